From an optimization exercise on the open Yosys and OpenROAD flow, aimed at small area and a short achievable clock period; shortcuts taken in it are not production practice. At most, simulation tests tie the RTL to the original design; equivalence was not proved. Order is by start time. A run may have started before the one above it ended, and the first run may already hold edits. The series may have gaps, and a smaller design here may also do less where the tests do not look. Function not checked in run 3: the RTL went through the layout flow alone. Power and IR drop assume default switching activity.

==> flow/design.v <==
`timescale 1ns / 1ps
module line_buffer_3x3 #(
    parameter IMG_W = 256
)(
    input  wire        clk,
    input  wire        rst,
    input  wire [7:0]  pixel_in,
    output wire [7:0]  w0,w1,w2,w3,w4,w5,w6,w7,w8
);
    reg [7:0] line1 [0:IMG_W-1];
    reg [7:0] line2 [0:IMG_W-1];
    reg [7:0] p0,p1,p2;
    integer i;
    always @(posedge clk or posedge rst) begin
        if (rst) begin
            p0<=0; p1<=0; p2<=0;
            for (i=0;i<IMG_W;i=i+1) begin
                line1[i]<=0; line2[i]<=0;
            end
        end else begin
            p2<=p1; p1<=p0; p0<=pixel_in;
            for (i=IMG_W-1;i>0;i=i-1) begin
                line2[i]<=line2[i-1];
                line1[i]<=line1[i-1];
            end
            line2[0]<=line1[IMG_W-1];
            line1[0]<=pixel_in;
        end
    end
    assign w0=line2[2]; assign w1=line2[1]; assign w2=line2[0];
    assign w3=line1[2]; assign w4=line1[1]; assign w5=line1[0];
    assign w6=p2;       assign w7=p1;       assign w8=p0;
endmodule
module line_buffer_5x5 #(
    parameter IMG_W = 256
)(
    input  wire        clk,
    input  wire        rst,
    input  wire [7:0]  pixel_in,
    output wire [7:0] w0,  w1,  w2,  w3,  w4,
    output wire [7:0] w5,  w6,  w7,  w8,  w9,
    output wire [7:0] w10, w11, w12, w13, w14,
    output wire [7:0] w15, w16, w17, w18, w19,
    output wire [7:0] w20, w21, w22, w23, w24
);
    reg [7:0] line [0:3][0:IMG_W-1];
    reg [7:0] p0,p1,p2,p3,p4;
    integer i,j;
    always @(posedge clk or posedge rst) begin
        if (rst) begin
            p0<=0; p1<=0; p2<=0; p3<=0; p4<=0;
            for (j=0;j<4;j=j+1)
                for (i=0;i<IMG_W;i=i+1)
                    line[j][i] <= 0;
        end else begin
            p4<=p3; p3<=p2; p2<=p1; p1<=p0; p0<=pixel_in;
            for (j=3;j>0;j=j-1)
                for (i=IMG_W-1;i>0;i=i-1)
                    line[j][i] <= line[j][i-1];
            for (i=IMG_W-1;i>0;i=i-1)
                line[0][i] <= line[0][i-1];
            line[3][0] <= line[2][IMG_W-1];
            line[2][0] <= line[1][IMG_W-1];
            line[1][0] <= line[0][IMG_W-1];
            line[0][0] <= pixel_in;
        end
    end
    assign w0=line[3][4];  assign w1=line[3][3];  assign w2=line[3][2];  assign w3=line[3][1];  assign w4=line[3][0];
    assign w5=line[2][4];  assign w6=line[2][3];  assign w7=line[2][2];  assign w8=line[2][1];  assign w9=line[2][0];
    assign w10=line[1][4]; assign w11=line[1][3]; assign w12=line[1][2]; assign w13=line[1][1]; assign w14=line[1][0];
    assign w15=line[0][4]; assign w16=line[0][3]; assign w17=line[0][2]; assign w18=line[0][1]; assign w19=line[0][0];
    assign w20=p4;         assign w21=p3;         assign w22=p2;         assign w23=p1;         assign w24=p0;
endmodule
module morph_dilate_3x3(
    input  wire [7:0] w0,w1,w2,w3,w4,w5,w6,w7,w8,
    output reg  [7:0] out
);
    always @(*) begin
        out=w0;
        if(w1>out)out=w1; if(w2>out)out=w2; if(w3>out)out=w3;
        if(w4>out)out=w4; if(w5>out)out=w5; if(w6>out)out=w6;
        if(w7>out)out=w7; if(w8>out)out=w8;
    end
endmodule
module morph_erode_3x3(
    input  wire [7:0] w0,w1,w2,w3,w4,w5,w6,w7,w8,
    output reg  [7:0] out
);
    always @(*) begin
        out=w0;
        if(w1<out)out=w1; if(w2<out)out=w2; if(w3<out)out=w3;
        if(w4<out)out=w4; if(w5<out)out=w5; if(w6<out)out=w6;
        if(w7<out)out=w7; if(w8<out)out=w8;
    end
endmodule
module morph_dilate_5x5(
    input wire [7:0] w0, w1, w2, w3, w4,
    input wire [7:0] w5, w6, w7, w8, w9,
    input wire [7:0] w10,w11,w12,w13,w14,
    input wire [7:0] w15,w16,w17,w18,w19,
    input wire [7:0] w20,w21,w22,w23,w24,
    output reg [7:0] out
);
    always @(*) begin
        out = w0;
        if(w1>out)out=w1; if(w2>out)out=w2; if(w3>out)out=w3; if(w4>out)out=w4;
        if(w5>out)out=w5; if(w6>out)out=w6; if(w7>out)out=w7; if(w8>out)out=w8; if(w9>out)out=w9;
        if(w10>out)out=w10; if(w11>out)out=w11; if(w12>out)out=w12; if(w13>out)out=w13; if(w14>out)out=w14;
        if(w15>out)out=w15; if(w16>out)out=w16; if(w17>out)out=w17; if(w18>out)out=w18; if(w19>out)out=w19;
        if(w20>out)out=w20; if(w21>out)out=w21; if(w22>out)out=w22; if(w23>out)out=w23; if(w24>out)out=w24;
    end
endmodule
module morph_erode_5x5(
    input wire [7:0] w0, w1, w2, w3, w4,
    input wire [7:0] w5, w6, w7, w8, w9,
    input wire [7:0] w10,w11,w12,w13,w14,
    input wire [7:0] w15,w16,w17,w18,w19,
    input wire [7:0] w20,w21,w22,w23,w24,
    output reg [7:0] out
);
    always @(*) begin
        out = w0;
        if(w1<out)out=w1; if(w2<out)out=w2; if(w3<out)out=w3; if(w4<out)out=w4;
        if(w5<out)out=w5; if(w6<out)out=w6; if(w7<out)out=w7; if(w8<out)out=w8; if(w9<out)out=w9;
        if(w10<out)out=w10; if(w11<out)out=w11; if(w12<out)out=w12; if(w13<out)out=w13; if(w14<out)out=w14;
        if(w15<out)out=w15; if(w16<out)out=w16; if(w17<out)out=w17; if(w18<out)out=w18; if(w19<out)out=w19;
        if(w20<out)out=w20; if(w21<out)out=w21; if(w22<out)out=w22; if(w23<out)out=w23; if(w24<out)out=w24;
    end
endmodule
module morph_edge_enhance(
    input  wire [7:0] pixel,
    input  wire [7:0] dilate,
    input  wire [7:0] erode,
    output wire [7:0] edge_out
);
    wire [7:0] yd, ye, emax, emin, diff;
    wire [8:0] sum;
    assign yd = (dilate > pixel) ? (dilate - pixel) : 8'd0;
    assign ye = (pixel > erode)  ? (pixel - erode)  : 8'd0;
    assign emax = (yd > ye) ? yd : ye;
    assign emin = (yd < ye) ? yd : ye;
    assign diff = emax - emin;
    assign sum = yd + ye + (diff >> 1);
    assign edge_out = (sum > 255) ? 8'hFF : sum[7:0];
endmodule
module morph_top_multiscale #(
    parameter IMG_W = 256
)(
    input  wire        clk,
    input  wire        rst,
    input  wire [7:0]  pixel_in,
    output reg  [7:0]  pixel_out
);
    wire [7:0] w0,w1,w2,w3,w4,w5,w6,w7,w8;
    wire [7:0] dilate_3, erode_3, edge_3;
    line_buffer_3x3 u_lb3 (
        .clk(clk), .rst(rst), .pixel_in(pixel_in),
        .w0(w0), .w1(w1), .w2(w2),
        .w3(w3), .w4(w4), .w5(w5),
        .w6(w6), .w7(w7), .w8(w8)
    );
    morph_dilate_3x3 u_d3 (
        w0,w1,w2,w3,w4,w5,w6,w7,w8,
        dilate_3
    );
    morph_erode_3x3 u_e3 (
        w0,w1,w2,w3,w4,w5,w6,w7,w8,
        erode_3
    );
    morph_edge_enhance u_edge3 (
        .pixel(pixel_in),
        .dilate(dilate_3),
        .erode(erode_3),
        .edge_out(edge_3)
    );
    wire [7:0]
        w50,w51,w52,w53,w54,
        w55,w56,w57,w58,w59,
        w510,w511,w512,w513,w514,
        w515,w516,w517,w518,w519,
        w520,w521,w522,w523,w524;
    wire [7:0] dilate_5, erode_5, edge_5;
    line_buffer_5x5 u_lb5 (
        .clk(clk), .rst(rst), .pixel_in(pixel_in),
        .w0(w50),  .w1(w51),  .w2(w52),  .w3(w53),  .w4(w54),
        .w5(w55),  .w6(w56),  .w7(w57),  .w8(w58),  .w9(w59),
        .w10(w510),.w11(w511),.w12(w512),.w13(w513),.w14(w514),
        .w15(w515),.w16(w516),.w17(w517),.w18(w518),.w19(w519),
        .w20(w520),.w21(w521),.w22(w522),.w23(w523),.w24(w524)
    );
    morph_dilate_5x5 u_d5 (
        w50,w51,w52,w53,w54,
        w55,w56,w57,w58,w59,
        w510,w511,w512,w513,w514,
        w515,w516,w517,w518,w519,
        w520,w521,w522,w523,w524,
        dilate_5
    );
    morph_erode_5x5 u_e5 (
        w50,w51,w52,w53,w54,
        w55,w56,w57,w58,w59,
        w510,w511,w512,w513,w514,
        w515,w516,w517,w518,w519,
        w520,w521,w522,w523,w524,
        erode_5
    );
    morph_edge_enhance u_edge5 (
        .pixel(pixel_in),
        .dilate(dilate_5),
        .erode(erode_5),
        .edge_out(edge_5)
    );
    wire [8:0] fuse_sum;
    wire [7:0] edge_fused;
    assign fuse_sum   = edge_3 + edge_5;
    assign edge_fused = fuse_sum >> 1;    
    reg [31:0] pix_cnt;
    wire       valid_pipe;
    assign valid_pipe = (pix_cnt > (IMG_W * 5));  
    always @(posedge clk) begin
        if (rst) begin
            pixel_out <= 8'd0;
            pix_cnt   <= 32'd0;
        end else begin
            pix_cnt <= pix_cnt + 1;
            if (valid_pipe)
                pixel_out <= edge_fused;
            else
                pixel_out <= 8'd0;    
        end
    end
endmodule
==> flow/run.sh <==
#!/bin/bash
# synth_recipe.tcl (not shown) runs the flow's synth.tcl, then flattens the netlist and writes it again
# the make line also repeats each setting of config.mk as NAME=value (left out here)
make -C /OpenROAD-flow-scripts/flow DESIGN_CONFIG=/design/flow/config.mk WORK_HOME=/design/flow/orfs CLKGATE_MAP_FILE= SYNTH_SCRIPT=/design/flow/synth_recipe.tcl finish
==> flow/config.mk <==
export PLATFORM = sky130hd
export DESIGN_NAME = morph_top_multiscale
export DESIGN_NICKNAME = morph_top_multiscale
export VERILOG_FILES = /design/flow/design.v
export SDC_FILE = /design/flow/constraint.sdc
export NUM_CORES = 4
export LEC_CHECK = 0
export CAP_MARGIN = 20
export CORE_MARGIN = 2
export CORE_UTILIZATION = 45
export SLEW_MARGIN = 20
==> flow/constraint.sdc <==
create_clock -name core_clock -period 58.0 [get_ports {clk}]
set_input_delay 11.6000 -clock core_clock [delete_from_list [all_inputs] [get_ports {clk}]]
set_output_delay 11.6000 -clock core_clock [all_outputs]
set_load 0.01 [all_outputs]
==> impl_metrics.py, run 1 <==
metrics = {
    "yosys": {
        "synthTopCellsByArea": "dfrtp_1, ha_1, inv_1, a21oi_1, o21ai_0",
        "ys_seq_elements": 6224,
        "synth_flop_cell": "dfrtp_1",
        "yosysSeqAreaShare_pct": 86.6,
        "synthTopCellsByCount": "dfrtp_1, ha_1, inv_1",
        "synth_top_area_share_pct": 86.1,
        "yosysUniqueCellTypes": 116,
        "synth_edf_count": 0,
        "post-synth-top-count-cell": "dfrtp_1",
        "synth_top_area_cell": "dfrtp_1",
        "avgSynthCellArea_um2": 18.6,
        "synth_area_mm2": 0.180,
        "synth-async-reset-ratio_pct": 99.4,
        "synthCells": 9671,
        "ys.warnings.count": 10,
    },
    "die": {
        "io_pins": 18,
        "fp-row-count": 232,
        "start_util_pct": 45.1,
        "core-area_mm2": 0.399,
        "die_x_um": 636,
        "chipHeight_um": 636,
        "die_area_mm2": 0.404,
    },
    "worst_setup_path": {
        "slowest_stage": "or4_4",
        "required_ns": 58.88,
        "path_class": "reg -> reg",
        "worstSetupStartpointType": "register",
        "critPathMaxFanout": 11,
        "cpMostUsedCell": "ha_1",
        "slowest_delay_ns": 0.56,
        "cp-end-kind": "register",
        "arrival_ns": 54.77,
    },
    "final_layout": {
        "synthToLayoutAreaGrowth_pct": 17.6,
        "drive_gt1_share_pct": 15.6,
        "nets": 11283,
        "final_util_pct": 53.0,
        "finalNonFillerCells": 16474,
        "fill_cells": 29706,
    },
    "drt": {
        "wl_mm": 347,
        "top_layer_used": "met4",
        "routed_via_density": 4.73,
        "drt_iter0_markers": 5717,
        "num_vias": 77943,
        "drc_errors": 0,
        "wl_met3_mm": 11.5,
        "first_pass_iters": 6,
        "wl_met1_mm": 162,
        "wl_per_cell_um": 21.1,
        "ant_nets": 0,
        "met2_length_mm": 164,
    },
    "place": {
        "gp_congestion": 0.868,
        "dp_slack_ns": 0.0942,
        "dp_hpwl_mm": 164,
        "port_buffers": 17,
        "dp.cells": 15379,
    },
    "clock_tree": {
        "clock_sinks": 6224,
        "clk_path_buf_depth": 4,
        "clk_latency_ns": 1.03,
        "cts-root-buf": "clkbuf_16",
        "numCtsBuffers": 581,
        "cts_tree": "yes",
        "htree_levels": 6,
        "hold_buffers": 0,
        "clkTransAtPathRegs_ns": 0.07,
    },
    "timing": {
        "period_share_pct": 92.9,
        "fin_ws_ns": 4.11,
        "report.final.hold_viol_count": 0,
        "setup_tns_ns": 0,
        "skew_ns": 0.0584,
        "relSlewSlack_pct": 33.9,
        "tightest_slew_ns": 0.987,
        "finalSetupViolCount": 0,
        "fmax_mhz": 18.6,
        "fin_crit_ns": 53.89,
        "slew_violations": 0,
    },
    "flow_run": {
        "max_cap_violations": 0,
    },
    "grt": {
        "grt_pass1_wl_mm": 551,
        "first_global_vias": 89658,
        "overflow": 0,
        "grt_usage_pct": 17.4,
        "antenna_found_initial": 18,
        "grt_max_degree": 219,
    },
    "status": {
        "outcome": "no timing/DRC/antenna violations",
    },
    "worst_hold_path": {
        "hold_path.class": "reg -> reg",
    },
}
-- what timing repair did --
| action | 4_1_cts | 5_1_grt |
|---|---|---|
| buffers inserted | 0 | 32 |
| gates resized for setup | 1 | 172 |
| cloned | 0 | 1 |
| endpoints found under the setup margin | 3 | 8 |
| pin swaps | 0 | 31 |
-- cell families (layout without fill, tap and decap cells) --
family | after synthesis | after routing | synth area share (%)
flip-flops | 6224 | 6224 | 86.6
AO/OA/AOI/OAI | 1091 | 1091 | 4.04
AND/OR/NAND/NOR | 977 | 977 | 2.72
adder cells (fa/ha/maj) | 537 | 537 | 3.83
buffers and inverters | 537 | 2065 | 1.13
multiplexers | 206 | 206 | 1.22
XOR/XNOR | 99 | 99 | 0.483
other | 0 | 10 | 0
-- path summary, 6_finish.rpt --
kind / start / end / slack (ns) / depth (start not counted)
max in group asynchronous: rst / u_lb5.line[702][0] / 40.19 / 13
hold reg to reg: u_lb5.line[63][0] / u_lb5.line[64][0] / 0.31 / 0
setup / recovery: u_lb5.line[771][1] / pixel_out[6] / 4.11 / 315
min in group asynchronous: rst / u_lb3.p0[3] / 11.31 / 3
hold / removal: u_lb5.line[63][0] / u_lb5.line[64][0] / 0.31 / 0
setup reg to reg: u_lb5.line[771][1] / pixel_out[6] / 4.11 / 315
-- layer usage --
layer / up-vias / track usage, %
li1: 33985 / -
met1: 41913 / 26.1
met2: 1398 / 27.2
met3: 647 / 2.43
met4: 0 / 4.62
met5: - / 0
-- flip-flops by register name, summed over array words and instances, names as in the netlist --
name	count
u_lb3.line2	24
u_lb3.p1	8
pixel_out	8
u_lb3.line1	344
u_lb3.p0	8
pix_cnt	32
u_lb5.line	5792
u_lb3.p2	8
-- layout make-up --
cell class	instances	area (um^2)	area share [%]
multi-input combinational	2910	22800	10.8
inverter	449	1690	0.800
clock buffer	851	17000	8.03
sequential	6224	156000	73.6
antenna	10	25.0	0.0118
clock inverter	190	2840	1.35
timing repair buffer	575	4840	2.29
tap	5265	6590	3.12
-- critical path, delay by kind of cell (launching register included) --
| kind | cells | cell delay (ns) |
|---|---|---|
| buf+inv | 52 | 6.36 |
| fa+ha+maj | 31 | 8.97 |
| xor+xnor | 3 | 0.50 |
| flops | 1 | 0.43 |
| simple gates | 81 | 11.59 |
| compound gates | 132 | 21.97 |
| mux | 16 | 3.81 |
-- through the flow --
step / instance area (um^2) / hold slack, ns
after CTS: 210000 / 0.311
after detailed placement: 190000 / 0.335
after floorplan: 180000 / 0.331
after global placement: 190000 / 0.331
after global routing: 211000 / 0.323
final: 211000 / 0.307
-- cells in the final DEF (no fill, tap or decap), types with 37 or more instances in the layout --
cell type	instances
dfrtp_1	6184
nor2b_1	66
o21a_1	55
xor2_1	50
clkbuf_16	586
o21ai_1	37
o21ai_0	208
clkinv_2	73
nor2_1	276
ha_1	507
clkbuf_1	135
nand3_1	76
mux2_2	98
nand2b_1	57
bufinv_16	38
nor3_1	44
a21oi_1	267
xnor2_1	49
a21o_1	137
dfxtp_1	40
clkbuf_8	130
inv_1	444
mux2i_1	89
nand4_1	42
nand2_1	209
buf_4	505
Power of run 1 is not shown: default switching activity piles up to over one toggle a cycle in this logic, so the estimate is an artifact.
==> run 2, diff against run 1 <==
==> flow/design.v (replaced) <==
module morph_edge_enhance(
    input  wire [7:0] pixel,
    input  wire [7:0] dilate,
    input  wire [7:0] erode,
    output wire [7:0] edge_out
);
    wire [7:0] yd, ye, emax, emin, diff;
    wire [8:0] sum;
    assign yd = (dilate > pixel) ? (dilate - pixel) : 8'd0;
    assign ye = (pixel > erode)  ? (pixel - erode)  : 8'd0;
    assign emax = (yd > ye) ? yd : ye;
    assign emin = (yd < ye) ? yd : ye;
    assign diff = emax - emin;
    assign sum = yd + ye + (diff >> 1);
    assign edge_out = (sum > 255) ? 8'hFF : sum[7:0];
endmodule
module morph_top_multiscale #(
    parameter IMG_W = 256
)(
    input  wire        clk,
    input  wire        rst,
    input  wire [7:0]  pixel_in,
    output reg  [7:0]  pixel_out
);
    localparam N = 3*IMG_W + 4;           
    reg [8*N-1:0] sr;
    always @(posedge clk)
        sr <= {sr[8*N-9:0], pixel_in};
    function [7:0] mx(input [7:0] a, input [7:0] b);
        mx = (a > b) ? a : b;
    endfunction
    function [7:0] mn(input [7:0] a, input [7:0] b);
        mn = (a < b) ? a : b;
    endfunction
    wire [7:0] a0 = sr[8*(1)-1 -: 8], a1 = sr[8*(2)-1 -: 8];
    wire [7:0] b0 = sr[8*(IMG_W)-1 -: 8], b1 = sr[8*(IMG_W+1)-1 -: 8], b2 = sr[8*(IMG_W+2)-1 -: 8];
    wire [7:0] a2 = sr[8*(3)-1 -: 8], a3 = sr[8*(4)-1 -: 8], b3 = sr[8*(IMG_W+3)-1 -: 8], b4 = sr[8*(IMG_W+4)-1 -: 8];
    wire [7:0] c0 = sr[8*(2*IMG_W)-1 -: 8], c1 = sr[8*(2*IMG_W+1)-1 -: 8], c2 = sr[8*(2*IMG_W+2)-1 -: 8],
               c3 = sr[8*(2*IMG_W+3)-1 -: 8], c4 = sr[8*(2*IMG_W+4)-1 -: 8];
    wire [7:0] d0 = sr[8*(3*IMG_W)-1 -: 8], d1 = sr[8*(3*IMG_W+1)-1 -: 8], d2 = sr[8*(3*IMG_W+2)-1 -: 8],
               d3 = sr[8*(3*IMG_W+3)-1 -: 8], d4 = sr[8*(3*IMG_W+4)-1 -: 8];
    wire [7:0] r3max = mx(mx(mx(a0, a1), b0), mx(b1, b2));
    wire [7:0] r3min = mn(mn(mn(a0, a1), b0), mn(b1, b2));
    wire [7:0] r5max = mx(mx(mx(r3max, mx(a2, a3)), mx(mx(b3, b4), mx(c0, c1))),
                          mx(mx(mx(c2, c3), mx(c4, d0)), mx(mx(d1, d2), mx(d3, d4))));
    wire [7:0] r5min = mn(mn(mn(r3min, mn(a2, a3)), mn(mn(b3, b4), mn(c0, c1))),
                          mn(mn(mn(c2, c3), mn(c4, d0)), mn(mn(d1, d2), mn(d3, d4))));
    reg [7:0] dil3, ero3, dil5, ero5;
    always @(posedge clk) begin
        dil3 <= mx(pixel_in, r3max);
        ero3 <= mn(pixel_in, r3min);
        dil5 <= mx(pixel_in, r5max);
        ero5 <= mn(pixel_in, r5min);
    end
    wire [7:0] edge_3, edge_5;
    morph_edge_enhance u_edge3 (.pixel(pixel_in), .dilate(dil3), .erode(ero3), .edge_out(edge_3));
    morph_edge_enhance u_edge5 (.pixel(pixel_in), .dilate(dil5), .erode(ero5), .edge_out(edge_5));
    wire [8:0] fuse_sum = edge_3 + edge_5;
    reg [10:0] cnt;
    wire       valid = (cnt == 11'd1281);
    always @(posedge clk) begin
        if (rst) begin
            pixel_out <= 8'd0;
            cnt       <= 11'd0;
        end else begin
            if (!valid)
                cnt <= cnt + 11'd1;
            pixel_out <= valid ? fuse_sum[8:1] : 8'd0;
        end
    end
endmodule
==> impl_metrics.py, run 2 <==
metrics = {
    "status": {
        "outcome": "no timing/DRC/antenna violations",
    },
    "flow_run": {
        "max_cap_violations": 0,
    },
    "worst_setup_path": {
        "worstSetupStartpointType": "input pin",
        "slowest_delay_ns": 0.75,
        "cp-end-kind": "register",
        "critPathBufInv": 4,
        "required_ns": 58.83,
        "path_class": "in -> reg",
        "cpMostUsedCell": "a21oi_1",
        "cp_top_family": "compound AO/OA/AOI/OAI gates",
        "slowest_stage": "o41ai_1",
        "arrival_ns": 22.06,
        "critPathMaxFanout": 7,
    },
    "clock_tree": {
        "hold_buffers": 0,
        "clk_latency_ns": 0.96,
        "cts_tree": "yes",
        "clock_sinks": 6227,
        "htree_levels": 6,
        "postCtsSetupBuffers": 0,
        "numCtsBuffers": 557,
        "cts_resized": 0,
        "cts-root-buf": "clkbuf_16",
        "clk_path_buf_depth": 4,
        "clkTransAtPathRegs_ns": 0.06,
    },
    "die": {
        "core-area_mm2": 0.309,
        "die_x_um": 561,
        "die_area_mm2": 0.314,
        "start_util_pct": 45.2,
        "chipHeight_um": 561,
        "fp-row-count": 204,
        "io_pins": 18,
    },
    "power": {
        "power.internal_mw": 6.80,
        "peakVddDrop_mv": 0.118,
        "p_clk_share_pct": 39.8,
        "p_comb_share_pct": 11.8,
        "p_sw_mw": 2.10,
        "p_seq_share_pct": 48.3,
        "power.density_mw_per_mm2": 54.6,
        "p_sw_share_pct": 23.6,
        "power_leakage_nw": 66.4,
    },
    "timing": {
        "period_share_pct": 36.6,
        "report.final.hold_viol_count": 0,
        "tightest_slew_ns": 1.00,
        "slew_violations": 0,
        "skew_ns": 0.0650,
        "relSlewSlack_pct": 33.0,
        "rsz0062_at_grt": "false",
        "fin_crit_ns": 21.23,
        "setup_tns_ns": 0,
        "fmax_mhz": 47.1,
        "finalSetupViolCount": 0,
    },
    "grt": {
        "overflow": 0,
        "grt_max_degree": 22,
        "grt_pass1_wl_mm": 303,
        "antenna_found_initial": 7,
        "first_global_vias": 56114,
        "grt_usage_pct": 11.7,
    },
    "yosys": {
        "synth-async-reset-ratio_pct": 0,
        "synthTopCellsByArea": "dfxtp_1, ha_1, mux2i_1, inv_1, a21oi_1",
        "synth_top_area_cell": "dfxtp_1",
        "synth_edf_count": 0,
        "ys_seq_elements": 6227,
        "yosysUniqueCellTypes": 108,
        "synth_top_area_share_pct": 89.4,
        "avgSynthCellArea_um2": 17.0,
        "yosysSeqAreaShare_pct": 89.4,
        "post-synth-top-count-cell": "dfxtp_1",
        "synthCells": 8184,
        "synthTopCellsByCount": "dfxtp_1, ha_1, inv_1",
        "synth_flop_cell": "dfxtp_1",
        "synth_area_mm2": 0.139,
        "ys.warnings.count": 1,
    },
    "place": {
        "port_buffers": 17,
        "gp_congestion": 0.744,
        "dp_hpwl_mm": 104,
        "dp.cells": 12300,
    },
    "final_layout": {
        "drive_gt1_share_pct": 10.5,
        "final_common_cell": "dfxtp_1",
        "multi_input_area_mm2": 0.0136,
        "largest_reg_flops": 6176,
        "reg_top3": "sr: 6176 flops, cnt: 11 flops",
        "layout_common_cells": "dfxtp_1, clkbuf_16, ha_1, inv_1, mux2i_1",
        "top_register": "sr",
        "final_util_pct": 52.8,
        "regArea_mm2": 0.125,
        "synthToLayoutAreaGrowth_pct": 16.9,
        "nets": 9094,
        "fill_cells": 24418,
        "finalNonFillerCells": 13291,
    },
    "drt": {
        "drc_errors": 0,
        "drt_iter0_markers": 2196,
        "num_vias": 53979,
        "wl_mm": 183,
        "routed_via_density": 4.06,
        "wl_per_cell_um": 13.7,
        "ant_nets": 0,
        "first_pass_iters": 5,
    },
    "worst_hold_path": {
        "hold_path.class": "reg -> reg",
    },
}
[run 2: changes by cell type in the layout (fill, tap and decap cells not counted), moves of 28 or more]
| cell | change |
|---|---|
| dfxtp_1 | +6187 |
| inv_1 | -177 |
| nor2_1 | -175 |
| nand2_1 | -77 |
| a21oi_1 | -142 |
| dfrtp_1 | -6184 |
| a21o_1 | -92 |
| mux2_2 | -72 |
| buf_6 | -28 |
| o21ai_0 | -124 |
| nor2b_1 | -36 |
| ha_1 | -185 |
| buf_4 | -496 |
| mux2i_1 | +114 |
[run 2: logic make-up (layout without fill, tap and decap cells)]
kind of cell             Yosys count  after routing  share of synthesized area, %
AO/OA/AOI/OAI                    508            508                          2.59
XOR/XNOR                          49             49                         0.308
adder cells (fa/ha/maj)          345            345                          3.22
buffers and inverters            304           1287                         0.869
flip-flops                      6227           6227                          89.4
multiplexers                     230            230                          1.68
other                              0              4                             0
AND/OR/NAND/NOR                  521            521                          1.92
[run 2: worst register-to-register path: cells and delay by family, from the launching register on]
| kind | cells | cell delay, ns |
|---|---|---|
| flops | 1 | 0.55 |
| buf+inv | 5 | 0.74 |
| fa+ha+maj | 7 | 2.10 |
| simple gates | 15 | 2.68 |
| compound gates | 31 | 6.22 |
| mux | 4 | 1.56 |
[run 2: metal layers]
| metal | GRT usage (%) | part of all wire [%] | up-vias |
|---|---|---|---|
| li1 | - | - | 27528 |
| met1 | 17.5 | 53 | 25314 |
| met2 | 16.7 | 41 | 704 |
| met3 | 2.48 | 3.7 | 433 |
| met4 | 4.44 | 2.9 | 0 |
| met5 | 0 | 0 | - |
[run 2: path summary, 6_finish.rpt]
check | from | end | slack [ns] | cells after the start
setup / recovery | pixel_in[0] | pixel_out[6] | 36.77 | 41
hold / removal | sr[2447] | sr[2455] | 0.28 | 0
setup reg to reg | sr[0] | dil5[3] | 43.98 | 62
hold reg to reg | sr[2447] | sr[2455] | 0.28 | 0
[run 2: area by class of cell]
class,count,area share (%)
clock inverters,149,1.18
diodes,4,0.00614
well taps,4120,3.16
clock buffers,838,10.1
flip-flops and latches,6227,76.5
repair buffers,26,0.146
inverters,274,0.634
multi-input cells,1653,8.32
[run 2: through the flow]
stage                     hold slack (ns)  power (mW)  setup slack, ns  instance area (um^2)
final                               0.278        8.90            36.77                163000
after CTS                           0.267        9.04            36.52                163000
after global routing                0.279        9.34            35.54                163000
after floorplan                     0.310        5.20            38.54                139000
after global placement              0.310        5.50            35.36                145000
after detailed placement            0.312        5.47            35.52                145000
[run 2: power by group through the flow]
stage	combinational (mW)	clock [mW]	sequential, mW
finish	1.05	3.54	4.30
CTS	1.08	3.65	4.30
detailed placement	1.07	0	4.40
floorplan	0.802	0	4.39
global route	1.21	3.83	4.30
global placement	1.10	0	4.40
==> run 3, diff against run 2 <==
--- a/flow/design.v
+++ b/flow/design.v
@@ -5,13 +5,24 @@
     output wire [7:0] edge_out
 );
-    wire [7:0] yd, ye, emax, emin, diff;
-    wire [8:0] sum;
-    assign yd = (dilate > pixel) ? (dilate - pixel) : 8'd0;
-    assign ye = (pixel > erode)  ? (pixel - erode)  : 8'd0;
-    assign emax = (yd > ye) ? yd : ye;
-    assign emin = (yd < ye) ? yd : ye;
-    assign diff = emax - emin;
-    assign sum = yd + ye + (diff >> 1);
-    assign edge_out = (sum > 255) ? 8'hFF : sum[7:0];
+    wire [8:0] sum_de = dilate + erode;
+    wire [7:0] half_lo = sum_de[8:1];                  
+    wire [8:0] half_hi = sum_de[8:1] + sum_de[0];      
+    wire [8:0] range  = dilate - erode;
+    wire [8:0] k_lo = range + half_lo;
+    wire [8:0] k_hi = range - half_hi;
+    wire [9:0] d3 = {dilate, 1'b0} + dilate;
+    wire [9:0] e3 = {erode, 1'b0} + erode;
+    wire [9:0] p3 = {pixel, 1'b0} + pixel;
+    wire [9:0] t_lo = d3 - p3;
+    wire [9:0] t_hi = p3 - e3;
+    wire [8:0] s_lo  = t_lo[9:1];
+    wire [8:0] s_mlo = k_lo - pixel;
+    wire [8:0] s_mhi = k_hi + pixel;
+    wire [8:0] s_hi  = t_hi[9:1];
+    wire below = (pixel <= erode);
+    wire above = (pixel >= dilate);
+    wire lower = (pixel <= half_lo);
+    wire [8:0] s = below ? s_lo : above ? s_hi : lower ? s_mlo : s_mhi;
+    assign edge_out = s[7:0] | {8{s[8]}};
 endmodule
 module morph_top_multiscale #(
==> flow/flow/run.sh (new file) <==
#!/bin/bash
# Standard ORFS layout, with timing repair aimed well below the clock period
# (the input-to-register path is otherwise left unoptimised because it meets
# the long clock by a wide margin) and CTS without dummy loads.
set -euo pipefail
bash standard.sh \
  SETUP_SLACK_MARGIN=44 \
  "CTS_ARGS=-sink_clustering_enable -repair_clock_nets -sink_clustering_size 20 -dont_use_dummy_load" \
  finish > standard_flow.log 2>&1
==> flow/standard.sh (new file) <==
#!/bin/bash
# synth_recipe.tcl (not shown) runs the flow's synth.tcl, then flattens the netlist and writes it again
# the make line also repeats each setting of config.mk as NAME=value (left out here)
make -C /OpenROAD-flow-scripts/flow DESIGN_CONFIG=/design/flow/config.mk WORK_HOME=/design/flow/orfs CLKGATE_MAP_FILE= SYNTH_SCRIPT=/design/flow/synth_recipe.tcl "${@:-finish}"
--- a/flow/config.mk
+++ b/flow/config.mk
@@ -8,4 +8,5 @@
 export CAP_MARGIN = 20
 export CORE_MARGIN = 2
-export CORE_UTILIZATION = 45
+export CORE_UTILIZATION = 60
+export CTS_CLUSTER_SIZE = 20
 export SLEW_MARGIN = 20
removed: flow/run.sh
==> impl_metrics.py, run 3 <==
metrics = {
    "status": {
        "outcome": "no timing/DRC/antenna violations",
    },
    "die": {
        "fp-row-count": 178,
        "io_pins": 18,
        "start_util_pct": 60.4,
        "chipHeight_um": 491,
        "core-area_mm2": 0.235,
        "die_area_mm2": 0.241,
        "die_x_um": 491,
    },
    "timing": {
        "skew_ns": 0.0731,
        "slew_violations": 0,
        "fmax_mhz": 61.8,
        "fin_crit_ns": 16.18,
        "relSlewSlack_pct": 29.1,
        "finalSetupViolCount": 0,
        "tightest_slew_ns": 1.06,
        "report.final.hold_viol_count": 0,
        "hold_slack_ns": 0.262,
        "rsz0062_at_grt": "true",
        "setup_tns_ns": 0,
        "period_share_pct": 27.9,
    },
    "final_layout": {
        "final_common_cell": "dfxtp_1",
        "top_register": "sr",
        "synthToLayoutAreaGrowth_pct": 13.3,
        "layout_common_cells": "dfxtp_1, clkbuf_16, ha_1, inv_1, mux2i_1",
        "fill_cells": 15158,
        "nets": 9614,
        "reg_top3": "sr: 6176 flops, cnt: 11 flops",
        "largest_reg_flops": 6176,
        "drive_gt1_share_pct": 8.62,
    },
    "power": {
        "power_leakage_nw": 66.6,
        "power.density_mw_per_mm2": 51.3,
        "total_power_mw": 8.27,
        "peakVddDrop_mv": 0.0534,
    },
    "place": {
        "port_buffers": 17,
        "dp_hpwl_mm": 112,
        "gp_congestion": 0.837,
    },
    "yosys": {
        "synth_flop_cell": "dfxtp_1",
        "synth_top_area_cell": "dfxtp_1",
        "synth_edf_count": 0,
        "ys.warnings.count": 1,
        "yosysUniqueCellTypes": 80,
        "synthCells": 8500,
        "yosysSeqAreaShare_pct": 87.6,
        "ys_seq_elements": 6227,
        "synth_top_area_share_pct": 87.6,
        "avgSynthCellArea_um2": 16.7,
        "synthTopCellsByArea": "dfxtp_1, ha_1, mux2i_1, inv_1, fa_1",
        "synthTopCellsByCount": "dfxtp_1, ha_1, inv_1",
        "post-synth-top-count-cell": "dfxtp_1",
        "synth_area_mm2": 0.142,
        "synth-async-reset-ratio_pct": 0,
    },
    "worst_setup_path": {
        "path_class": "in -> reg",
        "worst_r2r_endpoint": "dil5[0]",
        "reg2reg_from": "sr[10]",
        "cp-end-kind": "register",
        "required_ns": 58.81,
        "reg2reg_slack_ns": 44.88,
        "critPathMaxFanout": 4,
        "setup.worst_path.end": "pixel_out[7]",
        "reg2reg_depth": 61,
        "arrival_ns": 16.99,
        "cp-startpoint": "pixel_in[1]",
        "worstSetupStartpointType": "input pin",
    },
    "clock_tree": {
        "numCtsBuffers": 550,
        "clk_path_buf_depth": 4,
        "clk_latency_ns": 0.90,
        "clock_sinks": 6227,
        "htree_levels": 6,
        "clkTransAtPathRegs_ns": 0.06,
        "cts-root-buf": "clkbuf_16",
        "hold_buffers": 0,
        "cts_tree": "yes",
    },
    "worst_hold_path": {
        "hold_path.class": "reg -> reg",
    },
    "drt": {
        "routed_via_density": 4.52,
        "wl_per_cell_um": 16.1,
        "num_vias": 55473,
        "wl_mm": 197,
        "drc_errors": 0,
        "first_pass_iters": 5,
        "drt_iter0_markers": 2282,
        "ant_nets": 0,
    },
    "grt": {
        "grt_usage_pct": 16.6,
        "first_global_vias": 58394,
        "grt_pass1_wl_mm": 319,
        "overflow": 0,
        "grt_max_degree": 21,
        "antenna_found_initial": 17,
    },
    "flow_run": {
        "max_cap_violations": 0,
    },
}
[run 3: cell count changes in the layout (fill, tap and decap cells not counted), sizes merged, moves of 18 or more]
cell,previous run,this run
a21oi,131,184
buf,9,81
bufinv,18,0
clkbuf,838,550
clkinv,102,0
fa,23,70
ha,322,425
inv,297,375
nand2,133,94
nor2,106,160
nor3,37,9
o21bai,11,29
xnor2,24,60
[run 3: area by class of cell]
cell class              count  area (um^2)  area share [%]
well taps                3150         3940            2.44
clock buffers             550        13800            8.54
repair buffers             95          928           0.576
inverters                 381         1450           0.901
multi-input cells        1854        16500            10.2
flip-flops and latches   6227       125000            77.3
diodes                     11         27.5          0.0171
[run 3: cells by family after synthesis]
group           Yosys count  synth area share [%]
flops                  6227                  87.6
compound gates          552                  2.52
fa+ha+maj               495                  4.72
simple gates            453                  1.53
buf+inv                 419                  1.14
mux                     259                  1.87
xor+xnor                 95                 0.606
[run 3: how the worst min path moves through the flow]
stage | start | end | slack [ns] | cells after the start
6_report | sr[2226] | sr[2234] | 0.26 | 0
3_3_place_gp | sr[4851] | sr[4859] | 0.31 | 0
5_1_grt | sr[5914] | sr[5922] | 0.26 | 0
2_1_floorplan | sr[992] | sr[1000] | 0.31 | 0
3_5_place_dp | sr[1095] | sr[1103] | 0.31 | 0
4_1_cts | sr[5914] | sr[5922] | 0.26 | 0
[run 3: critical path, cell delays in order]
cell and delay, ns:
buf_6 0.10, buf_12 0.13, ha_4 0.16, fa_2 0.44
a211oi_4 0.27, o21bai_1 0.14, a21oi_4 0.20, xnor2_4 0.13
buf_6 0.15, fa_1 0.47, ha_2 0.19, or4_1 0.52
o22ai_1 0.15, xor3_2 0.31, a32oi_2 0.23, o41ai_4 0.13
a311oi_2 0.24, buf_4 0.16, nand2_2 0.05, fa_2 0.37
nor2b_4 0.13, o21ai_2 0.06, nand2b_1 0.11, a21oi_2 0.07
o21ai_2 0.15, a21o_1 0.15, a21oi_2 0.05, nor2_1 0.11
[run 3: metal layers]
| layer | vias to the layer above | GRT usage [%] | wire length [um] |
|---|---|---|---|
| met2 | 810 | 24.5 | 83600 |
| met5 | - | 0 | 0 |
| met1 | 26202 | 24.6 | 101000 |
| met4 | 0 | 5.82 | 5190 |
| met3 | 409 | 3.16 | 7620 |
| li1 | 28052 | - | - |
[run 3: stage by stage]
step	util (%)	cell area (um^2)	cells	worst slack, ns
2_1_floorplan	-	142000	8500	41.74
3_3_place_gp	62.2	146000	11645	39.89
3_5_place_dp	62.2	146000	11645	39.89
4_1_cts	68.3	161000	12240	41.60
5_1_grt	68.5	161000	12265	41.63
6_report	68.5	161000	12268	41.82
[run 3: power by group]
part / total [mW] / switching [mW] / internal, mW
clock network: 2.99 / 1.32 / 1.67
registers: 4.31 / 0.0153 / 4.30
logic: 0.976 / 0.539 / 0.436
[run 3: what timing repair did]
action / CTS / global route
endpoints found under the setup margin: 13 / 24
resized for setup: 77 / 42
buffers inserted: 45 / 16
pin swaps: 29 / 40
==> run 4, diff against run 3 <==
==> flow/design.v (replaced) <==
module morph_edge_const(
    input  wire [7:0] dilate,
    input  wire [7:0] erode,
    output wire [7:0] half,       
    output wire [9:0] c1,         
    output wire [9:0] c2,
    output wire [9:0] c3,
    output wire [9:0] c4,
    output wire       wide,       
    output wire       lo_en,      
    output wire [7:0] tl,
    output wire       hi_en,      
    output wire [7:0] th
);
    wire [8:0] sum_de = dilate + erode;
    assign half = sum_de[8:1];
    wire [7:0] range = dilate - erode;
    wire [8:0] k_lo = range + half;                         
    wire [9:0] k_hi = {1'b0, erode, 1'b0} - half;           
    wire [8:0] a3 = dilate + dilate[7:1];                   
    wire [8:0] b3 = erode + erode[7:1] + erode[0];          
    assign c1 = {a3, 1'b1};
    assign c2 = {k_lo, 1'b1};
    assign c3 = ~{k_hi[8:0], 1'b0};
    assign c4 = ~{b3, 1'b0};
    assign wide  = (range >= 8'd171);
    assign lo_en = wide | (dilate >= 8'd171);
    assign tl    = wide ? k_lo[7:0] : dilate + 8'd85;
    assign hi_en = wide | (erode <= 8'd84);
    assign th    = wide ? k_hi[7:0] : erode + 8'd171;
endmodule
module morph_edge_sel(
    input  wire [7:0] pixel,
    input  wire [9:0] u,          
    input  wire [9:0] v,          
    input  wire [7:0] dilate,
    input  wire [7:0] erode,
    input  wire [7:0] half,
    input  wire [9:0] c1,
    input  wire [9:0] c2,
    input  wire [9:0] c3,
    input  wire [9:0] c4,
    input  wire       wide,
    input  wire       lo_en,
    input  wire [7:0] tl,
    input  wire       hi_en,
    input  wire [7:0] th,
    output wire [9:0] c,          
    output wire [9:0] sp          
);
    wire below = (pixel <= erode);
    wire above = (pixel >= dilate);
    wire lower = (pixel <= half);
    wire sat   = (lo_en && pixel <= tl && (lower || !wide))
              || (hi_en && pixel >= th && (!lower || !wide));
    wire r1 = !sat && below;
    wire r4 = !sat && !below && above;
    wire r2 = !sat && !below && !above && lower;
    wire r3 = !sat && !below && !above && !lower;
    wire [9:0] p2 = {1'b0, pixel, 1'b0};
    wire [9:0] t1 = dilate[0] ? ~v : ~u;
    wire [9:0] t4 = erode[0] ? (u | 10'd1) : (v | 10'd1);
    assign c  = ({10{sat}} & 10'd510) | ({10{r1}} & c1) | ({10{r2}} & c2)
              | ({10{r3}} & c3) | ({10{r4}} & c4);
    assign sp = ({10{r1}} & t1) | ({10{r4}} & t4) | ({10{r2}} & ~p2)
              | ({10{r3}} & (p2 | 10'd1));
endmodule
module morph_fuse(
    input  wire [7:0]  pixel,
    input  wire [7:0]  dil3, ero3, half3, tl3, th3,
    input  wire [9:0]  c13, c23, c33, c43,
    input  wire        wide3, loen3, hien3,
    input  wire [7:0]  dil5, ero5, half5, tl5, th5,
    input  wire [9:0]  c15, c25, c35, c45,
    input  wire        wide5, loen5, hien5,
    output wire [7:0]  fused
);
    wire [8:0] w0 = pixel + pixel[7:1];                     
    wire [8:0] w1 = pixel + pixel[7:1] + pixel[0];          
    wire [9:0] u = {w1, 1'b0};
    wire [9:0] v = {w0, 1'b0};
    wire [9:0] c_3, sp_3, c_5, sp_5;
    morph_edge_sel u_s3 (.pixel(pixel), .u(u), .v(v), .dilate(dil3), .erode(ero3), .half(half3),
        .c1(c13), .c2(c23), .c3(c33), .c4(c43), .wide(wide3),
        .lo_en(loen3), .tl(tl3), .hi_en(hien3), .th(th3), .c(c_3), .sp(sp_3));
    morph_edge_sel u_s5 (.pixel(pixel), .u(u), .v(v), .dilate(dil5), .erode(ero5), .half(half5),
        .c1(c15), .c2(c25), .c3(c35), .c4(c45), .wide(wide5),
        .lo_en(loen5), .tl(tl5), .hi_en(hien5), .th(th5), .c(c_5), .sp(sp_5));
    wire [9:0] sum2 = c_3 + sp_3 + c_5 + sp_5;
    assign fused = sum2[9:2];
endmodule
module morph_top_multiscale #(
    parameter IMG_W = 256
)(
    input  wire        clk,
    input  wire        rst,
    input  wire [7:0]  pixel_in,
    output reg  [7:0]  pixel_out
);
    localparam N = 3*IMG_W + 4;           
    reg [8*N-1:0] sr;
    always @(posedge clk)
        sr <= {sr[8*N-9:0], pixel_in};
    function [7:0] mx(input [7:0] a, input [7:0] b);
        mx = (a > b) ? a : b;
    endfunction
    function [7:0] mn(input [7:0] a, input [7:0] b);
        mn = (a < b) ? a : b;
    endfunction
    function [15:0] srt(input [7:0] a, input [7:0] b);
        srt = (a > b) ? {a, b} : {b, a};
    endfunction
    wire [15:0] q1 = srt(sr[8*1-1 -: 8], sr[8*(IMG_W+1)-1 -: 8]);
    wire [15:0] q2 = srt(sr[8*2-1 -: 8], sr[8*(IMG_W+2)-1 -: 8]);
    wire [15:0] q3 = srt(sr[8*3-1 -: 8], sr[8*(IMG_W+3)-1 -: 8]);
    wire [15:0] q4 = srt(sr[8*4-1 -: 8], sr[8*(IMG_W+4)-1 -: 8]);
    wire [15:0] q5 = srt(sr[8*(2*IMG_W)-1 -: 8], sr[8*(3*IMG_W)-1 -: 8]);
    wire [15:0] q6 = srt(sr[8*(2*IMG_W+1)-1 -: 8], sr[8*(3*IMG_W+1)-1 -: 8]);
    wire [15:0] q7 = srt(sr[8*(2*IMG_W+2)-1 -: 8], sr[8*(3*IMG_W+2)-1 -: 8]);
    wire [15:0] q8 = srt(sr[8*(2*IMG_W+3)-1 -: 8], sr[8*(3*IMG_W+3)-1 -: 8]);
    wire [15:0] q9 = srt(sr[8*(2*IMG_W+4)-1 -: 8], sr[8*(3*IMG_W+4)-1 -: 8]);
    wire [7:0] r3max = mx(mx(q1[15:8], q2[15:8]), sr[8*(IMG_W)-1 -: 8]);
    wire [7:0] r3min = mn(mn(q1[7:0], q2[7:0]), sr[8*(IMG_W)-1 -: 8]);
    wire [7:0] r5max = mx(mx(mx(r3max, q3[15:8]), mx(q4[15:8], q5[15:8])),
                          mx(mx(q6[15:8], q7[15:8]), mx(q8[15:8], q9[15:8])));
    wire [7:0] r5min = mn(mn(mn(r3min, q3[7:0]), mn(q4[7:0], q5[7:0])),
                          mn(mn(q6[7:0], q7[7:0]), mn(q8[7:0], q9[7:0])));
    reg [7:0] r3max_q, r3min_q, r5max_q, r5min_q;
    always @(posedge clk) begin
        r3max_q <= r3max;
        r3min_q <= r3min;
        r5max_q <= r5max;
        r5min_q <= r5min;
    end
    wire [7:0] x1 = sr[7:0];
    wire [7:0] dil3 = mx(x1, r3max_q);
    wire [7:0] ero3 = mn(x1, r3min_q);
    wire [7:0] dil5 = mx(x1, r5max_q);
    wire [7:0] ero5 = mn(x1, r5min_q);
    wire [7:0] half3, tl3, th3, half5, tl5, th5;
    wire [9:0] c13, c23, c33, c43, c15, c25, c35, c45;
    wire       wide3, loen3, hien3, wide5, loen5, hien5;
    morph_edge_const u_k3 (.dilate(dil3), .erode(ero3), .half(half3),
        .c1(c13), .c2(c23), .c3(c33), .c4(c43), .wide(wide3),
        .lo_en(loen3), .tl(tl3), .hi_en(hien3), .th(th3));
    morph_edge_const u_k5 (.dilate(dil5), .erode(ero5), .half(half5),
        .c1(c15), .c2(c25), .c3(c35), .c4(c45), .wide(wide5),
        .lo_en(loen5), .tl(tl5), .hi_en(hien5), .th(th5));
    wire [7:0] edge_fused;
    morph_fuse u_fuse (.pixel(pixel_in),
        .dil3(dil3), .ero3(ero3), .half3(half3), .tl3(tl3), .th3(th3),
        .c13(c13), .c23(c23), .c33(c33), .c43(c43), .wide3(wide3), .loen3(loen3), .hien3(hien3),
        .dil5(dil5), .ero5(ero5), .half5(half5), .tl5(tl5), .th5(th5),
        .c15(c15), .c25(c25), .c35(c35), .c45(c45), .wide5(wide5), .loen5(loen5), .hien5(hien5),
        .fused(edge_fused));
    reg [10:0] cnt;
    wire       valid = (cnt == 11'd1281);
    always @(posedge clk) begin
        if (rst) begin
            pixel_out <= 8'd0;
            cnt       <= 11'd0;
        end else begin
            if (!valid)
                cnt <= cnt + 11'd1;
            pixel_out <= valid ? edge_fused : 8'd0;
        end
    end
endmodule
==> flow/flow/run.sh (replaced) <==
#!/bin/bash
# Standard ORFS layout (standard.sh, standard synthesis), with two
# changes to how the layout is made:
#  - timing repair aims far below the clock period: the input-to-register
#    path meets the long clock by a wide margin and would otherwise be left
#    unoptimised, though it sets the achieved period;
#  - CTS clusters up to 24 sinks per leaf buffer and adds no dummy loads.
# The make output goes to standard_flow.log; each ORFS step also writes its
# own log under orfs/logs/.
set -euo pipefail
bash standard.sh \
  SETUP_SLACK_MARGIN=46 \
  "CTS_ARGS=-sink_clustering_enable -repair_clock_nets -sink_clustering_size 24 -sink_clustering_max_diameter 60 -dont_use_dummy_load" \
  finish > standard_flow.log 2>&1
--- a/flow/config.mk
+++ b/flow/config.mk
@@ -8,5 +8,6 @@
 export CAP_MARGIN = 20
 export CORE_MARGIN = 2
-export CORE_UTILIZATION = 60
-export CTS_CLUSTER_SIZE = 20
+export CORE_UTILIZATION = 65
 export SLEW_MARGIN = 20
+export SYNTH_HIERARCHICAL = 1
+export SYNTH_MINIMUM_KEEP_SIZE = 0
==> impl_metrics.py, run 4 <==
metrics = {
    "status": {
        "outcome": "stopped before the end",
        "lastStage": "detailed placement",
        "error": "Error: detail_place.tcl, 38 bad optional access",
    },
    "yosys": {
        "synth_flop_cell": "dfxtp_1",
        "ys_seq_elements": 6227,
        "synth_edf_count": 0,
        "avgSynthCellArea_um2": 16.2,
        "post-synth-top-count-cell": "dfxtp_1",
        "synth-async-reset-ratio_pct": 0,
        "synth_top_area_cell": "dfxtp_1",
        "yosysSeqAreaShare_pct": 85.6,
        "synth-adder-area-share_pct": 4.30,
        "synth_top_area_share_pct": 85.6,
        "synth_area_mm2": 0.146,
        "synthTopCellsByArea": "dfxtp_1, ha_1, inv_1, mux2i_1, a21oi_1",
        "synthCells": 9011,
        "yosysUniqueCellTypes": 114,
        "synth_mux_area_share_pct": 1.75,
        "synthXorXnorAreaFrac_pct": 0.788,
        "ys.warnings.count": 7,
        "synth_top_family_by_area": "adder cells",
        "synth-compound-area-share_pct": 3.95,
        "synth-simple-area-share_pct": 2.21,
        "synthTopCellsByCount": "dfxtp_1, ha_1, inv_1",
    },
    "die": {
        "io_pins": 18,
        "fp-row-count": 173,
        "chipHeight_um": 477,
        "start_util_pct": 65.5,
        "die_x_um": 477,
    },
    "place": {
        "gp_congestion": 0.857,
        "port_buffers": 17,
    },
}
==> run 4: cell families after synthesis <==
group                    after synthesis
flip-flops                          6227
other                                  3
buffers and inverters                512
AND/OR/NAND/NOR                      618
adder cells (fa/ha/maj)              482
multiplexers                         241
AO/OA/AOI/OAI                        800
XOR/XNOR                             128
==> run 4: how the worst max path moves through the flow <==
stage                          from      endpoint  slack (ns)  depth (start not counted)
after global placement  pixel_in[0]  pixel_out[7]       39.97                         24
after floorplan         pixel_in[0]  pixel_out[7]       42.06                         23
==> run 4: stage by stage <==
step,hold slack [ns],setup WS (ns)
after floorplan,0.310,42.06
after global placement,0.309,39.97
==> run 4: Yosys stat by module, one instance, submodules excluded <==
module,area (um^2),flip-flops and latches
morph_top_multiscale,135000,6227
morph_edge_sel,1920,0
morph_edge_const,2680,0
morph_fuse,1460,0
==> run 5, diff against run 4 <==
--- a/flow/design.v
+++ b/flow/design.v
@@ -3,8 +3,8 @@
     input  wire [7:0] erode,
     output wire [7:0] half,       
-    output wire [9:0] c1,         
-    output wire [9:0] c2,
-    output wire [9:0] c3,
-    output wire [9:0] c4,
+    output wire [7:0] k1,         
+    output wire [7:0] k2,         
+    output wire [7:0] k3,         
+    output wire [7:0] k4,         
     output wire       wide,       
     output wire       lo_en,      
@@ -16,29 +16,23 @@
     assign half = sum_de[8:1];
     wire [7:0] range = dilate - erode;
-    wire [8:0] k_lo = range + half;                         
-    wire [9:0] k_hi = {1'b0, erode, 1'b0} - half;           
-    wire [8:0] a3 = dilate + dilate[7:1];                   
-    wire [8:0] b3 = erode + erode[7:1] + erode[0];          
-    assign c1 = {a3, 1'b1};
-    assign c2 = {k_lo, 1'b1};
-    assign c3 = ~{k_hi[8:0], 1'b0};
-    assign c4 = ~{b3, 1'b0};
+    assign k1 = dilate + dilate[7:1];
+    assign k2 = range + half;
+    assign k3 = {erode[6:0], 1'b0} - half;
+    assign k4 = erode + erode[7:1] + erode[0];
     assign wide  = (range >= 8'd171);
     assign lo_en = wide | (dilate >= 8'd171);
-    assign tl    = wide ? k_lo[7:0] : dilate + 8'd85;
+    assign tl    = wide ? k2 : dilate + 8'd85;
     assign hi_en = wide | (erode <= 8'd84);
-    assign th    = wide ? k_hi[7:0] : erode + 8'd171;
+    assign th    = wide ? k3 : erode + 8'd171;
 endmodule
 module morph_edge_sel(
     input  wire [7:0] pixel,
-    input  wire [9:0] u,          
-    input  wire [9:0] v,          
     input  wire [7:0] dilate,
     input  wire [7:0] erode,
     input  wire [7:0] half,
-    input  wire [9:0] c1,
-    input  wire [9:0] c2,
-    input  wire [9:0] c3,
-    input  wire [9:0] c4,
+    input  wire [7:0] k1,
+    input  wire [7:0] k2,
+    input  wire [7:0] k3,
+    input  wire [7:0] k4,
     input  wire       wide,
     input  wire       lo_en,
@@ -46,6 +40,5 @@
     input  wire       hi_en,
     input  wire [7:0] th,
-    output wire [9:0] c,          
-    output wire [9:0] sp          
+    output wire [7:0] edge_out
 );
     wire below = (pixel <= erode);
@@ -58,35 +51,30 @@
     wire r2 = !sat && !below && !above && lower;
     wire r3 = !sat && !below && !above && !lower;
-    wire [9:0] p2 = {1'b0, pixel, 1'b0};
-    wire [9:0] t1 = dilate[0] ? ~v : ~u;
-    wire [9:0] t4 = erode[0] ? (u | 10'd1) : (v | 10'd1);
-    assign c  = ({10{sat}} & 10'd510) | ({10{r1}} & c1) | ({10{r2}} & c2)
-              | ({10{r3}} & c3) | ({10{r4}} & c4);
-    assign sp = ({10{r1}} & t1) | ({10{r4}} & t4) | ({10{r2}} & ~p2)
-              | ({10{r3}} & (p2 | 10'd1));
+    wire [7:0] s1 = k1 - pixel - pixel[7:1] - (pixel[0] & !dilate[0]);
+    wire [7:0] s2 = k2 - pixel;
+    wire [7:0] s3 = pixel - k3;
+    wire [7:0] s4 = pixel + pixel[7:1] + (pixel[0] & erode[0]) - k4;
+    assign edge_out = {8{sat}} | ({8{r1}} & s1) | ({8{r2}} & s2)
+                    | ({8{r3}} & s3) | ({8{r4}} & s4);
 endmodule
 module morph_fuse(
     input  wire [7:0]  pixel,
     input  wire [7:0]  dil3, ero3, half3, tl3, th3,
-    input  wire [9:0]  c13, c23, c33, c43,
+    input  wire [7:0]  k13, k23, k33, k43,
     input  wire        wide3, loen3, hien3,
     input  wire [7:0]  dil5, ero5, half5, tl5, th5,
-    input  wire [9:0]  c15, c25, c35, c45,
+    input  wire [7:0]  k15, k25, k35, k45,
     input  wire        wide5, loen5, hien5,
     output wire [7:0]  fused
 );
-    wire [8:0] w0 = pixel + pixel[7:1];                     
-    wire [8:0] w1 = pixel + pixel[7:1] + pixel[0];          
-    wire [9:0] u = {w1, 1'b0};
-    wire [9:0] v = {w0, 1'b0};
-    wire [9:0] c_3, sp_3, c_5, sp_5;
-    morph_edge_sel u_s3 (.pixel(pixel), .u(u), .v(v), .dilate(dil3), .erode(ero3), .half(half3),
-        .c1(c13), .c2(c23), .c3(c33), .c4(c43), .wide(wide3),
-        .lo_en(loen3), .tl(tl3), .hi_en(hien3), .th(th3), .c(c_3), .sp(sp_3));
-    morph_edge_sel u_s5 (.pixel(pixel), .u(u), .v(v), .dilate(dil5), .erode(ero5), .half(half5),
-        .c1(c15), .c2(c25), .c3(c35), .c4(c45), .wide(wide5),
-        .lo_en(loen5), .tl(tl5), .hi_en(hien5), .th(th5), .c(c_5), .sp(sp_5));
-    wire [9:0] sum2 = c_3 + sp_3 + c_5 + sp_5;
-    assign fused = sum2[9:2];
+    wire [7:0] e3, e5;
+    morph_edge_sel u_s3 (.pixel(pixel), .dilate(dil3), .erode(ero3), .half(half3),
+        .k1(k13), .k2(k23), .k3(k33), .k4(k43), .wide(wide3),
+        .lo_en(loen3), .tl(tl3), .hi_en(hien3), .th(th3), .edge_out(e3));
+    morph_edge_sel u_s5 (.pixel(pixel), .dilate(dil5), .erode(ero5), .half(half5),
+        .k1(k15), .k2(k25), .k3(k35), .k4(k45), .wide(wide5),
+        .lo_en(loen5), .tl(tl5), .hi_en(hien5), .th(th5), .edge_out(e5));
+    wire [8:0] sum = e3 + e5;
+    assign fused = sum[8:1];
 endmodule
 module morph_top_multiscale #(
@@ -139,18 +127,18 @@
     wire [7:0] ero5 = mn(x1, r5min_q);
     wire [7:0] half3, tl3, th3, half5, tl5, th5;
-    wire [9:0] c13, c23, c33, c43, c15, c25, c35, c45;
+    wire [7:0] k13, k23, k33, k43, k15, k25, k35, k45;
     wire       wide3, loen3, hien3, wide5, loen5, hien5;
     morph_edge_const u_k3 (.dilate(dil3), .erode(ero3), .half(half3),
-        .c1(c13), .c2(c23), .c3(c33), .c4(c43), .wide(wide3),
+        .k1(k13), .k2(k23), .k3(k33), .k4(k43), .wide(wide3),
         .lo_en(loen3), .tl(tl3), .hi_en(hien3), .th(th3));
     morph_edge_const u_k5 (.dilate(dil5), .erode(ero5), .half(half5),
-        .c1(c15), .c2(c25), .c3(c35), .c4(c45), .wide(wide5),
+        .k1(k15), .k2(k25), .k3(k35), .k4(k45), .wide(wide5),
         .lo_en(loen5), .tl(tl5), .hi_en(hien5), .th(th5));
     wire [7:0] edge_fused;
     morph_fuse u_fuse (.pixel(pixel_in),
         .dil3(dil3), .ero3(ero3), .half3(half3), .tl3(tl3), .th3(th3),
-        .c13(c13), .c23(c23), .c33(c33), .c43(c43), .wide3(wide3), .loen3(loen3), .hien3(hien3),
+        .k13(k13), .k23(k23), .k33(k33), .k43(k43), .wide3(wide3), .loen3(loen3), .hien3(hien3),
         .dil5(dil5), .ero5(ero5), .half5(half5), .tl5(tl5), .th5(th5),
-        .c15(c15), .c25(c25), .c35(c35), .c45(c45), .wide5(wide5), .loen5(loen5), .hien5(hien5),
+        .k15(k15), .k25(k25), .k35(k35), .k45(k45), .wide5(wide5), .loen5(loen5), .hien5(hien5),
         .fused(edge_fused));
     reg [10:0] cnt;
--- a/flow/config.mk
+++ b/flow/config.mk
@@ -8,5 +8,5 @@
 export CAP_MARGIN = 20
 export CORE_MARGIN = 2
-export CORE_UTILIZATION = 65
+export CORE_UTILIZATION = 60
 export SLEW_MARGIN = 20
 export SYNTH_HIERARCHICAL = 1
==> impl_metrics.py, run 5 <==
metrics = {
    "grt": {
        "use_met2_pct": 29.1,
        "grt_usage_pct": 18.4,
        "grt_max_degree": 25,
        "first_global_vias": 62843,
        "grt.busiest_layer": "met2",
        "use_met3_pct": 2.35,
        "overflow": 0,
        "grt_pass1_wl_mm": 358,
        "antenna_found_initial": 4,
        "use_met1_pct": 26.4,
    },
    "die": {
        "io_pins": 18,
        "fp-row-count": 181,
        "die_x_um": 498,
        "start_util_pct": 60.3,
        "die_area_mm2": 0.248,
        "core-area_mm2": 0.243,
        "chipHeight_um": 498,
    },
    "drt": {
        "drt_iter0_markers": 3062,
        "ant_nets": 0,
        "num_vias": 58968,
        "routed_via_density": 4.63,
        "drc_errors": 0,
        "first_pass_iters": 5,
        "wl_mm": 226,
        "wl_per_cell_um": 17.7,
    },
    "timing": {
        "finalSetupViolCount": 0,
        "skew_ns": 0.0960,
        "rsz0062_at_grt": "true",
        "report.final.hold_viol_count": 0,
        "fin_ws_ns": 43.62,
        "fin_crit_ns": 14.38,
        "period_share_pct": 24.8,
        "tightest_slew_ns": 1.06,
        "relSlewSlack_pct": 29.6,
        "fmax_mhz": 69.5,
        "setup_tns_ns": 0,
        "slew_violations": 0,
        "hold_slack_ns": 0.232,
    },
    "worst_hold_path": {
        "hold_path.class": "reg -> reg",
    },
    "clock_tree": {
        "clk_path_buf_depth": 4,
        "numCtsBuffers": 322,
        "clk_latency_ns": 0.96,
        "cts_tree": "yes",
        "cts-root-buf": "clkbuf_16",
        "clkTransAtPathRegs_ns": 0.08,
        "htree_levels": 5,
        "clock_sinks": 6227,
    },
    "worst_setup_path": {
        "path_cells": "buf_8, buf_6, buf_16, clkinvlp_4, buf_12, ha_4, inv_2, a221o_1, a22oi_2, a211oi_2, o2111a_2, buf_4, a22oi_2, o2111ai_4, ha_1, nand4_1, buf_4, a21oi_4, mux2i_1, nand2_1, and2_4",
        "slowest_stage": "a221o_1",
        "worstSetupStartpointType": "input pin",
        "cp-end-kind": "register",
        "critPathMaxFanout": 5,
        "arrival_ns": 15.15,
        "path_class": "in -> reg",
        "required_ns": 58.76,
        "critPathBufInv": 8,
        "cp_top_family": "compound AO/OA/AOI/OAI gates",
        "slowest_delay_ns": 0.36,
    },
    "yosys": {
        "avgSynthCellArea_um2": 16.0,
        "synthXorXnorAreaFrac_pct": 1.01,
        "yosysUniqueCellTypes": 95,
        "ys.warnings.count": 7,
        "synth-async-reset-ratio_pct": 0,
        "ys_seq_elements": 6227,
        "synth_edf_count": 0,
        "synthCells": 9124,
        "synth_mux_area_share_pct": 1.62,
        "synth_top_family_by_area": "adder cells",
        "synthTopCellsByArea": "dfxtp_1, ha_1, inv_1, mux2i_1, a21oi_1",
        "synth_area_mm2": 0.146,
        "synth_flop_cell": "dfxtp_1",
        "synth-adder-area-share_pct": 5.03,
        "synth-compound-area-share_pct": 3.58,
        "synth_top_area_cell": "dfxtp_1",
        "synthTopCellsByCount": "dfxtp_1, ha_1, inv_1",
        "post-synth-top-count-cell": "dfxtp_1",
        "yosysSeqAreaShare_pct": 85.1,
        "synth-simple-area-share_pct": 2.16,
        "synth_top_area_share_pct": 85.1,
    },
    "place": {
        "dp_hpwl_mm": 128,
        "gp_congestion": 0.867,
        "dp_slack_ns": 41.86,
        "port_buffers": 17,
    },
    "final_layout": {
        "reg_top3": "sr: 6176 flops, cnt: 11 flops",
        "largest_reg_flops": 6176,
        "top_register": "sr",
        "nets": 10087,
        "regArea_mm2": 0.125,
        "fill_cells": 15830,
        "synthToLayoutAreaGrowth_pct": 9.59,
        "drive_gt1_share_pct": 7.76,
        "multi_input_area_mm2": 0.0206,
        "final_common_cell": "dfxtp_1",
        "layout_common_cells": "dfxtp_1, inv_1, ha_1, clkbuf_16, a21oi_1",
    },
    "status": {
        "outcome": "no timing/DRC/antenna violations",
    },
    "power": {
        "p_sw_share_pct": 27.4,
        "power.density_mw_per_mm2": 52.8,
        "power_leakage_nw": 66.2,
        "p_clk_share_pct": 26.0,
        "peakVddDrop_mv": 0.0380,
        "p_sw_mw": 2.32,
        "power.internal_mw": 6.15,
        "p_comb_share_pct": 23.3,
        "total_power_mw": 8.47,
        "p_seq_share_pct": 50.8,
    },
    "flow_run": {
        "max_cap_violations": 0,
    },
}
run 5: cell types whose count changed after synthesis, moves of 17 or more:
cell | previous run | this run
xor2_1 | 32 | 55
o22ai_1 | 33 | 9
o21ai_0 | 98 | 136
nand3_1 | 92 | 71
a21oi_1 | 243 | 220
fa_1 | 31 | 49
o31ai_1 | 8 | 25
xnor2_1 | 94 | 114
inv_1 | 433 | 495
nand2b_1 | 29 | 47
nor2_1 | 169 | 150
ha_1 | 449 | 508
o21a_1 | 28 | 50
run 5: what timing repair did:
action | in CTS | in global routing
pin swaps | 62 | 55
setup endpoints to repair | 32 | 32
gates resized for setup | 171 | 66
gates cloned | 2 | 1
buffers inserted | 54 | 28
hold buffers | 0 | 0
run 5: area by class of cell:
cell class                 count  area share (%)
timing repair buffer         124           0.752
tap                         3202            2.50
sequential                  6227            77.7
inverter                     498            1.18
clock buffer                 322            5.02
antenna                        4         0.00624
multi-input combinational   2347            12.8
run 5: worst paths after layout:
kind	end	start	slack [ns]	depth (start not counted)
setup reg to reg	r5max_q[7]	sr[0]	46.68	54
hold / removal	sr[2211]	sr[2203]	0.23	0
hold reg to reg	sr[2211]	sr[2203]	0.23	0
setup / recovery	pixel_out[6]	pixel_in[0]	43.62	21
run 5: per-module statistics from Yosys, one instance, submodules excluded:
module | cells inside | cell area, um^2
morph_top_multiscale | 7636 | 135000
morph_edge_sel | 376 | 2920
morph_edge_const | 347 | 2670
morph_fuse | 42 | 319
run 5: per-stage QoR:
stage | instances | utilization [%] | cell area (um^2)
after detailed placement | 12313 | 62.0 | 151000
after global placement | 12313 | 62.0 | 151000
final | 12724 | 66.0 | 160000
after global routing | 12721 | 66.0 | 160000
after CTS | 12691 | 65.8 | 160000
after floorplan | 9124 | - | 147000
run 5: logic make-up (layout without fill, tap and decap cells):
kind of cell             after synthesis  count (layout)
multiplexers                         227             227
other                                  0               4
AO/OA/AOI/OAI                        776             776
buffers and inverters                550             944
adder cells (fa/ha/maj)              559             559
flip-flops                          6227            6227
XOR/XNOR                             169             169
AND/OR/NAND/NOR                      616             616
run 5: metal layers:
| layer | vias to the layer above | part of all wire (%) | routed length, um |
|---|---|---|---|
| met3 | 410 | 2.7 | 6150 |
| li1 | 29849 | - | - |
| met1 | 27993 | 49 | 111000 |
| met2 | 716 | 45 | 101000 |
| met5 | - | 0 | 0 |
| met4 | 0 | 3.1 | 6960 |
run 5: power groups by stage:
stage / sequential (mW) / combinational (mW) / clock [mW]
floorplan: 4.39 / 1.22 / 0
global placement: 4.40 / 1.66 / 0
detailed placement: 4.40 / 1.67 / 0
CTS: 4.30 / 1.91 / 2.26
global route: 4.30 / 2.20 / 2.40
finish: 4.30 / 1.97 / 2.20
run 5: worst reg2reg max path, delay by kind of cell (launching register included):
kind / cells / cell delay [ns]
fa+ha+maj: 6 / 1.89
flops: 1 / 0.30
mux: 3 / 1.08
compound gates: 28 / 5.17
simple gates: 11 / 1.73
buf+inv: 6 / 1.08
==> run 6, diff against run 5 <==
--- a/flow/design.v
+++ b/flow/design.v
@@ -66,4 +66,5 @@
     input  wire [7:0]  k15, k25, k35, k45,
     input  wire        wide5, loen5, hien5,
+    input  wire        en,            
     output wire [7:0]  fused
 );
@@ -76,5 +77,5 @@
         .lo_en(loen5), .tl(tl5), .hi_en(hien5), .th(th5), .edge_out(e5));
     wire [8:0] sum = e3 + e5;
-    assign fused = sum[8:1];
+    assign fused = sum[8:1] & {8{en}};
 endmodule
 module morph_top_multiscale #(
@@ -90,12 +91,20 @@
     always @(posedge clk)
         sr <= {sr[8*N-9:0], pixel_in};
+    function gt(input [7:0] a, input [7:0] b);
+        integer i;
+        begin
+            gt = 1'b0;
+            for (i = 0; i < 8; i = i + 1)
+                gt = (a[i] & !b[i]) | ((a[i] | !b[i]) & gt);
+        end
+    endfunction
     function [7:0] mx(input [7:0] a, input [7:0] b);
-        mx = (a > b) ? a : b;
+        mx = gt(a, b) ? a : b;
     endfunction
     function [7:0] mn(input [7:0] a, input [7:0] b);
-        mn = (a < b) ? a : b;
+        mn = gt(a, b) ? b : a;
     endfunction
     function [15:0] srt(input [7:0] a, input [7:0] b);
-        srt = (a > b) ? {a, b} : {b, a};
+        srt = gt(a, b) ? {a, b} : {b, a};
     endfunction
     wire [15:0] q1 = srt(sr[8*1-1 -: 8], sr[8*(IMG_W+1)-1 -: 8]);
@@ -135,4 +144,6 @@
         .k1(k15), .k2(k25), .k3(k35), .k4(k45), .wide(wide5),
         .lo_en(loen5), .tl(tl5), .hi_en(hien5), .th(th5));
+    reg [10:0] cnt;
+    wire       valid = (cnt == 11'd1281);
     wire [7:0] edge_fused;
     morph_fuse u_fuse (.pixel(pixel_in),
@@ -141,16 +152,11 @@
         .dil5(dil5), .ero5(ero5), .half5(half5), .tl5(tl5), .th5(th5),
         .k15(k15), .k25(k25), .k35(k35), .k45(k45), .wide5(wide5), .loen5(loen5), .hien5(hien5),
-        .fused(edge_fused));
-    reg [10:0] cnt;
-    wire       valid = (cnt == 11'd1281);
+        .en(valid && !rst), .fused(edge_fused));
     always @(posedge clk) begin
-        if (rst) begin
-            pixel_out <= 8'd0;
-            cnt       <= 11'd0;
-        end else begin
-            if (!valid)
-                cnt <= cnt + 11'd1;
-            pixel_out <= valid ? edge_fused : 8'd0;
-        end
+        if (rst)
+            cnt <= 11'd0;
+        else if (!valid)
+            cnt <= cnt + 11'd1;
+        pixel_out <= edge_fused;
     end
 endmodule
--- a/flow/config.mk
+++ b/flow/config.mk
@@ -6,4 +6,5 @@
 export NUM_CORES = 4
 export LEC_CHECK = 0
+export ABC_AREA = 1
 export CAP_MARGIN = 20
 export CORE_MARGIN = 2
==> impl_metrics.py, run 6 <==
metrics = {
    "status": {
        "outcome": "no timing/DRC/antenna violations",
    },
    "die": {
        "die_area_mm2": 0.244,
        "die_x_um": 494,
        "chipHeight_um": 494,
        "core-area_mm2": 0.238,
        "io_pins": 18,
        "start_util_pct": 60.5,
        "fp-row-count": 179,
    },
    "grt": {
        "grt.busiest_layer": "met2",
        "grt_pass1_wl_mm": 338,
        "antenna_found_initial": 5,
        "overflow": 0,
        "first_global_vias": 60900,
        "use_met1_pct": 25.7,
        "use_met2_pct": 27.1,
        "use_met3_pct": 2.41,
        "grt_max_degree": 29,
        "grt_usage_pct": 17.5,
    },
    "drt": {
        "num_vias": 59614,
        "wl_mm": 211,
        "wl_per_cell_um": 16.0,
        "drc_errors": 0,
        "drt_iter0_markers": 3047,
        "first_pass_iters": 6,
        "ant_nets": 0,
        "routed_via_density": 4.51,
    },
    "worst_setup_path": {
        "setup.worst_path.end": "pixel_out[7]",
        "reg2reg_from": "sr[0]",
        "reg2reg_slack_ns": 49.60,
        "required_ns": 58.79,
        "path_class": "in -> reg",
        "reg2reg_depth": 46,
        "worstSetupStartpointType": "input pin",
        "cp-end-kind": "register",
        "cp-startpoint": "pixel_in[0]",
        "worst_r2r_endpoint": "pixel_out[5]",
        "arrival_ns": 14.90,
        "critPathMaxFanout": 5,
    },
    "timing": {
        "setup_tns_ns": 0,
        "fin_crit_ns": 14.11,
        "period_share_pct": 24.3,
        "fin_ws_ns": 43.89,
        "finalSetupViolCount": 0,
        "relSlewSlack_pct": 28.1,
        "rsz0062_at_grt": "true",
        "fmax_mhz": 70.9,
        "skew_ns": 0.0870,
        "slew_violations": 0,
        "report.final.hold_viol_count": 0,
        "tightest_slew_ns": 1.07,
    },
    "yosys": {
        "synthTopCellsByArea": "dfxtp_1, nand2_1, ha_1, inv_1, o21ai_0",
        "synth_area_mm2": 0.144,
        "synth_flop_cell": "dfxtp_1",
        "synthTopCellsByCount": "dfxtp_1, nand2_1, inv_1",
        "ys.warnings.count": 7,
        "synth-async-reset-ratio_pct": 0,
        "synthCells": 9674,
        "yosysUniqueCellTypes": 60,
        "ys_seq_elements": 6227,
        "avgSynthCellArea_um2": 14.9,
        "synth_top_area_cell": "dfxtp_1",
        "synth_edf_count": 0,
        "yosysSeqAreaShare_pct": 86.5,
        "post-synth-top-count-cell": "dfxtp_1",
        "synth_top_area_share_pct": 86.5,
    },
    "clock_tree": {
        "numCtsBuffers": 323,
        "clkTransAtPathRegs_ns": 0.09,
        "cts_tree": "yes",
        "clock_sinks": 6227,
        "cts-root-buf": "clkbuf_16",
        "clk_path_buf_depth": 4,
        "clk_latency_ns": 0.95,
        "htree_levels": 5,
    },
    "power": {
        "p_sw_share_pct": 27.9,
        "p_seq_share_pct": 51.9,
        "power.density_mw_per_mm2": 52.6,
        "p_comb_share_pct": 21.5,
        "p_sw_mw": 2.31,
        "power_leakage_nw": 64.6,
        "peakVddDrop_mv": 0.0632,
        "p_clk_share_pct": 26.5,
        "power.internal_mw": 5.97,
    },
    "final_layout": {
        "synthToLayoutAreaGrowth_pct": 9.19,
        "fill_cells": 16209,
        "layout_common_cells": "dfxtp_1, nand2_1, inv_1, clkbuf_16, o21ai_0",
        "nets": 10371,
        "top_register": "sr",
        "finalNonFillerCells": 13208,
        "final_util_pct": 66.1,
        "regArea_mm2": 0.125,
        "multi_input_area_mm2": 0.0168,
        "final_common_cell": "dfxtp_1",
        "largest_reg_flops": 6176,
        "stdcell_area_mm2": 0.157,
        "drive_gt1_share_pct": 7.40,
        "reg_top3": "sr: 6176 flops, cnt: 11 flops",
    },
    "place": {
        "gp_congestion": 0.846,
        "dp_hpwl_mm": 120,
        "placed_cell_area_mm2": 0.148,
        "dp_slack_ns": 42.23,
        "port_buffers": 17,
        "dp.cells": 12844,
    },
    "flow_run": {
        "max_cap_violations": 0,
    },
    "worst_hold_path": {
        "hold_path.class": "reg -> reg",
    },
}
-- run 6: cell count changes after synthesis, moves of 142 or more --
cell	delta
nand2_1	+826
ha_1	-237
inv_1	+241
nand3_1	+143
o21ai_0	+151
mux2i_1	-142
-- run 6: per-module statistics from Yosys (local to each module, per instance) --
module | copies in the design | cell area [um^2] | cells inside
morph_fuse | 1 | 389 | 70
morph_top_multiscale | 1 | 132000 | 7880
morph_edge_const | 2 | 2660 | 399
morph_edge_sel | 2 | 3050 | 463
-- run 6: repair_timing --
item	4_1_cts	5_1_grt
gates resized for setup	151	75
pin swaps	52	60
hold endpoints to repair	0	0
cloned	2	0
hold buffers	0	0
setup endpoints to repair	16	16
buffers inserted	21	16
-- run 6: layer usage --
metal	routed length (um)	vias up
li1	-	30540
met3	6360	398
met5	0	-
met4	6040	0
met2	92000	742
met1	107000	27934
-- run 6: worst max-delay path, stage by stage --
cell,delay [ns]
buf_6,0.12
buf_12,0.15
ha_4,0.27
fa_1,0.43
fa_2,0.38
fa_2,0.39
inv_2,0.07
nand4_1,0.08
nand3_2,0.09
xnor2_2,0.11
o21ai_1,0.08
nor2_1,0.16
nand3_2,0.14
ha_4,0.33
buf_4,0.12
nand2_4,0.05
o21a_1,0.16
a21oi_1,0.13
-- run 6: area by class of cell --
cell class,instances,share of cell area (%)
sequential,6227,79.2
multi-input combinational,2622,10.7
clock buffer,323,5.14
tap,3167,2.52
inverter,771,1.86
timing repair buffer,96,0.577
antenna,2,0.00318
-- run 6: worst min-delay path by stage --
stage                  start       end  slack [ns]  depth (start not counted)
finish              sr[3987]  sr[3995]        0.25                          0
floorplan            sr[992]  sr[1000]        0.31                          0
global placement    sr[5388]  sr[5396]        0.31                          0
CTS                 sr[3987]  sr[3995]        0.24                          0
detailed placement  sr[1012]  sr[1020]        0.31                          0
global route        sr[5064]  sr[5072]        0.25                          0
-- run 6: cell families after synthesis --
family                     synth area share, %
AOI/OAI and AO/OA                         2.74
buffers and inverters                     2.31
xor gates and xnor gates                 0.843
and+or+nand+nor                           4.59
adders and majority gates                 3.05
DFF                                       86.5
-- run 6: per-stage QoR --
step | power (mW) | hold slack, ns
2_1_floorplan | 5.53 | 0.310
3_3_place_gp | 5.99 | 0.309
3_5_place_dp | 5.97 | 0.312
4_1_cts | 8.27 | 0.245
5_1_grt | 8.72 | 0.252
6_report | 8.28 | 0.249
-- run 6: power groups by stage --
stage | Sequential [mW] | Combinational (mW) | Clock, mW
floorplan | 4.39 | 1.14 | 0
global placement | 4.40 | 1.60 | 0
detailed placement | 4.40 | 1.57 | 0
CTS | 4.30 | 1.70 | 2.27
global route | 4.30 | 2.01 | 2.40
finish | 4.30 | 1.78 | 2.20
==> run 7, diff against run 6 <==
--- a/flow/config.mk
+++ b/flow/config.mk
@@ -9,5 +9,5 @@
 export CAP_MARGIN = 20
 export CORE_MARGIN = 2
-export CORE_UTILIZATION = 60
+export CORE_UTILIZATION = 70
 export SLEW_MARGIN = 20
 export SYNTH_HIERARCHICAL = 1
==> impl_metrics.py, run 7 <==
metrics = {
    "clock_tree": {
        "clock_sinks": 6227,
        "numCtsBuffers": 318,
        "htree_levels": 5,
        "clk_path_buf_depth": 4,
        "postCtsSetupBuffers": 53,
        "cts_resized": 236,
        "hold_buffers": 0,
        "cts-root-buf": "clkbuf_16",
    },
    "status": {
        "outcome": "stopped before the end",
        "error": "[ERROR DPL-0033] detailed placement checks failed during check placement.",
        "lastStage": "clock tree synthesis",
    },
    "yosys": {
        "synth_edf_count": 0,
        "synth_top_area_share_pct": 86.5,
        "ys_seq_elements": 6227,
        "synth_flop_cell": "dfxtp_1",
        "yosysSeqAreaShare_pct": 86.5,
        "avgSynthCellArea_um2": 14.9,
        "synthTopCellsByArea": "dfxtp_1, nand2_1, ha_1, inv_1, o21ai_0",
        "synth_top_area_cell": "dfxtp_1",
        "synth_area_mm2": 0.144,
        "ys.warnings.count": 7,
        "post-synth-top-count-cell": "dfxtp_1",
        "yosysUniqueCellTypes": 60,
        "synthCells": 9674,
        "synthTopCellsByCount": "dfxtp_1, nand2_1, inv_1",
        "synth-async-reset-ratio_pct": 0,
    },
    "die": {
        "fp-row-count": 166,
        "start_util_pct": 70.5,
        "io_pins": 18,
        "die_x_um": 458,
        "chipHeight_um": 458,
    },
    "place": {
        "port_buffers": 17,
        "gp_congestion": 0.861,
        "dp_hpwl_mm": 178,
    },
}
## run 7: cell families after synthesis
| kind of cell | share of synthesized area [%] |
|---|---|
| and+or+nand+nor | 4.59 |
| AOI/OAI and AO/OA | 2.74 |
| adders and majority gates | 3.05 |
| DFF | 86.5 |
| xor gates and xnor gates | 0.843 |
| buffers and inverters | 2.31 |
## run 7: worst max-delay path by stage
stage	startpoint	end	slack, ns	cells past startpoint
after floorplan	pixel_in[0]	pixel_out[6]	43.52	18
after global placement	pixel_in[0]	pixel_out[6]	41.92	19
after detailed placement	pixel_in[0]	pixel_out[6]	41.97	19
## run 7: through the flow
step	util (%)	cell area [um^2]	std cells	setup WS, ns	hold WS, ns
floorplan	-	144000	9674	43.52	0.310
global placement	72.2	148000	12367	41.92	0.310
detailed placement	72.2	148000	12367	41.97	0.312
## run 7: Yosys stat by module, one instance, submodules excluded
module,area [um^2],cells inside,copies in the design
morph_fuse,389,70,1
morph_edge_sel,3050,463,2
morph_edge_const,2660,399,2
morph_top_multiscale,132000,7880,1
==> run 8, diff against run 7 <==
==> flow/design.v (replaced) <==
module morph_edge_const(
    input  wire [7:0] dilate,
    input  wire [7:0] erode,
    output wire [7:0] half,       
    output wire [8:0] k1,         
    output wire [8:0] k2,         
    output wire [8:0] k3,         
    output wire [8:0] k4          
);
    wire [8:0] sum_de = dilate + erode;
    assign half = sum_de[8:1];
    assign k1 = dilate + dilate[7:1] + 9'd1;
    assign k2 = dilate - erode + half;
    assign k3 = {erode, 1'b0} - half;
    assign k4 = erode + erode[7:1] - !erode[0];
endmodule
module morph_edge_sel(
    input  wire [7:0] pixel,
    input  wire [7:0] dilate,
    input  wire [7:0] erode,
    input  wire [7:0] half,
    input  wire [8:0] k1,
    input  wire [8:0] k2,
    input  wire [8:0] k3,
    input  wire [8:0] k4,
    output wire [7:0] edge_out
);
    wire below = (pixel <= erode);
    wire above = (pixel >= dilate);
    wire lower = (pixel <= half);
    wire r1 = below;
    wire r4 = !below && above;
    wire r2 = !below && !above && lower;
    wire r3 = !below && !above && !lower;
    wire [8:0] pa = ~{1'b0, pixel}, pb = ~{2'b00, pixel[7:1]};
    wire [8:0] x1 = k1 ^ pa ^ pb;
    wire [8:0] y1 = (k1 & pa) | (k1 & pb) | (pa & pb);
    wire [8:0] s1 = x1 + {y1[7:0], !(pixel[0] & !dilate[0])};
    wire [8:0] s2 = k2 - pixel;
    wire [8:0] s3 = pixel - k3;
    wire [8:0] pc = {2'b00, pixel[7:1]}, nk4 = ~k4;
    wire [8:0] x4 = {1'b0, pixel} ^ pc ^ nk4;
    wire [8:0] y4 = ({1'b0, pixel} & pc) | ({1'b0, pixel} & nk4) | (pc & nk4);
    wire [8:0] s4 = x4 + {y4[7:0], pixel[0] & erode[0]};
    wire [7:0] t1 = s1[7:0] | {8{s1[8]}};
    wire [7:0] t2 = s2[7:0] | {8{s2[8]}};
    wire [7:0] t3 = s3[7:0] | {8{s3[8]}};
    wire [7:0] t4 = s4[7:0] | {8{s4[8]}};
    assign edge_out = ({8{r1}} & t1) | ({8{r2}} & t2) | ({8{r3}} & t3) | ({8{r4}} & t4);
endmodule
module morph_fuse(
    input  wire [7:0]  pixel,
    input  wire [7:0]  dil3, ero3, half3,
    input  wire [8:0]  k13, k23, k33, k43,
    input  wire [7:0]  dil5, ero5, half5,
    input  wire [8:0]  k15, k25, k35, k45,
    input  wire        en,            
    output wire [7:0]  fused
);
    wire [7:0] e3, e5;
    morph_edge_sel u_s3 (.pixel(pixel), .dilate(dil3), .erode(ero3), .half(half3),
        .k1(k13), .k2(k23), .k3(k33), .k4(k43), .edge_out(e3));
    morph_edge_sel u_s5 (.pixel(pixel), .dilate(dil5), .erode(ero5), .half(half5),
        .k1(k15), .k2(k25), .k3(k35), .k4(k45), .edge_out(e5));
    wire [8:0] sum = e3 + e5;
    assign fused = sum[8:1] & {8{en}};
endmodule
module morph_top_multiscale #(
    parameter IMG_W = 256
)(
    input  wire        clk,
    input  wire        rst,
    input  wire [7:0]  pixel_in,
    output reg  [7:0]  pixel_out
);
    localparam N = 3*IMG_W + 4;           
    reg [8*N-1:0] sr;
    always @(posedge clk)
        sr <= {sr[8*N-9:0], pixel_in};
    function gt(input [7:0] a, input [7:0] b);
        integer i;
        begin
            gt = 1'b0;
            for (i = 0; i < 8; i = i + 1)
                gt = (a[i] & !b[i]) | ((a[i] | !b[i]) & gt);
        end
    endfunction
    function [7:0] mx(input [7:0] a, input [7:0] b);
        mx = gt(a, b) ? a : b;
    endfunction
    function [7:0] mn(input [7:0] a, input [7:0] b);
        mn = gt(a, b) ? b : a;
    endfunction
    function [15:0] srt(input [7:0] a, input [7:0] b);
        srt = gt(a, b) ? {a, b} : {b, a};
    endfunction
    wire [15:0] q1 = srt(sr[8*1-1 -: 8], sr[8*(IMG_W+1)-1 -: 8]);
    wire [15:0] q2 = srt(sr[8*2-1 -: 8], sr[8*(IMG_W+2)-1 -: 8]);
    wire [15:0] q3 = srt(sr[8*3-1 -: 8], sr[8*(IMG_W+3)-1 -: 8]);
    wire [15:0] q4 = srt(sr[8*4-1 -: 8], sr[8*(IMG_W+4)-1 -: 8]);
    wire [15:0] q5 = srt(sr[8*(2*IMG_W)-1 -: 8], sr[8*(3*IMG_W)-1 -: 8]);
    wire [15:0] q6 = srt(sr[8*(2*IMG_W+1)-1 -: 8], sr[8*(3*IMG_W+1)-1 -: 8]);
    wire [15:0] q7 = srt(sr[8*(2*IMG_W+2)-1 -: 8], sr[8*(3*IMG_W+2)-1 -: 8]);
    wire [15:0] q8 = srt(sr[8*(2*IMG_W+3)-1 -: 8], sr[8*(3*IMG_W+3)-1 -: 8]);
    wire [15:0] q9 = srt(sr[8*(2*IMG_W+4)-1 -: 8], sr[8*(3*IMG_W+4)-1 -: 8]);
    wire [7:0] r3max = mx(mx(q1[15:8], q2[15:8]), sr[8*(IMG_W)-1 -: 8]);
    wire [7:0] r3min = mn(mn(q1[7:0], q2[7:0]), sr[8*(IMG_W)-1 -: 8]);
    wire [7:0] r5max = mx(mx(mx(r3max, q3[15:8]), mx(q4[15:8], q5[15:8])),
                          mx(mx(q6[15:8], q7[15:8]), mx(q8[15:8], q9[15:8])));
    wire [7:0] r5min = mn(mn(mn(r3min, q3[7:0]), mn(q4[7:0], q5[7:0])),
                          mn(mn(q6[7:0], q7[7:0]), mn(q8[7:0], q9[7:0])));
    reg [7:0] r3max_q, r3min_q, r5max_q, r5min_q;
    always @(posedge clk) begin
        r3max_q <= r3max;
        r3min_q <= r3min;
        r5max_q <= r5max;
        r5min_q <= r5min;
    end
    wire [7:0] x1 = sr[7:0];
    wire [7:0] dil3 = mx(x1, r3max_q);
    wire [7:0] ero3 = mn(x1, r3min_q);
    wire [7:0] dil5 = mx(x1, r5max_q);
    wire [7:0] ero5 = mn(x1, r5min_q);
    wire [7:0] half3, half5;
    wire [8:0] k13, k23, k33, k43, k15, k25, k35, k45;
    morph_edge_const u_k3 (.dilate(dil3), .erode(ero3), .half(half3),
        .k1(k13), .k2(k23), .k3(k33), .k4(k43));
    morph_edge_const u_k5 (.dilate(dil5), .erode(ero5), .half(half5),
        .k1(k15), .k2(k25), .k3(k35), .k4(k45));
    reg [10:0] cnt;
    wire       valid = (cnt == 11'd1281);
    wire [7:0] edge_fused;
    morph_fuse u_fuse (.pixel(pixel_in),
        .dil3(dil3), .ero3(ero3), .half3(half3), .k13(k13), .k23(k23), .k33(k33), .k43(k43),
        .dil5(dil5), .ero5(ero5), .half5(half5), .k15(k15), .k25(k25), .k35(k35), .k45(k45),
        .en(valid && !rst), .fused(edge_fused));
    always @(posedge clk) begin
        if (rst)
            cnt <= 11'd0;
        else if (!valid)
            cnt <= cnt + 11'd1;
        pixel_out <= edge_fused;
    end
endmodule
--- a/flow/flow/run.sh
+++ b/flow/flow/run.sh
@@ -1,5 +1,8 @@
 #!/bin/bash
-# Standard ORFS layout (standard.sh, standard synthesis), with two
-# changes to how the layout is made:
+# Standard ORFS layout (standard.sh and its synthesis script), with
+# these changes to how the layout is made:
+#  - full- and half-adder cells are added to the don't-use list, so Yosys
+#    leaves adders as plain gates for ABC, which maps them with shorter
+#    carry paths than the extracted adder cells give;
 #  - timing repair aims far below the clock period: the input-to-register
 #    path meets the long clock by a wide margin and would otherwise be left
@@ -10,4 +13,5 @@
 set -euo pipefail
 bash standard.sh \
+  "DONT_USE_CELLS=sky130_fd_sc_hd__probe_p_8 sky130_fd_sc_hd__probec_p_8 sky130_fd_sc_hd__lpflow_bleeder_1 sky130_fd_sc_hd__lpflow_clkbufkapwr_1 sky130_fd_sc_hd__lpflow_clkbufkapwr_16 sky130_fd_sc_hd__lpflow_clkbufkapwr_2 sky130_fd_sc_hd__lpflow_clkbufkapwr_4 sky130_fd_sc_hd__lpflow_clkbufkapwr_8 sky130_fd_sc_hd__lpflow_clkinvkapwr_1 sky130_fd_sc_hd__lpflow_clkinvkapwr_16 sky130_fd_sc_hd__lpflow_clkinvkapwr_2 sky130_fd_sc_hd__lpflow_clkinvkapwr_4 sky130_fd_sc_hd__lpflow_clkinvkapwr_8 sky130_fd_sc_hd__lpflow_decapkapwr_12 sky130_fd_sc_hd__lpflow_decapkapwr_3 sky130_fd_sc_hd__lpflow_decapkapwr_4 sky130_fd_sc_hd__lpflow_decapkapwr_6 sky130_fd_sc_hd__lpflow_decapkapwr_8 sky130_fd_sc_hd__lpflow_inputiso0n_1 sky130_fd_sc_hd__lpflow_inputiso0p_1 sky130_fd_sc_hd__lpflow_inputiso1n_1 sky130_fd_sc_hd__lpflow_inputiso1p_1 sky130_fd_sc_hd__lpflow_inputisolatch_1 sky130_fd_sc_hd__lpflow_isobufsrc_1 sky130_fd_sc_hd__lpflow_isobufsrc_16 sky130_fd_sc_hd__lpflow_isobufsrc_2 sky130_fd_sc_hd__lpflow_isobufsrc_4 sky130_fd_sc_hd__lpflow_isobufsrc_8 sky130_fd_sc_hd__lpflow_isobufsrckapwr_16 sky130_fd_sc_hd__lpflow_lsbuf_lh_hl_isowell_tap_1 sky130_fd_sc_hd__lpflow_lsbuf_lh_hl_isowell_tap_2 sky130_fd_sc_hd__lpflow_lsbuf_lh_hl_isowell_tap_4 sky130_fd_sc_hd__lpflow_lsbuf_lh_isowell_4 sky130_fd_sc_hd__lpflow_lsbuf_lh_isowell_tap_1 sky130_fd_sc_hd__lpflow_lsbuf_lh_isowell_tap_2 sky130_fd_sc_hd__lpflow_lsbuf_lh_isowell_tap_4 sky130_fd_sc_hd__fa_1 sky130_fd_sc_hd__fa_2 sky130_fd_sc_hd__fa_4 sky130_fd_sc_hd__ha_1 sky130_fd_sc_hd__ha_2 sky130_fd_sc_hd__ha_4" \
   SETUP_SLACK_MARGIN=46 \
   "CTS_ARGS=-sink_clustering_enable -repair_clock_nets -sink_clustering_size 24 -sink_clustering_max_diameter 60 -dont_use_dummy_load" \
--- a/flow/config.mk
+++ b/flow/config.mk
@@ -9,5 +9,5 @@
 export CAP_MARGIN = 20
 export CORE_MARGIN = 2
-export CORE_UTILIZATION = 70
+export CORE_UTILIZATION = 60
 export SLEW_MARGIN = 20
 export SYNTH_HIERARCHICAL = 1
==> impl_metrics.py, run 8 <==
metrics = {
    "place": {
        "dp_hpwl_mm": 122,
        "port_buffers": 17,
        "gp_congestion": 0.887,
    },
    "worst_setup_path": {
        "required_ns": 58.73,
        "path_class": "in -> reg",
        "arrival_ns": 14.11,
        "reg2reg_depth": 44,
        "worstSetupStartpointType": "input pin",
        "cp-end-kind": "register",
        "critPathMaxFanout": 11,
        "reg2reg_from": "sr[1]",
        "worst_r2r_endpoint": "pixel_out[4]",
        "reg2reg_slack_ns": 50.56,
    },
    "status": {
        "outcome": "no timing/DRC/antenna violations",
    },
    "final_layout": {
        "nets": 10503,
        "drive_gt1_share_pct": 11.2,
        "multi_input_area_mm2": 0.0167,
        "final_common_cell": "dfxtp_1",
        "fill_cells": 16319,
        "layout_common_cells": "dfxtp_1, nand2_1, inv_1, clkbuf_16, nand2_2",
        "synthToLayoutAreaGrowth_pct": 10.1,
        "reg_top3": "sr: 6176 flops, cnt: 11 flops",
        "largest_reg_flops": 6176,
        "top_register": "sr",
        "regArea_mm2": 0.125,
    },
    "worst_hold_path": {
        "holdPathEnd": "sr[4763]",
        "hold_path.class": "reg -> reg",
        "hold_depth": 0,
        "worstHoldStart": "sr[4755]",
    },
    "drt": {
        "num_vias": 62012,
        "drc_errors": 0,
        "ant_nets": 0,
        "routed_via_density": 4.54,
        "first_pass_iters": 6,
        "drt_iter0_markers": 3208,
        "wl_per_cell_um": 15.1,
        "wl_mm": 207,
    },
    "timing": {
        "period_share_pct": 23.1,
        "slew_violations": 0,
        "rsz0062_at_grt": "true",
        "fmax_mhz": 74.8,
        "relSlewSlack_pct": 24.8,
        "fin_crit_ns": 13.37,
        "skew_ns": 0.121,
        "report.final.hold_viol_count": 0,
        "tightest_slew_ns": 1.12,
        "setup_tns_ns": 0,
        "finalSetupViolCount": 0,
    },
    "die": {
        "die_x_um": 493,
        "fp-row-count": 179,
        "chipHeight_um": 493,
        "die_area_mm2": 0.243,
        "start_util_pct": 60.3,
        "io_pins": 18,
        "core-area_mm2": 0.238,
    },
    "grt": {
        "grt_max_degree": 29,
        "overflow": 0,
        "antenna_found_initial": 5,
        "grt_usage_pct": 17.1,
        "first_global_vias": 61127,
        "grt_pass1_wl_mm": 332,
    },
    "clock_tree": {
        "clkTransAtPathRegs_ns": 0.08,
        "clk_latency_ns": 0.99,
        "cts-root-buf": "clkbuf_16",
        "cts_tree": "yes",
        "numCtsBuffers": 319,
        "htree_levels": 5,
        "clk_path_buf_depth": 4,
        "hold_buffers": 0,
        "clock_sinks": 6227,
    },
    "yosys": {
        "post-synth-top-count-cell": "dfxtp_1",
        "avgSynthCellArea_um2": 14.2,
        "yosysUniqueCellTypes": 56,
        "synthTopCellsByArea": "dfxtp_1, nand2_1, inv_1, nand3_1, o21ai_0",
        "synth-async-reset-ratio_pct": 0,
        "ys.warnings.count": 7,
        "synth_top_area_cell": "dfxtp_1",
        "synthCells": 10099,
        "synth_edf_count": 0,
        "yosysSeqAreaShare_pct": 87.0,
        "synth_top_area_share_pct": 87.0,
        "synth_flop_cell": "dfxtp_1",
        "ys_seq_elements": 6227,
        "synth_area_mm2": 0.143,
        "synthTopCellsByCount": "dfxtp_1, nand2_1, inv_1",
    },
    "flow_run": {
        "max_cap_violations": 0,
    },
}
run 8: changes by cell type after synthesis, sizes merged, moves of 12 or more:
cell,delta
o21ai,+12
a21boi,+16
nand4,-29
nor2,+126
inv,-85
buf,+25
xor2,-19
fa,-49
ha,-271
a21oi,-87
o22ai,+12
nand3,+113
nor3,+14
nand2,+659
run 8: per-module statistics from Yosys, one instance, submodules excluded:
module | cells | cell area (um^2) | copies in the design
morph_edge_const | 389 | 2040 | 2
morph_edge_sel | 679 | 3280 | 2
morph_fuse | 100 | 472 | 1
morph_top_multiscale | 7863 | 132000 | 1
run 8: what timing repair did:
action,in CTS,in global routing
setup buffers,73,17
resized for setup,392,104
pin swaps,121,75
gates cloned,11,0
setup endpoints to repair,16,16
run 8: per-stage QoR:
stage	utilization [%]	area (um^2)	instances	setup slack, ns	hold slack (ns)
floorplan	-	144000	10099	44.40	0.310
global placement	62.0	147000	13238	42.75	0.310
detailed placement	62.0	147000	13238	42.85	0.312
CTS	66.2	157000	13641	44.75	0.235
global route	66.4	158000	13659	44.50	0.237
finish	66.4	158000	13661	44.63	0.245
run 8: worst max-delay path, cell delays in order:
cell and delay [ns]:
buf_8 0.11, bufbuf_16 0.29, nand2_1 0.11, inv_1 0.06
a21boi_0 0.19, nand2_2 0.10, buf_4 0.14, a21oi_1 0.14
xnor2_1 0.22, nand2_1 0.09, nand2_1 0.09, nand2_1 0.06
inv_1 0.06, nand3_2 0.12, inv_1 0.08, nand2_1 0.05
nand2_2 0.12, nand2_2 0.09, nor2_4 0.13, nand2_4 0.06
a21oi_2 0.12, nor2_1 0.05
run 8: worst max path at each step:
stage	start	endpoint	slack, ns	cells past startpoint
finish	pixel_in[2]	pixel_out[6]	44.63	22
global placement	pixel_in[2]	pixel_out[5]	42.75	26
detailed placement	pixel_in[2]	pixel_out[5]	42.85	27
floorplan	pixel_in[6]	pixel_out[6]	44.40	26
global route	pixel_in[2]	pixel_out[4]	44.50	28
CTS	pixel_in[3]	pixel_out[4]	44.75	27
run 8: final cells by class:
class                   instances  share of cell area, %
multi-input cells            3111                   10.6
flip-flops and latches       6227                   79.1
repair inverters                2                 0.0111
well taps                    3167                   2.51
clock buffers                 319                   5.06
repair buffers                149                   1.02
diodes                          3                0.00476
inverters                     683                   1.72
run 8: kinds of logic after synthesis:
group / synth area share (%)
compound gates: 2.46
xor+xnor: 0.790
fa+ha+maj: 0.0349
buf+inv: 2.25
flops: 87.0
simple gates: 7.45
run 8: per-layer routing:
layer	part of all wire [%]	vias to the layer above	wire length [um]	GRT usage, %
met5	0	-	0	0
met4	2.8	0	5810	5.26
met3	3.7	387	7750	2.75
met2	43	907	88000	25.7
met1	51	28936	105000	25.5
li1	-	31782	-	-
Power of run 8 is not shown: the default activity estimate is doubtful for this run.
==> run 9, diff against run 8 <==
--- a/flow/flow/run.sh
+++ b/flow/flow/run.sh
@@ -8,5 +8,5 @@
 #    path meets the long clock by a wide margin and would otherwise be left
 #    unoptimised, though it sets the achieved period;
-#  - CTS clusters up to 24 sinks per leaf buffer and adds no dummy loads.
+#  - CTS clusters up to 20 sinks, at most 50 um apart, per leaf buffer and adds no dummy loads.
 # The make output goes to standard_flow.log; each ORFS step also writes its
 # own log under orfs/logs/.
@@ -15,4 +15,4 @@
   "DONT_USE_CELLS=sky130_fd_sc_hd__probe_p_8 sky130_fd_sc_hd__probec_p_8 sky130_fd_sc_hd__lpflow_bleeder_1 sky130_fd_sc_hd__lpflow_clkbufkapwr_1 sky130_fd_sc_hd__lpflow_clkbufkapwr_16 sky130_fd_sc_hd__lpflow_clkbufkapwr_2 sky130_fd_sc_hd__lpflow_clkbufkapwr_4 sky130_fd_sc_hd__lpflow_clkbufkapwr_8 sky130_fd_sc_hd__lpflow_clkinvkapwr_1 sky130_fd_sc_hd__lpflow_clkinvkapwr_16 sky130_fd_sc_hd__lpflow_clkinvkapwr_2 sky130_fd_sc_hd__lpflow_clkinvkapwr_4 sky130_fd_sc_hd__lpflow_clkinvkapwr_8 sky130_fd_sc_hd__lpflow_decapkapwr_12 sky130_fd_sc_hd__lpflow_decapkapwr_3 sky130_fd_sc_hd__lpflow_decapkapwr_4 sky130_fd_sc_hd__lpflow_decapkapwr_6 sky130_fd_sc_hd__lpflow_decapkapwr_8 sky130_fd_sc_hd__lpflow_inputiso0n_1 sky130_fd_sc_hd__lpflow_inputiso0p_1 sky130_fd_sc_hd__lpflow_inputiso1n_1 sky130_fd_sc_hd__lpflow_inputiso1p_1 sky130_fd_sc_hd__lpflow_inputisolatch_1 sky130_fd_sc_hd__lpflow_isobufsrc_1 sky130_fd_sc_hd__lpflow_isobufsrc_16 sky130_fd_sc_hd__lpflow_isobufsrc_2 sky130_fd_sc_hd__lpflow_isobufsrc_4 sky130_fd_sc_hd__lpflow_isobufsrc_8 sky130_fd_sc_hd__lpflow_isobufsrckapwr_16 sky130_fd_sc_hd__lpflow_lsbuf_lh_hl_isowell_tap_1 sky130_fd_sc_hd__lpflow_lsbuf_lh_hl_isowell_tap_2 sky130_fd_sc_hd__lpflow_lsbuf_lh_hl_isowell_tap_4 sky130_fd_sc_hd__lpflow_lsbuf_lh_isowell_4 sky130_fd_sc_hd__lpflow_lsbuf_lh_isowell_tap_1 sky130_fd_sc_hd__lpflow_lsbuf_lh_isowell_tap_2 sky130_fd_sc_hd__lpflow_lsbuf_lh_isowell_tap_4 sky130_fd_sc_hd__fa_1 sky130_fd_sc_hd__fa_2 sky130_fd_sc_hd__fa_4 sky130_fd_sc_hd__ha_1 sky130_fd_sc_hd__ha_2 sky130_fd_sc_hd__ha_4" \
   SETUP_SLACK_MARGIN=46 \
-  "CTS_ARGS=-sink_clustering_enable -repair_clock_nets -sink_clustering_size 24 -sink_clustering_max_diameter 60 -dont_use_dummy_load" \
+  "CTS_ARGS=-sink_clustering_enable -repair_clock_nets -sink_clustering_size 20 -sink_clustering_max_diameter 50 -dont_use_dummy_load" \
   finish > standard_flow.log 2>&1
==> impl_metrics.py, run 9 <==
metrics = {
    "die": {
        "die_x_um": 493,
        "chipHeight_um": 493,
        "io_pins": 18,
        "die_area_mm2": 0.243,
        "start_util_pct": 60.3,
        "core-area_mm2": 0.238,
        "fp-row-count": 179,
    },
    "yosys": {
        "yosysUniqueCellTypes": 56,
        "avgSynthCellArea_um2": 14.2,
        "synth-async-reset-ratio_pct": 0,
        "ys_seq_elements": 6227,
        "synthCells": 10099,
        "synth_top_area_cell": "dfxtp_1",
        "synthTopCellsByArea": "dfxtp_1, nand2_1, inv_1, nand3_1, o21ai_0",
        "synth_flop_cell": "dfxtp_1",
        "synth_area_mm2": 0.143,
        "yosysSeqAreaShare_pct": 87.0,
        "post-synth-top-count-cell": "dfxtp_1",
        "synth_top_area_share_pct": 87.0,
        "synthTopCellsByCount": "dfxtp_1, nand2_1, inv_1",
        "ys.warnings.count": 7,
        "synth_edf_count": 0,
    },
    "grt": {
        "grt_max_degree": 29,
        "grt_pass1_wl_mm": 340,
        "grt_usage_pct": 17.6,
        "first_global_vias": 62837,
        "overflow": 0,
        "antenna_found_initial": 5,
    },
    "timing": {
        "hold_slack_ns": 0.257,
        "tightest_slew_ns": 1.08,
        "fin_ws_ns": 44.68,
        "slew_violations": 0,
        "fin_crit_ns": 13.32,
        "fmax_mhz": 75.1,
        "skew_ns": 0.104,
        "relSlewSlack_pct": 27.0,
        "finalSetupViolCount": 0,
        "report.final.hold_viol_count": 0,
        "period_share_pct": 23.0,
        "setup_tns_ns": 0,
        "rsz0062_at_grt": "true",
    },
    "clock_tree": {
        "clk_latency_ns": 0.94,
        "cts_tree": "yes",
        "cts-root-buf": "clkbuf_16",
        "clkTransAtPathRegs_ns": 0.07,
        "hold_buffers": 0,
        "clk_path_buf_depth": 4,
        "htree_levels": 5,
        "numCtsBuffers": 393,
        "clock_sinks": 6227,
    },
    "final_layout": {
        "fill_cells": 16028,
        "synthToLayoutAreaGrowth_pct": 11.2,
        "reg_top3": "sr: 6176 flops, cnt: 11 flops",
        "final_util_pct": 67.1,
        "top_register": "sr",
        "drive_gt1_share_pct": 11.6,
        "layout_common_cells": "dfxtp_1, nand2_1, inv_1, clkbuf_16, nand2_2",
        "final_common_cell": "dfxtp_1",
        "nets": 10578,
        "largest_reg_flops": 6176,
    },
    "status": {
        "outcome": "no timing/DRC/antenna violations",
    },
    "power": {
        "power_leakage_nw": 65.8,
        "peakVddDrop_mv": 0.0775,
        "power.density_mw_per_mm2": 56.2,
        "total_power_mw": 8.95,
    },
    "worst_setup_path": {
        "critPathMaxFanout": 7,
        "path_class": "in -> reg",
        "cp_top_family": "simple AND/OR/NAND/NOR gates",
        "slowest_stage": "xor2_4",
        "reg2reg_depth": 43,
        "worst_r2r_endpoint": "pixel_out[5]",
        "worstSetupStartpointType": "input pin",
        "path_cells": "buf_12, buf_16, buf_4, nand2_2, nand2_2, nor2_2, a21oi_1, nand2_2, xor2_4, buf_6, nand2_1, nand2_2, nand2_2, inv_2, nand3_4, inv_1, nand2_1, nand2_2, nand2_2, nor2_2, nor2_2, nand3_1, nand2_1, nor2_1",
        "cpMostUsedCell": "nand2_2",
        "reg2reg_slack_ns": 50.63,
        "slowest_delay_ns": 0.29,
        "reg2reg_from": "sr[1]",
        "critPathBufInv": 6,
        "arrival_ns": 14.13,
        "cp-end-kind": "register",
        "required_ns": 58.81,
    },
    "place": {
        "port_buffers": 17,
        "gp_congestion": 0.887,
        "dp_hpwl_mm": 122,
        "dp_slack_ns": 42.85,
    },
    "worst_hold_path": {
        "hold_depth": 0,
        "holdPathEnd": "sr[4007]",
        "worstHoldStart": "sr[3999]",
        "hold_path.class": "reg -> reg",
    },
    "drt": {
        "first_pass_iters": 6,
        "ant_nets": 0,
        "wl_mm": 212,
        "drt_iter0_markers": 3397,
        "drc_errors": 0,
        "num_vias": 62355,
        "wl_per_cell_um": 15.5,
        "routed_via_density": 4.54,
    },
    "flow_run": {
        "max_cap_violations": 0,
    },
}
-- run 9: cell counts after synthesis --
Identical to the previous run, type by type.
-- run 9: layout make-up --
| type | instances | area, um^2 | share of cell area (%) |
|---|---|---|---|
| well taps | 3167 | 3960 | 2.49 |
| repair buffers | 151 | 1590 | 0.996 |
| flip-flops and latches | 6227 | 125000 | 78.3 |
| repair inverters | 1 | 11.3 | 0.00707 |
| multi-input cells | 3111 | 16500 | 10.4 |
| diodes | 3 | 7.51 | 0.00471 |
| inverters | 683 | 2720 | 1.71 |
| clock buffers | 393 | 9830 | 6.17 |
-- run 9: stage by stage --
stage,area (um^2),std cells
final,159000,13736
after global routing,159000,13734
after CTS,159000,13709
after detailed placement,147000,13238
after global placement,147000,13238
after floorplan,144000,10099
-- run 9: how the worst max path moves through the flow --
| stage | depth (start not counted) | start | end |
|---|---|---|---|
| after global placement | 26 | pixel_in[2] | pixel_out[5] |
| after detailed placement | 27 | pixel_in[2] | pixel_out[5] |
| after CTS | 1 | pixel_out[3] | pixel_out[3] |
| final | 24 | pixel_in[7] | pixel_out[6] |
| after global routing | 28 | pixel_in[3] | pixel_out[4] |
| after floorplan | 26 | pixel_in[6] | pixel_out[6] |
-- run 9: layer usage --
| layer | track usage, % | part of all wire (%) |
|---|---|---|
| met5 | 0 | 0 |
| met4 | 5.56 | 2.6 |
| met3 | 3.94 | 5.1 |
| met2 | 26.5 | 43 |
| met1 | 25.4 | 49 |
-- run 9: logic make-up after synthesis --
logic type	count (synthesis)	share of synthesized area, %
xor gates and xnor gates	125	0.790
buffers and inverters	761	2.25
adders and majority gates	5	0.0349
DFF	6227	87.0
AOI/OAI and AO/OA	606	2.46
and+or+nand+nor	2375	7.45
-- run 9: Yosys stat by module (local to each module, per instance) --
| module | times used | flops+latches |
|---|---|---|
| morph_fuse | 1 | 0 |
| morph_top_multiscale | 1 | 6227 |
| morph_edge_const | 2 | 0 |
| morph_edge_sel | 2 | 0 |
-- run 9: power breakdown --
part | switching, mW | internal, mW | leakage, nW | total, mW
clock network | 1.23 | 1.20 | 4.84 | 2.43
registers | 0.0112 | 4.29 | 50.3 | 4.30
logic | 1.46 | 0.755 | 10.7 | 2.22
-- run 9: worst reg2reg max path: cells and delay by family (launching register included) --
kind	cells	cell delay, ns
simple gates	22	2.33
xor+xnor	2	0.90
compound gates	14	2.53
buf+inv	5	0.82
flops	1	0.68
-- run 9: what timing repair did --
action                     CTS  global route
resized for setup          371            68
cloned                       8             1
setup buffers               70            22
pin swaps                  118            41
setup endpoints to repair   16            16
==> run 10, diff against run 9 <==
--- a/flow/design.v
+++ b/flow/design.v
@@ -17,4 +17,7 @@
 module morph_edge_sel(
     input  wire [7:0] pixel,
+    input  wire [8:0] pu,         
+    input  wire [8:0] pn,         
+    input  wire [8:0] po,         
     input  wire [7:0] dilate,
     input  wire [7:0] erode,
@@ -33,13 +36,11 @@
     wire r2 = !below && !above && lower;
     wire r3 = !below && !above && !lower;
-    wire [8:0] pa = ~{1'b0, pixel}, pb = ~{2'b00, pixel[7:1]};
-    wire [8:0] x1 = k1 ^ pa ^ pb;
-    wire [8:0] y1 = (k1 & pa) | (k1 & pb) | (pa & pb);
+    wire [8:0] x1 = k1 ^ pu;
+    wire [8:0] y1 = (k1 & ~pn) | (~k1 & ~po);
     wire [8:0] s1 = x1 + {y1[7:0], !(pixel[0] & !dilate[0])};
     wire [8:0] s2 = k2 - pixel;
     wire [8:0] s3 = pixel - k3;
-    wire [8:0] pc = {2'b00, pixel[7:1]}, nk4 = ~k4;
-    wire [8:0] x4 = {1'b0, pixel} ^ pc ^ nk4;
-    wire [8:0] y4 = ({1'b0, pixel} & pc) | ({1'b0, pixel} & nk4) | (pc & nk4);
+    wire [8:0] x4 = ~k4 ^ pu;
+    wire [8:0] y4 = (~k4 & po) | (k4 & pn);
     wire [8:0] s4 = x4 + {y4[7:0], pixel[0] & erode[0]};
     wire [7:0] t1 = s1[7:0] | {8{s1[8]}};
@@ -58,8 +59,10 @@
     output wire [7:0]  fused
 );
+    wire [8:0] p9 = {1'b0, pixel}, h9 = {2'b00, pixel[7:1]};
+    wire [8:0] pu = p9 ^ h9, pn = p9 & h9, po = p9 | h9;
     wire [7:0] e3, e5;
-    morph_edge_sel u_s3 (.pixel(pixel), .dilate(dil3), .erode(ero3), .half(half3),
+    morph_edge_sel u_s3 (.pixel(pixel), .pu(pu), .pn(pn), .po(po), .dilate(dil3), .erode(ero3), .half(half3),
         .k1(k13), .k2(k23), .k3(k33), .k4(k43), .edge_out(e3));
-    morph_edge_sel u_s5 (.pixel(pixel), .dilate(dil5), .erode(ero5), .half(half5),
+    morph_edge_sel u_s5 (.pixel(pixel), .pu(pu), .pn(pn), .po(po), .dilate(dil5), .erode(ero5), .half(half5),
         .k1(k15), .k2(k25), .k3(k35), .k4(k45), .edge_out(e5));
     wire [8:0] sum = e3 + e5;
==> impl_metrics.py, run 10 <==
metrics = {
    "status": {
        "outcome": "no timing/DRC/antenna violations",
    },
    "grt": {
        "first_global_vias": 65283,
        "grt_pass1_wl_mm": 361,
        "grt_max_degree": 29,
        "grt_usage_pct": 18.9,
        "antenna_found_initial": 5,
        "overflow": 0,
    },
    "drt": {
        "drt_iter0_markers": 3276,
        "num_vias": 63034,
        "drc_errors": 0,
        "wl_mm": 226,
        "routed_via_density": 4.55,
        "wl_per_cell_um": 16.3,
        "ant_nets": 0,
        "first_pass_iters": 6,
    },
    "clock_tree": {
        "cts-root-buf": "clkbuf_16",
        "numCtsBuffers": 393,
        "hold_buffers": 0,
        "htree_levels": 5,
        "clkTransAtPathRegs_ns": 0.07,
        "cts_tree": "yes",
        "clock_sinks": 6227,
        "clk_path_buf_depth": 4,
        "clk_latency_ns": 0.94,
    },
    "final_layout": {
        "top_register": "sr",
        "layout_common_cells": "dfxtp_1, nand2_1, inv_1, clkbuf_16, o21ai_0",
        "synthToLayoutAreaGrowth_pct": 11.2,
        "final_common_cell": "dfxtp_1",
        "finalNonFillerCells": 13866,
        "nets": 10707,
        "largest_reg_flops": 6176,
        "fill_cells": 15879,
        "reg_top3": "sr: 6176 flops, cnt: 11 flops",
        "drive_gt1_share_pct": 10.9,
    },
    "worst_setup_path": {
        "required_ns": 58.77,
        "cp-startpoint": "pixel_in[6]",
        "reg2reg_from": "sr[2]",
        "critPathMaxFanout": 8,
        "path_class": "in -> reg",
        "worstSetupStartpointType": "input pin",
        "cp_top_family": "simple AND/OR/NAND/NOR gates",
        "slowest_stage": "nor2_4",
        "slowest_delay_ns": 0.26,
        "cp-end-kind": "register",
        "cpMostUsedCell": "nand2_1",
        "arrival_ns": 14.26,
        "critPathBufInv": 6,
    },
    "yosys": {
        "synth_top_area_cell": "dfxtp_1",
        "synth_mux_area_share_pct": 0,
        "synth-adder-area-share_pct": 0.0140,
        "synthTopCellsByArea": "dfxtp_1, nand2_1, inv_1, o21ai_0, nand3_1",
        "ys_seq_elements": 6227,
        "synth_flop_cell": "dfxtp_1",
        "synth_area_mm2": 0.143,
        "synth_edf_count": 0,
        "synthTopCellsByCount": "dfxtp_1, nand2_1, inv_1",
        "synth-compound-area-share_pct": 2.50,
        "ys.warnings.count": 7,
        "synthXorXnorAreaFrac_pct": 0.811,
        "synth_top_family_by_area": "simple AND/OR/NAND/NOR gates",
        "yosysUniqueCellTypes": 58,
        "avgSynthCellArea_um2": 14.1,
        "synth_top_area_share_pct": 87.0,
        "synth-simple-area-share_pct": 7.50,
        "synth-async-reset-ratio_pct": 0,
        "synthCells": 10186,
        "yosysSeqAreaShare_pct": 87.0,
        "post-synth-top-count-cell": "dfxtp_1",
    },
    "die": {
        "chipHeight_um": 493,
        "start_util_pct": 60.3,
        "die_x_um": 493,
        "die_area_mm2": 0.243,
        "core-area_mm2": 0.238,
        "io_pins": 18,
        "fp-row-count": 179,
    },
    "timing": {
        "fin_crit_ns": 13.49,
        "slew_violations": 0,
        "report.final.hold_viol_count": 0,
        "finalSetupViolCount": 0,
        "setup_tns_ns": 0,
        "rsz0062_at_grt": "true",
        "relSlewSlack_pct": 22.8,
        "fmax_mhz": 74.1,
        "tightest_slew_ns": 1.15,
        "period_share_pct": 23.3,
        "skew_ns": 0.117,
    },
    "flow_run": {
        "max_cap_violations": 0,
    },
    "power": {
        "power_leakage_nw": 66.0,
        "power.density_mw_per_mm2": 54.3,
        "peakVddDrop_mv": 0.0467,
    },
    "place": {
        "gp_congestion": 0.882,
        "dp_hpwl_mm": 126,
        "dp.cells": 13345,
        "port_buffers": 17,
    },
    "worst_hold_path": {
        "worstHoldStart": "sr[6129]",
        "hold_path.class": "reg -> reg",
    },
}
run 10: path summary, 6_finish.rpt:
check,endpoint,slack (ns),depth (start not counted)
max reg2reg,pixel_out[5],50.59,40
min,sr[6137],0.24,0
max,pixel_out[6],44.51,27
min reg2reg,sr[6137],0.24,0
run 10: worst reg2reg max path: cells and delay by family (launching register included):
kind	cells	cell delay (ns)
and+or+nand+nor	24	2.50
buffers and inverters	5	0.72
xor gates and xnor gates	1	0.71
AOI/OAI and AO/OA	10	2.62
DFF	1	0.77
run 10: cell type report:
type,count,area [um^2],area share [%]
diodes,4,10.0,0.00628
clock buffers,393,9830,6.17
well taps,3167,3960,2.49
multi-input cells,3202,16600,10.4
flip-flops and latches,6227,125000,78.2
repair buffers,179,1630,1.02
inverters,694,2660,1.67
run 10: stage by stage:
stage / hold slack [ns] / power (mW) / area, um^2 / setup WS (ns) / utilization, %
after global routing: 0.239 / 9.08 / 159000 / 44.31 / 67.1
after floorplan: 0.310 / 5.59 / 143000 / 44.29 / -
after detailed placement: 0.312 / 6.01 / 147000 / 42.54 / 62.0
final: 0.235 / 8.65 / 159000 / 44.51 / 67.1
after CTS: 0.231 / 8.66 / 159000 / 44.58 / 66.9
after global placement: 0.309 / 6.02 / 147000 / 42.47 / 62.0
run 10: timing repair:
action / in CTS / in global routing
pin swaps: 133 / 74
buffers inserted: 104 / 17
gates cloned: 2 / 0
endpoints found under the setup margin: 16 / 16
gates resized for setup: 314 / 87
run 10: kinds of logic after synthesis:
kind of cell	Yosys count
other	1
and+or+nand+nor	2434
adders and majority gates	2
xor gates and xnor gates	131
AOI/OAI and AO/OA	626
buffers and inverters	765
DFF	6227
run 10: metal layers:
layer | up-vias | track usage, % | share of wire (%)
li1 | 32209 | - | -
met1 | 29493 | 26.5 | 48
met2 | 908 | 30.4 | 46
met3 | 424 | 2.73 | 3.4
met4 | 0 | 5.96 | 3.0
met5 | - | 0 | 0
run 10: per-module statistics from Yosys, one instance, submodules excluded:
module                cells inside  flip-flops and latches  cell area [um^2]
morph_edge_const               389                       0              2040
morph_fuse                     136                       0               607
morph_edge_sel                 706                       0              3270
morph_top_multiscale          7860                    6227            132000
run 10: report_power, final:
| group | switching [mW] | total [mW] | internal [mW] |
|---|---|---|---|
| Clock | 1.26 | 2.46 | 1.20 |
| Combinational | 1.23 | 1.89 | 0.661 |
| Sequential | 0.00975 | 4.30 | 4.29 |
| Total | 2.50 | 8.65 | 6.15 |
==> run 11, diff against run 10 <==
--- a/flow/design.v
+++ b/flow/design.v
@@ -1,30 +1,11 @@
-module morph_edge_const(
-    input  wire [7:0] dilate,
-    input  wire [7:0] erode,
-    output wire [7:0] half,       
-    output wire [8:0] k1,         
-    output wire [8:0] k2,         
-    output wire [8:0] k3,         
-    output wire [8:0] k4          
-);
-    wire [8:0] sum_de = dilate + erode;
-    assign half = sum_de[8:1];
-    assign k1 = dilate + dilate[7:1] + 9'd1;
-    assign k2 = dilate - erode + half;
-    assign k3 = {erode, 1'b0} - half;
-    assign k4 = erode + erode[7:1] - !erode[0];
-endmodule
 module morph_edge_sel(
     input  wire [7:0] pixel,
-    input  wire [8:0] pu,         
-    input  wire [8:0] pn,         
-    input  wire [8:0] po,         
     input  wire [7:0] dilate,
     input  wire [7:0] erode,
     input  wire [7:0] half,
-    input  wire [8:0] k1,
-    input  wire [8:0] k2,
-    input  wire [8:0] k3,
-    input  wire [8:0] k4,
+    input  wire [8:0] k1,         
+    input  wire [8:0] k2,         
+    input  wire [8:0] k3,         
+    input  wire [8:0] k4,         
     output wire [7:0] edge_out
 );
@@ -36,11 +17,13 @@
     wire r2 = !below && !above && lower;
     wire r3 = !below && !above && !lower;
-    wire [8:0] x1 = k1 ^ pu;
-    wire [8:0] y1 = (k1 & ~pn) | (~k1 & ~po);
+    wire [8:0] pa = ~{1'b0, pixel}, pb = ~{2'b00, pixel[7:1]};
+    wire [8:0] x1 = k1 ^ pa ^ pb;
+    wire [8:0] y1 = (k1 & pa) | (k1 & pb) | (pa & pb);
     wire [8:0] s1 = x1 + {y1[7:0], !(pixel[0] & !dilate[0])};
     wire [8:0] s2 = k2 - pixel;
     wire [8:0] s3 = pixel - k3;
-    wire [8:0] x4 = ~k4 ^ pu;
-    wire [8:0] y4 = (~k4 & po) | (k4 & pn);
+    wire [8:0] pc = {2'b00, pixel[7:1]}, nk4 = ~k4;
+    wire [8:0] x4 = {1'b0, pixel} ^ pc ^ nk4;
+    wire [8:0] y4 = ({1'b0, pixel} & pc) | ({1'b0, pixel} & nk4) | (pc & nk4);
     wire [8:0] s4 = x4 + {y4[7:0], pixel[0] & erode[0]};
     wire [7:0] t1 = s1[7:0] | {8{s1[8]}};
@@ -59,10 +42,8 @@
     output wire [7:0]  fused
 );
-    wire [8:0] p9 = {1'b0, pixel}, h9 = {2'b00, pixel[7:1]};
-    wire [8:0] pu = p9 ^ h9, pn = p9 & h9, po = p9 | h9;
     wire [7:0] e3, e5;
-    morph_edge_sel u_s3 (.pixel(pixel), .pu(pu), .pn(pn), .po(po), .dilate(dil3), .erode(ero3), .half(half3),
+    morph_edge_sel u_s3 (.pixel(pixel), .dilate(dil3), .erode(ero3), .half(half3),
         .k1(k13), .k2(k23), .k3(k33), .k4(k43), .edge_out(e3));
-    morph_edge_sel u_s5 (.pixel(pixel), .pu(pu), .pn(pn), .po(po), .dilate(dil5), .erode(ero5), .half(half5),
+    morph_edge_sel u_s5 (.pixel(pixel), .dilate(dil5), .erode(ero5), .half(half5),
         .k1(k15), .k2(k25), .k3(k35), .k4(k45), .edge_out(e5));
     wire [8:0] sum = e3 + e5;
@@ -125,10 +106,10 @@
     wire [7:0] dil5 = mx(x1, r5max_q);
     wire [7:0] ero5 = mn(x1, r5min_q);
-    wire [7:0] half3, half5;
-    wire [8:0] k13, k23, k33, k43, k15, k25, k35, k45;
-    morph_edge_const u_k3 (.dilate(dil3), .erode(ero3), .half(half3),
-        .k1(k13), .k2(k23), .k3(k33), .k4(k43));
-    morph_edge_const u_k5 (.dilate(dil5), .erode(ero5), .half(half5),
-        .k1(k15), .k2(k25), .k3(k35), .k4(k45));
+    wire [8:0] sum3 = dil3 + ero3, sum5 = dil5 + ero5;
+    wire [7:0] half3 = sum3[8:1], half5 = sum5[8:1];
+    wire [8:0] k13 = dil3 + dil3[7:1] + 9'd1,      k15 = dil5 + dil5[7:1] + 9'd1;
+    wire [8:0] k23 = dil3 - ero3 + half3,           k25 = dil5 - ero5 + half5;
+    wire [8:0] k33 = {ero3, 1'b0} - half3,          k35 = {ero5, 1'b0} - half5;
+    wire [8:0] k43 = ero3 + ero3[7:1] - !ero3[0],   k45 = ero5 + ero5[7:1] - !ero5[0];
     reg [10:0] cnt;
     wire       valid = (cnt == 11'd1281);
--- a/flow/flow/run.sh
+++ b/flow/flow/run.sh
@@ -8,5 +8,5 @@
 #    path meets the long clock by a wide margin and would otherwise be left
 #    unoptimised, though it sets the achieved period;
-#  - CTS clusters up to 20 sinks, at most 50 um apart, per leaf buffer and adds no dummy loads.
+#  - CTS clusters up to 24 sinks per leaf buffer and adds no dummy loads.
 # The make output goes to standard_flow.log; each ORFS step also writes its
 # own log under orfs/logs/.
@@ -15,4 +15,4 @@
   "DONT_USE_CELLS=sky130_fd_sc_hd__probe_p_8 sky130_fd_sc_hd__probec_p_8 sky130_fd_sc_hd__lpflow_bleeder_1 sky130_fd_sc_hd__lpflow_clkbufkapwr_1 sky130_fd_sc_hd__lpflow_clkbufkapwr_16 sky130_fd_sc_hd__lpflow_clkbufkapwr_2 sky130_fd_sc_hd__lpflow_clkbufkapwr_4 sky130_fd_sc_hd__lpflow_clkbufkapwr_8 sky130_fd_sc_hd__lpflow_clkinvkapwr_1 sky130_fd_sc_hd__lpflow_clkinvkapwr_16 sky130_fd_sc_hd__lpflow_clkinvkapwr_2 sky130_fd_sc_hd__lpflow_clkinvkapwr_4 sky130_fd_sc_hd__lpflow_clkinvkapwr_8 sky130_fd_sc_hd__lpflow_decapkapwr_12 sky130_fd_sc_hd__lpflow_decapkapwr_3 sky130_fd_sc_hd__lpflow_decapkapwr_4 sky130_fd_sc_hd__lpflow_decapkapwr_6 sky130_fd_sc_hd__lpflow_decapkapwr_8 sky130_fd_sc_hd__lpflow_inputiso0n_1 sky130_fd_sc_hd__lpflow_inputiso0p_1 sky130_fd_sc_hd__lpflow_inputiso1n_1 sky130_fd_sc_hd__lpflow_inputiso1p_1 sky130_fd_sc_hd__lpflow_inputisolatch_1 sky130_fd_sc_hd__lpflow_isobufsrc_1 sky130_fd_sc_hd__lpflow_isobufsrc_16 sky130_fd_sc_hd__lpflow_isobufsrc_2 sky130_fd_sc_hd__lpflow_isobufsrc_4 sky130_fd_sc_hd__lpflow_isobufsrc_8 sky130_fd_sc_hd__lpflow_isobufsrckapwr_16 sky130_fd_sc_hd__lpflow_lsbuf_lh_hl_isowell_tap_1 sky130_fd_sc_hd__lpflow_lsbuf_lh_hl_isowell_tap_2 sky130_fd_sc_hd__lpflow_lsbuf_lh_hl_isowell_tap_4 sky130_fd_sc_hd__lpflow_lsbuf_lh_isowell_4 sky130_fd_sc_hd__lpflow_lsbuf_lh_isowell_tap_1 sky130_fd_sc_hd__lpflow_lsbuf_lh_isowell_tap_2 sky130_fd_sc_hd__lpflow_lsbuf_lh_isowell_tap_4 sky130_fd_sc_hd__fa_1 sky130_fd_sc_hd__fa_2 sky130_fd_sc_hd__fa_4 sky130_fd_sc_hd__ha_1 sky130_fd_sc_hd__ha_2 sky130_fd_sc_hd__ha_4" \
   SETUP_SLACK_MARGIN=46 \
-  "CTS_ARGS=-sink_clustering_enable -repair_clock_nets -sink_clustering_size 20 -sink_clustering_max_diameter 50 -dont_use_dummy_load" \
+  "CTS_ARGS=-sink_clustering_enable -repair_clock_nets -sink_clustering_size 24 -sink_clustering_max_diameter 60 -dont_use_dummy_load" \
   finish > standard_flow.log 2>&1
==> impl_metrics.py, run 11 <==
metrics = {
    "worst_setup_path": {
        "required_ns": 58.71,
        "worstSetupStartpointType": "input pin",
        "cp_top_family": "simple AND/OR/NAND/NOR gates",
        "worst_r2r_endpoint": "pixel_out[6]",
        "slowest_delay_ns": 0.24,
        "critPathMaxFanout": 7,
        "reg2reg_slack_ns": 49.22,
        "path_class": "in -> reg",
        "slowest_stage": "xor2_4",
        "arrival_ns": 14.14,
        "path_cells": "buf_12, buf_16, inv_12, buf_4, nand2_1, nand2_2, nor2_1, nand3_2, nand2_4, xor2_4, nand2_1, nand2_1, nand2_1, inv_2, nand3_4, buf_6, nor2_4, nor2_4, nand3_2, nand2_4, nand2_4, nand3_2, nand2_1, nor2_1",
        "critPathBufInv": 6,
        "cp-end-kind": "register",
        "reg2reg_depth": 54,
        "reg2reg_from": "sr[0]",
        "cp.depth": 24,
        "cpMostUsedCell": "nand2_1",
    },
    "yosys": {
        "synth_mux_area_share_pct": 0,
        "synthTopCellsByArea": "dfxtp_1, nand2_1, inv_1, o21ai_0, nand3_1",
        "synth_edf_count": 0,
        "synthTopCellsByCount": "dfxtp_1, nand2_1, inv_1",
        "synth-async-reset-ratio_pct": 0,
        "synth_top_area_cell": "dfxtp_1",
        "yosysUniqueCellTypes": 55,
        "synth-compound-area-share_pct": 2.51,
        "ys_seq_elements": 6227,
        "post-synth-top-count-cell": "dfxtp_1",
        "avgSynthCellArea_um2": 14.3,
        "synth_flop_cell": "dfxtp_1",
        "yosysSeqAreaShare_pct": 87.9,
        "synth_area_mm2": 0.142,
        "synth-adder-area-share_pct": 0.0353,
        "synth_top_family_by_area": "simple AND/OR/NAND/NOR gates",
        "synth-simple-area-share_pct": 6.66,
        "synthCells": 9887,
        "synthXorXnorAreaFrac_pct": 0.792,
        "synth_top_area_share_pct": 87.9,
        "ys.warnings.count": 7,
    },
    "clock_tree": {
        "clk_latency_ns": 0.93,
        "clk_path_buf_depth": 4,
        "htree_levels": 5,
        "numCtsBuffers": 326,
        "clock_sinks": 6227,
        "cts_tree": "yes",
        "cts-root-buf": "clkbuf_16",
        "clkTransAtPathRegs_ns": 0.08,
    },
    "drt": {
        "first_pass_iters": 6,
        "ant_nets": 0,
        "routed_via_density": 4.50,
        "top_layer_used": "met4",
        "met2_length_mm": 91.6,
        "wl_per_cell_um": 15.7,
        "wl_met3_mm": 6.49,
        "num_vias": 60566,
        "wl_mm": 211,
        "drc_errors": 0,
        "wl_met1_mm": 105,
        "drt_iter0_markers": 3173,
    },
    "place": {
        "placed_cell_area_mm2": 0.146,
        "dp.cells": 13026,
        "gp_congestion": 0.860,
        "port_buffers": 17,
        "dp_hpwl_mm": 123,
    },
    "timing": {
        "report.final.hold_viol_count": 0,
        "fmax_mhz": 74.4,
        "relSlewSlack_pct": 38.3,
        "finalSetupViolCount": 0,
        "period_share_pct": 23.2,
        "slew_violations": 0,
        "fin_crit_ns": 13.44,
        "skew_ns": 0.0959,
        "tightest_slew_ns": 0.916,
        "rsz0062_at_grt": "true",
        "setup_tns_ns": 0,
    },
    "final_layout": {
        "reg_top3": "sr: 6176 flops, cnt: 11 flops",
        "drive_gt1_share_pct": 10.0,
        "synthToLayoutAreaGrowth_pct": 10.6,
        "top_register": "sr",
        "layout_common_cells": "dfxtp_1, nand2_1, inv_1, clkbuf_16, o21ai_0",
        "nets": 10309,
        "stdcell_area_mm2": 0.157,
        "largest_reg_flops": 6176,
        "final_common_cell": "dfxtp_1",
        "finalNonFillerCells": 13449,
        "final_util_pct": 66.7,
    },
    "grt": {
        "grt_usage_pct": 17.6,
        "antenna_found_initial": 7,
        "first_global_vias": 61002,
        "grt_pass1_wl_mm": 337,
        "overflow": 0,
        "grt_max_degree": 29,
    },
    "die": {
        "fp-row-count": 178,
        "die_x_um": 490,
        "core-area_mm2": 0.235,
        "start_util_pct": 60.3,
        "chipHeight_um": 490,
        "io_pins": 18,
        "die_area_mm2": 0.240,
    },
    "worst_hold_path": {
        "holdPathEnd": "sr[5657]",
        "hold_depth": 0,
        "worstHoldStart": "sr[5649]",
        "hold_path.class": "reg -> reg",
    },
    "power": {
        "power.density_mw_per_mm2": 54.7,
        "peakVddDrop_mv": 0.0738,
        "total_power_mw": 8.57,
        "power_leakage_nw": 64.4,
    },
    "flow_run": {
        "max_cap_violations": 0,
    },
    "status": {
        "outcome": "no timing/DRC/antenna violations",
    },
}
-- run 11: worst max path at each step --
| stage | from | end | slack, ns |
|---|---|---|---|
| final | pixel_in[6] | pixel_out[6] | 44.56 |
| after global routing | pixel_in[6] | pixel_out[5] | 44.41 |
| after CTS | pixel_in[4] | pixel_out[4] | 44.66 |
| after detailed placement | pixel_in[2] | pixel_out[6] | 42.82 |
| after global placement | pixel_in[2] | pixel_out[5] | 42.80 |
| after floorplan | pixel_in[5] | pixel_out[6] | 44.40 |
-- run 11: area by class of cell --
type	count	area (um^2)
antenna	2	5.00
clock buffer	326	8160
fill	16151	78400
inverter	664	2640
multi-input combinational	2936	15800
sequential	6227	125000
tap	3150	3940
timing repair buffer	144	1580
-- run 11: per-module statistics from Yosys (local to each module, per instance) --
module,flip-flops and latches,cell area [um^2],cells,copies in the design
morph_top_multiscale,6227,135000,8429,1
morph_edge_sel,0,3280,679,2
morph_fuse,0,472,100,1
-- run 11: per-stage QoR --
stage               hold slack (ns)  setup slack, ns
global route                  0.265            44.41
detailed placement            0.312            42.82
finish                        0.269            44.56
global placement              0.309            42.80
floorplan                     0.310            44.40
CTS                           0.260            44.66
-- run 11: kinds of logic (layout without fill, tap and decap cells) --
group,after synthesis,in the layout
AOI/OAI and AO/OA,616,616
DFF,6227,6227
buffers and inverters,724,1134
other,0,2
and+or+nand+nor,2191,2191
xor gates and xnor gates,124,124
adders and majority gates,5,5
-- run 11: worst reg2reg max path: cells and delay by family, from the launching register on --
family / cells / cell delay, ns
AND/OR/NAND/NOR: 30 / 3.07
AO/OA/AOI/OAI: 14 / 2.25
buffers and inverters: 6 / 1.40
XOR/XNOR: 4 / 1.28
flip-flops: 1 / 0.68
-- run 11: routing by layer --
layer  global-route usage [%]  vias up
met4                     6.58        0
li1                         -    31133
met2                     27.2      850
met5                        0        -
met3                     2.47      442
met1                     25.6    28141
-- run 11: repair_timing --
action	in CTS	in global routing
cloned	10	0
pin swaps	85	104
endpoints found under the setup margin	16	16
resized for setup	317	206
hold buffers	0	0
buffers inserted	47	38
-- run 11: power breakdown --
| part | switching (mW) | internal, mW | leakage, nW |
|---|---|---|---|
| clock | 1.19 | 1.00 | 4.02 |
| sequential | 0.00978 | 4.29 | 50.3 |
| combinational | 1.36 | 0.715 | 10.1 |
==> run 12, diff against run 11 <==
--- a/flow/flow/run.sh
+++ b/flow/flow/run.sh
@@ -8,5 +8,5 @@
 #    path meets the long clock by a wide margin and would otherwise be left
 #    unoptimised, though it sets the achieved period;
-#  - CTS clusters up to 24 sinks per leaf buffer and adds no dummy loads.
+#  - CTS clusters up to 22 sinks, at most 50 um apart, per leaf buffer and adds no dummy loads.
 # The make output goes to standard_flow.log; each ORFS step also writes its
 # own log under orfs/logs/.
@@ -15,4 +15,4 @@
   "DONT_USE_CELLS=sky130_fd_sc_hd__probe_p_8 sky130_fd_sc_hd__probec_p_8 sky130_fd_sc_hd__lpflow_bleeder_1 sky130_fd_sc_hd__lpflow_clkbufkapwr_1 sky130_fd_sc_hd__lpflow_clkbufkapwr_16 sky130_fd_sc_hd__lpflow_clkbufkapwr_2 sky130_fd_sc_hd__lpflow_clkbufkapwr_4 sky130_fd_sc_hd__lpflow_clkbufkapwr_8 sky130_fd_sc_hd__lpflow_clkinvkapwr_1 sky130_fd_sc_hd__lpflow_clkinvkapwr_16 sky130_fd_sc_hd__lpflow_clkinvkapwr_2 sky130_fd_sc_hd__lpflow_clkinvkapwr_4 sky130_fd_sc_hd__lpflow_clkinvkapwr_8 sky130_fd_sc_hd__lpflow_decapkapwr_12 sky130_fd_sc_hd__lpflow_decapkapwr_3 sky130_fd_sc_hd__lpflow_decapkapwr_4 sky130_fd_sc_hd__lpflow_decapkapwr_6 sky130_fd_sc_hd__lpflow_decapkapwr_8 sky130_fd_sc_hd__lpflow_inputiso0n_1 sky130_fd_sc_hd__lpflow_inputiso0p_1 sky130_fd_sc_hd__lpflow_inputiso1n_1 sky130_fd_sc_hd__lpflow_inputiso1p_1 sky130_fd_sc_hd__lpflow_inputisolatch_1 sky130_fd_sc_hd__lpflow_isobufsrc_1 sky130_fd_sc_hd__lpflow_isobufsrc_16 sky130_fd_sc_hd__lpflow_isobufsrc_2 sky130_fd_sc_hd__lpflow_isobufsrc_4 sky130_fd_sc_hd__lpflow_isobufsrc_8 sky130_fd_sc_hd__lpflow_isobufsrckapwr_16 sky130_fd_sc_hd__lpflow_lsbuf_lh_hl_isowell_tap_1 sky130_fd_sc_hd__lpflow_lsbuf_lh_hl_isowell_tap_2 sky130_fd_sc_hd__lpflow_lsbuf_lh_hl_isowell_tap_4 sky130_fd_sc_hd__lpflow_lsbuf_lh_isowell_4 sky130_fd_sc_hd__lpflow_lsbuf_lh_isowell_tap_1 sky130_fd_sc_hd__lpflow_lsbuf_lh_isowell_tap_2 sky130_fd_sc_hd__lpflow_lsbuf_lh_isowell_tap_4 sky130_fd_sc_hd__fa_1 sky130_fd_sc_hd__fa_2 sky130_fd_sc_hd__fa_4 sky130_fd_sc_hd__ha_1 sky130_fd_sc_hd__ha_2 sky130_fd_sc_hd__ha_4" \
   SETUP_SLACK_MARGIN=46 \
-  "CTS_ARGS=-sink_clustering_enable -repair_clock_nets -sink_clustering_size 24 -sink_clustering_max_diameter 60 -dont_use_dummy_load" \
+  "CTS_ARGS=-sink_clustering_enable -repair_clock_nets -sink_clustering_size 22 -sink_clustering_max_diameter 50 -dont_use_dummy_load" \
   finish > standard_flow.log 2>&1
==> impl_metrics.py, run 12 <==
metrics = {
    "yosys": {
        "post-synth-top-count-cell": "dfxtp_1",
        "yosysSeqAreaShare_pct": 87.9,
        "synth_top_area_share_pct": 87.9,
        "synthCells": 9887,
        "synthTopCellsByArea": "dfxtp_1, nand2_1, inv_1, o21ai_0, nand3_1",
        "synth_flop_cell": "dfxtp_1",
        "ys.warnings.count": 7,
        "ys_seq_elements": 6227,
        "synth_area_mm2": 0.142,
        "synthTopCellsByCount": "dfxtp_1, nand2_1, inv_1",
        "yosysUniqueCellTypes": 55,
        "synth_edf_count": 0,
        "synth_top_area_cell": "dfxtp_1",
        "avgSynthCellArea_um2": 14.3,
        "synth-async-reset-ratio_pct": 0,
    },
    "worst_setup_path": {
        "arrival_ns": 14.12,
        "cp-startpoint": "pixel_in[4]",
        "reg2reg_depth": 54,
        "required_ns": 58.75,
        "path_class": "in -> reg",
        "critPathMaxFanout": 8,
        "reg2reg_slack_ns": 49.14,
        "reg2reg_from": "sr[0]",
        "cp-end-kind": "register",
        "worstSetupStartpointType": "input pin",
    },
    "drt": {
        "num_vias": 60954,
        "ant_nets": 0,
        "wl_mm": 216,
        "first_pass_iters": 5,
        "drc_errors": 0,
        "routed_via_density": 4.52,
        "drt_iter0_markers": 3313,
        "wl_per_cell_um": 16.0,
    },
    "die": {
        "start_util_pct": 60.3,
        "chipHeight_um": 490,
        "die_x_um": 490,
        "fp-row-count": 178,
        "core-area_mm2": 0.235,
        "io_pins": 18,
        "die_area_mm2": 0.240,
    },
    "clock_tree": {
        "cts_tree": "yes",
        "clock_sinks": 6227,
        "hold_buffers": 0,
        "clk_latency_ns": 0.90,
        "numCtsBuffers": 383,
        "clkTransAtPathRegs_ns": 0.07,
        "clk_path_buf_depth": 4,
        "cts-root-buf": "clkbuf_16",
        "htree_levels": 5,
    },
    "worst_hold_path": {
        "hold_path.class": "reg -> reg",
        "hold_depth": 0,
        "worstHoldStart": "sr[1992]",
    },
    "timing": {
        "report.final.hold_viol_count": 0,
        "finalSetupViolCount": 0,
        "fin_crit_ns": 13.37,
        "rsz0062_at_grt": "true",
        "setup_tns_ns": 0,
        "fin_ws_ns": 44.63,
        "skew_ns": 0.0923,
        "period_share_pct": 23.1,
        "hold_slack_ns": 0.235,
        "tightest_slew_ns": 0.994,
        "fmax_mhz": 74.8,
        "relSlewSlack_pct": 33.0,
        "slew_violations": 0,
    },
    "place": {
        "dp_slack_ns": 42.82,
        "placed_cell_area_mm2": 0.146,
        "gp_congestion": 0.860,
        "port_buffers": 17,
        "dp_hpwl_mm": 123,
    },
    "status": {
        "outcome": "no timing/DRC/antenna violations",
    },
    "grt": {
        "grt_max_degree": 29,
        "overflow": 0,
        "grt_usage_pct": 18.1,
        "grt_pass1_wl_mm": 346,
        "first_global_vias": 62241,
        "antenna_found_initial": 8,
    },
    "final_layout": {
        "reg_top3": "sr: 6176 flops, cnt: 11 flops",
        "drive_gt1_share_pct": 9.54,
        "multi_input_area_mm2": 0.0153,
        "nets": 10343,
        "fill_cells": 15896,
        "stdcell_area_mm2": 0.158,
        "top_register": "sr",
        "regArea_mm2": 0.125,
        "synthToLayoutAreaGrowth_pct": 11.1,
        "final_common_cell": "dfxtp_1",
        "largest_reg_flops": 6176,
        "layout_common_cells": "dfxtp_1, nand2_1, inv_1, clkbuf_16, o21ai_0",
    },
    "power": {
        "p_sw_share_pct": 29.4,
        "power.internal_mw": 6.11,
        "power_leakage_nw": 64.8,
        "peakVddDrop_mv": 0.0701,
        "p_clk_share_pct": 27.8,
        "p_sw_mw": 2.54,
        "p_comb_share_pct": 22.5,
        "p_seq_share_pct": 49.7,
        "power.density_mw_per_mm2": 54.9,
    },
    "flow_run": {
        "max_cap_violations": 0,
    },
}
==> run 12: cell counts after synthesis <==
No cell type changed its count.
==> run 12: Yosys stat by module (local to each module, per instance) <==
module	times used	cells	flops+latches	area [um^2]
morph_top_multiscale	1	8429	6227	135000
morph_fuse	1	100	0	472
morph_edge_sel	2	679	0	3280
==> run 12: layout make-up <==
| cell class | instances | area share, % |
|---|---|---|
| Timing Repair Buffer | 121 | 0.872 |
| Clock buffer | 383 | 6.09 |
| Sequential cell | 6227 | 79.2 |
| Multi-Input combinational cell | 2936 | 9.71 |
| Antenna cell | 3 | 0.00477 |
| Inverter | 664 | 1.67 |
| Tap cell | 3150 | 2.50 |
==> run 12: worst paths after layout <==
| kind | to |
|---|---|
| max | pixel_out[6] |
| min | sr[2000] |
| max reg2reg | pixel_out[5] |
| min reg2reg | sr[2000] |
==> run 12: metrics by stage <==
stage	util, %	power [mW]	instances
floorplan	-	5.63	9887
global placement	62.1	6.11	13026
detailed placement	62.1	6.09	13026
CTS	66.7	8.61	13466
global route	67.0	9.09	13483
finish	67.0	8.65	13484
==> run 12: power by group through the flow <==
stage          clock network [mW]  logic [mW]  registers (mW)
2_1_floorplan                   0        1.23            4.40
4_1_cts                      2.47        1.84            4.30
6_report                     2.40        1.95            4.30
3_3_place_gp                    0        1.71            4.40
3_5_place_dp                    0        1.69            4.40
5_1_grt                      2.61        2.17            4.30
==> run 12: logic make-up after synthesis <==
kind of cell / count (synthesis) / share of synthesized area (%)
DFF: 6227 / 87.9
and+or+nand+nor: 2191 / 6.66
buffers and inverters: 724 / 2.08
AOI/OAI and AO/OA: 616 / 2.51
xor gates and xnor gates: 124 / 0.792
adders and majority gates: 5 / 0.0353
==> run 12: critical path, stage by stage <==
cell and delay [ns]:
buf_12 0.12, buf_16 0.18, buf_6 0.16, nand2_8 0.08, nand2_4 0.06, nand2_2 0.07
nand2_1 0.06, nand2_2 0.11, nand2_4 0.09, nor2_4 0.13, inv_2 0.04, nor2_2 0.08
nand2_2 0.07, nand2_2 0.06, nand2_2 0.06, nand2_4 0.11, nand2_1 0.07, nand2_1 0.09
nand3_2 0.11, nand2_2 0.12, inv_4 0.05, nor2_4 0.08, nand3_2 0.09, nand2_4 0.09
nand2_2 0.07, nand3_1 0.07, nand2_1 0.05, nor2_1 0.11
==> run 12: layer usage <==
layer / up-vias / routed length (um) / track usage [%]
met5: - / 0 / 0
met4: 0 / 8150 / 7.03
met3: 456 / 6320 / 2.61
met2: 878 / 95600 / 28.3
met1: 28412 / 106000 / 25.8
li1: 31208 / - / -
==> run 12: timing repair <==
item / CTS / global route
pin swaps: 71 / 48
gates resized for setup: 271 / 112
endpoints found under the setup margin: 16 / 16
gates cloned: 11 / 0
buffers inserted: 46 / 15
==> run 13, diff against run 12 <==
--- a/flow/flow/run.sh
+++ b/flow/flow/run.sh
@@ -14,5 +14,5 @@
 bash standard.sh \
   "DONT_USE_CELLS=sky130_fd_sc_hd__probe_p_8 sky130_fd_sc_hd__probec_p_8 sky130_fd_sc_hd__lpflow_bleeder_1 sky130_fd_sc_hd__lpflow_clkbufkapwr_1 sky130_fd_sc_hd__lpflow_clkbufkapwr_16 sky130_fd_sc_hd__lpflow_clkbufkapwr_2 sky130_fd_sc_hd__lpflow_clkbufkapwr_4 sky130_fd_sc_hd__lpflow_clkbufkapwr_8 sky130_fd_sc_hd__lpflow_clkinvkapwr_1 sky130_fd_sc_hd__lpflow_clkinvkapwr_16 sky130_fd_sc_hd__lpflow_clkinvkapwr_2 sky130_fd_sc_hd__lpflow_clkinvkapwr_4 sky130_fd_sc_hd__lpflow_clkinvkapwr_8 sky130_fd_sc_hd__lpflow_decapkapwr_12 sky130_fd_sc_hd__lpflow_decapkapwr_3 sky130_fd_sc_hd__lpflow_decapkapwr_4 sky130_fd_sc_hd__lpflow_decapkapwr_6 sky130_fd_sc_hd__lpflow_decapkapwr_8 sky130_fd_sc_hd__lpflow_inputiso0n_1 sky130_fd_sc_hd__lpflow_inputiso0p_1 sky130_fd_sc_hd__lpflow_inputiso1n_1 sky130_fd_sc_hd__lpflow_inputiso1p_1 sky130_fd_sc_hd__lpflow_inputisolatch_1 sky130_fd_sc_hd__lpflow_isobufsrc_1 sky130_fd_sc_hd__lpflow_isobufsrc_16 sky130_fd_sc_hd__lpflow_isobufsrc_2 sky130_fd_sc_hd__lpflow_isobufsrc_4 sky130_fd_sc_hd__lpflow_isobufsrc_8 sky130_fd_sc_hd__lpflow_isobufsrckapwr_16 sky130_fd_sc_hd__lpflow_lsbuf_lh_hl_isowell_tap_1 sky130_fd_sc_hd__lpflow_lsbuf_lh_hl_isowell_tap_2 sky130_fd_sc_hd__lpflow_lsbuf_lh_hl_isowell_tap_4 sky130_fd_sc_hd__lpflow_lsbuf_lh_isowell_4 sky130_fd_sc_hd__lpflow_lsbuf_lh_isowell_tap_1 sky130_fd_sc_hd__lpflow_lsbuf_lh_isowell_tap_2 sky130_fd_sc_hd__lpflow_lsbuf_lh_isowell_tap_4 sky130_fd_sc_hd__fa_1 sky130_fd_sc_hd__fa_2 sky130_fd_sc_hd__fa_4 sky130_fd_sc_hd__ha_1 sky130_fd_sc_hd__ha_2 sky130_fd_sc_hd__ha_4" \
-  SETUP_SLACK_MARGIN=46 \
+  SETUP_SLACK_MARGIN=45 \
   "CTS_ARGS=-sink_clustering_enable -repair_clock_nets -sink_clustering_size 22 -sink_clustering_max_diameter 50 -dont_use_dummy_load" \
   finish > standard_flow.log 2>&1
==> impl_metrics.py, run 13 <==
metrics = {
    "timing": {
        "setup_tns_ns": 0,
        "skew_ns": 0.115,
        "rsz0062_at_grt": "true",
        "fmax_mhz": 74.8,
        "slew_violations": 0,
        "finalSetupViolCount": 0,
        "period_share_pct": 23.0,
        "relSlewSlack_pct": 35.3,
        "report.final.hold_viol_count": 0,
        "fin_crit_ns": 13.37,
        "tightest_slew_ns": 0.961,
    },
    "clock_tree": {
        "cts_tree": "yes",
        "htree_levels": 5,
        "numCtsBuffers": 381,
        "cts-root-buf": "clkbuf_16",
        "clock_sinks": 6227,
        "clkTransAtPathRegs_ns": 0.08,
        "clk_latency_ns": 0.98,
        "clk_path_buf_depth": 4,
    },
    "die": {
        "die_x_um": 490,
        "start_util_pct": 60.3,
        "core-area_mm2": 0.235,
        "io_pins": 18,
        "fp-row-count": 178,
        "chipHeight_um": 490,
        "die_area_mm2": 0.240,
    },
    "grt": {
        "antenna_found_initial": 4,
        "overflow": 0,
        "first_global_vias": 64855,
        "grt_max_degree": 29,
        "grt_usage_pct": 20.0,
        "grt_pass1_wl_mm": 376,
    },
    "drt": {
        "ant_nets": 0,
        "drc_errors": 0,
        "routed_via_density": 4.56,
        "drt_iter0_markers": 3316,
        "first_pass_iters": 6,
        "wl_per_cell_um": 17.6,
        "wl_mm": 237,
        "num_vias": 61659,
    },
    "power": {
        "power_leakage_nw": 65.1,
        "power.density_mw_per_mm2": 55.6,
        "peakVddDrop_mv": 0.0412,
    },
    "final_layout": {
        "largest_reg_flops": 6176,
        "nets": 10372,
        "drive_gt1_share_pct": 10.7,
        "reg_top3": "sr: 6176 flops, cnt: 11 flops",
        "top_register": "sr",
        "synthToLayoutAreaGrowth_pct": 11.5,
        "final_util_pct": 67.2,
        "stdcell_area_mm2": 0.158,
        "layout_common_cells": "dfxtp_1, nand2_1, inv_1, clkbuf_16, o21ai_0",
        "final_common_cell": "dfxtp_1",
    },
    "place": {
        "dp_hpwl_mm": 126,
        "port_buffers": 17,
        "gp_congestion": 0.845,
        "placed_cell_area_mm2": 0.146,
    },
    "yosys": {
        "synth_flop_cell": "dfxtp_1",
        "synthCells": 9887,
        "synth_area_mm2": 0.142,
        "synthTopCellsByArea": "dfxtp_1, nand2_1, inv_1, o21ai_0, nand3_1",
        "synth-async-reset-ratio_pct": 0,
        "yosysUniqueCellTypes": 55,
        "avgSynthCellArea_um2": 14.3,
        "yosysSeqAreaShare_pct": 87.9,
        "synth_top_area_cell": "dfxtp_1",
        "ys_seq_elements": 6227,
        "ys.warnings.count": 7,
        "synth_top_area_share_pct": 87.9,
        "post-synth-top-count-cell": "dfxtp_1",
        "synth_edf_count": 0,
        "synthTopCellsByCount": "dfxtp_1, nand2_1, inv_1",
    },
    "worst_setup_path": {
        "path_cells": "buf_16, buf_16, inv_16, nand2_8, nand2_4, nand2_4, nand3_2, buf_4, nand2_1, nand2_1, a21oi_1, nand3b_1, nand2_1, nand2_1, nand2_1, nand3_4, xnor2_4, o21ai_1, nor2_1, a21boi_1",
        "slowest_delay_ns": 0.29,
        "required_ns": 58.74,
        "path_class": "in -> reg",
        "critPathBufInv": 4,
        "critPathMaxFanout": 8,
        "slowest_stage": "a21oi_1",
        "arrival_ns": 14.10,
        "cpMostUsedCell": "nand2_1",
        "reg2reg_slack_ns": 49.31,
        "cp_top_family": "simple AND/OR/NAND/NOR gates",
        "cp-end-kind": "register",
        "worstSetupStartpointType": "input pin",
    },
    "status": {
        "outcome": "no timing/DRC/antenna violations",
    },
    "worst_hold_path": {
        "hold_path.class": "reg -> reg",
    },
    "flow_run": {
        "max_cap_violations": 0,
    },
}
## run 13: layout make-up
class / instances / area (um^2)
Timing Repair inverter: 2 / 17.5
Multi-Input combinational cell: 2936 / 15700
Tap cell: 3150 / 3940
Timing Repair Buffer: 150 / 1620
Inverter: 664 / 2670
Clock buffer: 381 / 9530
Sequential cell: 6227 / 125000
Fill cell: 15430 / 77000
Antenna cell: 5 / 12.5
## run 13: metrics by stage
stage                     cells  total power [mW]  worst slack (ns)  hold WS, ns
after floorplan            9887              5.63             44.40        0.310
after global placement    13033              6.13             42.77        0.310
after detailed placement  13033              6.11             42.92        0.312
after CTS                 13495              8.74             44.71        0.240
after global routing      13511              9.23             44.47        0.243
final                     13515              8.79             44.63        0.241
## run 13: metal layers
metal  wire length (um)  up-vias  track usage [%]
met2             112000      903             33.2
met3               7370      420             2.66
met5                  0        -                0
met1             111000    29070             27.7
met4               6400        0             5.49
li1                   -    31266                -
## run 13: path summary, 6_finish.rpt
kind,from,endpoint,cells past startpoint
hold reg to reg,sr[3590],sr[3598],0
setup reg to reg,sr[0],pixel_out[2],50
setup / recovery,pixel_in[4],pixel_out[7],20
hold / removal,sr[3590],sr[3598],0
## run 13: cell families after synthesis
logic type      Yosys count  share of synthesized area [%]
compound gates          616                           2.51
xor+xnor                124                          0.792
fa+ha+maj                 5                         0.0353
buf+inv                 724                           2.08
flops                  6227                           87.9
simple gates           2191                           6.66
## run 13: power by group
| group | switching (mW) | leakage, nW | internal, mW | total, mW |
|---|---|---|---|---|
| Combinational | 1.36 | 10.1 | 0.709 | 2.06 |
| Sequential | 0.0102 | 50.3 | 4.29 | 4.30 |
| Clock | 1.27 | 4.70 | 1.16 | 2.43 |
| Total | 2.63 | 65.1 | 6.16 | 8.79 |
## run 13: per-module statistics from Yosys (local to each module, per instance)
module / flops+latches / area (um^2) / cells inside
morph_top_multiscale: 6227 / 135000 / 8429
morph_edge_sel: 0 / 3280 / 679
morph_fuse: 0 / 472 / 100
## run 13: timing repair
item	CTS	global route
cloned	12	1
setup endpoints to repair	16	9
buffers inserted	69	14
hold buffers	0	0
gates resized for setup	387	137
pin swaps	128	85
==> run 14, diff against run 13 <==
--- a/flow/flow/run.sh
+++ b/flow/flow/run.sh
@@ -14,5 +14,5 @@
 bash standard.sh \
   "DONT_USE_CELLS=sky130_fd_sc_hd__probe_p_8 sky130_fd_sc_hd__probec_p_8 sky130_fd_sc_hd__lpflow_bleeder_1 sky130_fd_sc_hd__lpflow_clkbufkapwr_1 sky130_fd_sc_hd__lpflow_clkbufkapwr_16 sky130_fd_sc_hd__lpflow_clkbufkapwr_2 sky130_fd_sc_hd__lpflow_clkbufkapwr_4 sky130_fd_sc_hd__lpflow_clkbufkapwr_8 sky130_fd_sc_hd__lpflow_clkinvkapwr_1 sky130_fd_sc_hd__lpflow_clkinvkapwr_16 sky130_fd_sc_hd__lpflow_clkinvkapwr_2 sky130_fd_sc_hd__lpflow_clkinvkapwr_4 sky130_fd_sc_hd__lpflow_clkinvkapwr_8 sky130_fd_sc_hd__lpflow_decapkapwr_12 sky130_fd_sc_hd__lpflow_decapkapwr_3 sky130_fd_sc_hd__lpflow_decapkapwr_4 sky130_fd_sc_hd__lpflow_decapkapwr_6 sky130_fd_sc_hd__lpflow_decapkapwr_8 sky130_fd_sc_hd__lpflow_inputiso0n_1 sky130_fd_sc_hd__lpflow_inputiso0p_1 sky130_fd_sc_hd__lpflow_inputiso1n_1 sky130_fd_sc_hd__lpflow_inputiso1p_1 sky130_fd_sc_hd__lpflow_inputisolatch_1 sky130_fd_sc_hd__lpflow_isobufsrc_1 sky130_fd_sc_hd__lpflow_isobufsrc_16 sky130_fd_sc_hd__lpflow_isobufsrc_2 sky130_fd_sc_hd__lpflow_isobufsrc_4 sky130_fd_sc_hd__lpflow_isobufsrc_8 sky130_fd_sc_hd__lpflow_isobufsrckapwr_16 sky130_fd_sc_hd__lpflow_lsbuf_lh_hl_isowell_tap_1 sky130_fd_sc_hd__lpflow_lsbuf_lh_hl_isowell_tap_2 sky130_fd_sc_hd__lpflow_lsbuf_lh_hl_isowell_tap_4 sky130_fd_sc_hd__lpflow_lsbuf_lh_isowell_4 sky130_fd_sc_hd__lpflow_lsbuf_lh_isowell_tap_1 sky130_fd_sc_hd__lpflow_lsbuf_lh_isowell_tap_2 sky130_fd_sc_hd__lpflow_lsbuf_lh_isowell_tap_4 sky130_fd_sc_hd__fa_1 sky130_fd_sc_hd__fa_2 sky130_fd_sc_hd__fa_4 sky130_fd_sc_hd__ha_1 sky130_fd_sc_hd__ha_2 sky130_fd_sc_hd__ha_4" \
-  SETUP_SLACK_MARGIN=45 \
+  SETUP_SLACK_MARGIN=48 \
   "CTS_ARGS=-sink_clustering_enable -repair_clock_nets -sink_clustering_size 22 -sink_clustering_max_diameter 50 -dont_use_dummy_load" \
   finish > standard_flow.log 2>&1
==> impl_metrics.py, run 14 <==
metrics = {
    "yosys": {
        "synth_top_area_cell": "dfxtp_1",
        "synth_flop_cell": "dfxtp_1",
        "yosysSeqAreaShare_pct": 87.9,
        "synthTopCellsByArea": "dfxtp_1, nand2_1, inv_1, o21ai_0, nand3_1",
        "ys_seq_elements": 6227,
        "yosysUniqueCellTypes": 55,
        "avgSynthCellArea_um2": 14.3,
        "synthCells": 9887,
        "synth_top_area_share_pct": 87.9,
        "synth_edf_count": 0,
        "post-synth-top-count-cell": "dfxtp_1",
        "synthTopCellsByCount": "dfxtp_1, nand2_1, inv_1",
        "synth-async-reset-ratio_pct": 0,
        "synth_area_mm2": 0.142,
        "ys.warnings.count": 7,
    },
    "timing": {
        "rsz0062_at_grt": "true",
        "report.final.hold_viol_count": 0,
        "fin_ws_ns": 44.55,
        "tightest_slew_ns": 1.10,
        "finalSetupViolCount": 0,
        "setup_tns_ns": 0,
        "relSlewSlack_pct": 25.8,
        "skew_ns": 0.115,
        "period_share_pct": 23.2,
        "fmax_mhz": 74.3,
        "fin_crit_ns": 13.45,
        "hold_slack_ns": 0.231,
        "slew_violations": 0,
    },
    "final_layout": {
        "stdcell_area_mm2": 0.157,
        "largest_reg_flops": 6176,
        "final_common_cell": "dfxtp_1",
        "reg_top3": "sr: 6176 flops, cnt: 11 flops",
        "nets": 10333,
        "drive_gt1_share_pct": 9.76,
        "layout_common_cells": "dfxtp_1, nand2_1, inv_1, clkbuf_16, o21ai_0",
        "fill_cells": 15400,
        "synthToLayoutAreaGrowth_pct": 11.1,
        "top_register": "sr",
    },
    "die": {
        "die_x_um": 490,
        "core-area_mm2": 0.235,
        "chipHeight_um": 490,
        "io_pins": 18,
        "die_area_mm2": 0.240,
        "fp-row-count": 178,
        "start_util_pct": 60.3,
    },
    "worst_setup_path": {
        "path_cells": "buf_12, buf_16, buf_6, inv_6, nand2_2, nand2_1, nor3_2, nand4_1, nand3_4, nor2_4, nand2_1, nand2_1, inv_1, nand3_4, nor2_4, inv_1, nand2_2, nor2_2, nor2_2, nand3_2, nand2_1, nor2_1",
        "worst_r2r_endpoint": "pixel_out[6]",
        "arrival_ns": 14.17,
        "setup.worst_path.end": "pixel_out[6]",
        "reg2reg_slack_ns": 48.84,
        "cp.depth": 22,
        "slowest_delay_ns": 0.35,
        "cp-startpoint": "pixel_in[3]",
        "critPathBufInv": 6,
        "worstSetupStartpointType": "input pin",
        "cp_top_family": "simple AND/OR/NAND/NOR gates",
        "critPathMaxFanout": 8,
        "cp-end-kind": "register",
        "reg2reg_depth": 51,
        "path_class": "in -> reg",
        "reg2reg_from": "sr[0]",
        "slowest_stage": "nand4_1",
        "required_ns": 58.72,
        "cpMostUsedCell": "nand2_1",
    },
    "power": {
        "power_leakage_nw": 64.8,
        "total_power_mw": 8.67,
        "peakVddDrop_mv": 0.0513,
        "power.density_mw_per_mm2": 55.0,
    },
    "drt": {
        "ant_nets": 0,
        "wl_per_cell_um": 17.7,
        "drt_iter0_markers": 3431,
        "routed_via_density": 4.54,
        "drc_errors": 0,
        "wl_mm": 239,
        "first_pass_iters": 5,
        "num_vias": 61217,
    },
    "grt": {
        "antenna_found_initial": 16,
        "first_global_vias": 64767,
        "grt_usage_pct": 20.1,
        "grt_pass1_wl_mm": 377,
        "overflow": 0,
        "grt_max_degree": 29,
    },
    "clock_tree": {
        "clkTransAtPathRegs_ns": 0.07,
        "clk_latency_ns": 0.96,
        "cts-root-buf": "clkbuf_16",
        "hold_buffers": 0,
        "numCtsBuffers": 381,
        "cts_tree": "yes",
        "clock_sinks": 6227,
        "clk_path_buf_depth": 4,
        "htree_levels": 5,
    },
    "worst_hold_path": {
        "hold_depth": 0,
        "hold_path.class": "reg -> reg",
    },
    "place": {
        "placed_cell_area_mm2": 0.146,
        "gp_congestion": 0.858,
        "dp_slack_ns": 42.83,
        "port_buffers": 17,
        "dp_hpwl_mm": 122,
    },
    "flow_run": {
        "max_cap_violations": 0,
    },
    "status": {
        "outcome": "no timing/DRC/antenna violations",
    },
}
run 14: cell counts after synthesis:
Identical to the previous run, type by type.
run 14: stage by stage:
stage / util, % / cells
floorplan: - / 9887
global route: 67.0 / 13472
finish: 67.0 / 13476
detailed placement: 62.0 / 13014
global placement: 62.0 / 13014
CTS: 66.7 / 13447
run 14: kinds of logic (layout without fill, tap and decap cells):
group                    count (synthesis)  after routing  share of synthesized area [%]
AO/OA/AOI/OAI                          616            616                           2.51
flip-flops                            6227           6227                           87.9
AND/OR/NAND/NOR                       2191           2191                           6.66
buffers and inverters                  724           1158                           2.08
other                                    0              5                              0
adder cells (fa/ha/maj)                  5              5                         0.0353
XOR/XNOR                               124            124                          0.792
run 14: Yosys stat by module, one instance, submodules excluded:
module / times used / area (um^2) / cells inside / flip-flops and latches
morph_top_multiscale: 1 / 135000 / 8429 / 6227
morph_fuse: 1 / 472 / 100 / 0
morph_edge_sel: 2 / 3280 / 679 / 0
run 14: layout make-up:
type	count	area (um^2)	area share [%]
clock buffers	381	9530	6.05
diodes	5	12.5	0.00795
repair buffers	112	1380	0.877
well taps	3150	3940	2.50
flip-flops and latches	6227	125000	79.2
repair inverters	1	8.76	0.00556
multi-input cells	2936	15300	9.72
inverters	664	2600	1.65
run 14: worst min-delay path by stage:
stage,from,endpoint,slack (ns)
finish,sr[343],sr[351],0.23
global route,sr[343],sr[351],0.22
CTS,sr[343],sr[351],0.23
detailed placement,sr[1153],sr[1161],0.31
global placement,sr[5633],sr[5641],0.31
floorplan,sr[992],sr[1000],0.31
run 14: layer usage:
metal / vias up / track usage [%] / routed length (um)
met5: - / 0 / 7
met2: 830 / 31.9 / 109000
met3: 393 / 2.70 / 7070
met1: 28807 / 29.1 / 117000
li1: 31185 / - / -
met4: 2 / 5.44 / 5880
run 14: repair_timing:
action,in CTS,in global routing
pin swaps,53,51
buffers inserted,44,20
resized for setup,283,127
setup endpoints to repair,35,35
cloned,8,4
run 14: power by group:
part / internal, mW / leakage [nW] / switching, mW
Combinational: 0.629 / 9.78 / 1.29
Sequential: 4.29 / 50.3 / 0.0126
Clock: 1.16 / 4.70 / 1.28

static timing again, ports no longer ideal:
No port has a modelled driver above. Below, the same layouts with a new extraction and two added sets of constraints.
Step 1 (the two cells are an assumption about what drives the block):
set clk [get_ports {clk}]
set_driving_cell -lib_cell sky130_fd_sc_hd__clkbuf_16 $clk
set_driving_cell -lib_cell sky130_fd_sc_hd__buf_2 [delete_from_list [all_inputs] $clk]
Step 2 moves the port delays by t, midway between the first and last clock arrival at a register: inputs arrive t later, outputs are due t later. That takes back most of the time a late clock gives input paths.
Three values: ideal ports, drivers, drivers and shift; two values: the first two.
| run | t, ns | setup slack, ns | hold slack, ns | latest minus earliest clock arrival (ns) |
|---|---|---|---|---|
| run 1 | 1.115 | 4.110 / 4.110 / 4.110 | 0.307 / 0.307 / 0.307 | 0.089 / 0.089 |
| run 2 | 1.024 | 36.770 / 36.795 / 35.771 | 0.278 / 0.278 / 0.278 | 0.070 / 0.070 |
| run 3 | 0.978 | 41.817 / 41.873 / 40.895 | 0.262 / 0.262 / 0.262 | 0.125 / 0.125 |
| run 5 | 1.000 | 43.617 / 43.570 / 42.571 | 0.232 / 0.232 / 0.232 | 0.200 / 0.201 |
| run 6 | 0.996 | 43.891 / 43.935 / 42.939 | 0.249 / 0.249 / 0.249 | 0.164 / 0.165 |
| run 8 | 0.997 | 44.626 / 44.556 / 43.559 | 0.245 / 0.245 / 0.245 | 0.182 / 0.182 |
| run 9 | 0.999 | 44.683 / 44.579 / 43.580 | 0.257 / 0.257 / 0.257 | 0.144 / 0.144 |
| run 10 | 1.000 | 44.510 / 44.552 / 43.552 | 0.235 / 0.235 / 0.235 | 0.176 / 0.177 |
| run 11 | 0.970 | 44.562 / 44.528 / 43.559 | 0.269 / 0.269 / 0.269 | 0.154 / 0.153 |
| run 12 | 0.983 | 44.627 / 44.560 / 43.577 | 0.235 / 0.235 / 0.235 | 0.179 / 0.179 |
| run 13 | 1.010 | 44.633 / 44.631 / 43.621 | 0.241 / 0.241 / 0.241 | 0.219 / 0.219 |
| run 14 | 0.997 | 44.545 / 44.475 / 43.478 | 0.231 / 0.231 / 0.231 | 0.174 / 0.174 |
After both steps setup and hold are still met in every run listed. For run 9, which loses most, drivers alone change the setup slack by -0.104 ns; drivers and shift together by -1.103 ns.
